From an optimization exercise on the open Yosys and OpenROAD flow, aimed at small area; shortcuts taken in it are not production practice.
Only simulation tests tie the RTL to the original design; equivalence was not proved.
Runs are listed by start time; runs that overlapped did not see each other's results, and the first one shown may already differ from the original design.
Some runs may be left out. An edit can pass the tests and still lose a function that they never use.
Power is estimated from default activity; no workload was simulated.

--- design/flow/config.mk ---
export PLATFORM = sky130hd
export DESIGN_NAME = top
export DESIGN_NICKNAME = top
export VERILOG_FILES = /design/flow/design.v
export SDC_FILE = /design/flow/constraint.sdc
export NUM_CORES = 4
export LEC_CHECK = 0
export CAP_MARGIN = 20
export CORE_MARGIN = 2
export CORE_UTILIZATION = 40
export PLACE_DENSITY = 0.6
export SLEW_MARGIN = 20
--- design/flow/constraint.sdc ---
create_clock -name core_clock -period 8.0 [get_ports {clk}]
set_input_delay 1.6000 -clock core_clock [delete_from_list [all_inputs] [get_ports {clk}]]
set_output_delay 1.6000 -clock core_clock [all_outputs]
set_load 0.01 [all_outputs]
--- design/flow/design.v ---
module top(
      clk,
      rst,
      srx_c,
      srx_d,
      pwm_a,
      pwm_b,
      led1,
      led2,
      led3,
      led4,
      led5,
      led6,
      output_switch0,
      output_switch1,
      output_switch2,
      output_switch3,
      output0_from_A,
      output1_from_A,
      output2_from_A,
      output3_from_A,
      output0_from_B,
      output1_from_B,
      output2_from_B,
      output3_from_B,
      sw0,
      sw1,
      sw2,
      reset_CPUA_pad,
      reset_CPUB_pad,
      power_on_A_pad,
      power_on_B_pad,
      GPIO_A,
      GPIO_B
    );
input clk;
input rst;
input srx_c;
input srx_d;
input pwm_a;
input pwm_b;
output led1;
output led2;
output led3;
output led4;
output led5;
output led6;
output GPIO_A;
output GPIO_B;
output sw0;
output sw1;
output sw2;
output reset_CPUA_pad;
output reset_CPUB_pad;
output power_on_A_pad;
output power_on_B_pad;
output [7:0] output_switch0;
output [7:0] output_switch1;
output [7:0] output_switch2;
output [7:0] output_switch3;
input  [7:0] output0_from_A;
input  [7:0] output1_from_A;
input  [7:0] output2_from_A;
input  [7:0] output3_from_A;
input  [7:0] output0_from_B;
input  [7:0] output1_from_B;
input  [7:0] output2_from_B;
input  [7:0] output3_from_B;
wire switch;
wire io_a, io_b;
wire error, debug_mode;
wire reset_A, reset_B;
wire pwr_A, pwr_B;
reg [7:0] os0, os1, os2, os3;
always @(posedge clk) begin
  os0 <= switch ? output0_from_B : output0_from_A;
  os1 <= switch ? output1_from_B : output1_from_A;
  os2 <= switch ? output2_from_B : output2_from_A;
  os3 <= switch ? output3_from_B : output3_from_A;
end
assign output_switch0 = os0;
assign output_switch1 = os1;
assign output_switch2 = os2;
assign output_switch3 = os3;
assign {sw0, sw1, sw2} = {switch, switch, switch};
assign led1 = switch;
assign led2 = ~switch;
assign GPIO_A = ~switch;
assign GPIO_B = switch;
assign led3 = ~io_a;
assign led4 = ~io_b;
assign led5 = ~error;
assign led6 = ~debug_mode;
assign reset_CPUA_pad = reset_A;
assign reset_CPUB_pad = reset_B;
assign power_on_A_pad = pwr_A;
assign power_on_B_pad = pwr_B;
sc_pulse pulse_a(.clk(clk), .rst(rst), .pwm(pwm_a), .io(io_a));
sc_pulse pulse_b(.clk(clk), .rst(rst), .pwm(pwm_b), .io(io_b));
reg en;
always @(posedge clk)
  if (rst) en <= 1'b0;
  else     en <= ~en;
wire       pop;
wire       push_a, push_b;
wire       nz_a, nz_b;
wire [7:0] head_a, head_b;
sc_rx rx_a(.clk(clk), .rst(rst), .en(en), .srx(srx_c), .pop(pop),
           .push(push_a), .nz(nz_a), .head(head_a));
sc_rx rx_b(.clk(clk), .rst(rst), .en(en), .srx(srx_d), .pop(pop),
           .push(push_b), .nz(nz_b), .head(head_b));
localparam [13:0] IDLE_T = 14'd12160;    
reg [13:0] ca, cb;
reg        toa, tob, cto_d, sel;
reg [9:0]  na, nb;
wire       cto   = toa & tob;
wire       sat_a = (ca & IDLE_T) == IDLE_T;
wire       sat_b = (cb & IDLE_T) == IDLE_T;
always @(posedge clk)
  if (rst) begin
    ca <= 14'd0; cb <= 14'd0;
    na <= 10'd0; nb <= 10'd0;
    toa <= 1'b0; tob <= 1'b0;
    cto_d <= 1'b0;
    sel <= 1'b0;
  end else begin
    cto_d <= cto;
    if (push_a) begin ca <= 14'd0; na <= na + 1'b1; end
    else if (!sat_a) ca <= ca + 1'b1;
    if (push_b) begin cb <= 14'd0; nb <= nb + 1'b1; end
    else if (!sat_b) cb <= cb + 1'b1;
    toa <= sat_a;
    tob <= sat_b;
    if (cto_d) begin na <= 10'd0; nb <= 10'd0; end
    if (cto) begin
      if (na > nb) sel <= 1'b0;
      if (na < nb) sel <= 1'b1;
    end
  end
wire       data_flag = sel ? nz_b : nz_a;
wire [7:0] byte_in   = sel ? head_b : head_a;
reg       dfd;
reg [1:0] cyc;
reg       popr;
assign pop = popr;
always @(posedge clk)
  if (rst) begin
    dfd <= 1'b0; cyc <= 2'd0; popr <= 1'b0;
  end else begin
    dfd  <= data_flag;
    popr <= data_flag & cto_d & (cyc == 2'd2);
    if (data_flag & cto_d)
      cyc <= (cyc == 2'd2) ? 2'd0 : cyc + 1'b1;
  end
reg  [4:0] cnt;
reg  [4:0] step;
reg        crst;
wire       rd_en = step[0] & (step <= 5'd17);
wire       do_wr = popr & ~cnt[4];
wire       do_rd = rd_en & (cnt != 5'd0);
always @(posedge clk)
  if (rst | crst) cnt <= 5'd0;
  else if (do_wr & ~do_rd) cnt <= cnt + 1'b1;
  else if (do_rd & ~do_wr) cnt <= cnt - 1'b1;
reg  [1:0] hdr;     
reg  [7:0] sum;     
reg  [3:0] cls;     
wire       acc = do_wr & (step == 5'd0) & ~crst & ~cnt[3];
reg  [3:0] enc;
always @* begin
  case (byte_in)
    8'h0a: enc = 4'b0000;
    8'h0b: enc = 4'b0001;
    8'hab: enc = 4'b0010;
    8'hba: enc = 4'b0011;
    8'h55: enc = 4'b0100;
    8'haa: enc = 4'b0101;
    8'h44: enc = 4'b0110;
    8'hbb: enc = 4'b0111;
    8'ha0: enc = 4'b1000;
    8'hb0: enc = 4'b1010;
    8'h11: enc = 4'b1100;
    8'h22: enc = 4'b1101;
    default: enc = 4'b1111;
  endcase
end
always @(posedge clk)
  if (acc)
    case (cnt[2:0])
      3'd0: hdr[0] <= (byte_in == 8'heb);
      3'd1: hdr[1] <= (byte_in == 8'h90);
      3'd2: sum <= byte_in;
      3'd3: begin
              sum <= sum + byte_in;
              cls <= (byte_in == 8'hab) ? 4'b0000 : 4'b1111;
            end
      3'd4: begin
              sum <= sum + byte_in;
              cls <= (&cls) ? 4'b1111 : enc;
            end
      3'd5: sum <= sum + byte_in;
      3'd6: sum <= sum | (byte_in ^ 8'h09);
      3'd7: sum <= sum | (byte_in ^ 8'hd7);
    endcase
wire trig  = cto_d & ~data_flag & dfd;
wire valid = (sum == 8'd0);
wire g0    = (cls[3:2] == 2'b00);
wire g1    = (cls[3:2] == 2'b01);
wire g2    = (cls[3:2] == 2'b10);
wire condreq = g2 | (g1 & ~cls[0]);
reg  act;
reg  err_r, dbg_r;
assign error      = err_r;
assign debug_mode = dbg_r;
always @(posedge clk)
  if (rst) begin
    step <= 5'd0; crst <= 1'b0; err_r <= 1'b0; dbg_r <= 1'b0; act <= 1'b0;
  end else begin
    act <= 1'b0;
    case (step)
      5'd0: begin
              crst <= trig & (cnt != 5'd8);
              if (trig & (cnt == 5'd8)) step <= 5'd1;
            end
      5'd2: if (hdr[0]) step <= 5'd3;
            else begin step <= 5'd21; crst <= 1'b1; err_r <= 1'b1; end
      5'd4: if (hdr[1]) step <= 5'd5;
            else begin step <= 5'd21; crst <= 1'b1; err_r <= 1'b1; end
      5'd20: begin
              step <= 5'd0;
              crst <= 1'b1;
              err_r <= ~valid;
              act <= valid & (~condreq | (switch ^ cls[1]));
              if (valid & (cls == 4'b1100)) dbg_r <= 1'b1;
              if (valid & (cls == 4'b1101)) dbg_r <= 1'b0;
            end
      5'd21: step <= 5'd0;
      default: step <= step + 1'b1;
    endcase
  end
wire force_swi = act & g0;
wire cmd_swi   = cls[0];
wire reset_a_flag = act & ((g0 & cls[1]) | (g2 & ~cls[1]));
wire reset_b_flag = act & ((g0 & cls[1]) | (g2 & cls[1]));
wire fpc_A  = act & g1 & ~cls[1];
wire fpc_B  = act & g1 & cls[1];
wire cpw_A  = cls[0];
wire cpw_B  = cls[0];
localparam [13:0] RST_T = 14'd10000;
reg        rsa, rsb;
reg [13:0] ka, kb;
wire       done_a = (ka & RST_T) == RST_T;
wire       done_b = (kb & RST_T) == RST_T;
assign reset_A = rsa;
assign reset_B = rsb;
always @(posedge clk)
  if (rst) begin
    rsa <= 1'b0; rsb <= 1'b0; ka <= 14'd0; kb <= 14'd0;
  end else begin
    ka <= rsa ? ka + 1'b1 : 14'd0;
    kb <= rsb ? kb + 1'b1 : 14'd0;
    if (done_a) rsa <= 1'b0; else if (reset_a_flag) rsa <= 1'b1;
    if (done_b) rsb <= 1'b0; else if (reset_b_flag) rsb <= 1'b1;
  end
localparam [14:0] FAIL_T = 15'd20000;
reg        cur_A, cur_B, nxt_A, nxt_B, afl, bfl, fda, fdb, sw_r;
reg [14:0] fa, fb;
wire       a_fail = (fa & FAIL_T) == FAIL_T;
wire       b_fail = (fb & FAIL_T) == FAIL_T;
wire       a_ff = ((~io_a & cur_A) | afl) & ~debug_mode;
wire       b_ff = ((~io_b & cur_B) | bfl) & ~debug_mode;
assign switch = sw_r;
assign pwr_A = cur_A;
assign pwr_B = cur_B;
always @(posedge clk)
  if (rst) begin
    cur_A <= 1'b1; cur_B <= 1'b0;
    nxt_A <= 1'b1; nxt_B <= 1'b0;
    afl <= 1'b0; bfl <= 1'b0;
    fda <= 1'b0; fdb <= 1'b0;
    fa <= 15'd0; fb <= 15'd0;
    sw_r <= 1'b0;
  end else begin
    cur_A <= nxt_A;
    cur_B <= nxt_B;
    fda <= fpc_A;
    fdb <= fpc_B;
    if (a_ff & ~fpc_A & ~fda & ~debug_mode) begin if (!a_fail) fa <= fa + 1'b1; end
    else fa <= 15'd0;
    if (b_ff & ~fpc_B & ~fdb & ~debug_mode) begin if (!b_fail) fb <= fb + 1'b1; end
    else fb <= 15'd0;
    if (force_swi) sw_r <= cmd_swi;
    else if (~a_fail & b_fail) sw_r <= 1'b0;
    else if (a_fail & ~b_fail) sw_r <= 1'b1;
    if (fpc_A | fpc_B | fda | fdb) begin
      if (fpc_A | fda) begin afl <= 1'b0; nxt_A <= cpw_A; end
      if (fpc_B | fdb) begin bfl <= 1'b0; nxt_B <= cpw_B; end
    end else if (~a_fail & b_fail) begin
      nxt_B <= 1'b0; nxt_A <= 1'b1; bfl <= 1'b1;
    end else if (a_fail & ~b_fail) begin
      nxt_A <= 1'b0; nxt_B <= 1'b1; afl <= 1'b1;
    end
  end
endmodule
module sc_pulse(clk, rst, pwm, io);
input  clk;
input  rst;
input  pwm;
output io;
reg        d1, d2, st, st1, st2;
reg [10:0] tc;           
reg        rok, fok;     
reg        io_r;
wire rise = d1 & ~d2;
wire fall = ~d1 & d2;
wire rin  = (tc >= 11'd950) & (tc <= 11'd1050);
wire fin  = (tc >= 11'd450) & (tc <= 11'd550);
assign io = io_r;
always @(posedge clk)
  if (rst) begin
    d1 <= 1'b0; d2 <= 1'b0; st <= 1'b0; st1 <= 1'b0; st2 <= 1'b0;
    tc <= 11'd0; rok <= 1'b0; fok <= 1'b0; io_r <= 1'b1;
  end else begin
    d1 <= pwm;
    d2 <= d1;
    st1 <= st;
    st2 <= st1;
    if (rise) st <= ~st;
    if (st & fall) fok <= fin;
    if (st & rise) rok <= rin;
    if (~st2) begin rok <= 1'b0; fok <= 1'b0; end
    if (~st1) tc <= 11'd0;
    else if (st & ~(&tc)) tc <= tc + 1'b1;
    if (~st1) io_r <= rok & fok;
  end
endmodule
module sc_rx(clk, rst, en, srx, pop, push, nz, head);
input        clk;
input        rst;
input        en;
input        srx;
input        pop;
output       push;
output       nz;
output [7:0] head;
reg s1, s2;
always @(posedge clk)
  if (rst) begin s1 <= 1'b0; s2 <= 1'b0; end
  else begin s1 <= srx; s2 <= s1; end
localparam [2:0] IDLE = 3'd0, START = 3'd1, PREP = 3'd2, BIT = 3'd3,
                 ENDB = 3'd4, STOP = 3'd5, PUSH = 3'd6;
reg [2:0] st;
reg [3:0] rc;
reg [2:0] bc;
reg [7:0] sh;
reg       ferr;
reg       rpush;
wire      rc7 = (rc == 4'd7);
wire      rc0 = (rc == 4'd0);
wire [3:0] rcm = rc - 1'b1;
always @(posedge clk)
  if (rst) begin
    st <= IDLE; rpush <= 1'b0;
  end else if (en) begin
    case (st)
      IDLE:  begin rpush <= 1'b0; rc <= 4'd14; if (!s2) st <= START; end
      START: begin rpush <= 1'b0; if (rc7) st <= s2 ? IDLE : PREP; rc <= rcm; end
      PREP:  begin bc <= 3'd7; if (rc0) st <= BIT; rc <= rcm; end
      BIT:   begin if (rc0) st <= ENDB; if (rc7) sh <= {s2, sh[7:1]}; rc <= rcm; end
      ENDB:  begin
               if (bc == 3'd0) st <= STOP;
               else begin st <= BIT; bc <= bc - 1'b1; end
               rc <= 4'd14;
             end
      STOP:  begin if (rc7) begin ferr <= ~s2; st <= PUSH; end rc <= rcm; end
      PUSH:  if (s2) begin rpush <= 1'b1; st <= IDLE; end
             else if (~ferr) begin rpush <= 1'b1; rc <= 4'd14; st <= START; end
      default: st <= IDLE;
    endcase
  end
assign push = rpush & ~en;
reg [7:0] mem [0:15];
reg [3:0] top, bot;
reg       full;
assign nz   = full | (top != bot);
assign head = mem[bot];
always @(posedge clk)
  if (push & ~full) mem[top] <= sh;
always @(posedge clk)
  if (rst) begin
    top <= 4'd0; bot <= 4'd0; full <= 1'b0;
  end else
    case ({push, pop})
      2'b10: if (~full) begin
               top <= top + 1'b1;
               if (top + 4'd1 == bot) full <= 1'b1;
             end
      2'b01: if (nz) begin bot <= bot + 1'b1; full <= 1'b0; end
      2'b11: begin top <= top + 1'b1; bot <= bot + 1'b1; end
      default: ;
    endcase
endmodule
--- design/flow/run.sh ---
#!/bin/bash
# synth_recipe.tcl (not shown) runs the flow's synth.tcl, then flattens the netlist and writes it again
# the make line also repeats each setting of config.mk as NAME=value (left out here)
make -C /OpenROAD-flow-scripts/flow DESIGN_CONFIG=/design/flow/config.mk WORK_HOME=/design/flow/orfs CLKGATE_MAP_FILE= SYNTH_SCRIPT=/design/flow/synth_recipe.tcl finish
==> impl_metrics.ini, run 1 <==
[sta]
tightestPinTransition_ps = 1108
fmax_mhz = 210.5
finalHoldViolCount = 0
hold_ws_ps = 432.2
max_slew_margin = 0.2589
rsz0062_at_grt = no
period_share = 0.5938
clock_skew_ps = 28.07
timing.final.ws_setup_ps = 3250
final-setup-viol-count = 0
fin_tns_setup_ps = 0
fin_crit_ps = 4750
drv_slew = 0

[synthesis]
yosysUniqueCellTypes = 72
async_flop_share = 0
synth-edff-count = 302
syn_inst = 2031
yosys.area.top_type_share = 0.3812
synth_ff_type = edfxtp_1
synth_area_mm2 = 0.02379
yosysSeqAreaShare = 0.5898
syn_area_per_cell_um2 = 11.71
ys_warn_count = 3
synth.net_count = 2161
yosys.area.top_type = edfxtp_1
synth-seq-cells = 550
synth_area_leaders = edfxtp_1 38%, dfxtp_1 21%, nor2_1 3.8%, xor2_1 3.1%, ha_1 3.1%

[detailed_routing]
drc = 0
ant_nets = 0
vias_per_cell = 5.256
drt_iter0_markers = 997
firstDrtPassIters = 5
avgRoutedWirePerCell_um = 17.30
wl_mm = 51.03
num_vias = 15500

[worst_setup_path]
cp_max_fo = 20
slowest_delay_ps = 710
cp-end-kind = flip-flop
crit_type = flip-flop to flip-flop
cp_num_buf_inv = 2
crit_top_cell = o21ai_0
crit_family = compound AO/OA/AOI/OAI gates
startpoint_type = flip-flop
arrival_ps = 5090
crit_chain = buf_4, mux4_2, mux2i_1, nor2_1, nor4_4, inv_4, ha_1, a21o_1, a21oi_1, o21ai_0, a21oi_1, o21ai_0, a221o_1, o21ai_0, o211ai_1
crit_required_ps = 8340
cp_slowest_cell = dfxtp_1

[worst_hold_path]
min_path_type = flip-flop to flip-flop

[final_layout]
diodes = 0
seq_area_mm2 = 0.01404
nFillCells = 5207
multi_input_area_mm2 = 0.009014
nets = 2260
final_layout_size_suffix_gt1_frac = 0.09467
fin_util = 0.4673
area.growth.synth_to_final_pct = 15.70

[place]
detailedPlace.worstSlack_ps = 3229
dpl.hpwl_mm = 34.68
routabilityCongestion = 0.8627
port_buffers = 116

[power]
peakVddDrop_mv = 0.1509
power_mw = 5.902
p_leak_nw = 9.164
powerDensity_mw_per_mm2 = 214.4

[cts]
clk_latency_ps = 610
cts_sinks = 550
post_cts_buffers = 0
hold_buffers = 0
cts-root-buf = clkbuf_16
numCtsBuffers = 58
cts_buffer_depth = 3
htreeDepth = 2
tritoncts = yes
path_clk_slew_ps = 60
cts_resized = 0

[floorplanning]
die_w_um = 247.9
num_rows = 89
start_util = 0.4039
top_level_ports = 117
core_area_mm2 = 0.05891
dieArea_mm2 = 0.06145
die_y_um = 247.9

[global_route]
antenna_found_initial = 0
first_global_vias = 15130
grt_overflow_total = 0
grt_pass1_wl_mm = 80.77
grt_max_degree = 52
grt_use_total = 0.1642

[flow_run]
drv_cap = 0

[outcome]
status = complete, no violations
cells in the mapped netlist (9+ instances only):
cell type	number
a211oi_1	18
a21o_1	10
a21oi_1	89
a22oi_1	23
a311oi_1	11
a31oi_1	20
and3_1	33
buf_2	12
buf_4	9
clkbuf_1	59
dfxtp_1	248
edfxtp_1	302
ha_1	58
inv_1	69
mux2_2	36
mux2i_1	65
mux4_2	30
nand2_1	131
nand2b_1	23
nand3_1	86
nand4_1	40
nor2_1	238
nor2b_1	35
nor3_1	56
nor4_1	11
o21ai_0	47
or2_2	10
or3_1	14
xnor2_1	62
xor2_1	83
worst paths after layout:
kind	from	to	slack, ps	cells after the start
worst min register to register	rx_a.s1$_SDFF_PP0_	rx_a.s2$_SDFF_PP0_	430	1
worst max register to register	flip-flop	sum[7]$_DFFE_PP_	3250	15
worst min-delay path	rx_a.s1$_SDFF_PP0_	rx_a.s2$_SDFF_PP0_	430	1
worst max-delay path	flip-flop	sum[7]$_DFFE_PP_	3250	15
worst register-to-register path: stages, from the launching register on:
cell	delay, ps
dfxtp_1	710
buf_4	390
mux4_2	550
mux2i_1	140
nor2_1	90
nor4_4	590
inv_4	130
ha_1	230
a21o_1	190
a21oi_1	230
o21ai_0	110
a21oi_1	220
o21ai_0	270
a221o_1	390
o21ai_0	160
o211ai_1	120
sequential cells by signal, summed over array words and instances (netlist names), 11 cells and up, named ones only:
signal	cells
rx_a.mem	128
rx_b.mem	128
fa	15
fb	15
ca	14
cb	14
ka	14
kb	14
pulse_a.tc	11
pulse_b.tc	11
cells by family after synthesis:
family	count (synthesis)	synth area share
and+or+nand+nor	717	0.1467
DFF	550	0.5898
AOI/OAI and AO/OA	254	0.06721
buffers and inverters	168	0.03134
xor gates and xnor gates	145	0.05338
muxes	137	0.07941
adders and majority gates	60	0.03218
per-stage QoR:
step                instance area [um2]  std cells
CTS                               27530       2949
finish                            27530       2949
global route                      27530       2949
detailed placement                25580       2843
floorplan                         23790       2031
global placement                  25580       2843
report_power, final:
group	switching, mW	internal (mW)	leakage [nW]	total (mW)
sequential	0.0273	2.98	4.71	3.00
combinational	0.0932	0.0987	3.50	0.192
clock	1.10	1.61	0.953	2.71
total	1.22	4.68	9.16	5.90
final cells by class:
| class | instances | area share |
|---|---|---|
| inverters | 76 | 0.01054 |
| flip-flops and latches | 550 | 0.5099 |
| clock buffers | 75 | 0.05968 |
| multi-input cells | 1313 | 0.3274 |
| repair buffers | 131 | 0.04618 |
| well taps | 773 | 0.03513 |
| clock inverters | 31 | 0.01109 |
layout by cell type, fill, tap and decap left out, types with 14 or more instances in the layout:
cell,count
o21ai_0,47
clkbuf_16,61
xnor2_1,62
or3_1,14
buf_4,16
a211oi_1,18
nor3_1,56
mux2i_1,65
nor2b_1,35
dfxtp_1,245
a21oi_1,89
xor2_1,83
nand2_1,131
mux4_2,30
nor2_1,238
ha_1,58
a31oi_1,20
clkdlybuf4s50_1,115
inv_1,69
a22oi_1,23
mux2_2,36
nand3_1,86
nand4_1,40
nand2b_1,23
edfxtp_1,302
and3_1,33
layer usage:
layer  track usage  vias to the layer above  part of all wire
met5             0                        -                 0
met4       0.04315                        0             0.019
met3       0.02606                       78             0.045
met2        0.2704                      331              0.48
met1        0.2256                     7562              0.46
li1              -                     7528                 -
==> inputs of run 2 (changes only) <==
--- a/design/flow/design.v
+++ b/design/flow/design.v
@@ -111,14 +111,19 @@
            .push(push_b), .nz(nz_b), .head(head_b));
-localparam [13:0] IDLE_T = 14'd12160;    
-reg [13:0] ca, cb;
+localparam [14:0] IDLE_HIT = 15'b001010011111011;    
+reg [14:0] la, lb;
+reg        fla, flb;
 reg        toa, tob, cto_d, sel;
 reg [9:0]  na, nb;
-wire       cto   = toa & tob;
-wire       sat_a = (ca & IDLE_T) == IDLE_T;
-wire       sat_b = (cb & IDLE_T) == IDLE_T;
+wire       cto = toa & tob;
+always @(posedge clk) begin
+  la  <= (rst | push_a) ? 15'd0 : {la[13:0], ~(la[14] ^ la[13])};
+  lb  <= (rst | push_b) ? 15'd0 : {lb[13:0], ~(lb[14] ^ lb[13])};
+  fla <= ~rst & ~push_a & (fla | (la == IDLE_HIT));
+  flb <= ~rst & ~push_b & (flb | (lb == IDLE_HIT));
+  toa <= ~rst & fla;
+  tob <= ~rst & flb;
+end
 always @(posedge clk)
   if (rst) begin
-    ca <= 14'd0; cb <= 14'd0;
     na <= 10'd0; nb <= 10'd0;
-    toa <= 1'b0; tob <= 1'b0;
     cto_d <= 1'b0;
@@ -127,8 +132,4 @@
     cto_d <= cto;
-    if (push_a) begin ca <= 14'd0; na <= na + 1'b1; end
-    else if (!sat_a) ca <= ca + 1'b1;
-    if (push_b) begin cb <= 14'd0; nb <= nb + 1'b1; end
-    else if (!sat_b) cb <= cb + 1'b1;
-    toa <= sat_a;
-    tob <= sat_b;
+    if (push_a) na <= na + 1'b1;
+    if (push_b) nb <= nb + 1'b1;
     if (cto_d) begin na <= 10'd0; nb <= 10'd0; end
@@ -248,15 +249,21 @@
 wire cpw_B  = cls[0];
-localparam [13:0] RST_T = 14'd10000;
-reg        rsa, rsb;
+localparam [13:0] RST_HIT = 14'b01100001001011;    
+reg        rsa, rsb, dla, dlb;
 reg [13:0] ka, kb;
-wire       done_a = (ka & RST_T) == RST_T;
-wire       done_b = (kb & RST_T) == RST_T;
+wire       eq_a   = (ka == RST_HIT);
+wire       eq_b   = (kb == RST_HIT);
+wire       done_a = eq_a | dla;
+wire       done_b = eq_b | dlb;
 assign reset_A = rsa;
 assign reset_B = rsb;
+always @(posedge clk) begin
+  ka  <= (rst | ~rsa) ? 14'd0 : {ka[12:0], ~(ka[13] ^ ka[12])};
+  kb  <= (rst | ~rsb) ? 14'd0 : {kb[12:0], ~(kb[13] ^ kb[12])};
+  dla <= ~rst & eq_a;
+  dlb <= ~rst & eq_b;
+end
 always @(posedge clk)
   if (rst) begin
-    rsa <= 1'b0; rsb <= 1'b0; ka <= 14'd0; kb <= 14'd0;
+    rsa <= 1'b0; rsb <= 1'b0;
   end else begin
-    ka <= rsa ? ka + 1'b1 : 14'd0;
-    kb <= rsb ? kb + 1'b1 : 14'd0;
     if (done_a) rsa <= 1'b0; else if (reset_a_flag) rsa <= 1'b1;
@@ -264,9 +271,16 @@
   end
-localparam [14:0] FAIL_T = 15'd20000;
+localparam [14:0] FAIL_HIT = 15'b010001011110011;    
 reg        cur_A, cur_B, nxt_A, nxt_B, afl, bfl, fda, fdb, sw_r;
 reg [14:0] fa, fb;
-wire       a_fail = (fa & FAIL_T) == FAIL_T;
-wire       b_fail = (fb & FAIL_T) == FAIL_T;
+reg        a_fail, b_fail;
 wire       a_ff = ((~io_a & cur_A) | afl) & ~debug_mode;
 wire       b_ff = ((~io_b & cur_B) | bfl) & ~debug_mode;
+wire       a_cnt = a_ff & ~fpc_A & ~fda & ~debug_mode;
+wire       b_cnt = b_ff & ~fpc_B & ~fdb & ~debug_mode;
+always @(posedge clk) begin
+  fa <= (rst | ~a_cnt) ? 15'd0 : {fa[13:0], ~(fa[14] ^ fa[13])};
+  fb <= (rst | ~b_cnt) ? 15'd0 : {fb[13:0], ~(fb[14] ^ fb[13])};
+  a_fail <= ~rst & a_cnt & (a_fail | (fa == FAIL_HIT));
+  b_fail <= ~rst & b_cnt & (b_fail | (fb == FAIL_HIT));
+end
 assign switch = sw_r;
@@ -280,3 +294,2 @@
     fda <= 1'b0; fdb <= 1'b0;
-    fa <= 15'd0; fb <= 15'd0;
     sw_r <= 1'b0;
@@ -287,6 +300,2 @@
     fdb <= fpc_B;
-    if (a_ff & ~fpc_A & ~fda & ~debug_mode) begin if (!a_fail) fa <= fa + 1'b1; end
-    else fa <= 15'd0;
-    if (b_ff & ~fpc_B & ~fdb & ~debug_mode) begin if (!b_fail) fb <= fb + 1'b1; end
-    else fb <= 15'd0;
     if (force_swi) sw_r <= cmd_swi;
@@ -315,4 +324,6 @@
 wire fall = ~d1 & d2;
-wire rin  = (tc >= 11'd950) & (tc <= 11'd1050);
-wire fin  = (tc >= 11'd450) & (tc <= 11'd550);
+localparam [10:0] P_LO = 11'd950, P_HI = 11'd1050;    
+localparam [10:0] D_LO = 11'd450, D_HI = 11'd550;     
+wire rin  = (tc >= P_LO) & (tc <= P_HI);
+wire fin  = (tc >= D_LO) & (tc <= D_HI);
 assign io = io_r;
==> run 2 against run 1 <==
Net effect: synthesized cell count down 5.3%; clock skew hardly changed; wire length is 5.2% lower; non-clock buffer count up 2; cell area is 1.3% lower; largest power group unchanged.
==> impl_metrics.ini, run 2 <==
[synthesis]
synth_area_leaders = edfxtp_1 39%, dfxtp_1 22%, mux2i_1 5.5%, ha_1 2.9%, nor2_1 2.8%
yosys.area.top_type_share = 0.3901
syn_inst = 1924
synth-edff-count = 302
syn_area_per_cell_um2 = 12.08
synth_ff_type = edfxtp_1
yosysMostFrequentCell = edfxtp_1
ys_warn_count = 3
async_flop_share = 0
yosysSeqAreaShare = 0.6106
synth_area_mm2 = 0.02324
synth_common_cells = 302 x edfxtp_1, 256 x dfxtp_1, 172 x nor2_1
yosysUniqueCellTypes = 84
synth-seq-cells = 558
synth.net_count = 2050
yosys.area.top_type = edfxtp_1

[final_layout]
reg_top3 = rx_a.mem (128), rx_b.mem (128)
nets = 2153
nFillCells = 5094
final_layout_size_suffix_gt1_frac = 0.09056
fin_cells = 2841
mostFrequentLayoutCells = 302 x edfxtp_1, 252 x dfxtp_1, 172 x nor2_1
diodes = 0
final_common_cell = edfxtp_1
area.growth.synth_to_final_pct = 16.88

[floorplanning]
dieArea_mm2 = 0.06006
core_area_mm2 = 0.05759
num_rows = 88
start_util = 0.4037
top_level_ports = 117
die_w_um = 245.1
die_y_um = 245.1

[worst_setup_path]
cp_slowest_cell = dfxtp_2
cp_num_buf_inv = 1
arrival_ps = 4950
crit_type = flip-flop to flip-flop
crit_chain = nor2b_1, a22oi_1, nand3_1, o41ai_1, nor3_2, inv_1, ha_1, a21oi_1, o21ai_0, nand2b_1, a21bo_2, o221ai_1, a32oi_1, o21ai_0
crit_required_ps = 8370
reg2reg_slack_ps = 3420
startpoint_type = flip-flop
crit_family = simple AND/OR/NAND/NOR gates
crit_top_cell = o21ai_0
cp-end-kind = flip-flop
slowest_delay_ps = 1010
cp_max_fo = 34

[sta]
clock_skew_ps = 28.55
rsz0062_at_grt = no
finalHoldViolCount = 0
timing.final.ws_setup_ps = 3421
fin_crit_ps = 4579
drv_slew = 0
tightestPinTransition_ps = 1117
max_slew_margin = 0.2556
fmax_mhz = 218.4
period_share = 0.5723
hold_ws_ps = 443.7
fin_tns_setup_ps = 0
final-setup-viol-count = 0

[detailed_routing]
num_vias = 14510
wl_mm = 48.37
firstDrtPassIters = 5
ant_nets = 0
drc = 0
avgRoutedWirePerCell_um = 17.02
drt_iter0_markers = 844
vias_per_cell = 5.106

[outcome]
status = complete, no violations

[power]
seqPwrFrac = 0.488
power_mw = 6.234
p_leak_nw = 9.134
powerDensity_mw_per_mm2 = 229.5
internal_power_mw = 4.969
p_sw_frac = 0.2030
clkPwrFrac = 0.483
p_comb_frac = 0.030
peakVddDrop_mv = 0.1571
p_sw_mw = 1.266

[cts]
path_clk_slew_ps = 60
htreeDepth = 2
hold_buffers = 0
cts-root-buf = clkbuf_16
cts_buffer_depth = 3
cts_sinks = 558
numCtsBuffers = 59
cts_resized = 0
tritoncts = yes
post_cts_buffers = 0
clk_latency_ps = 640

[place]
place_inst = 2731
detailedPlace.worstSlack_ps = 3471
dpl.hpwl_mm = 32.43
routabilityCongestion = 0.8937
port_buffers = 116

[global_route]
first_global_vias = 14440
grt_use_total = 0.1593
grt_overflow_total = 0
antenna_found_initial = 0
grt_max_degree = 77
grt_pass1_wl_mm = 77.15

[worst_hold_path]
min_path_type = flip-flop to flip-flop

[flow_run]
drv_cap = 0
==> run 2: worst paths after layout <==
check,from,end,cells after the start
setup / recovery,flip-flop,sum[7]$_DFFE_PP_,14
hold / removal,rx_a.s1$_SDFF_PP0_,rx_a.s2$_SDFF_PP0_,1
setup reg to reg,flip-flop,sum[7]$_DFFE_PP_,14
hold reg to reg,rx_a.s1$_SDFF_PP0_,rx_a.s2$_SDFF_PP0_,1
==> run 2: cell families after synthesis <==
kind of cell / after synthesis / share of synthesized area
fa+ha+maj: 56 / 0.03079
simple gates: 643 / 0.1424
mux: 165 / 0.07504
compound gates: 262 / 0.07590
buf+inv: 152 / 0.03213
flops: 558 / 0.6106
xor+xnor: 88 / 0.03316
==> run 2: cell type report <==
| type | count | area (um2) | share of cell area |
|---|---|---|---|
| Clock buffer | 78 | 1702 | 0.06263 |
| Sequential cell | 558 | 14200 | 0.5226 |
| Clock inverter | 32 | 486.7 | 0.01791 |
| Tap cell | 765 | 957.2 | 0.03523 |
| Inverter | 61 | 229.0 | 0.008428 |
| Multi-Input combinational cell | 1214 | 8309 | 0.3058 |
| Timing Repair Buffer | 133 | 1286 | 0.04734 |
==> run 2: worst register-to-register path: stages (launching register included) <==
cell and delay (ps):
dfxtp_2 1010, nor2b_1 570, a22oi_1 180, nand3_1 110, o41ai_1 110, nor3_2 590, inv_1 250, ha_1 380
a21oi_1 230, o21ai_0 230, nand2b_1 160, a21bo_2 130, o221ai_1 90, a32oi_1 170, o21ai_0 120
==> run 2: stage by stage <==
stage | cell area (um2) | utilization
CTS | 27170 | 0.4718
global placement | 24980 | 0.4338
finish | 27170 | 0.4718
global route | 27170 | 0.4718
floorplan | 23240 | -
detailed placement | 24980 | 0.4338
==> run 2: power groups by stage <==
stage	Clock, mW	Sequential, mW	Combinational, mW
after floorplan	0	3.10	0.105
after global placement	0	3.10	0.183
after detailed placement	0	3.10	0.184
after CTS	3.08	3.04	0.186
after global routing	3.20	3.04	0.206
final	3.01	3.04	0.185
==> run 2: routing by layer <==
layer | wire length [um] | track usage | vias up
li1 | - | - | 7129
met1 | 22220 | 0.2154 | 7001
met2 | 22660 | 0.2582 | 297
met3 | 2132 | 0.02941 | 80
met4 | 1358 | 0.05201 | 0
met5 | 0 | 0 | -
==> inputs of run 3 (changes only) <==
--- a/design/flow/config.mk
+++ b/design/flow/config.mk
@@ -10,2 +10,3 @@
 export CORE_UTILIZATION = 40
+export CTS_BUF_LIST = sky130_fd_sc_hd__clkbuf_2 sky130_fd_sc_hd__clkbuf_4 sky130_fd_sc_hd__clkbuf_8
 export PLACE_DENSITY = 0.6
==> run 3 against run 2 <==
Net effect: register-to-register slack got worse by 50 ps; worst hold slack got worse by 4.0 ps; highest routed layer unchanged; count of clock-buffer cells in the layout increased by 55; largest power group unchanged; cell area decreased by 0.83%; critical path type unchanged.
==> impl_metrics.ini, run 3 <==
[synthesis]
synth.net_count = 2050
synth-seq-cells = 558
synth_ff_type = edfxtp_1
syn_inst = 1924
synth_area_mm2 = 0.02324
yosysSeqAreaShare = 0.6106
async_flop_share = 0
syn_area_per_cell_um2 = 12.08
yosysMostFrequentCell = edfxtp_1
synth_area_leaders = edfxtp_1 39%, dfxtp_1 22%, mux2i_1 5.5%, ha_1 2.9%, nor2_1 2.8%
synth_common_cells = 302 x edfxtp_1, 256 x dfxtp_1, 172 x nor2_1
yosysUniqueCellTypes = 84
synth-edff-count = 302
yosys.area.top_type = edfxtp_1
yosys.area.top_type_share = 0.3901
ys_warn_count = 3

[outcome]
status = complete, no violations

[power]
peakVddDrop_mv = 0.1167
powerDensity_mw_per_mm2 = 215.7
p_leak_nw = 9.089

[final_layout]
reg_top3 = rx_a.mem (128), rx_b.mem (128)
mostFrequentLayoutCells = 302 x edfxtp_1, 252 x dfxtp_1, 172 x nor2_1
fin_area_mm2 = 0.02694
seq_area_mm2 = 0.01420
multi_input_area_mm2 = 0.008309
nFillCells = 5169
final_layout_size_suffix_gt1_frac = 0.1136
final_common_cell = edfxtp_1
area.growth.synth_to_final_pct = 15.91
nets = 2188

[floorplanning]
top_level_ports = 117
start_util = 0.4037
die_w_um = 245.1
die_y_um = 245.1
core_area_mm2 = 0.05759
dieArea_mm2 = 0.06006
num_rows = 88

[cts]
hold_buffers = 0
clk_latency_ps = 670
cts_resized = 0
tritoncts = yes
numCtsBuffers = 94
htreeDepth = 3
cts-root-buf = clkbuf_8
path_clk_slew_ps = 60
cts_buffer_depth = 3
cts_sinks = 558
post_cts_buffers = 0

[worst_setup_path]
crit_required_ps = 8380
startpoint_type = flip-flop
crit_type = flip-flop to flip-flop
crit_top_cell = a21oi_1
cp_max_fo = 34
cp_num_buf_inv = 1
slowest_delay_ps = 1000
cp_slowest_cell = dfxtp_2
crit_chain = nor2b_1, a22o_1, a21oi_1, a211oi_2, inv_1, ha_1, a21oi_1, o21bai_1, a21oi_1, o21ai_0, nand2b_1, a21bo_2, o221ai_1, a32oi_1, o21ai_0
arrival_ps = 5010
crit_family = compound AO/OA/AOI/OAI gates
cp-end-kind = flip-flop

[sta]
tightestPinTransition_ps = 1097
period_share = 0.5789
fin_crit_ps = 4631
final-setup-viol-count = 0
fmax_mhz = 215.9
drv_slew = 0
max_slew_margin = 0.2686
finalHoldViolCount = 0
fin_tns_setup_ps = 0
rsz0062_at_grt = no
clock_skew_ps = 31.03

[global_route]
grt_pass1_wl_mm = 77.76
grt_use_total = 0.1614
grt_max_degree = 77
grt_overflow_total = 0
first_global_vias = 14780
antenna_found_initial = 1

[detailed_routing]
drt_iter0_markers = 708
firstDrtPassIters = 5
drc = 0
vias_per_cell = 5.078
ant_nets = 0
num_vias = 14750
wl_mm = 48.79
avgRoutedWirePerCell_um = 16.80

[worst_hold_path]
min_path_type = flip-flop to flip-flop

[flow_run]
drv_cap = 0

[place]
routabilityCongestion = 0.8937
port_buffers = 116
dpl_cell_area_mm2 = 0.02498
dpl.hpwl_mm = 32.43
==> run 3: changes by cell type in the layout (fill, tap and decap cells not counted), sizes merged <==
cell and delta:
clkbuf +55, clkinv +17, bufinv -9, clkinvlp +2, inv -2, diode +1
==> run 3: stage by stage <==
stage,cells,total power [mW],setup slack [ps],hold WS [ps],util
global route,2905,6.051,3039,464.7,0.4679
floorplan,1924,3.202,4358,413.8,-
detailed placement,2731,3.287,3471,430.8,0.4338
global placement,2731,3.284,3615,429.0,0.4338
finish,2905,5.812,3369,439.7,0.4679
CTS,2904,5.892,3423,451.1,0.4678
==> run 3: logic make-up (layout without fill, tap and decap cells) <==
group / count (synthesis) / in the layout / synth area share
buf+inv: 152 / 367 / 0.03213
xor+xnor: 88 / 88 / 0.03316
mux: 165 / 165 / 0.07504
other cells: 0 / 1 / 0
simple gates: 643 / 643 / 0.1424
fa+ha+maj: 56 / 56 / 0.03079
flops: 558 / 558 / 0.6106
compound gates: 262 / 262 / 0.07590
==> run 3: worst paths after layout <==
path,start,to,cells past startpoint,slack (ps)
worst max-delay path,flip-flop,sum[7]$_DFFE_PP_,15,3370
worst min-delay path,fb[8]$_SDFF_PN0_,fb[9]$_SDFF_PN0_,1,440
worst min register to register,fb[8]$_SDFF_PN0_,fb[9]$_SDFF_PN0_,1,440
worst max register to register,flip-flop,sum[7]$_DFFE_PP_,15,3370
==> run 3: layout make-up <==
type	instances	share of cell area
Antenna cell	1	0.00009288
Inverter	61	0.008499
Timing Repair Buffer	133	0.04774
Sequential cell	558	0.5270
Tap cell	765	0.03553
Multi-Input combinational cell	1214	0.3084
Clock inverter	40	0.009195
Clock buffer	133	0.06353
==> run 3: worst register-to-register path, cell delays in order, from the launching register on <==
cell	delay, ps
dfxtp_2	1000
nor2b_1	540
a22o_1	250
a21oi_1	70
a211oi_2	430
inv_1	220
ha_1	370
a21oi_1	220
o21bai_1	90
a21oi_1	230
o21ai_0	240
nand2b_1	160
a21bo_2	140
o221ai_1	90
a32oi_1	180
o21ai_0	120
==> run 3: where the power goes <==
part	leakage, nW	switching, mW	internal, mW	total (mW)
clock	1.04	1.14	1.45	2.59
combinational	3.28	0.0889	0.0958	0.185
sequential	4.77	0.0236	3.02	3.04
==> run 3: layer usage <==
layer,track usage,routed length (um),up-vias
li1,-,-,7206
met1,0.2135,21940,7115
met2,0.2625,23040,354
met3,0.03072,2616,78
met4,0.06115,1195,0
met5,0,0,-
==> inputs of run 4 (changes only) <==
--- a/design/flow/design.v
+++ b/design/flow/design.v
@@ -112,14 +112,22 @@
 localparam [14:0] IDLE_HIT = 15'b001010011111011;    
-reg [14:0] la, lb;
+localparam [14:0] PM15 = 15'b010101010101010;
+localparam [13:0] PM14 = 14'b10101010101010;
+reg [14:0] la, lb;       
 reg        fla, flb;
-reg        toa, tob, cto_d, sel;
+reg        cto, cto_d, sel;    
 reg [9:0]  na, nb;
-wire       cto = toa & tob;
+function [14:0] lfsr15;
+  input [14:0] x;
+  lfsr15 = {x[13:0], ~(x[14] ^ x[13])};
+endfunction
+function [13:0] lfsr14;
+  input [13:0] x;
+  lfsr14 = {x[12:0], ~(x[13] ^ x[12])};
+endfunction
 always @(posedge clk) begin
-  la  <= (rst | push_a) ? 15'd0 : {la[13:0], ~(la[14] ^ la[13])};
-  lb  <= (rst | push_b) ? 15'd0 : {lb[13:0], ~(lb[14] ^ lb[13])};
-  fla <= ~rst & ~push_a & (fla | (la == IDLE_HIT));
-  flb <= ~rst & ~push_b & (flb | (lb == IDLE_HIT));
-  toa <= ~rst & fla;
-  tob <= ~rst & flb;
+  la  <= ((rst | push_a) ? 15'd0 : lfsr15(la ^ PM15)) ^ PM15;
+  lb  <= ((rst | push_b) ? 15'd0 : lfsr15(lb ^ PM15)) ^ PM15;
+  fla <= ~rst & ~push_a & (fla | (la == (IDLE_HIT ^ PM15)));
+  flb <= ~rst & ~push_b & (flb | (lb == (IDLE_HIT ^ PM15)));
+  cto <= ~rst & fla & flb;
 end
@@ -251,5 +259,5 @@
 reg        rsa, rsb, dla, dlb;
-reg [13:0] ka, kb;
-wire       eq_a   = (ka == RST_HIT);
-wire       eq_b   = (kb == RST_HIT);
+reg [13:0] ka, kb;       
+wire       eq_a   = (ka == (RST_HIT ^ PM14));
+wire       eq_b   = (kb == (RST_HIT ^ PM14));
 wire       done_a = eq_a | dla;
@@ -259,4 +267,4 @@
 always @(posedge clk) begin
-  ka  <= (rst | ~rsa) ? 14'd0 : {ka[12:0], ~(ka[13] ^ ka[12])};
-  kb  <= (rst | ~rsb) ? 14'd0 : {kb[12:0], ~(kb[13] ^ kb[12])};
+  ka  <= ((rst | ~rsa) ? 14'd0 : lfsr14(ka ^ PM14)) ^ PM14;
+  kb  <= ((rst | ~rsb) ? 14'd0 : lfsr14(kb ^ PM14)) ^ PM14;
   dla <= ~rst & eq_a;
@@ -273,3 +281,3 @@
 reg        cur_A, cur_B, nxt_A, nxt_B, afl, bfl, fda, fdb, sw_r;
-reg [14:0] fa, fb;
+reg [14:0] fa, fb;       
 reg        a_fail, b_fail;
@@ -280,6 +288,6 @@
 always @(posedge clk) begin
-  fa <= (rst | ~a_cnt) ? 15'd0 : {fa[13:0], ~(fa[14] ^ fa[13])};
-  fb <= (rst | ~b_cnt) ? 15'd0 : {fb[13:0], ~(fb[14] ^ fb[13])};
-  a_fail <= ~rst & a_cnt & (a_fail | (fa == FAIL_HIT));
-  b_fail <= ~rst & b_cnt & (b_fail | (fb == FAIL_HIT));
+  fa <= ((rst | ~a_cnt) ? 15'd0 : lfsr15(fa ^ PM15)) ^ PM15;
+  fb <= ((rst | ~b_cnt) ? 15'd0 : lfsr15(fb ^ PM15)) ^ PM15;
+  a_fail <= ~rst & a_cnt & (a_fail | (fa == (FAIL_HIT ^ PM15)));
+  b_fail <= ~rst & b_cnt & (b_fail | (fb == (FAIL_HIT ^ PM15)));
 end
@@ -364,4 +372,3 @@
 reg [3:0] rc;
-reg [2:0] bc;
-reg [7:0] sh;
+reg [8:0] sh;       
 reg       ferr;
@@ -378,9 +385,5 @@
       START: begin rpush <= 1'b0; if (rc7) st <= s2 ? IDLE : PREP; rc <= rcm; end
-      PREP:  begin bc <= 3'd7; if (rc0) st <= BIT; rc <= rcm; end
-      BIT:   begin if (rc0) st <= ENDB; if (rc7) sh <= {s2, sh[7:1]}; rc <= rcm; end
-      ENDB:  begin
-               if (bc == 3'd0) st <= STOP;
-               else begin st <= BIT; bc <= bc - 1'b1; end
-               rc <= 4'd14;
-             end
+      PREP:  begin sh <= 9'h100; if (rc0) st <= BIT; rc <= rcm; end
+      BIT:   begin if (rc0) st <= ENDB; if (rc7) sh <= {s2, sh[8:1]}; rc <= rcm; end
+      ENDB:  begin st <= sh[0] ? STOP : BIT; rc <= 4'd14; end
       STOP:  begin if (rc7) begin ferr <= ~s2; st <= PUSH; end rc <= rcm; end
@@ -398,3 +401,3 @@
 always @(posedge clk)
-  if (push & ~full) mem[top] <= sh;
+  if (push & ~full) mem[top] <= sh[8:1];
 always @(posedge clk)
--- a/design/flow/config.mk
+++ b/design/flow/config.mk
@@ -10,3 +10,5 @@
 export CORE_UTILIZATION = 40
-export CTS_BUF_LIST = sky130_fd_sc_hd__clkbuf_2 sky130_fd_sc_hd__clkbuf_4 sky130_fd_sc_hd__clkbuf_8
+export CTS_BUF_LIST = sky130_fd_sc_hd__clkbuf_8
+export CTS_CLUSTER_DIAMETER = 50
+export CTS_CLUSTER_SIZE = 14
 export PLACE_DENSITY = 0.6
==> run 4 against run 3 <==
Net effect: still clean on timing, DRC and antenna; global-route usage is 0.13 points lower; sequential power hardly changed; synthesized cell count is 3.0% lower; power is 10% lower; via count is 2.7% lower; largest power group unchanged; critical path type unchanged; sequential share of layout area is 1.4 points higher; combinational power is 2% higher.
==> impl_metrics.ini, run 4 <==
[global_route]
grt_max_degree = 64
grt_overflow_total = 0
grt_use_total = 0.1601
antenna_found_initial = 2
first_global_vias = 14370
grt_pass1_wl_mm = 76.90

[worst_hold_path]
min_path_type = flip-flop to flip-flop
whs_path_depth = 1
hold_start = la[12]$_SDFF_PN0_
hold_end = la[13]$_DFF_P_

[cts]
cts_buffer_depth = 3
path_clk_slew_ps = 80
clk_latency_ps = 700
hold_buffers = 0
htreeDepth = 2
numCtsBuffers = 59
tritoncts = yes
cts-root-buf = clkbuf_8
cts_resized = 0
cts_sinks = 553
post_cts_buffers = 0

[worst_setup_path]
crit_required_ps = 8400
cp_max_fo = 24
crit_type = flip-flop to flip-flop
worst-r2r-cell-count = 14
startpoint_type = flip-flop
arrival_ps = 5260
reg2reg_slack_ps = 3140
cp-end-kind = flip-flop
worstReg2RegEnd = sum[6]$_DFFE_PP_

[floorplanning]
die_w_um = 243.1
die_y_um = 243.1
top_level_ports = 117
num_rows = 87
core_area_mm2 = 0.05650
dieArea_mm2 = 0.05908
start_util = 0.4046

[synthesis]
yosysUniqueCellTypes = 80
yosysMostFrequentCell = edfxtp_1
synth_ff_type = edfxtp_1
synth-edff-count = 298
synth_area_mm2 = 0.02286
syn_area_per_cell_um2 = 12.24
synth_common_cells = 298 x edfxtp_1, 255 x dfxtp_1, 224 x nor2_1
yosys.area.top_type = edfxtp_1
ys_warn_count = 3
synth.net_count = 1990
async_flop_share = 0
synth_area_leaders = edfxtp_1 39%, dfxtp_1 22%, mux4_2 4.6%, nor2_1 3.7%, ha_1 2.8%
syn_inst = 1867
synth-seq-cells = 553
yosys.area.top_type_share = 0.3914
yosysSeqAreaShare = 0.6147

[final_layout]
area.growth.synth_to_final_pct = 13.64
mostFrequentLayoutCells = 298 x edfxtp_1, 251 x dfxtp_1, 224 x nor2_1
fin_area_mm2 = 0.02598
final_layout_size_suffix_gt1_frac = 0.1103
nets = 2100
final_common_cell = edfxtp_1
reg_top3 = rx_a.mem (128), rx_b.mem (128)

[power]
p_comb_frac = 0.036
clkPwrFrac = 0.384
seqPwrFrac = 0.579
peakVddDrop_mv = 0.1381
p_sw_frac = 0.2273
power_mw = 5.203
p_leak_nw = 8.657
internal_power_mw = 4.020
p_sw_mw = 1.183
powerDensity_mw_per_mm2 = 200.3

[sta]
max_slew_margin = 0.2714
rsz0062_at_grt = no
fin_crit_ps = 4864
final-setup-viol-count = 0
fin_tns_setup_ps = 0
drv_slew = 0
fmax_mhz = 205.6
period_share = 0.6079
finalHoldViolCount = 0
tightestPinTransition_ps = 1089
clock_skew_ps = 50.32

[outcome]
status = complete, no violations

[detailed_routing]
wl_mm = 47.46
drc = 0
avgRoutedWirePerCell_um = 17.08
drt_iter0_markers = 970
ant_nets = 0
vias_per_cell = 5.167
num_vias = 14360
firstDrtPassIters = 5

[place]
dpl_cell_area_mm2 = 0.02467
routabilityCongestion = 0.8380
dpl.hpwl_mm = 32.33
port_buffers = 116

[flow_run]
drv_cap = 0
-- run 4: cell types whose count changed after synthesis, sizes merged, moves of 20 or more --
cell	before	now
a22oi	34	14
mux4	4	47
mux2i	127	53
nor2	177	226
nand2	116	156
and2	96	27
nand3	26	46
-- run 4: worst max-delay path by stage --
stage                       end  startpoint  cells after the start
2_1_floorplan  sum[6]$_DFFE_PP_   flip-flop                     16
3_3_place_gp   sum[6]$_DFFE_PP_   flip-flop                     14
3_5_place_dp   sum[6]$_DFFE_PP_   flip-flop                     14
4_1_cts        sum[6]$_DFFE_PP_   flip-flop                     14
5_1_grt        sum[6]$_DFFE_PP_   flip-flop                     14
6_report       sum[6]$_DFFE_PP_   flip-flop                     14
-- run 4: power by group through the flow --
stage / sequential, mW / combinational [mW] / clock, mW
floorplan: 3.07 / 0.113 / 0
global placement: 3.08 / 0.188 / 0
detailed placement: 3.08 / 0.190 / 0
CTS: 3.01 / 0.191 / 2.07
global route: 3.02 / 0.212 / 2.17
finish: 3.01 / 0.189 / 2.00
-- run 4: per-layer routing --
metal / part of all wire / track usage / vias to the layer above
li1: - / - / 6958
met1: 0.46 / 0.2135 / 7012
met2: 0.48 / 0.2692 / 298
met3: 0.042 / 0.02355 / 87
met4: 0.024 / 0.05052 / 0
met5: 0 / 0 / -
-- run 4: cell type report --
cell class	instances	area (um2)
sequential	553	14060
clock buffer	63	867.1
tap	756	945.9
inverter	61	229.0
fill	5074	30520
antenna	1	2.502
timing repair buffer	133	1286
clock inverter	42	434.2
multi-input combinational	1169	8157
-- run 4: critical path, cell delays in order, from the launching register on --
cell	delay [ps]
dfxtp_2	670
buf_4	500
mux4_2	560
a22oi_1	240
nand4_1	460
ha_1	410
fa_1	420
a21o_1	170
a21oi_1	220
o21bai_1	100
a21oi_1	170
xor2_1	190
o21ai_0	90
a221oi_1	250
a21boi_0	120
-- run 4: kinds of logic (layout without fill, tap and decap cells) --
group / Yosys count / count (layout) / synth area share
AOI/OAI and AO/OA: 216 / 216 / 0.06294
DFF: 553 / 553 / 0.6147
and+or+nand+nor: 678 / 678 / 0.1436
adders and majority gates: 53 / 53 / 0.02966
other: 0 / 1 / 0
buffers and inverters: 145 / 299 / 0.02890
xor gates and xnor gates: 86 / 86 / 0.03295
muxes: 136 / 136 / 0.08724
-- run 4: metrics by stage --
stage | setup slack (ps) | utilization | instances | hold slack (ps)
CTS | 3098 | 0.4598 | 2777 | 380.5
floorplan | 4303 | - | 1867 | 352.7
detailed placement | 3094 | 0.4368 | 2672 | 361.0
finish | 3136 | 0.4599 | 2778 | 374.2
global route | 2628 | 0.4599 | 2778 | 394.9
global placement | 3135 | 0.4368 | 2672 | 359.1
==> inputs of run 5 (changes only) <==
--- a/design/flow/config.mk
+++ b/design/flow/config.mk
@@ -10,5 +10,5 @@
 export CORE_UTILIZATION = 40
-export CTS_BUF_LIST = sky130_fd_sc_hd__clkbuf_8
+export CTS_BUF_LIST = sky130_fd_sc_hd__clkbuf_4
 export CTS_CLUSTER_DIAMETER = 50
-export CTS_CLUSTER_SIZE = 14
+export CTS_CLUSTER_SIZE = 8
 export PLACE_DENSITY = 0.6
==> run 5 against run 4 <==
Net effect: via count is 1.0% higher; clock power down 9.5%; critical path depth is the same; still clean on timing, DRC and antenna; sequential power hardly changed; clock skew increased by 11 ps; die area stayed put; synthesized area stayed put; sequential share of layout area grew 0.42 points; critical path type unchanged; synthesized cell count did not move; critical endpoint unchanged; core utilization is 0.36 points lower; first-iteration DRC count increased by 0.52%; register-to-register slack worse by 40 ps.
==> impl_metrics.ini, run 5 <==
[final_layout]
mostFrequentLayoutCells = 298 x edfxtp_1, 251 x dfxtp_1, 224 x nor2_1
final_layout_size_suffix_gt1_frac = 0.1278
seq_area_mm2 = 0.01406
multi_input_area_mm2 = 0.008157
area.growth.synth_to_final_pct = 12.76
reg_top3 = rx_a.mem (128), rx_b.mem (128)
fin_util = 0.4563
nFillCells = 5142
final_common_cell = edfxtp_1
fin_cells = 2812
nets = 2124

[detailed_routing]
firstDrtPassIters = 5
drt_iter0_markers = 975
drc = 0
num_vias = 14510
avgRoutedWirePerCell_um = 17.01
vias_per_cell = 5.158
ant_nets = 0
wl_mm = 47.82

[power]
p_leak_nw = 8.594
powerDensity_mw_per_mm2 = 194.5
power_mw = 5.015
peakVddDrop_mv = 0.1262

[floorplanning]
top_level_ports = 117
die_y_um = 243.1
die_w_um = 243.1
core_area_mm2 = 0.05650
num_rows = 87
start_util = 0.4046
dieArea_mm2 = 0.05908

[global_route]
first_global_vias = 14570
grt_overflow_total = 0
grt_pass1_wl_mm = 77.78
grt_max_degree = 64
antenna_found_initial = 3
grt_use_total = 0.1631

[synthesis]
synth.net_count = 1990
synth_area_mm2 = 0.02286
yosysSeqAreaShare = 0.6147
synth-edff-count = 298
yosys.area.top_type_share = 0.3914
synth_area_leaders = edfxtp_1 39%, dfxtp_1 22%, mux4_2 4.6%, nor2_1 3.7%, ha_1 2.8%
syn_area_per_cell_um2 = 12.24
synth_common_cells = 298 x edfxtp_1, 255 x dfxtp_1, 224 x nor2_1
yosysMostFrequentCell = edfxtp_1
yosysUniqueCellTypes = 80
synth_ff_type = edfxtp_1
async_flop_share = 0
syn_inst = 1867
ys_warn_count = 3
yosys.area.top_type = edfxtp_1
synth-seq-cells = 553

[cts]
path_clk_slew_ps = 100
clk_latency_ps = 870
cts_sinks = 553
htreeDepth = 3
hold_buffers = 0
post_cts_buffers = 0
cts-root-buf = clkbuf_4
numCtsBuffers = 83
cts_resized = 0
tritoncts = yes
cts_buffer_depth = 3

[worst_setup_path]
worstReg2RegEnd = sum[6]$_DFFE_PP_
arrival_ps = 5460
crit_type = flip-flop to flip-flop
crit_required_ps = 8560
cp-end-kind = flip-flop
startpoint_type = flip-flop
reg2reg_slack_ps = 3100
cp_max_fo = 24
worst-r2r-cell-count = 14

[sta]
finalHoldViolCount = 0
fin_tns_setup_ps = 0
tightestPinTransition_ps = 1079
period_share = 0.6124
clock_skew_ps = 61.41
max_slew_margin = 0.2779
final-setup-viol-count = 0
rsz0062_at_grt = no
fmax_mhz = 204.1
drv_slew = 0
fin_crit_ps = 4899

[flow_run]
drv_cap = 0

[place]
port_buffers = 116
routabilityCongestion = 0.8380
dpl.hpwl_mm = 32.33
place_inst = 2672

[worst_hold_path]
whs_path_depth = 1
hold_start = fa[12]$_SDFF_PP0_
min_path_type = flip-flop to flip-flop
hold_end = fa[13]$_DFF_P_

[outcome]
status = complete, no violations
run 5: cell types whose count changed in the layout (fill, tap and decap cells not counted), moves of 4 or more:
cell,change
clkbuf_4,+121
clkbuf_8,-63
inv_1,-10
inv_6,-7
diode_2,+5
clkinv_2,-4
clkinv_4,-4
inv_8,-4
run 5: routing by layer:
layer  up-vias  GRT usage  share of wire
li1       7029          -              -
met1      7058     0.2164           0.46
met2       316     0.2682           0.48
met3       102    0.03218          0.044
met4         0    0.05341          0.024
met5         -          0              0
run 5: cell families after synthesis:
group | Yosys count | synth area share
flip-flops | 553 | 0.6147
XOR/XNOR | 86 | 0.03295
adder cells (fa/ha/maj) | 53 | 0.02966
buffers and inverters | 145 | 0.02890
AND/OR/NAND/NOR | 678 | 0.1436
multiplexers | 136 | 0.08724
AO/OA/AOI/OAI | 216 | 0.06294
run 5: final cells by class:
class / instances / share of cell area
antenna: 6 / 0.0005824
clock buffer: 121 / 0.03524
clock inverter: 13 / 0.006941
inverter: 61 / 0.008882
multi-input combinational: 1169 / 0.3164
sequential: 553 / 0.5454
tap: 756 / 0.03669
timing repair buffer: 133 / 0.04990
run 5: worst max path at each step:
stage	start	to	cells past startpoint
floorplan	flip-flop	sum[6]$_DFFE_PP_	16
finish	flip-flop	sum[6]$_DFFE_PP_	14
global route	flip-flop	sum[6]$_DFFE_PP_	14
global placement	flip-flop	sum[6]$_DFFE_PP_	14
detailed placement	flip-flop	sum[6]$_DFFE_PP_	14
CTS	flip-flop	sum[6]$_DFFE_PP_	14
run 5: through the flow:
step	instance area (um2)	worst slack, ps	hold WS, ps
2_1_floorplan	22860	4303	352.7
3_3_place_gp	24670	3135	359.1
3_5_place_dp	24670	3094	361.0
4_1_cts	25760	3039	360.6
5_1_grt	25780	2553	364.4
6_report	25780	3101	365.2
run 5: report_power, final:
group          switching [mW]  internal, mW
clock                   0.991         0.822
combinational          0.0912        0.0979
sequential             0.0255          2.99
total                    1.11          3.91
run 5: critical path, cell delays in order, from the launching register on:
cell	delay [ps]
dfxtp_2	670
buf_4	500
mux4_2	560
a22oi_1	240
nand4_1	450
ha_1	410
fa_1	420
a21o_1	170
a21oi_1	240
o21bai_1	100
a21oi_1	170
xor2_1	190
o21ai_0	90
a221oi_1	250
a21boi_0	120
==> inputs of run 6 (changes only) <==
==> design/flow/flow/run.sh (new file) <==
#!/bin/bash
# Own layout flow: the standard flow (standard.sh) with three ORFS
# variables changed:
#   - port buffers use the smallest buffer cell (buf_1);
#   - clock tree: clkbuf_4 leaf clusters of at most 10 sinks, no dummy loads;
#   - global route recovers power (downsizes cells) on all paths with slack.
# Everything else (synthesis, floorplan, power grid, taps, routing) is the
# standard flow's. The full make output goes to flow_make.log here.
set -uo pipefail
bash standard.sh \
  "BUFFER_PORTS_ARGS=-buffer_cell sky130_fd_sc_hd__buf_1" \
  "CTS_ARGS=-sink_clustering_enable -repair_clock_nets -dont_use_dummy_load -buf_list sky130_fd_sc_hd__clkbuf_4 -sink_clustering_size 10 -sink_clustering_max_diameter 50" \
  "RECOVER_POWER=100" \
  finish > flow_make.log 2>&1
status=$?
tail -n 30 flow_make.log
exit $status
==> design/flow/standard.sh (new file) <==
#!/bin/bash
# synth_recipe.tcl (not shown) runs the flow's synth.tcl, then flattens the netlist and writes it again
# the make line also repeats each setting of config.mk as NAME=value (left out here)
make -C /OpenROAD-flow-scripts/flow DESIGN_CONFIG=/design/flow/config.mk WORK_HOME=/design/flow/orfs CLKGATE_MAP_FILE= SYNTH_SCRIPT=/design/flow/synth_recipe.tcl "${@:-finish}"
--- a/design/flow/config.mk
+++ b/design/flow/config.mk
@@ -10,5 +10,2 @@
 export CORE_UTILIZATION = 40
-export CTS_BUF_LIST = sky130_fd_sc_hd__clkbuf_4
-export CTS_CLUSTER_DIAMETER = 50
-export CTS_CLUSTER_SIZE = 8
 export PLACE_DENSITY = 0.6
removed: design/flow/run.sh
==> run 6 against run 5 <==
Net effect: the layout now fails its checks (max-capacitance violations, max-slew violations); wire length decreased by 2.3%; core utilization decreased by 2.4 points; highest routed layer is now met5; power decreased by 11%; maximum frequency decreased by 8.7%; clock skew increased by 51 ps.
==> impl_metrics.ini, run 6 <==
[outcome]
status = finished with violations
so.violations = max-capacitance violations, max-slew violations

[sta]
drv_slew = 152
fin_crit_ps = 5369
timing.final.ws_setup_ps = 2631
hold_ws_ps = 372.7
max_slew_margin = -0.5256
final-setup-viol-count = 0
clock_skew_ps = 111.9
rsz0062_at_grt = no
period_share = 0.6711
fmax_mhz = 186.2
finalHoldViolCount = 0
tightestPinTransition_ps = 2288
fin_tns_setup_ps = 0

[cts]
tritoncts = yes
cts_buffer_depth = 3
cts_resized = 0
numCtsBuffers = 71
path_clk_slew_ps = 110
htreeDepth = 3
clk_latency_ps = 810
cts_sinks = 553
hold_buffers = 0
post_cts_buffers = 0
cts-root-buf = clkbuf_4

[floorplanning]
top_level_ports = 117
start_util = 0.4046
dieArea_mm2 = 0.05908
num_rows = 87
core_area_mm2 = 0.05650
die_w_um = 243.1
die_y_um = 243.1

[detailed_routing]
wl_mm = 46.72
num_vias = 14370
wl_met3_mm = 2.240
drt_iter0_markers = 978
met2WireLength_mm = 21.99
top_layer_used = met5
avgRoutedWirePerCell_um = 17.02
drc = 0
ant_nets = 0
vias_per_cell = 5.236
drt-met1-wl_mm = 21.12
firstDrtPassIters = 5

[place]
dpl.hpwl_mm = 31.71
port_buffers = 116
detailedPlace.worstSlack_ps = 3072
routabilityCongestion = 0.8291

[synthesis]
synth-seq-cells = 553
synth-edff-count = 298
yosysMostFrequentCell = edfxtp_1
ys_warn_count = 3
syn_inst = 1867
yosysUniqueCellTypes = 80
yosys.area.top_type = edfxtp_1
async_flop_share = 0
synth_area_mm2 = 0.02286
synth_common_cells = 298 x edfxtp_1, 255 x dfxtp_1, 224 x nor2_1
synth.net_count = 1990
syn_area_per_cell_um2 = 12.24
yosys.area.top_type_share = 0.3914
synth_ff_type = edfxtp_1
yosysSeqAreaShare = 0.6147
synth_area_leaders = edfxtp_1 39%, dfxtp_1 22%, mux4_2 4.6%, nor2_1 3.7%, ha_1 2.8%

[global_route]
grt_pass1_wl_mm = 75.43
first_global_vias = 14370
grt_max_degree = 53
grt_overflow_total = 0
grt_use_total = 0.1582
antenna_found_initial = 4

[final_layout]
final_layout_size_suffix_gt1_frac = 0.09109
nets = 2112
multi_input_area_mm2 = 0.008147
nFillCells = 5263
reg_top3 = rx_a.mem (128), rx_b.mem (128)
area.growth.synth_to_final_pct = 6.912
final_common_cell = edfxtp_1
seq_area_mm2 = 0.01406
mostFrequentLayoutCells = 298 x edfxtp_1, 253 x dfxtp_1, 224 x nor2_1

[worst_hold_path]
min_path_type = flip-flop to flip-flop

[flow_run]
drv_cap = 5

[worst_setup_path]
startpoint_type = flip-flop
cp-end-kind = flip-flop
crit_required_ps = 8430
crit_type = flip-flop to flip-flop
cp_max_fo = 22
arrival_ps = 5800

[power]
p_leak_nw = 7.892
powerDensity_mw_per_mm2 = 182.0
peakVddDrop_mv = 0.08931
run 6: path summary, 6_finish.rpt:
check | cells after the start | slack, ps | to | start
setup / recovery | 14 | 2630 | sum[7]$_DFFE_PP_ | flip-flop
hold / removal | 1 | 370 | fb[11]$_DFF_P_ | fb[10]$_SDFF_PP0_
setup reg to reg | 14 | 2630 | sum[7]$_DFFE_PP_ | flip-flop
hold reg to reg | 1 | 370 | fb[11]$_DFF_P_ | fb[10]$_SDFF_PP0_
run 6: cell families (layout without fill, tap and decap cells):
group / Yosys count / after routing / synth area share
other: 0 / 2 / 0
muxes: 136 / 136 / 0.08724
adders and majority gates: 53 / 53 / 0.02966
buffers and inverters: 145 / 265 / 0.02890
DFF: 553 / 553 / 0.6147
and+or+nand+nor: 678 / 678 / 0.1436
AOI/OAI and AO/OA: 216 / 216 / 0.06294
xor gates and xnor gates: 86 / 86 / 0.03295
run 6: layer usage:
layer | up-vias | global-route usage
met2 | 322 | 0.2578
met5 | - | 0
met4 | 2 | 0.05323
met1 | 6972 | 0.2116
met3 | 103 | 0.03096
li1 | 6974 | -
run 6: worst max-delay path, stage by stage, from the launching register on:
cell      delay [ps]
dfxtp_1         1110
buf_4            530
mux4_2           570
a22oi_1          220
and4_1           410
inv_1            170
ha_1             310
a21o_1           170
a21oi_1          230
o21bai_1          90
a21oi_1          230
o21ai_0          240
and4_1           280
a311oi_1         320
o211ai_1         130
run 6: stage by stage:
stage | utilization | area [um2] | instances | power, mW
global route | 0.4326 | 24440 | 2745 | 4.652
finish | 0.4326 | 24440 | 2745 | 4.448
CTS | 0.4334 | 24490 | 2743 | 4.527
floorplan | - | 22860 | 1867 | 3.184
global placement | 0.4240 | 23950 | 2672 | 3.229
detailed placement | 0.4240 | 23950 | 2672 | 3.233
run 6: cell type report:
cell class              instances  area share
diodes                          2   0.0002048
clock buffers                  71     0.02181
inverters                      61    0.009368
multi-input cells            1169      0.3333
flip-flops and latches        553      0.5751
well taps                     756     0.03870
repair buffers                133     0.02150
run 6: report_power, final:
group	internal, mW	leakage [nW]	switching [mW]	total, mW
sequential	2.99	4.74	0.0263	3.01
clock	0.409	0.327	0.871	1.28
combinational	0.0624	2.82	0.0903	0.153
total	3.46	7.89	0.988	4.45
==> inputs of run 7 (changes only) <==
==> design/flow/flow/run.sh (replaced) <==
#!/bin/bash
# Own layout flow: the standard flow (standard.sh) with two ORFS
# variables changed:
#   - port buffers use the smallest buffer cell (buf_1);
#   - clock tree: clkbuf_4 leaf clusters of at most 10 sinks, no dummy loads.
# Everything else (synthesis, floorplan, power grid, taps, routing) is the
# standard flow's. The full make output goes to flow_make.log here.
set -uo pipefail
bash standard.sh \
  "BUFFER_PORTS_ARGS=-buffer_cell sky130_fd_sc_hd__buf_1" \
  "CTS_ARGS=-sink_clustering_enable -repair_clock_nets -dont_use_dummy_load -buf_list sky130_fd_sc_hd__clkbuf_4 -sink_clustering_size 10 -sink_clustering_max_diameter 50" \
  finish > flow_make.log 2>&1
status=$?
tail -n 30 flow_make.log
exit $status
==> run 7 against run 6 <==
Net effect: now clean on timing, DRC and antenna; sequential power hardly changed; count of clock-buffer cells in the layout is the same; maximum frequency rose by 8.1%; register-to-register slack better by 400 ps; sequential share of layout area shrank 0.12 points; critical path depth unchanged; power about the same; flip-flop and latch count is the same; die area stayed put; largest cell class unchanged.
==> impl_metrics.ini, run 7 <==
[outcome]
status = complete, no violations

[detailed_routing]
drc = 0
met2WireLength_mm = 21.95
firstDrtPassIters = 5
wl_met3_mm = 2.112
top_layer_used = met5
drt_iter0_markers = 1009
num_vias = 14310
drt-met1-wl_mm = 21.18
ant_nets = 0
wl_mm = 46.59
avgRoutedWirePerCell_um = 16.97
vias_per_cell = 5.213

[sta]
clock_skew_ps = 110.6
period_share = 0.6208
fin_tns_setup_ps = 0
tightestPinTransition_ps = 990.9
max_slew_margin = 0.3370
fin_crit_ps = 4967
drv_slew = 0
fmax_mhz = 201.3
rsz0062_at_grt = no
timing.final.ws_setup_ps = 3033
finalHoldViolCount = 0
final-setup-viol-count = 0

[final_layout]
area.growth.synth_to_final_pct = 7.153
reg_top3 = rx_a.mem (128), rx_b.mem (128)
nets = 2112
mostFrequentLayoutCells = 298 x edfxtp_1, 252 x dfxtp_1, 223 x nor2_1
final_layout_size_suffix_gt1_frac = 0.1007
final_common_cell = edfxtp_1

[synthesis]
synth_ff_type = edfxtp_1
ys_warn_count = 3
yosysSeqAreaShare = 0.6147
synth_common_cells = 298 x edfxtp_1, 255 x dfxtp_1, 224 x nor2_1
syn_area_per_cell_um2 = 12.24
synth-seq-cells = 553
synth.net_count = 1990
yosysUniqueCellTypes = 80
synth_area_leaders = edfxtp_1 39%, dfxtp_1 22%, mux4_2 4.6%, nor2_1 3.7%, ha_1 2.8%
yosys.area.top_type_share = 0.3914
synth_area_mm2 = 0.02286
syn_inst = 1867
async_flop_share = 0
synth-edff-count = 298
yosysMostFrequentCell = edfxtp_1
yosys.area.top_type = edfxtp_1

[cts]
clk_latency_ps = 810
hold_buffers = 0
numCtsBuffers = 71
cts_sinks = 553
path_clk_slew_ps = 110
post_cts_buffers = 0
cts_buffer_depth = 3
tritoncts = yes
htreeDepth = 3
cts-root-buf = clkbuf_4
cts_resized = 0

[power]
p_leak_nw = 7.975
powerDensity_mw_per_mm2 = 181.6
peakVddDrop_mv = 0.08950

[place]
dpl.hpwl_mm = 31.71
routabilityCongestion = 0.8291
port_buffers = 116
detailedPlace.worstSlack_ps = 3072

[floorplanning]
die_y_um = 243.1
core_area_mm2 = 0.05650
die_w_um = 243.1
top_level_ports = 117
start_util = 0.4046
dieArea_mm2 = 0.05908
num_rows = 87

[worst_setup_path]
crit_type = flip-flop to flip-flop
worstReg2RegEnd = sum[7]$_DFFE_PP_
cp-end-kind = flip-flop
startpoint_type = flip-flop
worst-r2r-cell-count = 14
cp_max_fo = 22
crit_required_ps = 8430
reg2reg_slack_ps = 3030
arrival_ps = 5400

[flow_run]
drv_cap = 0

[global_route]
grt_pass1_wl_mm = 75.43
grt_max_degree = 53
antenna_found_initial = 4
grt_use_total = 0.1582
first_global_vias = 14370
grt_overflow_total = 0

[worst_hold_path]
hold_end = fb[11]$_DFF_P_
min_path_type = flip-flop to flip-flop
hold_start = fb[10]$_SDFF_PP0_
whs_path_depth = 1
[run 7: worst max-delay path, cell delays in order (launching register included)]
cell	delay [ps]
dfxtp_2	750
buf_4	480
mux4_2	570
a22oi_1	230
and4_1	410
inv_1	170
ha_1	310
a21o_1	170
a21oi_1	220
o21bai_1	90
a21oi_1	220
o21ai_0	240
and4_1	280
a311oi_1	320
o211ai_1	130
[run 7: power breakdown]
group          switching [mW]  total [mW]  internal [mW]  leakage (nW)
sequential             0.0261        3.01           2.99          4.74
clock                   0.873        1.28          0.409         0.327
combinational          0.0898       0.153         0.0628          2.90
[run 7: per-layer routing]
metal	GRT usage	vias to the layer above
li1	-	6976
met1	0.2116	6943
met5	0	-
met4	0.05323	2
met2	0.2578	288
met3	0.03096	100
[run 7: worst max path at each step]
stage | from | end | slack [ps] | depth (start not counted)
floorplan | flip-flop | sum[6]$_DFFE_PP_ | 4300 | 16
global placement | flip-flop | sum[6]$_DFFE_PP_ | 3120 | 14
detailed placement | flip-flop | sum[6]$_DFFE_PP_ | 3070 | 14
CTS | flip-flop | sum[7]$_DFFE_PP_ | 3000 | 14
global route | flip-flop | sum[7]$_DFFE_PP_ | 2660 | 13
finish | flip-flop | sum[7]$_DFFE_PP_ | 3030 | 14
[run 7: logic make-up (layout without fill, tap and decap cells)]
kind of cell | after synthesis | count (layout) | share of synthesized area
compound gates | 216 | 216 | 0.06294
other cells | 0 | 2 | 0
fa+ha+maj | 53 | 53 | 0.02966
flops | 553 | 553 | 0.6147
xor+xnor | 86 | 86 | 0.03295
simple gates | 678 | 678 | 0.1436
mux | 136 | 136 | 0.08724
buf+inv | 145 | 265 | 0.02890
[run 7: layout make-up]
cell class | instances | area (um2)
inverters | 61 | 229.0
clock buffers | 71 | 533.0
flip-flops and latches | 553 | 14060
multi-input cells | 1169 | 8159
well taps | 756 | 945.9
repair buffers | 133 | 566.8
diodes | 2 | 5.005
fillers | 5251 | 32000
[run 7: per-stage QoR]
step | total power [mW] | area [um2] | utilization | hold WS (ps) | instances
floorplan | 3.184 | 22860 | - | 352.7 | 1867
global placement | 3.229 | 23950 | 0.4240 | 359.8 | 2672
detailed placement | 3.233 | 23950 | 0.4240 | 367.1 | 2672
CTS | 4.527 | 24490 | 0.4334 | 379.0 | 2743
global route | 4.652 | 24500 | 0.4336 | 401.4 | 2745
finish | 4.449 | 24500 | 0.4336 | 371.6 | 2745
==> inputs of run 8 (changes only) <==
--- a/design/flow/design.v
+++ b/design/flow/design.v
@@ -107,5 +107,5 @@
 wire [7:0] head_a, head_b;
-sc_rx rx_a(.clk(clk), .rst(rst), .en(en), .srx(srx_c), .pop(pop),
+sc_rx rx_a(.clk(clk), .rst(rst), .en(en), .srx(srx_c), .pop(pop), .rd(~sel),
            .push(push_a), .nz(nz_a), .head(head_a));
-sc_rx rx_b(.clk(clk), .rst(rst), .en(en), .srx(srx_d), .pop(pop),
+sc_rx rx_b(.clk(clk), .rst(rst), .en(en), .srx(srx_d), .pop(pop), .rd(sel),
            .push(push_b), .nz(nz_b), .head(head_b));
@@ -149,3 +149,3 @@
 wire       data_flag = sel ? nz_b : nz_a;
-wire [7:0] byte_in   = sel ? head_b : head_a;
+wire [7:0] byte_in   = head_a | head_b;    
 reg       dfd;
@@ -355,3 +355,3 @@
 endmodule
-module sc_rx(clk, rst, en, srx, pop, push, nz, head);
+module sc_rx(clk, rst, en, srx, pop, rd, push, nz, head);
 input        clk;
@@ -363,2 +363,3 @@
 output       nz;
+input        rd;      
 output [7:0] head;
@@ -399,3 +400,15 @@
 assign nz   = full | (top != bot);
-assign head = mem[bot];
+reg [7:0] grp [0:3];
+reg [7:0] head_r;
+integer   hi, hj;
+always @* begin
+  head_r = 8'h00;
+  for (hj = 0; hj < 4; hj = hj + 1) begin
+    grp[hj] = 8'h00;
+    for (hi = 0; hi < 4; hi = hi + 1)
+      grp[hj] = grp[hj] | (mem[{hj[1:0], hi[1:0]}] & {8{bot[1:0] == hi[1:0]}});
+    head_r = head_r | (grp[hj] & {8{rd & (bot[3:2] == hj[1:0])}});
+  end
+end
+assign head = head_r;
 always @(posedge clk)
==> run 8 against run 7 <==
Net effect: still clean on timing, DRC and antenna; count of clock-buffer cells in the layout shrank 2; synthesized cell count up 1.7%; critical path depth increased by 2; clock power is essentially flat; worst hold slack worse by 19 ps; synthesized area shrank 2.9%; wire length up 4.6%; cell count increased by 0.58%.
==> impl_metrics.ini, run 8 <==
[detailed_routing]
firstDrtPassIters = 7
ant_nets = 0
vias_per_cell = 5.259
drc = 0
wl_mm = 48.76
num_vias = 14520
drt_iter0_markers = 1012
avgRoutedWirePerCell_um = 17.66

[synthesis]
ys_warn_count = 4
yosys.area.top_type = edfxtp_1
yosys.area.top_type_share = 0.4030
syn_area_per_cell_um2 = 11.70
synth-seq-cells = 545
synth.net_count = 2028
yosysSeqAreaShare = 0.6257
synth_area_mm2 = 0.02220
yosysMostFrequentCell = edfxtp_1
synth_common_cells = 298 x edfxtp_1, 247 x dfxtp_1, 227 x nor2_1
synth_area_leaders = edfxtp_1 40%, dfxtp_1 22%, a22oi_1 4.7%, nor2_1 3.8%, ha_1 3.3%
async_flop_share = 0
synth-edff-count = 298
synth_ff_type = edfxtp_1
syn_inst = 1898
yosysUniqueCellTypes = 76

[cts]
path_clk_slew_ps = 100
post_cts_buffers = 0
cts_sinks = 545
cts-root-buf = clkbuf_4
numCtsBuffers = 69
clk_latency_ps = 820
htreeDepth = 3
hold_buffers = 0
cts_resized = 0
tritoncts = yes
cts_buffer_depth = 3

[sta]
fin_crit_ps = 4338
timing.final.ws_setup_ps = 3662
fin_tns_setup_ps = 0
fmax_mhz = 230.5
max_slew_margin = 0.3291
clock_skew_ps = 97.57
final-setup-viol-count = 0
finalHoldViolCount = 0
tightestPinTransition_ps = 1003
period_share = 0.5423
drv_slew = 0
rsz0062_at_grt = no

[worst_setup_path]
cp_slowest_cell = ha_1
reg2reg_slack_ps = 3660
slowest_delay_ps = 520
crit_type = flip-flop to flip-flop
crit_top_cell = a21oi_1
cp-end-kind = flip-flop
regToRegStartpoint = rx_b.bot[0]$_SDFFE_PP0P_
startpoint_type = flip-flop
arrival_ps = 4810
worstReg2RegEnd = sum[7]$_DFFE_PP_
startpoint = rx_b.bot[0]$_SDFFE_PP0P_
crit_required_ps = 8470
crit_chain = inv_1, ha_1, buf_4, a22oi_1, a21oi_1, a21oi_1, nand4_1, ha_1, a21boi_0, o21ai_0, a21oi_1, o21ai_0, nand2b_1, a221oi_1, a21oi_1, a211o_1
worst-r2r-cell-count = 16
cp_max_fo = 32

[global_route]
grt_pass1_wl_mm = 76.22
grt_max_degree = 62
first_global_vias = 14400
grt_overflow_total = 0
antenna_found_initial = 1
grt_use_total = 0.1689

[power]
p_sw_frac = 0.2229
peakVddDrop_mv = 0.07911
seqPwrFrac = 0.678
p_leak_nw = 7.865
p_sw_mw = 0.9782
p_comb_frac = 0.036
powerDensity_mw_per_mm2 = 184.7
internal_power_mw = 3.409
clkPwrFrac = 0.287

[floorplanning]
num_rows = 86
die_y_um = 239.6
dieArea_mm2 = 0.05741
top_level_ports = 117
core_area_mm2 = 0.05499
die_w_um = 239.6
start_util = 0.4038

[place]
place_inst = 2691
routabilityCongestion = 0.8815
port_buffers = 116
dpl.hpwl_mm = 32.70
detailedPlace.worstSlack_ps = 3791

[worst_hold_path]
min_path_type = flip-flop to flip-flop
hold_end = ka[7]$_DFF_P_
whs_path_depth = 1
hold_start = ka[6]$_SDFF_PP0_

[final_layout]
area.growth.synth_to_final_pct = 6.970
final_common_cell = edfxtp_1
fin_cells = 2761
final_layout_size_suffix_gt1_frac = 0.07853
reg_top3 = rx_a.mem (128), rx_b.mem (128)
nets = 2144
fin_util = 0.4320
mostFrequentLayoutCells = 298 x edfxtp_1, 247 x dfxtp_1, 227 x nor2_1

[outcome]
status = complete, no violations

[flow_run]
drv_cap = 0
## run 8: logic make-up after synthesis
kind of cell / after synthesis / share of synthesized area
xor+xnor: 87 / 0.03432
fa+ha+maj: 60 / 0.03449
compound gates: 358 / 0.1059
mux: 42 / 0.02085
buf+inv: 148 / 0.03257
simple gates: 658 / 0.1461
flops: 545 / 0.6257
## run 8: final cells by class
cell class,instances,area [um2]
timing repair buffer,131,551.8
clock buffer,69,518.0
inverter,62,232.7
antenna,1,2.502
fill,5142,31230
tap,748,935.9
multi-input combinational,1205,7617
sequential,545,13890
## run 8: stage by stage
step	total power, mW	hold WS [ps]	area, um2
after floorplan	3.141	352.7	22200
after global placement	3.191	360.3	23210
after detailed placement	3.193	362.4	23210
after CTS	4.456	350.6	23730
after global routing	4.575	349.9	23750
final	4.388	352.5	23750
## run 8: worst max-delay path by stage
| stage | endpoint | slack, ps |
|---|---|---|
| floorplan | sum[7]$_DFFE_PP_ | 4420 |
| global placement | sum[7]$_DFFE_PP_ | 3970 |
| detailed placement | sum[7]$_DFFE_PP_ | 3790 |
| CTS | sum[7]$_DFFE_PP_ | 3690 |
| global route | sum[7]$_DFFE_PP_ | 3320 |
| finish | sum[7]$_DFFE_PP_ | 3660 |
## run 8: per-layer routing
| metal | track usage | up-vias | part of all wire |
|---|---|---|---|
| met2 | 0.2692 | 387 | 0.46 |
| met5 | 0 | - | 0 |
| li1 | - | 7041 | - |
| met3 | 0.03112 | 91 | 0.055 |
| met4 | 0.07102 | 0 | 0.029 |
| met1 | 0.2262 | 7000 | 0.45 |
## run 8: critical path, delay by kind of cell, from the launching register on
kind / cells / cell delay (ps)
buffers and inverters: 2 / 350
AOI/OAI and AO/OA: 10 / 1840
adders and majority gates: 2 / 720
and+or+nand+nor: 2 / 600
DFF: 1 / 470
## run 8: power groups by stage
stage | clock network (mW) | registers, mW | logic, mW
after global routing | 1.42 | 2.98 | 0.178
after floorplan | 0 | 3.03 | 0.109
final | 1.26 | 2.97 | 0.158
after global placement | 0 | 3.04 | 0.155
after detailed placement | 0 | 3.04 | 0.156
after CTS | 1.32 | 2.97 | 0.158
==> inputs of run 9 (changes only) <==
==> design/flow/run.sh (new file) <==
#!/bin/bash
# synth_recipe.tcl (not shown) runs the flow's synth.tcl, then flattens the netlist and writes it again
# the make line also repeats each setting of config.mk as NAME=value (left out here)
make -C /OpenROAD-flow-scripts/flow DESIGN_CONFIG=/design/flow/config.mk WORK_HOME=/design/flow/orfs CLKGATE_MAP_FILE= SYNTH_SCRIPT=/design/flow/synth_recipe.tcl finish
--- a/design/flow/config.mk
+++ b/design/flow/config.mk
@@ -10,2 +10,5 @@
 export CORE_UTILIZATION = 40
+export CTS_BUF_LIST = sky130_fd_sc_hd__clkbuf_4
+export CTS_CLUSTER_DIAMETER = 50
+export CTS_CLUSTER_SIZE = 8
 export PLACE_DENSITY = 0.6
removed: design/flow/flow/run.sh
removed: design/flow/standard.sh
==> run 9 against run 8 <==
Net effect: combinational power increased by 21%; clock skew decreased by 52 ps; largest cell class unchanged; critical endpoint unchanged; setup slack improved by 37 ps.
==> impl_metrics.ini, run 9 <==
[final_layout]
fin_area_mm2 = 0.02497
reg_top3 = rx_a.mem (128), rx_b.mem (128)
final_common_cell = edfxtp_1
area.growth.synth_to_final_pct = 12.45
nets = 2159
mostFrequentLayoutCells = 298 x edfxtp_1, 247 x dfxtp_1, 227 x nor2_1
fin_cells = 2817
final_layout_size_suffix_gt1_frac = 0.1020

[sta]
period_share = 0.5376
hold_ws_ps = 368.2
rsz0062_at_grt = no
tightestPinTransition_ps = 1069
fin_crit_ps = 4301
finalHoldViolCount = 0
final-setup-viol-count = 0
fmax_mhz = 232.5
fin_tns_setup_ps = 0
clock_skew_ps = 45.86
max_slew_margin = 0.2846
drv_slew = 0

[floorplanning]
start_util = 0.4038
die_w_um = 239.6
core_area_mm2 = 0.05499
num_rows = 86
dieArea_mm2 = 0.05741
die_y_um = 239.6
top_level_ports = 117

[cts]
hold_buffers = 0
tritoncts = yes
cts_buffer_depth = 3
post_cts_buffers = 0
cts_resized = 0
cts_sinks = 545
numCtsBuffers = 83
clk_latency_ps = 840
htreeDepth = 3
cts-root-buf = clkbuf_4
path_clk_slew_ps = 110

[worst_hold_path]
hold_end = ka[3]$_DFF_P_
hold_start = ka[2]$_SDFF_PP0_
min_path_type = flip-flop to flip-flop
whs_path_depth = 1

[power]
powerDensity_mw_per_mm2 = 195.8
peakVddDrop_mv = 0.09856
p_leak_nw = 8.459

[synthesis]
yosys.area.top_type = edfxtp_1
async_flop_share = 0
syn_area_per_cell_um2 = 11.70
ys_warn_count = 4
synth_area_mm2 = 0.02220
synth_ff_type = edfxtp_1
synth_area_leaders = edfxtp_1 40%, dfxtp_1 22%, a22oi_1 4.7%, nor2_1 3.8%, ha_1 3.3%
synth-seq-cells = 545
yosysSeqAreaShare = 0.6257
synth_common_cells = 298 x edfxtp_1, 247 x dfxtp_1, 227 x nor2_1
synth-edff-count = 298
yosys.area.top_type_share = 0.4030
synth.net_count = 2028
yosysMostFrequentCell = edfxtp_1
syn_inst = 1898
yosysUniqueCellTypes = 76

[place]
routabilityCongestion = 0.8582
place_inst = 2692
dpl_cell_area_mm2 = 0.02393
dpl.hpwl_mm = 32.93
port_buffers = 116

[worst_setup_path]
reg2reg_slack_ps = 3700
worstReg2RegEnd = sum[7]$_DFFE_PP_
regToRegStartpoint = rx_a.bot[0]$_SDFFE_PP0P_
startpoint_type = flip-flop
cp-end-kind = flip-flop
worst-r2r-cell-count = 16
cp_max_fo = 32
arrival_ps = 4870
crit_type = flip-flop to flip-flop
crit_required_ps = 8570

[flow_run]
drv_cap = 0

[global_route]
antenna_found_initial = 1
grt_overflow_total = 0
grt_max_degree = 65
first_global_vias = 14620
grt_use_total = 0.1715
grt_pass1_wl_mm = 77.51

[detailed_routing]
wl_mm = 49.26
firstDrtPassIters = 5
drc = 0
ant_nets = 0
avgRoutedWirePerCell_um = 17.49
num_vias = 14700
drt_iter0_markers = 1114
vias_per_cell = 5.220

[outcome]
status = complete, no violations
[run 9: cell counts after synthesis]
No cell type changed its count.
[run 9: kinds of logic (layout without fill, tap and decap cells)]
family	after synthesis	in the layout	synth area share
buffers and inverters	148	318	0.03257
and+or+nand+nor	658	658	0.1461
DFF	545	545	0.6257
adders and majority gates	60	60	0.03449
AOI/OAI and AO/OA	358	358	0.1059
other	0	1	0
xor gates and xnor gates	87	87	0.03432
muxes	42	42	0.02085
[run 9: critical path: stages (launching register included)]
cell      delay (ps)
dfxtp_1          480
inv_1            110
ha_1             210
buf_4            240
a22oi_1          230
a21oi_1          110
a21oi_1          190
nand4_1          490
ha_1             530
a21boi_0         130
o21ai_0          210
a21oi_1          110
o21ai_0          160
nand2b_1         150
a221oi_1         310
a21oi_1          110
a211o_1          230
[run 9: stage by stage]
stage	power, mW	setup WS (ps)	util
after floorplan	3.141	4421	-
after global placement	3.225	3956	0.4352
after detailed placement	3.228	3828	0.4353
after CTS	4.962	3786	0.4536
after global routing	5.105	3329	0.4541
final	4.889	3699	0.4541
[run 9: metal layers]
layer	share of wire	global-route usage	up-vias
met5	0	0	-
met1	0.45	0.2313	7097
li1	-	-	7126
met2	0.47	0.2739	395
met3	0.053	0.02939	86
met4	0.026	0.07083	0
[run 9: how the worst max path moves through the flow]
stage / start / end
after global routing: rx_a.bot[0]$_SDFFE_PP0P_ / sum[7]$_DFFE_PP_
final: rx_a.bot[0]$_SDFFE_PP0P_ / sum[7]$_DFFE_PP_
after global placement: rx_a.bot[0]$_SDFFE_PP0P_ / sum[7]$_DFFE_PP_
after CTS: rx_a.bot[0]$_SDFFE_PP0P_ / sum[7]$_DFFE_PP_
after floorplan: rx_a.bot[0]$_SDFFE_PP0P_ / sum[7]$_DFFE_PP_
after detailed placement: rx_a.bot[0]$_SDFFE_PP0P_ / sum[7]$_DFFE_PP_
[run 9: power by group]
part	internal (mW)	leakage, nW	total, mW	switching, mW
sequential	2.95	4.68	2.97	0.0254
combinational	0.0980	3.19	0.191	0.0926
clock	0.772	0.593	1.73	0.954
[run 9: area by class of cell]
class / instances / area [um2]
diodes: 1 / 2.502
well taps: 748 / 935.9
multi-input cells: 1205 / 7617
repair buffers: 132 / 1279
fillers: 5024 / 30020
clock buffers: 112 / 840.8
clock inverters: 12 / 166.4
inverters: 62 / 232.7
flip-flops and latches: 545 / 13890
==> inputs of run 10 (changes only) <==
==> design/flow/flow/run.sh (new file) <==
#!/bin/bash
# Own layout flow: the standard flow (standard.sh) with two ORFS
# variables changed:
#   - port buffers use the smallest buffer cell (buf_1);
#   - clock tree: clkbuf_4 leaf clusters of at most 10 sinks, no dummy loads.
# Everything else (synthesis, floorplan, power grid, taps, routing) is the
# standard flow's. The full make output goes to flow_make.log here.
set -uo pipefail
bash standard.sh \
  "BUFFER_PORTS_ARGS=-buffer_cell sky130_fd_sc_hd__buf_1" \
  "CTS_ARGS=-sink_clustering_enable -repair_clock_nets -dont_use_dummy_load -buf_list sky130_fd_sc_hd__clkbuf_2 -sink_clustering_size 6 -sink_clustering_max_diameter 30" \
  finish > flow_make.log 2>&1
status=$?
tail -n 30 flow_make.log
exit $status
==> design/flow/standard.sh (new file) <==
#!/bin/bash
# synth_recipe.tcl (not shown) runs the flow's synth.tcl, then flattens the netlist and writes it again
# the make line also repeats each setting of config.mk as NAME=value (left out here)
make -C /OpenROAD-flow-scripts/flow DESIGN_CONFIG=/design/flow/config.mk WORK_HOME=/design/flow/orfs CLKGATE_MAP_FILE= SYNTH_SCRIPT=/design/flow/synth_recipe.tcl "${@:-finish}"
--- a/design/flow/config.mk
+++ b/design/flow/config.mk
@@ -10,5 +10,2 @@
 export CORE_UTILIZATION = 40
-export CTS_BUF_LIST = sky130_fd_sc_hd__clkbuf_4
-export CTS_CLUSTER_DIAMETER = 50
-export CTS_CLUSTER_SIZE = 8
 export PLACE_DENSITY = 0.6
removed: design/flow/run.sh
==> run 10 against run 9 <==
Net effect: non-clock buffer count is 1 lower; die area stayed put; via count is 0.44% higher; global-route usage is 0.20 points lower; clock power is 24% lower; clock skew is 77 ps higher; cell area is 4.6% lower; maximum frequency is 0.38% lower; largest cell class unchanged; highest routed layer unchanged.
==> impl_metrics.ini, run 10 <==
[outcome]
status = complete, no violations

[synthesis]
ys_warn_count = 4
synth.net_count = 2028
synth-seq-cells = 545
syn_area_per_cell_um2 = 11.70
synth_ff_type = edfxtp_1
yosys.area.top_type = edfxtp_1
yosys.area.top_type_share = 0.4030
async_flop_share = 0
syn_inst = 1898
synth_common_cells = 298 x edfxtp_1, 247 x dfxtp_1, 227 x nor2_1
yosysUniqueCellTypes = 76
synth-edff-count = 298
synth_area_mm2 = 0.02220
yosysMostFrequentCell = edfxtp_1
yosysSeqAreaShare = 0.6257
synth_area_leaders = edfxtp_1 40%, dfxtp_1 22%, a22oi_1 4.7%, nor2_1 3.8%, ha_1 3.3%

[place]
routabilityCongestion = 0.8815
place_inst = 2691
port_buffers = 116
dpl.hpwl_mm = 32.70
detailedPlace.worstSlack_ps = 3791

[cts]
tritoncts = yes
cts_buffer_depth = 3
clk_latency_ps = 1110
post_cts_buffers = 0
cts_resized = 0
path_clk_slew_ps = 110
htreeDepth = 3
cts-root-buf = clkbuf_2
hold_buffers = 0
cts_sinks = 545
numCtsBuffers = 119

[worst_setup_path]
cp-end-kind = flip-flop
cp_max_fo = 32
crit_type = flip-flop to flip-flop
crit_required_ps = 8740
startpoint_type = flip-flop
arrival_ps = 5050
worst-r2r-cell-count = 17

[floorplanning]
die_w_um = 239.6
core_area_mm2 = 0.05499
dieArea_mm2 = 0.05741
num_rows = 86
top_level_ports = 117
die_y_um = 239.6
start_util = 0.4038

[sta]
drv_slew = 0
finalHoldViolCount = 0
max_slew_margin = 0.3222
fin_tns_setup_ps = 0
period_share = 0.5397
clock_skew_ps = 122.7
final-setup-viol-count = 0
timing.final.ws_setup_ps = 3683
fin_crit_ps = 4317
fmax_mhz = 231.6
tightestPinTransition_ps = 1013
rsz0062_at_grt = no

[power]
p_sw_mw = 1.055
peakVddDrop_mv = 0.07784
p_leak_nw = 8.042
powerDensity_mw_per_mm2 = 186.8
internal_power_mw = 3.396
clkPwrFrac = 0.297
p_comb_frac = 0.035
p_sw_frac = 0.2369
seqPwrFrac = 0.668

[final_layout]
final_common_cell = edfxtp_1
mostFrequentLayoutCells = 298 x edfxtp_1, 247 x dfxtp_1, 227 x nor2_1
area.growth.synth_to_final_pct = 7.320
final_layout_size_suffix_gt1_frac = 0.1009
fin_util = 0.4334
nets = 2194
reg_top3 = rx_a.mem (128), rx_b.mem (128)
fin_cells = 2811

[detailed_routing]
avgRoutedWirePerCell_um = 17.45
vias_per_cell = 5.254
firstDrtPassIters = 5
drt_iter0_markers = 941
drc = 0
wl_mm = 49.05
ant_nets = 0
num_vias = 14770

[worst_hold_path]
min_path_type = flip-flop to flip-flop
whs_path_depth = 1

[global_route]
first_global_vias = 14790
grt_use_total = 0.1696
antenna_found_initial = 1
grt_max_degree = 62
grt_overflow_total = 0
grt_pass1_wl_mm = 76.58

[flow_run]
drv_cap = 0
## run 10: final timing paths
kind	from	end	slack [ps]
worst max-delay path	rx_a.bot[1]$_SDFFE_PP0P_	sum[7]$_DFFE_PP_	3680
worst min-delay path	kb[11]$_DFF_P_	kb[12]$_SDFF_PP0_	310
worst max register to register	rx_a.bot[1]$_SDFFE_PP0P_	sum[7]$_DFFE_PP_	3680
worst min register to register	kb[11]$_DFF_P_	kb[12]$_SDFF_PP0_	310
## run 10: cell type report
type,count,area (um2)
antenna,1,2.502
clock buffer,119,595.6
fill,5150,31160
inverter,62,232.7
multi-input combinational,1205,7617
sequential,545,13890
tap,748,935.9
timing repair buffer,131,551.8
## run 10: worst max-delay path, stage by stage, from the launching register on
cell	delay (ps)
dfxtp_1	480
inv_1	110
ha_1	190
buf_4	250
a22oi_1	260
nand2_1	90
a21oi_1	290
nand4_2	320
ha_1	430
a21oi_1	190
a21boi_0	100
o21ai_0	210
a21oi_1	110
o21ai_0	180
nand2b_1	140
a221oi_1	290
a21oi_1	110
a211o_1	240
## run 10: cell families after synthesis
logic type	after synthesis	share of synthesized area
AOI/OAI and AO/OA	358	0.1059
muxes	42	0.02085
xor gates and xnor gates	87	0.03432
adders and majority gates	60	0.03449
buffers and inverters	148	0.03257
and+or+nand+nor	658	0.1461
DFF	545	0.6257
## run 10: power groups by stage
stage	logic, mW	clock network (mW)	registers, mW
2_1_floorplan	0.109	0	3.03
6_report	0.157	1.32	2.97
4_1_cts	0.158	1.39	2.97
3_5_place_dp	0.156	0	3.04
3_3_place_gp	0.155	0	3.04
5_1_grt	0.178	1.49	2.98
## run 10: per-layer routing
layer | global-route usage | up-vias | wire length [um]
met2 | 0.2682 | 425 | 22600
li1 | - | 7159 | -
met4 | 0.08163 | 0 | 1507
met1 | 0.2221 | 7075 | 22100
met5 | 0 | - | 0
met3 | 0.03515 | 110 | 2842
## run 10: metrics by stage
| stage | power, mW | instance area [um2] | hold slack, ps |
|---|---|---|---|
| detailed placement | 3.193 | 23210 | 362.4 |
| finish | 4.451 | 23830 | 308.6 |
| CTS | 4.522 | 23810 | 273.7 |
| floorplan | 3.141 | 22200 | 352.7 |
| global placement | 3.191 | 23210 | 360.3 |
| global route | 4.650 | 23830 | 315.2 |
==> inputs of run 11 (changes only) <==
--- a/design/flow/flow/run.sh
+++ b/design/flow/flow/run.sh
@@ -10,3 +10,3 @@
   "BUFFER_PORTS_ARGS=-buffer_cell sky130_fd_sc_hd__buf_1" \
-  "CTS_ARGS=-sink_clustering_enable -repair_clock_nets -dont_use_dummy_load -buf_list sky130_fd_sc_hd__clkbuf_2 -sink_clustering_size 6 -sink_clustering_max_diameter 30" \
+  "CTS_ARGS=-sink_clustering_enable -repair_clock_nets -dont_use_dummy_load -buf_list sky130_fd_sc_hd__clkbuf_8 -sink_clustering_size 16 -sink_clustering_max_diameter 40" \
   finish > flow_make.log 2>&1
==> run 11 against run 10 <==
Net effect: combinational power barely moved; maximum frequency is 0.11% lower; via count down 1.7%; sequential power about the same; critical path type unchanged; still clean; highest routed layer unchanged; cell count fell by 1.5%; core utilization increased by 0.84 points; count of clock-buffer cells in the layout is 42 lower; clock skew is 42 ps lower; cell area rose by 1.9%; first-iteration DRC count grew 4.7%; clock power grew 34%.
==> impl_metrics.ini, run 11 <==
[cts]
clk_latency_ps = 660
cts-root-buf = clkbuf_8
path_clk_slew_ps = 90
cts_resized = 0
post_cts_buffers = 0
hold_buffers = 0
cts_buffer_depth = 3
numCtsBuffers = 77
tritoncts = yes
cts_sinks = 545
htreeDepth = 3

[synthesis]
syn_inst = 1898
yosysUniqueCellTypes = 76
syn_area_per_cell_um2 = 11.70
yosysSeqAreaShare = 0.6257
synth_area_mm2 = 0.02220
synth_common_cells = 298 x edfxtp_1, 247 x dfxtp_1, 227 x nor2_1
async_flop_share = 0
yosys.area.top_type_share = 0.4030
synth_area_leaders = edfxtp_1 40%, dfxtp_1 22%, a22oi_1 4.7%, nor2_1 3.8%, ha_1 3.3%
ys_warn_count = 4
synth-edff-count = 298
synth.net_count = 2028
synth_ff_type = edfxtp_1
synth-seq-cells = 545
yosysMostFrequentCell = edfxtp_1
yosys.area.top_type = edfxtp_1

[sta]
clock_skew_ps = 80.85
timing.final.ws_setup_ps = 3678
period_share = 0.5403
fin_tns_setup_ps = 0
max_slew_margin = 0.3191
final-setup-viol-count = 0
fmax_mhz = 231.4
finalHoldViolCount = 0
drv_slew = 0
tightestPinTransition_ps = 1018
hold_ws_ps = 340.5
fin_crit_ps = 4322
rsz0062_at_grt = no

[place]
routabilityCongestion = 0.8815
port_buffers = 116
dpl.hpwl_mm = 32.70
dpl_cell_area_mm2 = 0.02321
detailedPlace.worstSlack_ps = 3791

[worst_setup_path]
crit_family = compound AO/OA/AOI/OAI gates
startpoint_type = flip-flop
cp_num_buf_inv = 2
cp-end-kind = flip-flop
startpoint = rx_a.bot[1]$_SDFFE_PP0P_
worstReg2RegEnd = sum[7]$_DFFE_PP_
cp-endpoint = sum[7]$_DFFE_PP_
arrival_ps = 4650
crit_type = flip-flop to flip-flop
crit_top_cell = a21oi_1
worst-r2r-cell-count = 17
cp_slowest_cell = dfxtp_1
crit_required_ps = 8330
regToRegStartpoint = rx_a.bot[1]$_SDFFE_PP0P_
reg2reg_slack_ps = 3680
cp_max_fo = 32
slowest_delay_ps = 470
crit_cells = 17
crit_chain = inv_1, ha_1, buf_4, a22oi_1, nand2_1, a21oi_1, nand4_2, ha_1, a21oi_1, a21boi_0, o21ai_0, a21oi_1, o21ai_0, nand2b_1, a221oi_1, a21oi_1, a211o_1

[detailed_routing]
drc = 0
avgRoutedWirePerCell_um = 17.60
firstDrtPassIters = 5
vias_per_cell = 5.244
ant_nets = 0
drt_iter0_markers = 985
num_vias = 14520
wl_mm = 48.72

[final_layout]
final_common_cell = edfxtp_1
area.growth.synth_to_final_pct = 9.411
reg_top3 = rx_a.mem (128), rx_b.mem (128)
nets = 2152
mostFrequentLayoutCells = 298 x edfxtp_1, 247 x dfxtp_1, 227 x nor2_1
final_layout_size_suffix_gt1_frac = 0.08218
fin_area_mm2 = 0.02429

[global_route]
grt_use_total = 0.1683
grt_pass1_wl_mm = 75.87
first_global_vias = 14410
antenna_found_initial = 1
grt_overflow_total = 0
grt_max_degree = 62

[floorplanning]
die_w_um = 239.6
num_rows = 86
top_level_ports = 117
dieArea_mm2 = 0.05741
core_area_mm2 = 0.05499
start_util = 0.4038
die_y_um = 239.6

[power]
p_leak_nw = 8.101
peakVddDrop_mv = 0.1066
powerDensity_mw_per_mm2 = 201.7

[outcome]
status = complete, no violations

[worst_hold_path]
min_path_type = flip-flop to flip-flop

[flow_run]
drv_cap = 0
-- run 11: layout make-up --
type	instances	area (um2)
diodes	1	2.502
clock buffers	77	1060
fillers	5068	30690
inverters	62	232.7
multi-input cells	1205	7617
flip-flops and latches	545	13890
well taps	748	935.9
repair buffers	131	551.8
-- run 11: where the power goes --
part | switching (mW) | internal [mW] | total [mW]
clock network | 0.917 | 0.848 | 1.77
logic | 0.0940 | 0.0636 | 0.158
registers | 0.0251 | 2.95 | 2.98
-- run 11: cells by family (layout without fill, tap and decap cells) --
| family | after synthesis | count (layout) | synth area share |
|---|---|---|---|
| mux | 42 | 42 | 0.02085 |
| other cells | 0 | 1 | 0 |
| buf+inv | 148 | 270 | 0.03257 |
| compound gates | 358 | 358 | 0.1059 |
| fa+ha+maj | 60 | 60 | 0.03449 |
| flops | 545 | 545 | 0.6257 |
| xor+xnor | 87 | 87 | 0.03432 |
| simple gates | 658 | 658 | 0.1461 |
-- run 11: how the worst min path moves through the flow --
stage / from / end / slack [ps] / cells past startpoint
after floorplan: la[8]$_SDFF_PN0_ / la[9]$_DFF_P_ / 350 / 1
after global placement: ka[4]$_SDFF_PP0_ / ka[5]$_DFF_P_ / 360 / 1
after detailed placement: lb[8]$_SDFF_PN0_ / lb[9]$_DFF_P_ / 360 / 1
after CTS: fb[12]$_SDFF_PP0_ / fb[13]$_DFF_P_ / 340 / 1
after global routing: fb[12]$_SDFF_PP0_ / fb[13]$_DFF_P_ / 340 / 1
final: fb[12]$_SDFF_PP0_ / fb[13]$_DFF_P_ / 340 / 1
-- run 11: metrics by stage --
step,std cells,util,power (mW)
after floorplan,1898,-,3.141
after global placement,2691,0.4221,3.191
after detailed placement,2691,0.4221,3.193
after CTS,2768,0.4414,4.970
after global routing,2769,0.4418,5.087
final,2769,0.4418,4.900
-- run 11: worst register-to-register path, cell delays in order (launching register included) --
cell      delay [ps]
dfxtp_1          470
inv_1            100
ha_1             200
buf_4            260
a22oi_1          260
nand2_1           90
a21oi_1          280
nand4_2          320
ha_1             440
a21oi_1          190
a21boi_0         100
o21ai_0          210
a21oi_1          110
o21ai_0          180
nand2b_1         150
a221oi_1         290
a21oi_1          110
a211o_1          240
-- run 11: metal layers --
layer | track usage | part of all wire
met3 | 0.03273 | 0.057
met1 | 0.2243 | 0.45
met5 | 0 | 0
met4 | 0.07197 | 0.029
met2 | 0.2677 | 0.46
==> inputs of run 12 (changes only) <==
--- a/design/flow/design.v
+++ b/design/flow/design.v
@@ -69,4 +69,4 @@
 wire switch;
-wire io_a, io_b;
-wire error, debug_mode;
+wire bad_a, bad_b;      
+wire debug_mode;
 wire reset_A, reset_B;
@@ -89,5 +89,5 @@
 assign GPIO_B = switch;
-assign led3 = ~io_a;
-assign led4 = ~io_b;
-assign led5 = ~error;
+assign led3 = bad_a;
+assign led4 = bad_b;
+assign led5 = ok_r;
 assign led6 = ~debug_mode;
@@ -97,4 +97,4 @@
 assign power_on_B_pad = pwr_B;
-sc_pulse pulse_a(.clk(clk), .rst(rst), .pwm(pwm_a), .io(io_a));
-sc_pulse pulse_b(.clk(clk), .rst(rst), .pwm(pwm_b), .io(io_b));
+sc_pulse pulse_a(.clk(clk), .rst(rst), .pwm(pwm_a), .io_n(bad_a));
+sc_pulse pulse_b(.clk(clk), .rst(rst), .pwm(pwm_b), .io_n(bad_b));
 reg en;
@@ -166,9 +166,8 @@
 reg        crst;
-wire       rd_en = step[0] & (step <= 5'd17);
+wire       trig  = cto_d & ~data_flag & dfd;
+wire       start = (step == 5'd0) & trig & (cnt == 5'd8);
 wire       do_wr = popr & ~cnt[4];
-wire       do_rd = rd_en & (cnt != 5'd0);
 always @(posedge clk)
-  if (rst | crst) cnt <= 5'd0;
-  else if (do_wr & ~do_rd) cnt <= cnt + 1'b1;
-  else if (do_rd & ~do_wr) cnt <= cnt - 1'b1;
+  if (rst | crst | start) cnt <= 5'd0;
+  else if (do_wr) cnt <= cnt + 1'b1;
 reg  [1:0] hdr;     
@@ -213,3 +212,2 @@
     endcase
-wire trig  = cto_d & ~data_flag & dfd;
 wire valid = (sum == 8'd0);
@@ -220,4 +218,3 @@
 reg  act;
-reg  err_r, dbg_r;
-assign error      = err_r;
+reg  ok_r, dbg_r;       
 assign debug_mode = dbg_r;
@@ -225,3 +222,3 @@
   if (rst) begin
-    step <= 5'd0; crst <= 1'b0; err_r <= 1'b0; dbg_r <= 1'b0; act <= 1'b0;
+    step <= 5'd0; crst <= 1'b0; ok_r <= 1'b1; dbg_r <= 1'b0; act <= 1'b0;
   end else begin
@@ -234,5 +231,5 @@
       5'd2: if (hdr[0]) step <= 5'd3;
-            else begin step <= 5'd21; crst <= 1'b1; err_r <= 1'b1; end
+            else begin step <= 5'd21; crst <= 1'b1; ok_r <= 1'b0; end
       5'd4: if (hdr[1]) step <= 5'd5;
-            else begin step <= 5'd21; crst <= 1'b1; err_r <= 1'b1; end
+            else begin step <= 5'd21; crst <= 1'b1; ok_r <= 1'b0; end
       5'd20: begin
@@ -240,3 +237,3 @@
               crst <= 1'b1;
-              err_r <= ~valid;
+              ok_r <= valid;
               act <= valid & (~condreq | (switch ^ cls[1]));
@@ -253,4 +250,7 @@
 wire reset_b_flag = act & ((g0 & cls[1]) | (g2 & cls[1]));
+reg  act_d;              
 wire fpc_A  = act & g1 & ~cls[1];
 wire fpc_B  = act & g1 & cls[1];
+wire fda    = act_d & g1 & ~cls[1];
+wire fdb    = act_d & g1 & cls[1];
 wire cpw_A  = cls[0];
@@ -280,7 +280,7 @@
 localparam [14:0] FAIL_HIT = 15'b010001011110011;    
-reg        cur_A, cur_B, nxt_A, nxt_B, afl, bfl, fda, fdb, sw_r;
+reg        cur_A, cur_B, nxt_A, nxt_B, afl, bfl, sw_r;
 reg [14:0] fa, fb;       
 reg        a_fail, b_fail;
-wire       a_ff = ((~io_a & cur_A) | afl) & ~debug_mode;
-wire       b_ff = ((~io_b & cur_B) | bfl) & ~debug_mode;
+wire       a_ff = ((bad_a & cur_A) | afl) & ~debug_mode;
+wire       b_ff = ((bad_b & cur_B) | bfl) & ~debug_mode;
 wire       a_cnt = a_ff & ~fpc_A & ~fda & ~debug_mode;
@@ -301,3 +301,3 @@
     afl <= 1'b0; bfl <= 1'b0;
-    fda <= 1'b0; fdb <= 1'b0;
+    act_d <= 1'b0;
     sw_r <= 1'b0;
@@ -306,4 +306,3 @@
     cur_B <= nxt_B;
-    fda <= fpc_A;
-    fdb <= fpc_B;
+    act_d <= act;
     if (force_swi) sw_r <= cmd_swi;
@@ -321,3 +320,3 @@
 endmodule
-module sc_pulse(clk, rst, pwm, io);
+module sc_pulse(clk, rst, pwm, io_n);
 input  clk;
@@ -325,3 +324,3 @@
 input  pwm;
-output io;
+output io_n;      
 reg        d1, d2, st, st1, st2;
@@ -329,3 +328,3 @@
 reg        rok, fok;     
-reg        io_r;
+reg        bad;          
 wire rise = d1 & ~d2;
@@ -336,3 +335,3 @@
 wire fin  = (tc >= D_LO) & (tc <= D_HI);
-assign io = io_r;
+assign io_n = bad;
 always @(posedge clk)
@@ -340,3 +339,3 @@
     d1 <= 1'b0; d2 <= 1'b0; st <= 1'b0; st1 <= 1'b0; st2 <= 1'b0;
-    tc <= 11'd0; rok <= 1'b0; fok <= 1'b0; io_r <= 1'b1;
+    tc <= 11'd0; rok <= 1'b0; fok <= 1'b0; bad <= 1'b0;
   end else begin
@@ -351,4 +350,4 @@
     if (~st1) tc <= 11'd0;
-    else if (st & ~(&tc)) tc <= tc + 1'b1;
-    if (~st1) io_r <= rok & fok;
+    else if (~(&tc)) tc <= tc + 1'b1;
+    if (~st1) bad <= ~(rok & fok);
   end
--- a/design/flow/flow/run.sh
+++ b/design/flow/flow/run.sh
@@ -10,3 +10,3 @@
   "BUFFER_PORTS_ARGS=-buffer_cell sky130_fd_sc_hd__buf_1" \
-  "CTS_ARGS=-sink_clustering_enable -repair_clock_nets -dont_use_dummy_load -buf_list sky130_fd_sc_hd__clkbuf_8 -sink_clustering_size 16 -sink_clustering_max_diameter 40" \
+  "CTS_ARGS=-sink_clustering_enable -repair_clock_nets -dont_use_dummy_load -buf_list sky130_fd_sc_hd__clkbuf_4 -sink_clustering_size 10 -sink_clustering_max_diameter 50" \
   finish > flow_make.log 2>&1
==> run 12 against run 11 <==
Net effect: critical path type unchanged; core utilization down 0.63 points; register-to-register slack better by 40 ps; power decreased by 13%; largest power group unchanged; largest cell class unchanged; wire length about the same; via count down 1.2%; non-clock buffer count increased by 5; first-iteration DRC count up 4.3%; maximum frequency increased by 0.91%; sequential power barely moved.
==> impl_metrics.ini, run 12 <==
[outcome]
status = complete, no violations

[worst_setup_path]
crit_required_ps = 8520
startpoint_type = flip-flop
cp_max_fo = 32
cp-end-kind = flip-flop
reg2reg_slack_ps = 3720
crit_type = flip-flop to flip-flop
arrival_ps = 4810

[floorplanning]
die_y_um = 238.4
start_util = 0.4066
core_area_mm2 = 0.05403
num_rows = 85
top_level_ports = 117
die_w_um = 238.4
dieArea_mm2 = 0.05682

[synthesis]
yosys.area.top_type = edfxtp_1
syn_inst = 1853
synthAdderAreaFrac = 0.03508
synth_area_leaders = edfxtp_1 41%, dfxtp_1 22%, a22oi_1 4.4%, nor2_1 3.5%, ha_1 3.4%
synth-seq-cells = 544
ys_warn_count = 4
synth.net_count = 1984
async_flop_share = 0
synth_ff_type = edfxtp_1
syn_area_per_cell_um2 = 11.86
synth_top_family_by_area = simple AND/OR/NAND/NOR gates
synth_common_cells = 298 x edfxtp_1, 246 x dfxtp_1, 207 x nor2_1
yosysMostFrequentCell = edfxtp_1
yosysSeqAreaShare = 0.6315
synth_area_mm2 = 0.02197
synth-xor-area-share = 0.03149
synth-simple-area-share = 0.1442
yosysUniqueCellTypes = 74
synth_compound_area_frac = 0.1068
synth-edff-count = 298
yosys.area.top_type_share = 0.4073
muxShareOfSynthArea = 0.02147

[final_layout]
mostFrequentLayoutCells = 298 x edfxtp_1, 246 x dfxtp_1, 207 x nor2_1
reg_top3 = rx_a.mem (128), rx_b.mem (128)
area.growth.synth_to_final_pct = 7.096
final_layout_size_suffix_gt1_frac = 0.07891
multi_input_area_mm2 = 0.007465
nFillCells = 5044
nets = 2110
fin_util = 0.4355
seq_area_mm2 = 0.01387
final_common_cell = edfxtp_1

[sta]
clock_skew_ps = 72.46
drv_slew = 0
fmax_mhz = 233.5
final-setup-viol-count = 0
period_share = 0.5354
fin_crit_ps = 4283
finalHoldViolCount = 0
tightestPinTransition_ps = 1115
rsz0062_at_grt = no
fin_tns_setup_ps = 0
max_slew_margin = 0.2542

[global_route]
first_global_vias = 14040
grt_use_total = 0.1704
grt_overflow_total = 0
grt_pass1_wl_mm = 76.34
antenna_found_initial = 3
grt_max_degree = 65

[place]
port_buffers = 116
dpl.hpwl_mm = 32.56
routabilityCongestion = 0.8393

[cts]
hold_buffers = 0
cts-root-buf = clkbuf_4
post_cts_buffers = 0
numCtsBuffers = 66
clk_latency_ps = 820
cts_resized = 0
cts_buffer_depth = 3
path_clk_slew_ps = 120
tritoncts = yes
cts_sinks = 544
htreeDepth = 3

[detailed_routing]
wl_mm = 48.71
num_vias = 14350
avgRoutedWirePerCell_um = 18.19
drc = 0
ant_nets = 0
drt_iter0_markers = 1027
vias_per_cell = 5.359
firstDrtPassIters = 6

[flow_run]
drv_cap = 0

[worst_hold_path]
min_path_type = flip-flop to flip-flop

[power]
powerDensity_mw_per_mm2 = 181.7
peakVddDrop_mv = 0.1022
p_leak_nw = 7.787
[run 12: area by class of cell]
class,instances,area share
Clock buffer,66,0.02106
Inverter,60,0.009572
Multi-Input combinational cell,1171,0.3173
Antenna cell,4,0.0004254
Sequential cell,544,0.5896
Timing Repair Buffer,136,0.02505
Tap cell,696,0.03701
[run 12: final timing paths]
| path | depth (start not counted) | startpoint | end |
|---|---|---|---|
| max | 16 | rx_a.bot[1]$_SDFFE_PP0P_ | sum[7]$_DFFE_PP_ |
| min | 1 | lb[6]$_SDFF_PN0_ | lb[7]$_DFF_P_ |
| min reg2reg | 1 | lb[6]$_SDFF_PN0_ | lb[7]$_DFF_P_ |
| max reg2reg | 16 | rx_a.bot[1]$_SDFFE_PP0P_ | sum[7]$_DFFE_PP_ |
[run 12: critical path: stages (launching register included)]
cell      delay, ps
dfxtp_1         510
inv_1           110
ha_1            200
buf_4           260
a22oi_1         220
nand2_1          70
a21oi_1         250
nand4_2         380
ha_1            450
a21boi_0        150
o21ai_0         170
nand2b_1        120
a21o_1          190
a21oi_1         290
mux2i_1         220
a21oi_1          90
o32a_1          280
[run 12: per-stage QoR]
| step | setup slack (ps) | hold WS [ps] | instances | area, um2 | power, mW |
|---|---|---|---|---|---|
| 6_report | 3717 | 352.3 | 2677 | 23530 | 4.276 |
| 3_5_place_dp | 3838 | 363.6 | 2607 | 23020 | 3.111 |
| 2_1_floorplan | 3987 | 352.7 | 1853 | 21970 | 3.074 |
| 4_1_cts | 3728 | 365.0 | 2673 | 23520 | 4.336 |
| 3_3_place_gp | 4015 | 359.4 | 2607 | 23020 | 3.108 |
| 5_1_grt | 3362 | 377.8 | 2677 | 23530 | 4.440 |
[run 12: cells by family (layout without fill, tap and decap cells)]
| family | after synthesis | count (layout) |
|---|---|---|
| xor+xnor | 79 | 79 |
| buf+inv | 138 | 262 |
| other cells | 0 | 4 |
| compound gates | 357 | 357 |
| flops | 544 | 544 |
| mux | 43 | 43 |
| fa+ha+maj | 61 | 61 |
| simple gates | 631 | 631 |
[run 12: where the power goes]
part	leakage, nW	switching, mW	internal [mW]	total, mW
registers	4.67	0.0172	2.94	2.95
clock network	0.304	0.849	0.381	1.23
logic	2.82	0.0536	0.0380	0.0916
[run 12: routing by layer]
metal / up-vias / share of wire / GRT usage
li1: 6947 / - / -
met1: 6948 / 0.45 / 0.2328
met2: 362 / 0.47 / 0.2777
met3: 89 / 0.049 / 0.03043
met4: 0 / 0.026 / 0.05000
met5: - / 0 / 0
==> inputs of run 13 (changes only) <==
--- a/design/flow/config.mk
+++ b/design/flow/config.mk
@@ -9,4 +9,4 @@
 export CORE_MARGIN = 2
-export CORE_UTILIZATION = 40
-export PLACE_DENSITY = 0.6
+export CORE_UTILIZATION = 65
+export PLACE_DENSITY = 0.75
 export SLEW_MARGIN = 20
==> run 13 against run 12 <==
Net effect: still clean on timing, DRC and antenna; sequential power hardly changed; clock power is 5% lower; synthesized cell count stayed put; combinational power is 0.4% lower; register-to-register slack better by 110 ps; non-clock buffer count is 1 lower; critical path type unchanged; critical endpoint unchanged; largest cell class unchanged; largest power group unchanged.
==> impl_metrics.ini, run 13 <==
[outcome]
status = complete, no violations

[sta]
timing.final.ws_setup_ps = 3830
clock_skew_ps = 59.79
hold_ws_ps = 375.2
drv_slew = 0
finalHoldViolCount = 0
fmax_mhz = 239.8
period_share = 0.5213
fin_tns_setup_ps = 0
rsz0062_at_grt = no
fin_crit_ps = 4170
max_slew_margin = 0.3026
final-setup-viol-count = 0
tightestPinTransition_ps = 1037

[worst_setup_path]
cp-end-kind = flip-flop
arrival_ps = 4760
cp_max_fo = 32
reg2reg_slack_ps = 3830
crit_type = flip-flop to flip-flop
startpoint_type = flip-flop
crit_required_ps = 8590

[synthesis]
synth_common_cells = 298 x edfxtp_1, 246 x dfxtp_1, 207 x nor2_1
yosysUniqueCellTypes = 74
syn_inst = 1853
synth.net_count = 1984
ys_warn_count = 4
yosys.area.top_type_share = 0.4073
async_flop_share = 0
yosys.area.top_type = edfxtp_1
synth-edff-count = 298
synth_area_leaders = edfxtp_1 41%, dfxtp_1 22%, a22oi_1 4.4%, nor2_1 3.5%, ha_1 3.4%
synth_ff_type = edfxtp_1
synth_area_mm2 = 0.02197
synth-seq-cells = 544
yosysSeqAreaShare = 0.6315
yosysMostFrequentCell = edfxtp_1
syn_area_per_cell_um2 = 11.86

[place]
place_inst = 2358
dpl_cell_area_mm2 = 0.02269
detailedPlace.worstSlack_ps = 3894
routabilityCongestion = 0.8641
dpl.hpwl_mm = 30.52
port_buffers = 116

[cts]
cts_resized = 0
cts_sinks = 544
path_clk_slew_ps = 110
clk_latency_ps = 850
cts-root-buf = clkbuf_4
tritoncts = yes
cts_buffer_depth = 3
numCtsBuffers = 61
hold_buffers = 0
htreeDepth = 2
post_cts_buffers = 0

[global_route]
first_global_vias = 13820
grt_max_degree = 59
grt_overflow_total = 0
grt_pass1_wl_mm = 72.43
grt_use_total = 0.2577
antenna_found_initial = 1

[final_layout]
final_layout_size_suffix_gt1_frac = 0.07560
fin_cells = 2420
final_common_cell = edfxtp_1
fin_area_mm2 = 0.02317
nFillCells = 2437
mostFrequentLayoutCells = 298 x edfxtp_1, 245 x dfxtp_1, 207 x nor2_1
reg_top3 = rx_a.mem (128), rx_b.mem (128)
fin_util = 0.6926
area.growth.synth_to_final_pct = 5.450
nets = 2104

[detailed_routing]
firstDrtPassIters = 5
avgRoutedWirePerCell_um = 18.80
ant_nets = 0
drt_iter0_markers = 1212
vias_per_cell = 5.943
num_vias = 14380
wl_mm = 45.50
drc = 0

[floorplanning]
die_w_um = 187.8
top_level_ports = 117
start_util = 0.6568
num_rows = 67
core_area_mm2 = 0.03345
dieArea_mm2 = 0.03529
die_y_um = 187.8

[worst_hold_path]
min_path_type = flip-flop to flip-flop

[power]
peakVddDrop_mv = 0.1742
p_leak_nw = 7.749
powerDensity_mw_per_mm2 = 182.1
power_mw = 4.220

[flow_run]
drv_cap = 0
run 13: cell count changes in the layout (fill, tap and decap cells not counted):
cell,previous run,this run
buf_2,0,1
a2111oi_4,0,1
clkbuf_4,67,61
nor3_2,2,0
nor3_1,37,39
dfxtp_1,246,245
buf_4,20,19
diode_2,4,1
a2111oi_2,1,0
dfxtp_2,0,1
run 13: cell type report:
type                    instances  area [um2]  share of cell area
flip-flops and latches        544       13870              0.5989
multi-input cells            1171        7467              0.3223
repair buffers                135       579.3             0.02501
well taps                     448       560.5             0.02420
clock buffers                  61       457.9             0.01977
inverters                      60       225.2            0.009721
diodes                          1       2.502           0.0001080
run 13: final timing paths:
kind | from | end | cells after the start
setup / recovery | rx_a.bot[1]$_SDFFE_PP0P_ | sum[7]$_DFFE_PP_ | 17
hold / removal | fb[10]$_SDFF_PP0_ | fb[11]$_DFF_P_ | 1
hold reg to reg | fb[10]$_SDFF_PP0_ | fb[11]$_DFF_P_ | 1
setup reg to reg | rx_a.bot[1]$_SDFFE_PP0P_ | sum[7]$_DFFE_PP_ | 17
run 13: logic make-up after synthesis:
kind of cell / count (synthesis) / synth area share
flops: 544 / 0.6315
compound gates: 357 / 0.1068
simple gates: 631 / 0.1442
buf+inv: 138 / 0.02950
xor+xnor: 79 / 0.03149
mux: 43 / 0.02147
fa+ha+maj: 61 / 0.03508
run 13: worst max-delay path: stages, from the launching register on:
cell and delay [ps]:
dfxtp_1 500, inv_1 120, ha_1 200, buf_4 260
a22oi_1 250, nand2_1 90, a21oi_2 220, nand4_4 240
ha_1 390, a21oi_1 180, a21boi_0 130, o21ai_0 170
nand2b_1 120, a21o_1 190, a21oi_1 270, mux2i_1 230
a21oi_1 100, o32a_1 280
run 13: power breakdown:
group / internal, mW / switching [mW]
sequential: 2.94 / 0.0175
combinational: 0.0379 / 0.0533
clock: 0.348 / 0.827
total: 3.32 / 0.897
run 13: routing by layer:
| layer | track usage | vias to the layer above | wire length, um |
|---|---|---|---|
| li1 | - | 6912 | - |
| met1 | 0.3599 | 6856 | 19660 |
| met2 | 0.4066 | 525 | 21330 |
| met3 | 0.04305 | 88 | 3177 |
| met4 | 0.1036 | 0 | 1340 |
| met5 | 0 | - | 0 |
==> inputs of run 14 (changes only) <==
--- a/design/flow/design.v
+++ b/design/flow/design.v
@@ -114,5 +114,6 @@
 localparam [13:0] PM14 = 14'b10101010101010;
-reg [14:0] la, lb;       
-reg        fla, flb;
+reg [14:0] la;           
+reg        fl;
 reg        cto, cto_d, sel;    
+wire       push_any = push_a | push_b;
 reg [9:0]  na, nb;
@@ -127,7 +128,5 @@
 always @(posedge clk) begin
-  la  <= ((rst | push_a) ? 15'd0 : lfsr15(la ^ PM15)) ^ PM15;
-  lb  <= ((rst | push_b) ? 15'd0 : lfsr15(lb ^ PM15)) ^ PM15;
-  fla <= ~rst & ~push_a & (fla | (la == (IDLE_HIT ^ PM15)));
-  flb <= ~rst & ~push_b & (flb | (lb == (IDLE_HIT ^ PM15)));
-  cto <= ~rst & fla & flb;
+  la  <= ((rst | push_any) ? 15'd0 : lfsr15(la ^ PM15)) ^ PM15;
+  fl  <= ~rst & ~push_any & (fl | (la == (IDLE_HIT ^ PM15)));
+  cto <= ~rst & fl;
 end
@@ -258,8 +257,6 @@
 localparam [13:0] RST_HIT = 14'b01100001001011;    
-reg        rsa, rsb, dla, dlb;
-reg [13:0] ka, kb;       
-wire       eq_a   = (ka == (RST_HIT ^ PM14));
-wire       eq_b   = (kb == (RST_HIT ^ PM14));
-wire       done_a = eq_a | dla;
-wire       done_b = eq_b | dlb;
+reg        rsa, rsb, dlk;
+reg [13:0] kc;           
+wire       eq_k   = (kc == (RST_HIT ^ PM14));
+wire       done_k = eq_k | dlk;
 assign reset_A = rsa;
@@ -267,6 +264,4 @@
 always @(posedge clk) begin
-  ka  <= ((rst | ~rsa) ? 14'd0 : lfsr14(ka ^ PM14)) ^ PM14;
-  kb  <= ((rst | ~rsb) ? 14'd0 : lfsr14(kb ^ PM14)) ^ PM14;
-  dla <= ~rst & eq_a;
-  dlb <= ~rst & eq_b;
+  kc  <= ((rst | ~(rsa | rsb)) ? 14'd0 : lfsr14(kc ^ PM14)) ^ PM14;
+  dlk <= ~rst & eq_k;
 end
@@ -276,4 +271,4 @@
   end else begin
-    if (done_a) rsa <= 1'b0; else if (reset_a_flag) rsa <= 1'b1;
-    if (done_b) rsb <= 1'b0; else if (reset_b_flag) rsb <= 1'b1;
+    if (done_k) rsa <= 1'b0; else if (reset_a_flag) rsa <= 1'b1;
+    if (done_k) rsb <= 1'b0; else if (reset_b_flag) rsb <= 1'b1;
   end
==> run 14 against run 13 <==
Net effect: worst hold slack improved by 8.4 ps; via count fell by 3.9%; sequential share of layout area rose by 0.30 points; critical path depth fell by 2; cell count down 6.1%; synthesized area fell by 4.8%; critical endpoint unchanged; maximum frequency rose by 1.9%; clock skew is 12 ps higher; critical path type unchanged; register-to-register slack improved by 80 ps; synthesized cell count is 5.0% lower; power fell by 3.4%; still clean on timing, DRC and antenna; die area fell by 4.7%.
==> impl_metrics.ini, run 14 <==
[outcome]
status = complete, no violations

[flow_run]
drv_cap = 0

[worst_setup_path]
cp_max_fo = 32
startpoint_type = flip-flop
crit_type = flip-flop to flip-flop
arrival_ps = 4580
cp-end-kind = flip-flop
crit_required_ps = 8490

[place]
dpl_cell_area_mm2 = 0.02156
place_inst = 2213
routabilityCongestion = 0.8944
port_buffers = 116
detailedPlace.worstSlack_ps = 3948
dpl.hpwl_mm = 29.58

[floorplanning]
die_y_um = 183.4
die_w_um = 183.4
num_rows = 65
core_area_mm2 = 0.03164
top_level_ports = 117
start_util = 0.6613
dieArea_mm2 = 0.03364

[final_layout]
final_common_cell = edfxtp_1
multi_input_area_mm2 = 0.007074
reg_top3 = rx_a.mem (128), rx_b.mem (128)
fin_cells = 2272
nFillCells = 2312
nets = 1999
fin_area_mm2 = 0.02202
fin_util = 0.6960
seq_area_mm2 = 0.01325
mostFrequentLayoutCells = 298 x edfxtp_1, 215 x dfxtp_1, 189 x nor2_1
area.growth.synth_to_final_pct = 5.257
final_layout_size_suffix_gt1_frac = 0.07063

[cts]
post_cts_buffers = 0
hold_buffers = 0
numCtsBuffers = 58
cts_sinks = 513
cts_resized = 0
tritoncts = yes
cts-root-buf = clkbuf_4
path_clk_slew_ps = 110
htreeDepth = 2
clk_latency_ps = 790
cts_buffer_depth = 3

[synthesis]
syn_area_per_cell_um2 = 11.89
async_flop_share = 0
yosysSeqAreaShare = 0.6335
synth-edff-count = 298
synth_common_cells = 298 x edfxtp_1, 215 x dfxtp_1, 189 x nor2_1
ys_warn_count = 4
yosysUniqueCellTypes = 68
synth_area_mm2 = 0.02092
syn_inst = 1760
synth_area_leaders = edfxtp_1 43%, dfxtp_1 21%, a22oi_1 4.8%, ha_1 3.4%, nor2_1 3.4%
yosys.area.top_type = edfxtp_1
synth_ff_type = edfxtp_1
synth-seq-cells = 513
synth.net_count = 1888
yosys.area.top_type_share = 0.4278
yosysMostFrequentCell = edfxtp_1

[global_route]
top_usage_layer = met2
grt_use_met1 = 0.3351
first_global_vias = 13450
grt_overflow_total = 0
grt_pass1_wl_mm = 68.51
antenna_found_initial = 1
grt_max_degree = 50
grtUsageMet2 = 0.4423
met3_usage = 0.04607
grt_use_total = 0.2585

[detailed_routing]
drt_iter0_markers = 1133
ant_nets = 0
avgRoutedWirePerCell_um = 19.21
vias_per_cell = 6.085
drc = 0
num_vias = 13820
firstDrtPassIters = 7
wl_mm = 43.64

[power]
peakVddDrop_mv = 0.1257
power_mw = 4.078
p_leak_nw = 7.359
powerDensity_mw_per_mm2 = 185.2

[sta]
max_slew_margin = 0.3197
hold_ws_ps = 383.6
fmax_mhz = 244.2
rsz0062_at_grt = no
timing.final.ws_setup_ps = 3906
fin_crit_ps = 4094
clock_skew_ps = 71.88
finalHoldViolCount = 0
period_share = 0.5118
tightestPinTransition_ps = 1018
fin_tns_setup_ps = 0
drv_slew = 0
final-setup-viol-count = 0

[worst_hold_path]
min_path_type = flip-flop to flip-flop
[run 14: cell types whose count changed after synthesis, sizes merged, moves of 4 or more]
cell    previous run  this run
a21o               9         3
inv               60        56
dfxtp            246       215
a211oi             6        11
clkbuf            39        44
buf               39        35
and2              30        24
xnor2             40        36
nand2            158       149
nor2             207       189
[run 14: path summary, 6_finish.rpt]
kind	startpoint	depth (start not counted)	to	slack [ps]
hold reg to reg	fa[0]$_SDFF_PP0_	1	fa[1]$_DFF_P_	380
hold / removal	fa[0]$_SDFF_PP0_	1	fa[1]$_DFF_P_	380
setup / recovery	rx_a.bot[0]$_SDFFE_PP0P_	15	sum[7]$_DFFE_PP_	3910
setup reg to reg	rx_a.bot[0]$_SDFFE_PP0P_	15	sum[7]$_DFFE_PP_	3910
[run 14: kinds of logic (layout without fill, tap and decap cells)]
family	Yosys count	count (layout)	synth area share
AO/OA/AOI/OAI	349	349	0.1078
XOR/XNOR	77	77	0.03224
adder cells (fa/ha/maj)	58	58	0.03505
buffers and inverters	135	244	0.03038
flip-flops	513	513	0.6335
multiplexers	40	40	0.02111
other	0	1	0
AND/OR/NAND/NOR	588	588	0.1399
[run 14: area by class of cell]
type	instances	share of cell area
diodes	1	0.0001136
clock buffers	58	0.01977
repair buffers	130	0.02460
flip-flops and latches	513	0.6019
inverters	56	0.009546
multi-input cells	1112	0.3213
well taps	402	0.02284
[run 14: power by group]
| group | switching (mW) | internal [mW] | leakage [nW] | total, mW |
|---|---|---|---|---|
| Sequential | 0.0233 | 2.79 | 4.41 | 2.81 |
| Clock | 0.782 | 0.331 | 0.267 | 1.11 |
| Combinational | 0.0907 | 0.0627 | 2.68 | 0.153 |
[run 14: per-layer routing]
metal  share of wire  vias to the layer above
met5               0                        -
met4           0.028                        0
met3           0.063                       89
met2            0.49                      454
met1            0.42                     6664
li1                -                     6617
[run 14: critical path: stages, from the launching register on]
cell and delay, ps:
dfxtp_1 480, inv_1 130, ha_1 220, buf_4 260, a22oi_1 250, a21oi_1 100
a21oi_1 190, nand4_1 420, ha_1 480, a21boi_0 150, o21ai_0 210, a21boi_0 140
o21ai_0 180, nand2b_1 130, o311ai_0 330, a211oi_1 120
==> inputs of run 15 (changes only) <==
--- a/design/flow/config.mk
+++ b/design/flow/config.mk
@@ -9,4 +9,4 @@
 export CORE_MARGIN = 2
-export CORE_UTILIZATION = 65
-export PLACE_DENSITY = 0.75
+export CORE_UTILIZATION = 80
+export PLACE_DENSITY = 0.88
 export SLEW_MARGIN = 20
==> run 15 against run 14 <==
Net effect: still clean on timing, DRC and antenna; count of clock-buffer cells in the layout decreased by 1; register-to-register slack got worse by 60 ps; sequential power about the same; critical path type unchanged; critical endpoint unchanged; largest cell class unchanged; largest power group unchanged.
==> impl_metrics.ini, run 15 <==
[sta]
tightestPinTransition_ps = 1032
rsz0062_at_grt = no
fin_crit_ps = 4153
fmax_mhz = 240.8
timing.final.ws_setup_ps = 3847
finalHoldViolCount = 0
drv_slew = 0
period_share = 0.5191
fin_tns_setup_ps = 0
final-setup-viol-count = 0
clock_skew_ps = 43.08
max_slew_margin = 0.3054

[power]
p_leak_nw = 7.356
powerDensity_mw_per_mm2 = 184.0
peakVddDrop_mv = 0.1618

[floorplanning]
num_rows = 59
die_w_um = 165.7
die_y_um = 165.7
core_area_mm2 = 0.02584
dieArea_mm2 = 0.02746
start_util = 0.8097
top_level_ports = 117

[worst_setup_path]
worst-r2r-cell-count = 16
crit_type = flip-flop to flip-flop
arrival_ps = 4600
cp_max_fo = 32
crit_top_cell = a21oi_1
cp_slowest_cell = dfxtp_1
crit_family = compound AO/OA/AOI/OAI gates
startpoint_type = flip-flop
cp_num_buf_inv = 2
crit_chain = inv_1, ha_1, buf_4, a22oi_1, a21oi_1, a21oi_1, nand4_4, ha_1, a21oi_1, a21boi_0, o21ai_0, a21boi_0, o21ai_0, nand2b_1, o311ai_0, a211oi_1
crit_cells = 16
crit_required_ps = 8450
slowest_delay_ps = 490
cp-end-kind = flip-flop

[detailed_routing]
avgRoutedWirePerCell_um = 20.41
drt_iter0_markers = 1788
vias_per_cell = 6.516
wl_mm = 45.04
num_vias = 14380
firstDrtPassIters = 6
ant_nets = 0
drc = 0

[cts]
hold_buffers = 0
clk_latency_ps = 710
cts_buffer_depth = 3
cts-root-buf = clkbuf_4
tritoncts = yes
numCtsBuffers = 57
cts_sinks = 513
cts_resized = 0
post_cts_buffers = 0
htreeDepth = 2
path_clk_slew_ps = 110

[synthesis]
synth_area_mm2 = 0.02092
synth-seq-cells = 513
syn_area_per_cell_um2 = 11.89
synth-edff-count = 298
yosysMostFrequentCell = edfxtp_1
yosys.area.top_type = edfxtp_1
syn_inst = 1760
yosysUniqueCellTypes = 68
yosys.area.top_type_share = 0.4278
synth.net_count = 1888
synth_area_leaders = edfxtp_1 43%, dfxtp_1 21%, a22oi_1 4.8%, ha_1 3.4%, nor2_1 3.4%
synth_common_cells = 298 x edfxtp_1, 215 x dfxtp_1, 189 x nor2_1
synth_ff_type = edfxtp_1
ys_warn_count = 4
yosysSeqAreaShare = 0.6335
async_flop_share = 0

[final_layout]
final_layout_size_suffix_gt1_frac = 0.06948
mostFrequentLayoutCells = 298 x edfxtp_1, 215 x dfxtp_1, 189 x nor2_1
multi_input_area_mm2 = 0.007066
seq_area_mm2 = 0.01325
reg_top3 = rx_a.mem (128), rx_b.mem (128)
nets = 2001
nFillCells = 1404
area.growth.synth_to_final_pct = 4.862
final_common_cell = edfxtp_1

[global_route]
antenna_found_initial = 1
grt_overflow_total = 0
first_global_vias = 13970
grt_max_degree = 48
grt_use_total = 0.3216
grt_pass1_wl_mm = 71.35

[place]
detailedPlace.worstSlack_ps = 3966
port_buffers = 116
dpl.hpwl_mm = 30.59
routabilityCongestion = 0.9242

[outcome]
status = complete, no violations

[worst_hold_path]
whs_path_depth = 1
min_path_type = flip-flop to flip-flop

[flow_run]
drv_cap = 0
[run 15: path summary, 6_finish.rpt]
kind,from,to,slack (ps)
worst max-delay path,rx_b.bot[0]$_SDFFE_PP0P_,sum[7]$_DFFE_PP_,3850
worst min-delay path,la[1]$_DFF_P_,la[2]$_SDFF_PP0_,350
worst max register to register,rx_b.bot[0]$_SDFFE_PP0P_,sum[7]$_DFFE_PP_,3850
worst min register to register,la[1]$_DFF_P_,la[2]$_SDFF_PP0_,350
[run 15: cell families after synthesis]
logic type      Yosys count  share of synthesized area
flops                   513                     0.6335
xor+xnor                 77                    0.03224
fa+ha+maj                58                    0.03505
simple gates            588                     0.1399
compound gates          349                     0.1078
mux                      40                    0.02111
buf+inv                 135                    0.03038
[run 15: power breakdown]
part	internal (mW)	leakage, nW	switching (mW)
Sequential	2.79	4.41	0.0236
Combinational	0.0629	2.68	0.0918
Clock	0.326	0.262	0.745
Total	3.18	7.36	0.860
[run 15: worst reg2reg max path, cell delays in order, from the launching register on]
cell,delay [ps]
dfxtp_1,490
inv_1,120
ha_1,230
buf_4,260
a22oi_1,250
a21oi_1,110
a21oi_1,260
nand4_4,240
ha_1,380
a21oi_1,200
a21boi_0,140
o21ai_0,240
a21boi_0,170
o21ai_0,170
nand2b_1,130
o311ai_0,360
a211oi_1,130
[run 15: per-stage QoR]
stage	utilization	instances	hold slack, ps	power (mW)	area (um2)
after floorplan	-	1760	352.7	2.973	20920
after global placement	0.8309	2147	361.0	3.014	21470
after detailed placement	0.8315	2149	365.7	3.023	21480
after CTS	0.8481	2206	355.2	4.053	21910
after global routing	0.8491	2207	365.8	4.175	21940
final	0.8491	2207	350.6	4.037	21940
[run 15: layout make-up]
type / instances / area share
inverters: 56 / 0.009582
repair buffers: 133 / 0.02549
diodes: 1 / 0.0001141
multi-input cells: 1112 / 0.3221
flip-flops and latches: 513 / 0.6041
clock buffers: 57 / 0.01951
well taps: 335 / 0.01911
[run 15: layer usage]
layer / track usage / part of all wire / up-vias
met5: 0 / 0 / -
met4: 0.1263 / 0.035 / 0
met3: 0.04755 / 0.094 / 106
met1: 0.4400 / 0.39 / 6871
li1: - / - / 6612
met2: 0.5288 / 0.48 / 792
==> inputs of run 16 (changes only) <==
--- a/design/flow/flow/run.sh
+++ b/design/flow/flow/run.sh
@@ -10,3 +10,3 @@
   "BUFFER_PORTS_ARGS=-buffer_cell sky130_fd_sc_hd__buf_1" \
-  "CTS_ARGS=-sink_clustering_enable -repair_clock_nets -dont_use_dummy_load -buf_list sky130_fd_sc_hd__clkbuf_4 -sink_clustering_size 10 -sink_clustering_max_diameter 50" \
+  "CTS_ARGS=-sink_clustering_enable -repair_clock_nets -dont_use_dummy_load -buf_list sky130_fd_sc_hd__clkbuf_4 -sink_clustering_size 8 -sink_clustering_max_diameter 40" \
   finish > flow_make.log 2>&1
--- a/design/flow/config.mk
+++ b/design/flow/config.mk
@@ -9,4 +9,4 @@
 export CORE_MARGIN = 2
-export CORE_UTILIZATION = 80
-export PLACE_DENSITY = 0.88
+export CORE_UTILIZATION = 65
+export PLACE_DENSITY = 0.75
 export SLEW_MARGIN = 20
==> run 16 against run 15 <==
Net effect: setup slack improved by 56 ps; synthesized area unchanged; power increased by 4.6%; sequential share of layout area decreased by 0.63 points; first-iteration DRC count decreased by 40%; count of clock-buffer cells in the layout increased by 21; synthesized cell count unchanged; largest power group unchanged; highest routed layer unchanged.
==> impl_metrics.ini, run 16 <==
[sta]
finalHoldViolCount = 0
drv_slew = 0
fin_tns_setup_ps = 0
fmax_mhz = 244.1
rsz0062_at_grt = no
final-setup-viol-count = 0
fin_crit_ps = 4097
period_share = 0.5121
tightestPinTransition_ps = 1023
clock_skew_ps = 50.59
max_slew_margin = 0.3166

[final_layout]
area.growth.synth_to_final_pct = 5.975
final_layout_size_suffix_gt1_frac = 0.08047
mostFrequentLayoutCells = 298 x edfxtp_1, 215 x dfxtp_1, 189 x nor2_1
nets = 2019
reg_top3 = rx_a.mem (128), rx_b.mem (128)
final_common_cell = edfxtp_1

[worst_hold_path]
min_path_type = flip-flop to flip-flop

[worst_setup_path]
arrival_ps = 4520
crit_chain = inv_1, ha_1, buf_4, a22oi_1, a21oi_1, a21oi_1, nand4_4, ha_1, a21oi_1, a21boi_0, o21ai_0, a21boi_0, o21ai_0, nand2b_1, o311ai_0, a211oi_1
crit_type = flip-flop to flip-flop
cp-end-kind = flip-flop
cp_num_buf_inv = 2
cp_max_fo = 32
cp_slowest_cell = dfxtp_1
crit_family = compound AO/OA/AOI/OAI gates
crit_required_ps = 8420
startpoint_type = flip-flop
crit_top_cell = a21oi_1
slowest_delay_ps = 510

[floorplanning]
core_area_mm2 = 0.03164
start_util = 0.6613
die_y_um = 183.4
dieArea_mm2 = 0.03364
die_w_um = 183.4
num_rows = 65
top_level_ports = 117

[power]
p_comb_frac = 0.037
internal_power_mw = 3.299
p_sw_frac = 0.2188
p_leak_nw = 7.451
seqPwrFrac = 0.666
power_mw = 4.223
clkPwrFrac = 0.298
peakVddDrop_mv = 0.1545
powerDensity_mw_per_mm2 = 190.5
p_sw_mw = 0.9241

[cts]
tritoncts = yes
cts_resized = 0
clk_latency_ps = 710
hold_buffers = 0
cts_buffer_depth = 3
numCtsBuffers = 78
path_clk_slew_ps = 90
cts_sinks = 513
htreeDepth = 3
cts-root-buf = clkbuf_4
post_cts_buffers = 0

[synthesis]
synth-simple-area-share = 0.1399
synth_area_mm2 = 0.02092
yosysMostFrequentCell = edfxtp_1
muxShareOfSynthArea = 0.02111
ys_warn_count = 4
yosysUniqueCellTypes = 68
yosys.area.top_type = edfxtp_1
synth_compound_area_frac = 0.1078
yosys.area.top_type_share = 0.4278
synth_top_family_by_area = simple AND/OR/NAND/NOR gates
synth-xor-area-share = 0.03224
synth_ff_type = edfxtp_1
syn_area_per_cell_um2 = 11.89
synth_area_leaders = edfxtp_1 43%, dfxtp_1 21%, a22oi_1 4.8%, ha_1 3.4%, nor2_1 3.4%
synthAdderAreaFrac = 0.03505
synth_common_cells = 298 x edfxtp_1, 215 x dfxtp_1, 189 x nor2_1
async_flop_share = 0
synth-edff-count = 298
synth-seq-cells = 513
syn_inst = 1760
yosysSeqAreaShare = 0.6335
synth.net_count = 1888

[detailed_routing]
avgRoutedWirePerCell_um = 19.13
drt_iter0_markers = 1071
num_vias = 13930
firstDrtPassIters = 5
wl_mm = 43.84
drc = 0
vias_per_cell = 6.079
ant_nets = 0

[global_route]
first_global_vias = 13550
top_usage_layer = met2
grtUsageMet2 = 0.4486
grt_use_total = 0.2601
grt_pass1_wl_mm = 68.92
grt_overflow_total = 0
grt_max_degree = 50
met3_usage = 0.04150
antenna_found_initial = 1
grt_use_met1 = 0.3401

[place]
port_buffers = 116
routabilityCongestion = 0.8944
dpl.hpwl_mm = 29.58

[flow_run]
drv_cap = 0

[outcome]
status = complete, no violations
run 16: worst paths after layout:
check	endpoint	start	depth (start not counted)	slack [ps]
setup / recovery	sum[7]$_DFFE_PP_	rx_a.bot[1]$_SDFFE_PP0P_	16	3900
hold / removal	la[13]$_DFF_P_	la[12]$_SDFF_PP0_	1	370
setup reg to reg	sum[7]$_DFFE_PP_	rx_a.bot[1]$_SDFFE_PP0P_	16	3900
hold reg to reg	la[13]$_DFF_P_	la[12]$_SDFF_PP0_	1	370
run 16: cell type report:
| class | count | area (um2) |
|---|---|---|
| Fill cell | 2279 | 9467 |
| Tap cell | 402 | 503.0 |
| Antenna cell | 1 | 2.502 |
| Inverter | 56 | 210.2 |
| Clock buffer | 78 | 585.6 |
| Sequential cell | 513 | 13250 |
| Multi-Input combinational cell | 1112 | 7074 |
| Timing Repair Buffer | 130 | 541.8 |
run 16: metrics by stage:
| stage | instance area, um2 | utilization | instances | setup WS, ps | hold slack, ps |
|---|---|---|---|---|---|
| after floorplan | 20920 | - | 1760 | 4009 | 352.7 |
| after global placement | 21560 | 0.6814 | 2213 | 4204 | 359.3 |
| after detailed placement | 21560 | 0.6814 | 2213 | 3948 | 364.7 |
| after CTS | 22140 | 0.6999 | 2291 | 3930 | 372.4 |
| after global routing | 22170 | 0.7008 | 2292 | 3509 | 386.1 |
| final | 22170 | 0.7008 | 2292 | 3903 | 368.8 |
run 16: layer usage:
metal | wire, um | vias up | part of all wire
met2 | 21760 | 471 | 0.50
met3 | 2616 | 81 | 0.060
met4 | 954 | 0 | 0.022
li1 | - | 6661 | -
met5 | 0 | - | 0
met1 | 18510 | 6721 | 0.42
run 16: power groups by stage:
stage | Clock, mW | Combinational (mW) | Sequential (mW)
floorplan | 0 | 0.105 | 2.87
global placement | 0 | 0.148 | 2.87
detailed placement | 0 | 0.152 | 2.87
CTS | 1.29 | 0.155 | 2.81
global route | 1.39 | 0.176 | 2.82
finish | 1.26 | 0.155 | 2.81
run 16: worst reg2reg max path, delay by kind of cell (launching register included):
family	cells	cell delay [ps]
AO/OA/AOI/OAI	10	1940
adder cells (fa/ha/maj)	2	580
buffers and inverters	2	360
flip-flops	1	510
AND/OR/NAND/NOR	2	400
run 16: logic make-up after synthesis:
family | after synthesis
AND/OR/NAND/NOR | 588
flip-flops | 513
AO/OA/AOI/OAI | 349
buffers and inverters | 135
XOR/XNOR | 77
adder cells (fa/ha/maj) | 58
multiplexers | 40
==> inputs of run 17 (changes only) <==
--- a/design/flow/design.v
+++ b/design/flow/design.v
@@ -151,3 +151,3 @@
 reg [1:0] cyc;
-reg       popr;
+wire      popr = (cyc == 2'd3);
 assign pop = popr;
@@ -155,8 +155,9 @@
   if (rst) begin
-    dfd <= 1'b0; cyc <= 2'd0; popr <= 1'b0;
+    dfd <= 1'b0; cyc <= 2'd0;
   end else begin
-    dfd  <= data_flag;
-    popr <= data_flag & cto_d & (cyc == 2'd2);
+    dfd <= data_flag;
     if (data_flag & cto_d)
-      cyc <= (cyc == 2'd2) ? 2'd0 : cyc + 1'b1;
+      cyc <= (cyc == 2'd3) ? 2'd1 : cyc + 1'b1;
+    else if (cyc == 2'd3)
+      cyc <= 2'd0;
   end
@@ -164,5 +165,6 @@
 reg  [4:0] step;
-reg        crst;
+wire       idle  = (step == 5'd0) | (step == 5'd22);
+wire       crst  = (step == 5'd21) | (step == 5'd22);    
 wire       trig  = cto_d & ~data_flag & dfd;
-wire       start = (step == 5'd0) & trig & (cnt == 5'd8);
+wire       start = idle & trig & (cnt == 5'd8);
 wire       do_wr = popr & ~cnt[4];
@@ -174,3 +176,3 @@
 reg  [3:0] cls;     
-wire       acc = do_wr & (step == 5'd0) & ~crst & ~cnt[3];
+wire       acc = do_wr & (step == 5'd0) & ~cnt[3];
 reg  [3:0] enc;
@@ -221,3 +223,3 @@
   if (rst) begin
-    step <= 5'd0; crst <= 1'b0; ok_r <= 1'b1; dbg_r <= 1'b0; act <= 1'b0;
+    step <= 5'd0; ok_r <= 1'b1; dbg_r <= 1'b0; act <= 1'b0;
   end else begin
@@ -225,13 +227,10 @@
     case (step)
-      5'd0: begin
-              crst <= trig & (cnt != 5'd8);
-              if (trig & (cnt == 5'd8)) step <= 5'd1;
-            end
+      5'd0, 5'd22:
+            step <= ~trig ? 5'd0 : (cnt == 5'd8) ? 5'd1 : 5'd22;
       5'd2: if (hdr[0]) step <= 5'd3;
-            else begin step <= 5'd21; crst <= 1'b1; ok_r <= 1'b0; end
+            else begin step <= 5'd21; ok_r <= 1'b0; end
       5'd4: if (hdr[1]) step <= 5'd5;
-            else begin step <= 5'd21; crst <= 1'b1; ok_r <= 1'b0; end
+            else begin step <= 5'd21; ok_r <= 1'b0; end
       5'd20: begin
-              step <= 5'd0;
-              crst <= 1'b1;
+              step <= 5'd22;
               ok_r <= valid;
@@ -241,3 +240,3 @@
             end
-      5'd21: step <= 5'd0;
+      5'd21: step <= 5'd22;
       default: step <= step + 1'b1;
@@ -257,6 +256,5 @@
 localparam [13:0] RST_HIT = 14'b01100001001011;    
-reg        rsa, rsb, dlk;
+reg        rsa, rsb;
 reg [13:0] kc;           
-wire       eq_k   = (kc == (RST_HIT ^ PM14));
-wire       done_k = eq_k | dlk;
+wire       done_k = (kc == (RST_HIT ^ PM14));
 assign reset_A = rsa;
@@ -265,3 +263,2 @@
   kc  <= ((rst | ~(rsa | rsb)) ? 14'd0 : lfsr14(kc ^ PM14)) ^ PM14;
-  dlk <= ~rst & eq_k;
 end
--- a/design/flow/flow/run.sh
+++ b/design/flow/flow/run.sh
@@ -10,3 +10,3 @@
   "BUFFER_PORTS_ARGS=-buffer_cell sky130_fd_sc_hd__buf_1" \
-  "CTS_ARGS=-sink_clustering_enable -repair_clock_nets -dont_use_dummy_load -buf_list sky130_fd_sc_hd__clkbuf_4 -sink_clustering_size 8 -sink_clustering_max_diameter 40" \
+  "CTS_ARGS=-sink_clustering_enable -repair_clock_nets -dont_use_dummy_load -buf_list sky130_fd_sc_hd__clkbuf_4 -sink_clustering_size 10 -sink_clustering_max_diameter 50" \
   finish > flow_make.log 2>&1
==> run 17 against run 16 <==
Net effect: setup slack lost 410 ps; power shrank 4.4%; still clean on timing, DRC and antenna; non-clock buffer count shrank 1; cell area shrank 0.50%; sequential share of layout area is essentially flat; synthesized area grew 0.23%.
==> impl_metrics.ini, run 17 <==
[cts]
htreeDepth = 2
clk_latency_ps = 760
cts-root-buf = clkbuf_4
path_clk_slew_ps = 100
cts_sinks = 510
tritoncts = yes
cts_resized = 0
post_cts_buffers = 0
numCtsBuffers = 59
cts_buffer_depth = 3
hold_buffers = 0

[synthesis]
syn_area_per_cell_um2 = 11.96
synth_area_leaders = edfxtp_1 43%, dfxtp_1 20%, a22oi_1 4.7%, ha_1 3.6%, nor2_1 3.4%
yosysMostFrequentCell = edfxtp_1
synth-seq-cells = 510
synth.net_count = 1885
async_flop_share = 0
syn_inst = 1753
synth_ff_type = edfxtp_1
yosys.area.top_type = edfxtp_1
synth_area_mm2 = 0.02097
yosysSeqAreaShare = 0.6292
synth_common_cells = 298 x edfxtp_1, 212 x dfxtp_1, 191 x nor2_1
yosysUniqueCellTypes = 78
yosys.area.top_type_share = 0.4268
ys_warn_count = 4
synth-edff-count = 298

[worst_setup_path]
cp-endpoint = sum[7]$_DFFE_PP_
crit_chain = inv_1, ha_1, buf_4, a22oi_1, a21oi_1, a21oi_1, nand4_1, ha_1, a21o_1, a21oi_1, o21ai_0, a21o_1, a21oi_1, o21ai_0, a22o_1, a311oi_1
reg2reg_slack_ps = 3500
crit_family = compound AO/OA/AOI/OAI gates
crit_top_cell = a21oi_1
worstReg2RegEnd = sum[7]$_DFFE_PP_
crit_type = flip-flop to flip-flop
startpoint_type = flip-flop
startpoint = rx_b.bot[0]$_SDFFE_PP0P_
cp-end-kind = flip-flop
cp_num_buf_inv = 2
cp_slowest_cell = dfxtp_1
worst-r2r-cell-count = 16
regToRegStartpoint = rx_b.bot[0]$_SDFFE_PP0P_
arrival_ps = 5020
crit_required_ps = 8510
cp_max_fo = 32
slowest_delay_ps = 490
crit_cells = 16

[final_layout]
final_layout_size_suffix_gt1_frac = 0.07388
nets = 2002
final_common_cell = edfxtp_1
reg_top3 = rx_a.mem (128), rx_b.mem (128)
mostFrequentLayoutCells = 298 x edfxtp_1, 212 x dfxtp_1, 191 x nor2_1
nFillCells = 2331
area.growth.synth_to_final_pct = 5.203
fin_util = 0.6973

[worst_hold_path]
whs_path_depth = 1
min_path_type = flip-flop to flip-flop

[place]
detailedPlace.worstSlack_ps = 3667
dpl.hpwl_mm = 29.38
routabilityCongestion = 0.8571
port_buffers = 116

[sta]
fmax_mhz = 222.0
fin_tns_setup_ps = 0
max_slew_margin = 0.3824
finalHoldViolCount = 0
rsz0062_at_grt = no
final-setup-viol-count = 0
fin_crit_ps = 4505
tightestPinTransition_ps = 926.4
timing.final.ws_setup_ps = 3495
drv_slew = 0
clock_skew_ps = 96.75
hold_ws_ps = 385.8
period_share = 0.5631

[detailed_routing]
drt-met1-wl_mm = 18.71
met2WireLength_mm = 19.65
vias_per_cell = 6.081
ant_nets = 0
top_layer_used = met4
wl_met3_mm = 3.405
num_vias = 13810
drc = 0
wl_mm = 42.67
drt_iter0_markers = 1180
firstDrtPassIters = 5
avgRoutedWirePerCell_um = 18.79

[floorplanning]
core_area_mm2 = 0.03164
start_util = 0.6628
num_rows = 65
die_y_um = 183.6
die_w_um = 183.6
top_level_ports = 117
dieArea_mm2 = 0.03371

[power]
p_leak_nw = 7.389
peakVddDrop_mv = 0.1119
power_mw = 4.036
powerDensity_mw_per_mm2 = 183.0

[global_route]
grt_max_degree = 68
antenna_found_initial = 1
grt_use_total = 0.2564
first_global_vias = 13420
grt_overflow_total = 0
grt_pass1_wl_mm = 68.52

[outcome]
status = complete, no violations

[flow_run]
drv_cap = 0
## run 17: per-layer routing
metal | track usage | up-vias
met5 | 0 | -
met4 | 0.07360 | 0
met3 | 0.04814 | 69
met2 | 0.4066 | 470
met1 | 0.3649 | 6666
li1 | - | 6605
## run 17: worst min path at each step
stage                                start            end  slack (ps)
after floorplan           la[8]$_SDFF_PP0_  la[9]$_DFF_P_         350
after global placement    fa[6]$_SDFF_PP0_  fa[7]$_DFF_P_         360
after detailed placement  fa[6]$_SDFF_PP0_  fa[7]$_DFF_P_         360
after CTS                 fa[6]$_SDFF_PP0_  fa[7]$_DFF_P_         390
after global routing      fb[8]$_SDFF_PP0_  fb[9]$_DFF_P_         400
final                     kc[2]$_SDFF_PP0_  kc[3]$_DFF_P_         390
## run 17: cell families after synthesis
family	after synthesis	share of synthesized area
compound gates	358	0.1131
xor+xnor	80	0.03341
fa+ha+maj	62	0.03735
buf+inv	134	0.03157
flops	510	0.6292
mux	41	0.02160
simple gates	568	0.1338
## run 17: through the flow
step / instances / instance area [um2]
2_1_floorplan: 1753 / 20970
3_3_place_gp: 2211 / 21570
3_5_place_dp: 2211 / 21580
4_1_cts: 2270 / 22020
5_1_grt: 2271 / 22060
6_report: 2271 / 22060
## run 17: layout make-up
class                           instances  area (um2)  share of cell area
Antenna cell                            1       2.502           0.0001134
Clock buffer                           59       442.9             0.02008
Inverter                               61       229.0             0.01038
Multi-Input combinational cell       1109        7156              0.3244
Sequential cell                       510       13190              0.5980
Tap cell                              402       503.0             0.02280
Timing Repair Buffer                  129       534.3             0.02422
## run 17: power by group
part           total, mW  switching (mW)  internal (mW)
clock               1.09           0.749          0.337
sequential          2.80          0.0245           2.77
combinational      0.153          0.0921         0.0609
==> inputs of run 18 (changes only) <==
--- a/design/flow/config.mk
+++ b/design/flow/config.mk
@@ -7,3 +7,3 @@
 export LEC_CHECK = 0
-export CAP_MARGIN = 20
+export CAP_MARGIN = 5
 export CORE_MARGIN = 2
@@ -11,2 +11,2 @@
 export PLACE_DENSITY = 0.75
-export SLEW_MARGIN = 20
+export SLEW_MARGIN = 5
==> run 18 against run 17 <==
Net effect: still clean; count of clock-buffer cells in the layout is the same; global-route usage about the same; cell area fell by 0.15%; register-to-register slack improved by 50 ps; worst hold slack got worse by 6.0 ps; sequential power about the same; critical path type unchanged; largest power group unchanged.
==> impl_metrics.ini, run 18 <==
[outcome]
status = complete, no violations

[worst_setup_path]
arrival_ps = 4990
crit_type = flip-flop to flip-flop
cp-end-kind = flip-flop
startpoint_type = flip-flop
crit_required_ps = 8540
cp_max_fo = 32

[synthesis]
yosysMostFrequentCell = edfxtp_1
synthAdderAreaFrac = 0.03735
synth-xor-area-share = 0.03341
synth_area_leaders = edfxtp_1 43%, dfxtp_1 20%, a22oi_1 4.7%, ha_1 3.6%, nor2_1 3.4%
async_flop_share = 0
synth-simple-area-share = 0.1338
synth.net_count = 1885
yosysSeqAreaShare = 0.6292
synth_area_mm2 = 0.02097
ys_warn_count = 4
yosys.area.top_type_share = 0.4268
syn_area_per_cell_um2 = 11.96
synth_top_family_by_area = simple AND/OR/NAND/NOR gates
synth_ff_type = edfxtp_1
yosys.area.top_type = edfxtp_1
synth_common_cells = 298 x edfxtp_1, 212 x dfxtp_1, 191 x nor2_1
muxShareOfSynthArea = 0.02160
syn_inst = 1753
synth_compound_area_frac = 0.1131
synth-edff-count = 298
yosysUniqueCellTypes = 78
synth-seq-cells = 510

[sta]
max_slew_margin = 0.1143
fin_tns_setup_ps = 0
final-setup-viol-count = 0
timing.final.ws_setup_ps = 3547
tightestPinTransition_ps = 1318
finalHoldViolCount = 0
drv_slew = 0
clock_skew_ps = 83.97
fin_crit_ps = 4453
hold_ws_ps = 379.8
rsz0062_at_grt = no
period_share = 0.5566
fmax_mhz = 224.6

[floorplanning]
die_y_um = 183.6
dieArea_mm2 = 0.03371
top_level_ports = 117
num_rows = 65
core_area_mm2 = 0.03164
start_util = 0.6628
die_w_um = 183.6

[flow_run]
drv_cap = 0

[power]
peakVddDrop_mv = 0.1443
p_sw_frac = 0.2152
seqPwrFrac = 0.692
p_leak_nw = 7.363
clkPwrFrac = 0.270
p_comb_frac = 0.038
p_sw_mw = 0.8696
internal_power_mw = 3.171
powerDensity_mw_per_mm2 = 183.5

[cts]
post_cts_buffers = 0
hold_buffers = 0
cts_resized = 0
htreeDepth = 2
numCtsBuffers = 59
cts_buffer_depth = 3
tritoncts = yes
cts_sinks = 510
clk_latency_ps = 770
path_clk_slew_ps = 100
cts-root-buf = clkbuf_4

[final_layout]
reg_top3 = rx_a.mem (128), rx_b.mem (128)
final_common_cell = edfxtp_1
fin_area_mm2 = 0.02203
final_layout_size_suffix_gt1_frac = 0.07013
mostFrequentLayoutCells = 298 x edfxtp_1, 212 x dfxtp_1, 191 x nor2_1
fin_util = 0.6962
area.growth.synth_to_final_pct = 5.042
nets = 2002

[global_route]
grt_pass1_wl_mm = 68.45
grt_use_total = 0.2563
first_global_vias = 13510
grt_max_degree = 68
antenna_found_initial = 1
grt_overflow_total = 0

[place]
dpl.hpwl_mm = 29.40
port_buffers = 116
dpl_cell_area_mm2 = 0.02157
detailedPlace.worstSlack_ps = 3648
routabilityCongestion = 0.8571

[detailed_routing]
drc = 0
vias_per_cell = 6.054
num_vias = 13760
top_layer_used = met4
ant_nets = 0
drt_iter0_markers = 1214
avgRoutedWirePerCell_um = 18.72
wl_mm = 42.53
firstDrtPassIters = 5
wl_met3_mm = 3.418
met2WireLength_mm = 19.59
drt-met1-wl_mm = 18.57

[worst_hold_path]
min_path_type = flip-flop to flip-flop
run 18: cell counts after synthesis:
Identical to the previous run, type by type.
run 18: routing by layer:
| metal | vias to the layer above | GRT usage |
|---|---|---|
| li1 | 6588 | - |
| met1 | 6615 | 0.3629 |
| met2 | 467 | 0.4035 |
| met3 | 85 | 0.05428 |
| met4 | 0 | 0.07424 |
| met5 | - | 0 |
run 18: final cells by class:
class                      count  area [um2]
multi-input combinational   1109        7119
timing repair buffer         129       534.3
inverter                      61       229.0
clock buffer                  59       442.9
antenna                        2       5.005
fill                        2334        9610
sequential                   510       13190
tap                          402       503.0
run 18: final timing paths:
check,start,end,slack [ps],cells past startpoint
max reg2reg,rx_b.bot[0]$_SDFFE_PP0P_,sum[7]$_DFFE_PP_,3550,16
min,la[10]$_SDFF_PP0_,la[11]$_DFF_P_,380,1
min reg2reg,la[10]$_SDFF_PP0_,la[11]$_DFF_P_,380,1
max,rx_b.bot[0]$_SDFFE_PP0P_,sum[7]$_DFFE_PP_,3550,16
run 18: kinds of logic after synthesis:
family,count (synthesis)
flip-flops,510
multiplexers,41
AND/OR/NAND/NOR,568
XOR/XNOR,80
buffers and inverters,134
adder cells (fa/ha/maj),62
AO/OA/AOI/OAI,358
run 18: power groups by stage:
stage                     registers (mW)  logic (mW)  clock network (mW)
after floorplan                     2.85       0.107                   0
final                               2.80       0.152                1.09
after CTS                           2.80       0.153                1.12
after global placement              2.86       0.147                   0
after detailed placement            2.86       0.152                   0
after global routing                2.80       0.172                1.23
run 18: per-stage QoR:
stage | total power, mW | std cells
floorplan | 2.960 | 1753
global placement | 3.004 | 2211
detailed placement | 3.009 | 2211
CTS | 4.072 | 2270
global route | 4.202 | 2272
finish | 4.041 | 2272
run 18: worst max-delay path, stage by stage, from the launching register on:
cell and delay [ps]:
dfxtp_1 480, inv_1 100, ha_1 210, buf_4 250, a22oi_1 240, a21oi_1 130
a21oi_1 220, nand4_1 470, ha_1 410, a21o_1 180, a21oi_1 200, o21ai_0 200
a21o_1 220, a21oi_1 310, o21ai_0 140, a22o_1 200, a311oi_1 260
==> inputs of run 19 (changes only) <==
--- a/design/flow/design.v
+++ b/design/flow/design.v
@@ -319,3 +319,3 @@
 reg [10:0] tc;           
-reg        rok, fok;     
+reg        ok;
 reg        bad;          
@@ -331,3 +331,3 @@
     d1 <= 1'b0; d2 <= 1'b0; st <= 1'b0; st1 <= 1'b0; st2 <= 1'b0;
-    tc <= 11'd0; rok <= 1'b0; fok <= 1'b0; bad <= 1'b0;
+    tc <= 11'd0; ok <= 1'b0; bad <= 1'b0;
   end else begin
@@ -338,8 +338,8 @@
     if (rise) st <= ~st;
-    if (st & fall) fok <= fin;
-    if (st & rise) rok <= rin;
-    if (~st2) begin rok <= 1'b0; fok <= 1'b0; end
+    if (st & fall) ok <= fin;
+    if (st & rise) ok <= ok & rin;
+    if (~st2) ok <= 1'b0;
     if (~st1) tc <= 11'd0;
     else if (~(&tc)) tc <= tc + 1'b1;
-    if (~st1) bad <= ~(rok & fok);
+    if (~st1) bad <= ~ok;
   end
--- a/design/flow/config.mk
+++ b/design/flow/config.mk
@@ -7,3 +7,3 @@
 export LEC_CHECK = 0
-export CAP_MARGIN = 5
+export CAP_MARGIN = 20
 export CORE_MARGIN = 2
@@ -11,2 +11,2 @@
 export PLACE_DENSITY = 0.75
-export SLEW_MARGIN = 5
+export SLEW_MARGIN = 20
==> run 19 against run 18 <==
Net effect: still clean; sequential share of layout area up 0.076 points; cell area is 0.42% lower; critical endpoint is now sum[6]$_DFFE_PP_; die area shrank 0.29%; highest routed layer unchanged; maximum frequency up 1.2%.
==> impl_metrics.ini, run 19 <==
[outcome]
status = complete, no violations

[power]
power_mw = 4.046
peakVddDrop_mv = 0.1468
powerDensity_mw_per_mm2 = 184.5
p_leak_nw = 7.373

[detailed_routing]
vias_per_cell = 6.118
drt_iter0_markers = 1172
num_vias = 13800
firstDrtPassIters = 6
avgRoutedWirePerCell_um = 19.52
ant_nets = 0
drc = 0
wl_mm = 44.02

[synthesis]
syn_inst = 1745
yosysSeqAreaShare = 0.6291
ys_warn_count = 4
yosys.area.top_type = edfxtp_1
synth-edff-count = 298
syn_area_per_cell_um2 = 11.98
synth_area_mm2 = 0.02091
synth_ff_type = edfxtp_1
synth-seq-cells = 508
yosysMostFrequentCell = edfxtp_1
yosys.area.top_type_share = 0.4280
synth_common_cells = 298 x edfxtp_1, 210 x dfxtp_1, 187 x nor2_1
synth.net_count = 1874
async_flop_share = 0
yosysUniqueCellTypes = 73
synth_area_leaders = edfxtp_1 43%, dfxtp_1 20%, a22oi_1 4.8%, ha_1 3.5%, nor2_1 3.4%

[global_route]
grt_pass1_wl_mm = 68.86
grt_use_total = 0.2598
first_global_vias = 13230
antenna_found_initial = 1
grt_overflow_total = 0
grt_max_degree = 77

[final_layout]
final_layout_size_suffix_gt1_frac = 0.07343
seq_area_mm2 = 0.01315
reg_top3 = rx_a.mem (128), rx_b.mem (128)
fin_cells = 2255
nets = 1983
multi_input_area_mm2 = 0.007102
final_common_cell = edfxtp_1
nFillCells = 2332
mostFrequentLayoutCells = 298 x edfxtp_1, 209 x dfxtp_1, 187 x nor2_1
area.growth.synth_to_final_pct = 4.907
fin_area_mm2 = 0.02193

[cts]
path_clk_slew_ps = 100
hold_buffers = 0
cts_sinks = 508
htreeDepth = 2
post_cts_buffers = 0
tritoncts = yes
cts_buffer_depth = 3
cts-root-buf = clkbuf_4
cts_resized = 0
clk_latency_ps = 750
numCtsBuffers = 57

[place]
place_inst = 2197
routabilityCongestion = 0.8634
dpl_cell_area_mm2 = 0.02148
port_buffers = 116
dpl.hpwl_mm = 29.82

[sta]
clock_skew_ps = 30.11
fin_tns_setup_ps = 0
drv_slew = 0
rsz0062_at_grt = no
final-setup-viol-count = 0
fin_crit_ps = 4401
period_share = 0.5502
fmax_mhz = 227.2
tightestPinTransition_ps = 960.8
max_slew_margin = 0.3536
hold_ws_ps = 376.6
finalHoldViolCount = 0

[floorplanning]
num_rows = 65
start_util = 0.6609
top_level_ports = 117
core_area_mm2 = 0.03164
dieArea_mm2 = 0.03362
die_w_um = 183.3
die_y_um = 183.3

[worst_setup_path]
crit_required_ps = 8500
arrival_ps = 4900
crit_type = flip-flop to flip-flop
cp-end-kind = flip-flop
startpoint_type = flip-flop
cp_max_fo = 20

[flow_run]
drv_cap = 0

[worst_hold_path]
min_path_type = flip-flop to flip-flop
[run 19: cell count changes after synthesis, sizes merged, moves of 5 or more]
cell / before / now
o21ai: 33 / 27
and2: 27 / 20
nand2: 147 / 139
and3: 6 / 15
nand4: 25 / 30
and4: 1 / 6
[run 19: kinds of logic (layout without fill, tap and decap cells)]
kind of cell             after synthesis  count (layout)  share of synthesized area
buffers and inverters                136             243                    0.03381
AO/OA/AOI/OAI                        341             341                     0.1066
multiplexers                          42              42                    0.02208
adder cells (fa/ha/maj)               59              59                    0.03567
other                                  0               1                          0
XOR/XNOR                              82              82                    0.03435
flip-flops                           508             508                     0.6291
AND/OR/NAND/NOR                      577             577                     0.1384
[run 19: where the power goes]
part / total (mW) / switching [mW] / leakage, nW / internal, mW
Clock: 1.08 / 0.757 / 0.262 / 0.326
Sequential: 2.79 / 0.0293 / 4.38 / 2.76
Combinational: 0.170 / 0.101 / 2.73 / 0.0695
Total: 4.05 / 0.887 / 7.37 / 3.16
[run 19: worst max-delay path: stages (launching register included)]
cell and delay [ps]:
dfxtp_1 510, ha_1 670, buf_4 380, a22oi_1 110
a21oi_1 220, a21oi_1 80, nand4_1 450, ha_1 270
inv_1 60, fa_1 400, inv_1 70, a21oi_1 60
o21bai_1 220, a21o_1 150, a21oi_1 70, xnor2_1 120
a221o_1 280
[run 19: area by class of cell]
| class | count | area share |
|---|---|---|
| repair buffers | 128 | 0.02402 |
| multi-input cells | 1101 | 0.3238 |
| diodes | 1 | 0.0001141 |
| inverters | 58 | 0.009926 |
| well taps | 402 | 0.02293 |
| flip-flops and latches | 508 | 0.5997 |
| clock buffers | 57 | 0.01951 |
[run 19: layer usage]
layer,vias to the layer above,global-route usage,wire length (um)
met5,-,0,0
li1,6574,-,-
met3,83,0.04130,2709
met2,439,0.4397,21650
met4,0,0.07808,1279
met1,6699,0.3488,18380
[run 19: final timing paths]
check,start,to,slack [ps],cells after the start
max,rx_b.bot[1]$_SDFFE_PP0P_,sum[6]$_DFFE_PP_,3600,16
min,la[10]$_SDFF_PP0_,la[11]$_DFF_P_,380,1
max reg2reg,rx_b.bot[1]$_SDFFE_PP0P_,sum[6]$_DFFE_PP_,3600,16
min reg2reg,la[10]$_SDFF_PP0_,la[11]$_DFF_P_,380,1
[run 19: stage by stage]
stage / setup WS [ps] / utilization
detailed placement: 3713 / 0.6790
global placement: 3921 / 0.6787
global route: 3387 / 0.6933
floorplan: 3987 / -
finish: 3599 / 0.6933
CTS: 3695 / 0.6925
==> inputs of run 20 (changes only) <==
--- a/design/flow/design.v
+++ b/design/flow/design.v
@@ -361,3 +361,3 @@
 localparam [2:0] IDLE = 3'd0, START = 3'd1, PREP = 3'd2, BIT = 3'd3,
-                 ENDB = 3'd4, STOP = 3'd5, PUSH = 3'd6;
+                 ENDB = 3'd4, STOP = 3'd5, PUSH = 3'd6, PUSHF = 3'd7;
 reg [2:0] st;
@@ -365,3 +365,2 @@
 reg [8:0] sh;       
-reg       ferr;
 reg       rpush;
@@ -380,6 +379,9 @@
       ENDB:  begin st <= sh[0] ? STOP : BIT; rc <= 4'd14; end
-      STOP:  begin if (rc7) begin ferr <= ~s2; st <= PUSH; end rc <= rcm; end
-      PUSH:  if (s2) begin rpush <= 1'b1; st <= IDLE; end
-             else if (~ferr) begin rpush <= 1'b1; rc <= 4'd14; st <= START; end
-      default: st <= IDLE;
+      STOP:  begin if (rc7) st <= s2 ? PUSH : PUSHF; rc <= rcm; end
+      PUSH:  begin
+               rpush <= 1'b1;
+               if (s2) st <= IDLE;
+               else begin rc <= 4'd14; st <= START; end
+             end
+      PUSHF: if (s2) begin rpush <= 1'b1; st <= IDLE; end
     endcase
==> run 20 against run 19 <==
Net effect: highest routed layer unchanged; largest power group unchanged; register-to-register slack better by 220 ps; critical path type unchanged; first-iteration DRC count is 2.5% lower; critical endpoint is now sum[7]$_DFFE_PP_; synthesized area is 0.29% higher.
==> impl_metrics.ini, run 20 <==
[cts]
post_cts_buffers = 0
hold_buffers = 0
cts_buffer_depth = 3
clk_latency_ps = 760
cts_resized = 0
htreeDepth = 2
tritoncts = yes
numCtsBuffers = 57
cts_sinks = 506
cts-root-buf = clkbuf_4
path_clk_slew_ps = 110

[synthesis]
yosysMostFrequentCell = edfxtp_1
synth-simple-area-share = 0.1358
synth-seq-cells = 506
synth_ff_type = edfxtp_1
yosys.area.top_type_share = 0.4239
syn_area_per_cell_um2 = 12.06
async_flop_share = 0
yosysSeqAreaShare = 0.6244
synth_top_family_by_area = simple AND/OR/NAND/NOR gates
synth.net_count = 1871
ys_warn_count = 4
synth-xor-area-share = 0.03383
yosysUniqueCellTypes = 77
syn_inst = 1739
synth_area_mm2 = 0.02097
synth_common_cells = 296 x edfxtp_1, 210 x dfxtp_1, 174 x nor2_1
synthAdderAreaFrac = 0.03736
yosys.area.top_type = edfxtp_1
synth_compound_area_frac = 0.1134
synth-edff-count = 296
synth_area_leaders = edfxtp_1 42%, dfxtp_1 20%, a22oi_1 4.5%, ha_1 3.6%, nor2_1 3.1%
muxShareOfSynthArea = 0.02262

[worst_setup_path]
worstReg2RegEnd = sum[7]$_DFFE_PP_
crit_type = flip-flop to flip-flop
startpoint_type = flip-flop
arrival_ps = 4670
crit_required_ps = 8490
cp_max_fo = 32
reg2reg_slack_ps = 3820
worst-r2r-cell-count = 17
regToRegStartpoint = rx_b.bot[1]$_SDFFE_PP0P_
cp-end-kind = flip-flop

[sta]
max_slew_margin = 0.3099
fmax_mhz = 239.1
fin_crit_ps = 4182
final-setup-viol-count = 0
rsz0062_at_grt = no
clock_skew_ps = 48.64
fin_tns_setup_ps = 0
finalHoldViolCount = 0
tightestPinTransition_ps = 1035
drv_slew = 0
hold_ws_ps = 375.4
period_share = 0.5228

[final_layout]
mostFrequentLayoutCells = 296 x edfxtp_1, 210 x dfxtp_1, 174 x nor2_1
final_common_cell = edfxtp_1
reg_top3 = rx_a.mem (128), rx_b.mem (128)
final_layout_size_suffix_gt1_frac = 0.08013
area.growth.synth_to_final_pct = 4.911
nets = 1981

[global_route]
first_global_vias = 13040
grt_pass1_wl_mm = 67.85
antenna_found_initial = 1
grt_overflow_total = 0
grt_max_degree = 54
grt_use_total = 0.2538

[detailed_routing]
num_vias = 13580
ant_nets = 0
vias_per_cell = 6.036
avgRoutedWirePerCell_um = 19.02
drt_iter0_markers = 1143
wl_mm = 42.79
firstDrtPassIters = 6
drc = 0

[floorplanning]
core_area_mm2 = 0.03164
top_level_ports = 117
start_util = 0.6628
die_w_um = 183.6
die_y_um = 183.6
dieArea_mm2 = 0.03371
num_rows = 65

[place]
routabilityCongestion = 0.8501
port_buffers = 116
dpl.hpwl_mm = 29.04

[outcome]
status = complete, no violations

[flow_run]
drv_cap = 0

[worst_hold_path]
hold_end = la[5]$_DFF_P_
whs_path_depth = 1
min_path_type = flip-flop to flip-flop
hold_start = la[4]$_SDFF_PP0_

[power]
peakVddDrop_mv = 0.1250
powerDensity_mw_per_mm2 = 183.0
p_leak_nw = 7.422
-- run 20: worst max path at each step --
| stage | start | to | depth (start not counted) |
|---|---|---|---|
| finish | rx_b.bot[1]$_SDFFE_PP0P_ | sum[7]$_DFFE_PP_ | 17 |
| global route | rx_b.bot[1]$_SDFFE_PP0P_ | sum[7]$_DFFE_PP_ | 17 |
| CTS | rx_a.bot[0]$_SDFFE_PP0P_ | sum[7]$_DFFE_PP_ | 17 |
| detailed placement | rx_b.bot[1]$_SDFFE_PP0P_ | sum[7]$_DFFE_PP_ | 17 |
| global placement | rx_a.bot[1]$_SDFFE_PP0P_ | sum[7]$_DFFE_PP_ | 17 |
| floorplan | rx_a.bot[0]$_SDFFE_PP0P_ | sum[7]$_DFFE_PP_ | 18 |
-- run 20: kinds of logic after synthesis --
kind of cell    after synthesis
mux                          43
fa+ha+maj                    62
flops                       506
xor+xnor                     81
compound gates              356
buf+inv                     136
simple gates                555
-- run 20: layout make-up --
class,instances,area [um2]
fill,2272,9639
clock buffer,57,427.9
sequential,506,13090
timing repair buffer,132,556.8
multi-input combinational,1097,7208
tap,402,503.0
inverter,55,206.4
antenna,1,2.502
-- run 20: critical path, stage by stage (launching register included) --
cell and delay [ps]:
dfxtp_1 480, inv_1 100, ha_1 190, buf_4 260, a22oi_1 240, a21oi_1 100, a21oi_1 170, and4_1 420
clkinv_1 270, ha_1 400, a21oi_1 150, o21ai_0 140, a21o_1 200, a21oi_1 300, nand3_1 110, o21ai_0 100
a311oi_1 120, o32a_1 190
-- run 20: stage by stage --
step                worst slack (ps)    util  total power [mW]  cell area, um2  std cells
floorplan                       4433       -             2.952           20970       1739
global placement                4018  0.6812             2.997           21550       2192
detailed placement              3847  0.6814             3.003           21560       2192
CTS                             3836  0.6949             4.054           21980       2249
global route                    3449  0.6953             4.179           22000       2250
finish                          3818  0.6953             4.025           22000       2250
-- run 20: power by group --
| part | internal [mW] | switching [mW] | leakage (nW) | total, mW |
|---|---|---|---|---|
| clock | 0.326 | 0.755 | 0.262 | 1.08 |
| combinational | 0.0674 | 0.0927 | 2.79 | 0.160 |
| sequential | 2.75 | 0.0307 | 4.37 | 2.78 |
-- run 20: layer usage --
metal / GRT usage / routed length (um) / vias to the layer above / part of all wire
met3: 0.04319 / 2802 / 97 / 0.065
met4: 0.08736 / 1403 / 0 / 0.033
met5: 0 / 0 / - / 0
met1: 0.3613 / 19030 / 6503 / 0.44
li1: - / - / 6537 / -
met2: 0.3985 / 19560 / 443 / 0.46
==> inputs of run 21 (changes only) <==
--- a/design/flow/config.mk
+++ b/design/flow/config.mk
@@ -7,3 +7,3 @@
 export LEC_CHECK = 0
-export CAP_MARGIN = 20
+export CAP_MARGIN = 5
 export CORE_MARGIN = 2
@@ -11,2 +11,2 @@
 export PLACE_DENSITY = 0.75
-export SLEW_MARGIN = 20
+export SLEW_MARGIN = 5
==> run 21 against run 20 <==
Net effect: still clean on timing, DRC and antenna; flip-flop and latch count unchanged; wire length increased by 0.71%; via count decreased by 0.23%; cell area about the same; worst hold slack got worse by 10 ps; combinational power about the same; non-clock buffer count unchanged; critical path depth unchanged; critical path type unchanged.
==> impl_metrics.ini, run 21 <==
[synthesis]
synth_area_leaders = edfxtp_1 42%, dfxtp_1 20%, a22oi_1 4.5%, ha_1 3.6%, nor2_1 3.1%
ys_warn_count = 4
synth-seq-cells = 506
synth_common_cells = 296 x edfxtp_1, 210 x dfxtp_1, 174 x nor2_1
yosys.area.top_type_share = 0.4239
async_flop_share = 0
yosysUniqueCellTypes = 77
synth_area_mm2 = 0.02097
syn_area_per_cell_um2 = 12.06
yosysSeqAreaShare = 0.6244
yosys.area.top_type = edfxtp_1
synth-edff-count = 296
synth.net_count = 1871
syn_inst = 1739
synth_ff_type = edfxtp_1
yosysMostFrequentCell = edfxtp_1

[worst_setup_path]
crit_top_cell = a21oi_1
crit_type = flip-flop to flip-flop
cp-end-kind = flip-flop
reg2reg_slack_ps = 3820
slowest_delay_ps = 500
cp_slowest_cell = dfxtp_1
cp_num_buf_inv = 3
crit_family = compound AO/OA/AOI/OAI gates
crit_chain = inv_1, ha_1, buf_4, a22oi_1, a21oi_1, a21oi_1, and4_1, clkinv_1, ha_1, a21oi_1, o21ai_0, a21o_1, a21oi_1, nand3_1, o21ai_0, a311oi_1, o32a_1
arrival_ps = 4710
startpoint_type = flip-flop
crit_required_ps = 8530
cp_max_fo = 32

[detailed_routing]
num_vias = 13550
ant_nets = 0
avgRoutedWirePerCell_um = 19.15
vias_per_cell = 6.019
drt_iter0_markers = 1147
drc = 0
wl_mm = 43.10
firstDrtPassIters = 5

[global_route]
antenna_found_initial = 1
first_global_vias = 13000
grt_use_total = 0.2565
grt_max_degree = 54
grt_overflow_total = 0
grt_pass1_wl_mm = 68.06

[power]
p_sw_mw = 0.8853
peakVddDrop_mv = 0.1332
p_sw_frac = 0.2192
internal_power_mw = 3.153
p_comb_frac = 0.040
p_leak_nw = 7.415
power_mw = 4.038
clkPwrFrac = 0.270
powerDensity_mw_per_mm2 = 183.6
seqPwrFrac = 0.690

[final_layout]
final_layout_size_suffix_gt1_frac = 0.07900
nets = 1982
fin_cells = 2251
reg_top3 = rx_a.mem (128), rx_b.mem (128)
mostFrequentLayoutCells = 296 x edfxtp_1, 210 x dfxtp_1, 174 x nor2_1
final_common_cell = edfxtp_1
area.growth.synth_to_final_pct = 4.869
fin_util = 0.6950

[floorplanning]
die_w_um = 183.6
core_area_mm2 = 0.03164
start_util = 0.6628
die_y_um = 183.6
num_rows = 65
dieArea_mm2 = 0.03371
top_level_ports = 117

[sta]
timing.final.ws_setup_ps = 3817
finalHoldViolCount = 0
max_slew_margin = 0.1664
clock_skew_ps = 68.40
final-setup-viol-count = 0
fmax_mhz = 239.0
fin_tns_setup_ps = 0
tightestPinTransition_ps = 1241
fin_crit_ps = 4183
rsz0062_at_grt = no
period_share = 0.5229
drv_slew = 0

[cts]
numCtsBuffers = 58
clk_latency_ps = 800
cts-root-buf = clkbuf_4
tritoncts = yes
htreeDepth = 2
cts_sinks = 506
post_cts_buffers = 0
cts_buffer_depth = 3
cts_resized = 0
hold_buffers = 0
path_clk_slew_ps = 110

[place]
place_inst = 2192
detailedPlace.worstSlack_ps = 3842
port_buffers = 116
dpl.hpwl_mm = 29.10
routabilityCongestion = 0.8501

[worst_hold_path]
min_path_type = flip-flop to flip-flop

[outcome]
status = complete, no violations

[flow_run]
drv_cap = 0
run 21: cell counts after synthesis:
Identical to the previous run, type by type.
run 21: kinds of logic (layout without fill, tap and decap cells):
kind of cell | after synthesis | count (layout) | synth area share
AND/OR/NAND/NOR | 555 | 555 | 0.1358
AO/OA/AOI/OAI | 356 | 356 | 0.1134
buffers and inverters | 136 | 245 | 0.03258
flip-flops | 506 | 506 | 0.6244
adder cells (fa/ha/maj) | 62 | 62 | 0.03736
multiplexers | 43 | 43 | 0.02262
XOR/XNOR | 81 | 81 | 0.03383
other | 0 | 1 | 0
run 21: layout make-up:
type | instances | area, um2
clock buffer | 58 | 435.4
tap | 402 | 503.0
sequential | 506 | 13090
multi-input combinational | 1097 | 7192
timing repair buffer | 132 | 556.8
antenna | 1 | 2.502
fill | 2269 | 9648
inverter | 55 | 206.4
run 21: metrics by stage:
stage	hold slack (ps)	cell area, um2
after global placement	361.7	21550
after detailed placement	363.9	21550
after CTS	364.4	21990
after floorplan	352.7	20970
final	365.0	21990
after global routing	360.6	21990
run 21: worst paths after layout:
kind	from	to	cells after the start
setup reg to reg	rx_b.bot[1]$_SDFFE_PP0P_	sum[7]$_DFFE_PP_	17
setup / recovery	rx_b.bot[1]$_SDFFE_PP0P_	sum[7]$_DFFE_PP_	17
hold / removal	fa[10]$_SDFF_PP0_	fa[11]$_DFF_P_	1
hold reg to reg	fa[10]$_SDFF_PP0_	fa[11]$_DFF_P_	1
run 21: per-layer routing:
layer  track usage  routed length (um)  vias to the layer above
met3       0.04992                2860                       84
met5             0                   0                        -
met2        0.3997               19860                      448
met1        0.3614               19080                     6483
met4       0.09376                1297                        0
li1              -                   -                     6534
run 21: power by group through the flow:
| stage | registers [mW] | logic, mW | clock network, mW |
|---|---|---|---|
| finish | 2.78 | 0.161 | 1.09 |
| global route | 2.79 | 0.184 | 1.22 |
| CTS | 2.78 | 0.160 | 1.12 |
| detailed placement | 2.84 | 0.159 | 0 |
| global placement | 2.84 | 0.155 | 0 |
| floorplan | 2.83 | 0.120 | 0 |
==> inputs of run 22 (changes only) <==
--- a/design/flow/design.v
+++ b/design/flow/design.v
@@ -361,3 +361,3 @@
 localparam [2:0] IDLE = 3'd0, START = 3'd1, PREP = 3'd2, BIT = 3'd3,
-                 ENDB = 3'd4, STOP = 3'd5, PUSH = 3'd6, PUSHF = 3'd7;
+                 ENDB = 3'd4, STOP = 3'd5, PUSH = 3'd6;
 reg [2:0] st;
@@ -365,2 +365,3 @@
 reg [8:0] sh;       
+reg       ferr;
 reg       rpush;
@@ -379,9 +380,6 @@
       ENDB:  begin st <= sh[0] ? STOP : BIT; rc <= 4'd14; end
-      STOP:  begin if (rc7) st <= s2 ? PUSH : PUSHF; rc <= rcm; end
-      PUSH:  begin
-               rpush <= 1'b1;
-               if (s2) st <= IDLE;
-               else begin rc <= 4'd14; st <= START; end
-             end
-      PUSHF: if (s2) begin rpush <= 1'b1; st <= IDLE; end
+      STOP:  begin if (rc7) begin ferr <= ~s2; st <= PUSH; end rc <= rcm; end
+      PUSH:  if (s2) begin rpush <= 1'b1; st <= IDLE; end
+             else if (~ferr) begin rpush <= 1'b1; rc <= 4'd14; st <= START; end
+      default: st <= IDLE;
     endcase
--- a/design/flow/flow/run.sh
+++ b/design/flow/flow/run.sh
@@ -10,3 +10,3 @@
   "BUFFER_PORTS_ARGS=-buffer_cell sky130_fd_sc_hd__buf_1" \
-  "CTS_ARGS=-sink_clustering_enable -repair_clock_nets -dont_use_dummy_load -buf_list sky130_fd_sc_hd__clkbuf_4 -sink_clustering_size 10 -sink_clustering_max_diameter 50" \
+  "CTS_ARGS=-sink_clustering_enable -repair_clock_nets -dont_use_dummy_load -buf_list sky130_fd_sc_hd__clkbuf_4 -sink_clustering_size 9 -sink_clustering_max_diameter 50" \
   finish > flow_make.log 2>&1
--- a/design/flow/config.mk
+++ b/design/flow/config.mk
@@ -7,3 +7,3 @@
 export LEC_CHECK = 0
-export CAP_MARGIN = 5
+export CAP_MARGIN = 20
 export CORE_MARGIN = 2
@@ -11,2 +11,2 @@
 export PLACE_DENSITY = 0.75
-export SLEW_MARGIN = 5
+export SLEW_MARGIN = 20
==> run 22 against run 21 <==
Net effect: critical endpoint is now sum[6]$_DFFE_PP_; register-to-register slack worse by 210 ps; still clean; maximum frequency is 4.8% lower; critical path depth down 1; largest cell class unchanged; die area decreased by 0.28%; first-iteration DRC count decreased by 4.6%.
==> impl_metrics.ini, run 22 <==
[worst_setup_path]
crit_required_ps = 8430
slowest_delay_ps = 660
arrival_ps = 4820
crit_top_cell = a21oi_1
cp-endpoint = sum[6]$_DFFE_PP_
startpoint = rx_b.bot[1]$_SDFFE_PP0P_
crit_family = adder cells
worstReg2RegEnd = sum[6]$_DFFE_PP_
regToRegStartpoint = rx_b.bot[1]$_SDFFE_PP0P_
crit_chain = ha_1, buf_4, a22oi_1, a21oi_1, a21oi_1, nand4_1, ha_1, inv_1, fa_1, inv_1, a21oi_1, o21bai_1, a21o_1, a21oi_1, xnor2_1, a221o_1
cp_max_fo = 20
reg2reg_slack_ps = 3600
cp_num_buf_inv = 3
startpoint_type = flip-flop
worst-r2r-cell-count = 16
cp-end-kind = flip-flop
crit_type = flip-flop to flip-flop
cp_slowest_cell = ha_1
crit_cells = 16

[detailed_routing]
ant_nets = 0
wl_mm = 44.55
avgRoutedWirePerCell_um = 19.68
drt_iter0_markers = 1094
num_vias = 13890
vias_per_cell = 6.133
firstDrtPassIters = 5
drc = 0

[final_layout]
fin_util = 0.6954
final_layout_size_suffix_gt1_frac = 0.07792
area.growth.synth_to_final_pct = 5.230
nets = 1992
nFillCells = 2336
fin_cells = 2264
final_common_cell = edfxtp_1
mostFrequentLayoutCells = 298 x edfxtp_1, 209 x dfxtp_1, 187 x nor2_1
reg_top3 = rx_a.mem (128), rx_b.mem (128)

[sta]
period_share = 0.5495
tightestPinTransition_ps = 961.8
timing.final.ws_setup_ps = 3604
final-setup-viol-count = 0
max_slew_margin = 0.3553
fin_crit_ps = 4396
fin_tns_setup_ps = 0
finalHoldViolCount = 0
rsz0062_at_grt = no
clock_skew_ps = 78.88
drv_slew = 0
fmax_mhz = 227.5

[flow_run]
drv_cap = 0

[floorplanning]
dieArea_mm2 = 0.03362
start_util = 0.6609
top_level_ports = 117
num_rows = 65
die_y_um = 183.3
die_w_um = 183.3
core_area_mm2 = 0.03164

[worst_hold_path]
min_path_type = flip-flop to flip-flop

[place]
routabilityCongestion = 0.8634
dpl.hpwl_mm = 29.82
place_inst = 2197
detailedPlace.worstSlack_ps = 3713
port_buffers = 116

[synthesis]
synth_compound_area_frac = 0.1066
synth_common_cells = 298 x edfxtp_1, 210 x dfxtp_1, 187 x nor2_1
synth_ff_type = edfxtp_1
synth-edff-count = 298
synth_area_mm2 = 0.02091
yosys.area.top_type_share = 0.4280
yosysSeqAreaShare = 0.6291
synthAdderAreaFrac = 0.03567
ys_warn_count = 4
syn_area_per_cell_um2 = 11.98
yosys.area.top_type = edfxtp_1
async_flop_share = 0
synth_area_leaders = edfxtp_1 43%, dfxtp_1 20%, a22oi_1 4.8%, ha_1 3.5%, nor2_1 3.4%
synth_top_family_by_area = simple AND/OR/NAND/NOR gates
synth-simple-area-share = 0.1384
syn_inst = 1745
yosysUniqueCellTypes = 73
muxShareOfSynthArea = 0.02208
synth-xor-area-share = 0.03435
yosysMostFrequentCell = edfxtp_1
synth-seq-cells = 508
synth.net_count = 1874

[cts]
path_clk_slew_ps = 110
clk_latency_ps = 720
cts-root-buf = clkbuf_4
cts_sinks = 508
cts_resized = 0
post_cts_buffers = 0
htreeDepth = 3
tritoncts = yes
numCtsBuffers = 66
hold_buffers = 0
cts_buffer_depth = 3

[outcome]
status = complete, no violations

[global_route]
grt_use_total = 0.2621
grt_pass1_wl_mm = 69.28
first_global_vias = 13380
antenna_found_initial = 1
grt_overflow_total = 0
grt_max_degree = 77

[power]
powerDensity_mw_per_mm2 = 187.7
p_leak_nw = 7.415
seqPwrFrac = 0.676
clkPwrFrac = 0.282
p_sw_mw = 0.9143
p_sw_frac = 0.2214
internal_power_mw = 3.215
p_comb_frac = 0.041
peakVddDrop_mv = 0.1299
-- run 22: changes by cell type after synthesis, sizes merged, moves of 6 or more --
cell	previous run	this run
clkbuf	43	36
o21a	10	0
nand4	24	30
nor2b	34	28
nand3	30	39
o21ai	33	27
nor2	174	189
-- run 22: final cells by class --
cell class	instances	area, um2	area share
Antenna cell	1	2.502	0.0001137
Clock buffer	66	495.5	0.02252
Inverter	58	217.7	0.009895
Multi-Input combinational cell	1101	7102	0.3228
Sequential cell	508	13150	0.5979
Tap cell	402	503.0	0.02286
Timing Repair Buffer	128	526.8	0.02394
-- run 22: worst min path at each step --
stage                                 start        endpoint  slack (ps)  cells past startpoint
final                     la[10]$_SDFF_PP0_  la[11]$_DFF_P_         370                      1
after global routing      fa[10]$_SDFF_PP0_  fa[11]$_DFF_P_         400                      1
after CTS                 la[10]$_SDFF_PP0_  la[11]$_DFF_P_         380                      1
after detailed placement  fb[12]$_SDFF_PP0_  fb[13]$_DFF_P_         370                      1
after global placement     fa[2]$_SDFF_PP0_   fa[3]$_DFF_P_         360                      1
after floorplan            la[8]$_SDFF_PP0_   la[9]$_DFF_P_         350                      1
-- run 22: routing by layer --
layer | GRT usage | part of all wire | routed length (um) | vias to the layer above
met5 | 0 | 0 | 0 | -
met3 | 0.04925 | 0.063 | 2808 | 85
li1 | - | - | - | 6573
met2 | 0.4411 | 0.49 | 21940 | 456
met1 | 0.3475 | 0.42 | 18550 | 6771
met4 | 0.08224 | 0.028 | 1241 | 0
-- run 22: kinds of logic (layout without fill, tap and decap cells) --
group                      count (synthesis)  after routing
other                                      0              1
buffers and inverters                    136            252
AOI/OAI and AO/OA                        341            341
muxes                                     42             42
DFF                                      508            508
adders and majority gates                 59             59
and+or+nand+nor                          577            577
xor gates and xnor gates                  82             82
-- run 22: power by group through the flow --
stage | sequential [mW] | clock, mW | combinational, mW
finish | 2.79 | 1.17 | 0.171
floorplan | 2.84 | 0 | 0.121
global placement | 2.85 | 0 | 0.162
CTS | 2.79 | 1.19 | 0.169
global route | 2.80 | 1.28 | 0.194
detailed placement | 2.85 | 0 | 0.168
-- run 22: metrics by stage --
step / hold slack, ps / total power [mW] / area, um2
floorplan: 352.7 / 2.965 / 20910
global placement: 360.5 / 3.013 / 21470
detailed placement: 366.5 / 3.021 / 21480
CTS: 375.3 / 4.153 / 21980
global route: 395.1 / 4.272 / 22000
finish: 374.9 / 4.129 / 22000
==> inputs of run 23 (changes only) <==
--- a/design/flow/flow/run.sh
+++ b/design/flow/flow/run.sh
@@ -10,3 +10,3 @@
   "BUFFER_PORTS_ARGS=-buffer_cell sky130_fd_sc_hd__buf_1" \
-  "CTS_ARGS=-sink_clustering_enable -repair_clock_nets -dont_use_dummy_load -buf_list sky130_fd_sc_hd__clkbuf_4 -sink_clustering_size 9 -sink_clustering_max_diameter 50" \
+  "CTS_ARGS=-sink_clustering_enable -repair_clock_nets -dont_use_dummy_load -buf_list sky130_fd_sc_hd__clkbuf_4 -sink_clustering_size 10 -sink_clustering_max_diameter 40" \
   finish > flow_make.log 2>&1
==> run 23 against run 22 <==
Net effect: worst hold slack lost 16 ps; sequential share of layout area grew 0.12 points; maximum frequency grew 0.37%; clock skew shrank 24 ps; flip-flop and latch count is the same; critical endpoint unchanged.
==> impl_metrics.ini, run 23 <==
[outcome]
status = complete, no violations

[sta]
fin_tns_setup_ps = 0
drv_slew = 0
fin_crit_ps = 4380
hold_ws_ps = 359.0
tightestPinTransition_ps = 950.2
max_slew_margin = 0.3607
fmax_mhz = 228.3
finalHoldViolCount = 0
clock_skew_ps = 55.02
period_share = 0.5474
rsz0062_at_grt = no
final-setup-viol-count = 0

[power]
power_mw = 4.063
p_leak_nw = 7.387
peakVddDrop_mv = 0.1532
powerDensity_mw_per_mm2 = 185.0

[floorplanning]
top_level_ports = 117
dieArea_mm2 = 0.03362
core_area_mm2 = 0.03164
num_rows = 65
die_y_um = 183.3
die_w_um = 183.3
start_util = 0.6609

[detailed_routing]
drt_iter0_markers = 1098
num_vias = 13740
top_layer_used = met4
wl_met3_mm = 2.835
ant_nets = 0
avgRoutedWirePerCell_um = 19.53
met2WireLength_mm = 21.54
vias_per_cell = 6.083
drt-met1-wl_mm = 18.50
drc = 0
wl_mm = 44.10
firstDrtPassIters = 6

[synthesis]
muxShareOfSynthArea = 0.02208
yosysMostFrequentCell = edfxtp_1
yosysUniqueCellTypes = 73
synth-xor-area-share = 0.03435
async_flop_share = 0
synthAdderAreaFrac = 0.03567
synth-edff-count = 298
ys_warn_count = 4
synth-seq-cells = 508
syn_area_per_cell_um2 = 11.98
synth_area_leaders = edfxtp_1 43%, dfxtp_1 20%, a22oi_1 4.8%, ha_1 3.5%, nor2_1 3.4%
synth.net_count = 1874
synth_compound_area_frac = 0.1066
yosysSeqAreaShare = 0.6291
synth_common_cells = 298 x edfxtp_1, 210 x dfxtp_1, 187 x nor2_1
synth_area_mm2 = 0.02091
syn_inst = 1745
synth_top_family_by_area = simple AND/OR/NAND/NOR gates
synth-simple-area-share = 0.1384
yosys.area.top_type_share = 0.4280
synth_ff_type = edfxtp_1
yosys.area.top_type = edfxtp_1

[global_route]
antenna_found_initial = 1
grt_pass1_wl_mm = 68.89
first_global_vias = 13250
grt_max_degree = 77
grt_use_total = 0.2600
grt_overflow_total = 0

[worst_setup_path]
cp-end-kind = flip-flop
startpoint = rx_b.bot[1]$_SDFFE_PP0P_
arrival_ps = 4900
crit_required_ps = 8520
reg2reg_slack_ps = 3620
startpoint_type = flip-flop
cp_max_fo = 20
crit_type = flip-flop to flip-flop
regToRegStartpoint = rx_b.bot[1]$_SDFFE_PP0P_

[cts]
cts_resized = 0
htreeDepth = 2
cts-root-buf = clkbuf_4
path_clk_slew_ps = 110
cts_buffer_depth = 3
tritoncts = yes
numCtsBuffers = 60
hold_buffers = 0
post_cts_buffers = 0
clk_latency_ps = 770
cts_sinks = 508

[final_layout]
fin_cells = 2258
mostFrequentLayoutCells = 298 x edfxtp_1, 209 x dfxtp_1, 187 x nor2_1
seq_area_mm2 = 0.01315
reg_top3 = rx_a.mem (128), rx_b.mem (128)
nFillCells = 2319
nets = 1986
final_common_cell = edfxtp_1
final_layout_size_suffix_gt1_frac = 0.07493
area.growth.synth_to_final_pct = 5.015
multi_input_area_mm2 = 0.007102

[place]
place_inst = 2197
routabilityCongestion = 0.8634
dpl.hpwl_mm = 29.82
port_buffers = 116

[flow_run]
drv_cap = 0

[worst_hold_path]
hold_start = kc[6]$_SDFF_PP0_
min_path_type = flip-flop to flip-flop
## run 23: stage by stage
stage	setup WS, ps	cell area (um2)	utilization
floorplan	3987	20910	-
global placement	3921	21470	0.6787
detailed placement	3713	21480	0.6790
CTS	3724	21930	0.6932
global route	3391	21960	0.6940
finish	3620	21960	0.6940
## run 23: layout make-up
cell class | count | area share
well taps | 402 | 0.02291
multi-input cells | 1101 | 0.3235
repair buffers | 128 | 0.02399
inverters | 58 | 0.009916
clock buffers | 60 | 0.02052
diodes | 1 | 0.0001140
flip-flops and latches | 508 | 0.5991
## run 23: power breakdown
part | internal [mW] | total [mW] | switching, mW
Combinational | 0.0695 | 0.170 | 0.101
Clock | 0.342 | 1.10 | 0.757
Sequential | 2.76 | 2.79 | 0.0292
Total | 3.18 | 4.06 | 0.887
## run 23: worst paths after layout
| path | to | depth (start not counted) |
|---|---|---|
| worst max-delay path | sum[6]$_DFFE_PP_ | 16 |
| worst min-delay path | kc[7]$_DFF_P_ | 1 |
| worst max register to register | sum[6]$_DFFE_PP_ | 16 |
| worst min register to register | kc[7]$_DFF_P_ | 1 |
## run 23: critical path: stages (launching register included)
cell and delay, ps:
dfxtp_1 510, ha_1 680, buf_4 380, a22oi_1 110
a21oi_1 210, a21oi_1 70, nand4_1 440, ha_1 280
inv_1 60, fa_1 400, inv_1 80, a21oi_1 60
o21bai_1 220, a21o_1 150, a21oi_1 70, xnor2_1 130
a221o_1 280
## run 23: cell families after synthesis
logic type               count (synthesis)
multiplexers                            42
XOR/XNOR                                82
buffers and inverters                  136
AND/OR/NAND/NOR                        577
flip-flops                             508
AO/OA/AOI/OAI                          341
adder cells (fa/ha/maj)                 59
## run 23: routing by layer
metal | global-route usage | vias to the layer above
li1 | - | 6573
met1 | 0.3465 | 6657
met2 | 0.4371 | 434
met3 | 0.04766 | 72
met4 | 0.08032 | 0
met5 | 0 | -
==> inputs of run 24 (changes only) <==
--- a/design/flow/flow/run.sh
+++ b/design/flow/flow/run.sh
@@ -4,3 +4,4 @@
 #   - port buffers use the smallest buffer cell (buf_1);
-#   - clock tree: clkbuf_4 leaf clusters of at most 10 sinks, no dummy loads.
+#   - clock tree: clkbuf_4 leaf clusters of at most 10 sinks within 40 um,
+#     no dummy loads.
 # Everything else (synthesis, floorplan, power grid, taps, routing) is the
==> run 24 against run 23 <==
Net effect: still clean on timing, DRC and antenna; cell area is the same; combinational power is essentially flat; register-to-register slack is essentially flat; critical path type unchanged; largest power group unchanged.
==> impl_metrics.ini, run 24 <==
[final_layout]
multi_input_area_mm2 = 0.007102
reg_top3 = rx_a.mem (128), rx_b.mem (128)
seq_area_mm2 = 0.01315
mostFrequentLayoutCells = 298 x edfxtp_1, 209 x dfxtp_1, 187 x nor2_1
nets = 1986
fin_cells = 2258
fin_area_mm2 = 0.02196
nFillCells = 2319
final_common_cell = edfxtp_1
final_layout_size_suffix_gt1_frac = 0.07493
area.growth.synth_to_final_pct = 5.015

[floorplanning]
die_y_um = 183.3
top_level_ports = 117
die_w_um = 183.3
dieArea_mm2 = 0.03362
start_util = 0.6609
core_area_mm2 = 0.03164
num_rows = 65

[detailed_routing]
top_layer_used = met4
ant_nets = 0
wl_met3_mm = 2.835
firstDrtPassIters = 6
avgRoutedWirePerCell_um = 19.53
num_vias = 13740
met2WireLength_mm = 21.54
vias_per_cell = 6.083
drc = 0
drt-met1-wl_mm = 18.50
drt_iter0_markers = 1098
wl_mm = 44.10

[synthesis]
async_flop_share = 0
synth_area_leaders = edfxtp_1 43%, dfxtp_1 20%, a22oi_1 4.8%, ha_1 3.5%, nor2_1 3.4%
yosys.area.top_type_share = 0.4280
ys_warn_count = 4
yosysMostFrequentCell = edfxtp_1
synth_common_cells = 298 x edfxtp_1, 210 x dfxtp_1, 187 x nor2_1
yosysUniqueCellTypes = 73
synth-edff-count = 298
synth.net_count = 1874
synth-seq-cells = 508
yosysSeqAreaShare = 0.6291
syn_area_per_cell_um2 = 11.98
syn_inst = 1745
synth_area_mm2 = 0.02091
synth_ff_type = edfxtp_1
yosys.area.top_type = edfxtp_1

[worst_setup_path]
arrival_ps = 4900
worst-r2r-cell-count = 16
cp_max_fo = 20
reg2reg_slack_ps = 3620
crit_required_ps = 8520
crit_type = flip-flop to flip-flop
cp-end-kind = flip-flop
startpoint_type = flip-flop

[global_route]
grt_overflow_total = 0
first_global_vias = 13250
grt_max_degree = 77
antenna_found_initial = 1
grt_pass1_wl_mm = 68.89
grt_use_total = 0.2600

[sta]
final-setup-viol-count = 0
clock_skew_ps = 55.02
period_share = 0.5474
max_slew_margin = 0.3607
fin_tns_setup_ps = 0
tightestPinTransition_ps = 950.2
fmax_mhz = 228.3
fin_crit_ps = 4380
drv_slew = 0
finalHoldViolCount = 0
rsz0062_at_grt = no

[place]
dpl_cell_area_mm2 = 0.02148
port_buffers = 116
dpl.hpwl_mm = 29.82
place_inst = 2197
routabilityCongestion = 0.8634

[cts]
clk_latency_ps = 770
numCtsBuffers = 60
cts_sinks = 508
tritoncts = yes
path_clk_slew_ps = 110
cts-root-buf = clkbuf_4
cts_buffer_depth = 3
htreeDepth = 2
cts_resized = 0
post_cts_buffers = 0
hold_buffers = 0

[power]
p_sw_frac = 0.2183
p_leak_nw = 7.387
power_mw = 4.063
peakVddDrop_mv = 0.1532
internal_power_mw = 3.176
p_comb_frac = 0.042
powerDensity_mw_per_mm2 = 185.0
clkPwrFrac = 0.271
seqPwrFrac = 0.688
p_sw_mw = 0.8868

[worst_hold_path]
min_path_type = flip-flop to flip-flop
whs_path_depth = 1

[outcome]
status = complete, no violations

[flow_run]
drv_cap = 0
## run 24: stage by stage
stage | hold slack (ps) | util | setup slack (ps)
after floorplan | 352.7 | - | 3987
after global placement | 360.5 | 0.6787 | 3921
after detailed placement | 366.5 | 0.6790 | 3713
after CTS | 362.6 | 0.6932 | 3724
after global routing | 377.9 | 0.6940 | 3391
final | 359.0 | 0.6940 | 3620
## run 24: final cells by class
cell class | count | area share
inverter | 58 | 0.009916
timing repair buffer | 128 | 0.02399
tap | 402 | 0.02291
clock buffer | 60 | 0.02052
antenna | 1 | 0.0001140
multi-input combinational | 1101 | 0.3235
sequential | 508 | 0.5991
## run 24: final timing paths
| path | startpoint | endpoint |
|---|---|---|
| hold / removal | kc[6]$_SDFF_PP0_ | kc[7]$_DFF_P_ |
| setup reg to reg | rx_b.bot[1]$_SDFFE_PP0P_ | sum[6]$_DFFE_PP_ |
| hold reg to reg | kc[6]$_SDFF_PP0_ | kc[7]$_DFF_P_ |
| setup / recovery | rx_b.bot[1]$_SDFFE_PP0P_ | sum[6]$_DFFE_PP_ |
## run 24: cells by family (layout without fill, tap and decap cells)
family | Yosys count | count (layout) | synth area share
AND/OR/NAND/NOR | 577 | 577 | 0.1384
flip-flops | 508 | 508 | 0.6291
AO/OA/AOI/OAI | 341 | 341 | 0.1066
buffers and inverters | 136 | 246 | 0.03381
XOR/XNOR | 82 | 82 | 0.03435
adder cells (fa/ha/maj) | 59 | 59 | 0.03567
multiplexers | 42 | 42 | 0.02208
other | 0 | 1 | 0
## run 24: power groups by stage
| stage | sequential, mW | clock (mW) | combinational, mW |
|---|---|---|---|
| after floorplan | 2.84 | 0 | 0.121 |
| after global placement | 2.85 | 0 | 0.162 |
| after detailed placement | 2.85 | 0 | 0.168 |
| after CTS | 2.79 | 1.13 | 0.169 |
| after global routing | 2.80 | 1.22 | 0.194 |
| final | 2.79 | 1.10 | 0.170 |
## run 24: worst max-delay path, stage by stage, from the launching register on
cell and delay [ps]:
dfxtp_1 510, ha_1 680, buf_4 380, a22oi_1 110
a21oi_1 210, a21oi_1 70, nand4_1 440, ha_1 280
inv_1 60, fa_1 400, inv_1 80, a21oi_1 60
o21bai_1 220, a21o_1 150, a21oi_1 70, xnor2_1 130
a221o_1 280
## run 24: routing by layer
metal	track usage	vias to the layer above
met4	0.08032	0
met5	0	-
li1	-	6573
met1	0.3465	6657
met2	0.4371	434
met3	0.04766	72
==> inputs of run 25 (changes only) <==
--- a/design/flow/design.v
+++ b/design/flow/design.v
@@ -165,4 +165,4 @@
 reg  [4:0] step;
-wire       idle  = (step == 5'd0) | (step == 5'd22);
-wire       crst  = (step == 5'd21) | (step == 5'd22);    
+wire       idle  = (step == 5'd0) | (step >= 5'd22);
+wire       crst  = (step >= 5'd21) & (step <= 5'd23);    
 wire       trig  = cto_d & ~data_flag & dfd;
@@ -173,6 +173,7 @@
   else if (do_wr) cnt <= cnt + 1'b1;
-reg  [1:0] hdr;     
 reg  [7:0] sum;     
 reg  [3:0] cls;     
-wire       acc = do_wr & (step == 5'd0) & ~cnt[3];
+localparam [3:0] BAD0 = 4'b1001, BAD1 = 4'b1011;
+wire       badh = cls[3] & ~cls[2] & cls[0];    
+wire       acc = do_wr & ((step == 5'd0) | (step == 5'd24)) & ~cnt[3];
 reg  [3:0] enc;
@@ -198,4 +199,4 @@
     case (cnt[2:0])
-      3'd0: hdr[0] <= (byte_in == 8'heb);
-      3'd1: hdr[1] <= (byte_in == 8'h90);
+      3'd0: cls <= (byte_in == 8'heb) ? 4'b0000 : BAD0;
+      3'd1: if (~badh) cls <= (byte_in == 8'h90) ? 4'b0000 : BAD1;
       3'd2: sum <= byte_in;
@@ -203,3 +204,3 @@
               sum <= sum + byte_in;
-              cls <= (byte_in == 8'hab) ? 4'b0000 : 4'b1111;
+              if (~badh) cls <= (byte_in == 8'hab) ? 4'b0000 : 4'b1111;
             end
@@ -207,3 +208,3 @@
               sum <= sum + byte_in;
-              cls <= (&cls) ? 4'b1111 : enc;
+              if (~badh & ~(&cls)) cls <= enc;
             end
@@ -218,3 +219,3 @@
 wire condreq = g2 | (g1 & ~cls[0]);
-reg  act;
+wire act = (step == 5'd23);
 reg  ok_r, dbg_r;       
@@ -223,16 +224,16 @@
   if (rst) begin
-    step <= 5'd0; ok_r <= 1'b1; dbg_r <= 1'b0; act <= 1'b0;
+    step <= 5'd0; ok_r <= 1'b1; dbg_r <= 1'b0;
   end else begin
-    act <= 1'b0;
     case (step)
-      5'd0, 5'd22:
+      5'd0, 5'd22, 5'd24:
             step <= ~trig ? 5'd0 : (cnt == 5'd8) ? 5'd1 : 5'd22;
-      5'd2: if (hdr[0]) step <= 5'd3;
+      5'd23:
+            step <= ~trig ? 5'd24 : (cnt == 5'd8) ? 5'd1 : 5'd22;
+      5'd2: if (cls != BAD0) step <= 5'd3;
             else begin step <= 5'd21; ok_r <= 1'b0; end
-      5'd4: if (hdr[1]) step <= 5'd5;
+      5'd4: if (cls != BAD1) step <= 5'd5;
             else begin step <= 5'd21; ok_r <= 1'b0; end
       5'd20: begin
-              step <= 5'd22;
+              step <= (valid & (~condreq | (switch ^ cls[1]))) ? 5'd23 : 5'd22;
               ok_r <= valid;
-              act <= valid & (~condreq | (switch ^ cls[1]));
               if (valid & (cls == 4'b1100)) dbg_r <= 1'b1;
@@ -248,3 +249,3 @@
 wire reset_b_flag = act & ((g0 & cls[1]) | (g2 & cls[1]));
-reg  act_d;              
+wire act_d = (step == 5'd24);    
 wire fpc_A  = act & g1 & ~cls[1];
@@ -293,3 +294,2 @@
     afl <= 1'b0; bfl <= 1'b0;
-    act_d <= 1'b0;
     sw_r <= 1'b0;
@@ -298,3 +298,2 @@
     cur_B <= nxt_B;
-    act_d <= act;
     if (force_swi) sw_r <= cmd_swi;
==> run 25 against run 24 <==
Net effect: still clean; count of clock-buffer cells in the layout rose by 1; sequential power about the same; synthesized cell count grew 1.1%; flip-flop and latch count fell by 4; worst hold slack better by 13 ps; combinational power about the same; sequential share of layout area shrank 1.1 points; power is 0.71% lower; critical path depth up 1; clock power hardly changed; register-to-register slack better by 180 ps; critical path type unchanged; largest cell class unchanged.
==> impl_metrics.ini, run 25 <==
[detailed_routing]
vias_per_cell = 6.012
num_vias = 13730
drc = 0
wl_mm = 42.90
ant_nets = 0
firstDrtPassIters = 5
drt_iter0_markers = 1102
avgRoutedWirePerCell_um = 18.79

[cts]
htreeDepth = 2
cts_sinks = 504
clk_latency_ps = 750
numCtsBuffers = 61
post_cts_buffers = 0
hold_buffers = 0
path_clk_slew_ps = 110
cts_buffer_depth = 3
cts-root-buf = clkbuf_4
tritoncts = yes
cts_resized = 0

[synthesis]
synthAdderAreaFrac = 0.03596
muxShareOfSynthArea = 0.02160
synth_area_mm2 = 0.02109
synth_compound_area_frac = 0.1192
synth.net_count = 1894
yosysSeqAreaShare = 0.6190
synth-xor-area-share = 0.03364
syn_inst = 1764
ys_warn_count = 4
synth-edff-count = 296
syn_area_per_cell_um2 = 11.95
yosys.area.top_type = edfxtp_1
yosys.area.top_type_share = 0.4215
yosysUniqueCellTypes = 80
synth_top_family_by_area = simple AND/OR/NAND/NOR gates
yosysMostFrequentCell = edfxtp_1
async_flop_share = 0
synth_ff_type = edfxtp_1
synth_common_cells = 296 x edfxtp_1, 208 x dfxtp_1, 186 x nor2_1
synth-seq-cells = 504
synth-simple-area-share = 0.1382
synth_area_leaders = edfxtp_1 42%, dfxtp_1 20%, a22oi_1 4.5%, ha_1 3.5%, nor2_1 3.3%

[final_layout]
multi_input_area_mm2 = 0.007367
final_common_cell = edfxtp_1
seq_area_mm2 = 0.01305
mostFrequentLayoutCells = 296 x edfxtp_1, 208 x dfxtp_1, 186 x nor2_1
nFillCells = 2354
reg_top3 = rx_a.mem (128), rx_b.mem (128)
fin_cells = 2283
nets = 2012
final_layout_size_suffix_gt1_frac = 0.09202
area.growth.synth_to_final_pct = 5.304
fin_area_mm2 = 0.02221

[sta]
period_share = 0.5253
rsz0062_at_grt = no
final-setup-viol-count = 0
drv_slew = 0
max_slew_margin = 0.2708
clock_skew_ps = 57.32
tightestPinTransition_ps = 1085
fmax_mhz = 237.9
finalHoldViolCount = 0
fin_tns_setup_ps = 0
fin_crit_ps = 4203

[worst_setup_path]
arrival_ps = 4630
crit_top_cell = a21oi_1
slowest_delay_ps = 490
crit_family = compound AO/OA/AOI/OAI gates
startpoint_type = flip-flop
cp-end-kind = flip-flop
crit_required_ps = 8430
cp_slowest_cell = dfxtp_1
reg2reg_slack_ps = 3800
worst-r2r-cell-count = 17
worstReg2RegEnd = sum[7]$_DFFE_PP_
cp_num_buf_inv = 2
crit_chain = inv_1, ha_1, buf_4, a22oi_1, a21oi_1, a21oi_1, nand4_2, ha_1, a21o_1, a21oi_1, o21bai_1, a21oi_1, o21bai_1, a21oi_1, o21ai_0, a221oi_1, o21ai_0
crit_type = flip-flop to flip-flop
cp_max_fo = 32
regToRegStartpoint = rx_b.bot[1]$_SDFFE_PP0P_

[outcome]
status = complete, no violations

[floorplanning]
start_util = 0.6649
die_w_um = 184.1
num_rows = 65
core_area_mm2 = 0.03172
dieArea_mm2 = 0.03390
top_level_ports = 117
die_y_um = 184.1

[global_route]
first_global_vias = 13310
top_usage_layer = met2
met3_usage = 0.03715
grt_use_met1 = 0.3426
grt_overflow_total = 0
antenna_found_initial = 1
grt_pass1_wl_mm = 68.51
grtUsageMet2 = 0.4335
grt_max_degree = 40
grt_use_total = 0.2547

[power]
power_mw = 4.034
p_leak_nw = 7.427
powerDensity_mw_per_mm2 = 181.7
peakVddDrop_mv = 0.1554

[flow_run]
drv_cap = 0

[worst_hold_path]
hold_start = la[0]$_SDFF_PP0_
min_path_type = flip-flop to flip-flop
whs_path_depth = 1
hold_end = la[1]$_DFF_P_

[place]
dpl.hpwl_mm = 29.46
dpl_cell_area_mm2 = 0.02174
place_inst = 2221
port_buffers = 116
routabilityCongestion = 0.8976
run 25: how the worst max path moves through the flow:
stage,endpoint,cells after the start,slack (ps),from
after global routing,sum[7]$_DFFE_PP_,17,3360,rx_b.bot[1]$_SDFFE_PP0P_
after global placement,sum[7]$_DFFE_PP_,17,4100,rx_b.bot[1]$_SDFFE_PP0P_
after detailed placement,sum[7]$_DFFE_PP_,17,3890,rx_b.bot[1]$_SDFFE_PP0P_
final,sum[7]$_DFFE_PP_,17,3800,rx_b.bot[1]$_SDFFE_PP0P_
after CTS,sum[7]$_DFFE_PP_,17,3850,rx_b.bot[1]$_SDFFE_PP0P_
after floorplan,sum[7]$_DFFE_PP_,17,4510,rx_b.bot[0]$_SDFFE_PP0P_
run 25: per-stage QoR:
stage / hold slack (ps) / setup WS, ps / utilization
after detailed placement: 367.6 / 3887 / 0.6854
final: 372.4 / 3797 / 0.7001
after global placement: 362.7 / 4099 / 0.6851
after floorplan: 352.7 / 4511 / -
after CTS: 379.0 / 3849 / 0.6999
after global routing: 386.9 / 3357 / 0.7001
run 25: final cells by class:
type,instances,area share
timing repair buffer,134,0.02575
tap,402,0.02265
antenna,1,0.0001127
inverter,67,0.01133
multi-input combinational,1114,0.3318
sequential,504,0.5878
clock buffer,61,0.02062
run 25: where the power goes:
| part | total (mW) | switching (mW) | leakage (nW) | internal [mW] |
|---|---|---|---|---|
| combinational | 0.173 | 0.102 | 2.81 | 0.0714 |
| clock | 1.09 | 0.741 | 0.281 | 0.348 |
| sequential | 2.77 | 0.0301 | 4.34 | 2.74 |
| total | 4.03 | 0.873 | 7.43 | 3.16 |
run 25: logic make-up (layout without fill, tap and decap cells):
logic type | after synthesis | count (layout)
fa+ha+maj | 60 | 60
compound gates | 367 | 367
flops | 504 | 504
xor+xnor | 81 | 81
mux | 41 | 41
other cells | 0 | 1
simple gates | 565 | 565
buf+inv | 146 | 262
run 25: worst reg2reg max path, stage by stage, from the launching register on:
cell	delay [ps]
dfxtp_1	490
inv_1	100
ha_1	190
buf_4	250
a22oi_1	240
a21oi_1	100
a21oi_1	210
nand4_2	330
ha_1	340
a21o_1	180
a21oi_1	220
o21bai_1	110
a21oi_1	230
o21bai_1	100
a21oi_1	270
o21ai_0	120
a221oi_1	310
o21ai_0	120
run 25: layer usage:
metal | part of all wire | vias up
met2 | 0.50 | 379
met3 | 0.052 | 76
li1 | - | 6650
met1 | 0.43 | 6621
met5 | 0 | -
met4 | 0.025 | 0
==> inputs of run 26 (changes only) <==
--- a/design/flow/design.v
+++ b/design/flow/design.v
@@ -92,3 +92,3 @@
 assign led5 = ok_r;
-assign led6 = ~debug_mode;
+assign led6 = ndbg_r;
 assign reset_CPUA_pad = reset_A;
@@ -165,4 +165,4 @@
 reg  [4:0] step;
-wire       idle  = (step == 5'd0) | (step >= 5'd22);
-wire       crst  = (step >= 5'd21) & (step <= 5'd23);    
+wire       idle  = (step == 5'd0) | (step == 5'd22);
+wire       crst  = (step == 5'd21) | (step == 5'd22);    
 wire       trig  = cto_d & ~data_flag & dfd;
@@ -173,7 +173,6 @@
   else if (do_wr) cnt <= cnt + 1'b1;
+reg  [1:0] hdr;     
 reg  [7:0] sum;     
 reg  [3:0] cls;     
-localparam [3:0] BAD0 = 4'b1001, BAD1 = 4'b1011;
-wire       badh = cls[3] & ~cls[2] & cls[0];    
-wire       acc = do_wr & ((step == 5'd0) | (step == 5'd24)) & ~cnt[3];
+wire       acc = do_wr & (step == 5'd0) & ~cnt[3];
 reg  [3:0] enc;
@@ -199,4 +198,4 @@
     case (cnt[2:0])
-      3'd0: cls <= (byte_in == 8'heb) ? 4'b0000 : BAD0;
-      3'd1: if (~badh) cls <= (byte_in == 8'h90) ? 4'b0000 : BAD1;
+      3'd0: hdr[0] <= (byte_in == 8'heb);
+      3'd1: hdr[1] <= (byte_in == 8'h90);
       3'd2: sum <= byte_in;
@@ -204,3 +203,3 @@
               sum <= sum + byte_in;
-              if (~badh) cls <= (byte_in == 8'hab) ? 4'b0000 : 4'b1111;
+              cls <= (byte_in == 8'hab) ? 4'b0000 : 4'b1111;
             end
@@ -208,3 +207,3 @@
               sum <= sum + byte_in;
-              if (~badh & ~(&cls)) cls <= enc;
+              cls <= (&cls) ? 4'b1111 : enc;
             end
@@ -219,23 +218,23 @@
 wire condreq = g2 | (g1 & ~cls[0]);
-wire act = (step == 5'd23);
-reg  ok_r, dbg_r;       
-assign debug_mode = dbg_r;
+reg  act;
+reg  ok_r, ndbg_r;      
+assign debug_mode = ~ndbg_r;
 always @(posedge clk)
   if (rst) begin
-    step <= 5'd0; ok_r <= 1'b1; dbg_r <= 1'b0;
+    step <= 5'd0; ok_r <= 1'b1; ndbg_r <= 1'b1; act <= 1'b0;
   end else begin
+    act <= 1'b0;
     case (step)
-      5'd0, 5'd22, 5'd24:
+      5'd0, 5'd22:
             step <= ~trig ? 5'd0 : (cnt == 5'd8) ? 5'd1 : 5'd22;
-      5'd23:
-            step <= ~trig ? 5'd24 : (cnt == 5'd8) ? 5'd1 : 5'd22;
-      5'd2: if (cls != BAD0) step <= 5'd3;
+      5'd2: if (hdr[0]) step <= 5'd3;
             else begin step <= 5'd21; ok_r <= 1'b0; end
-      5'd4: if (cls != BAD1) step <= 5'd5;
+      5'd4: if (hdr[1]) step <= 5'd5;
             else begin step <= 5'd21; ok_r <= 1'b0; end
       5'd20: begin
-              step <= (valid & (~condreq | (switch ^ cls[1]))) ? 5'd23 : 5'd22;
+              step <= 5'd22;
               ok_r <= valid;
-              if (valid & (cls == 4'b1100)) dbg_r <= 1'b1;
-              if (valid & (cls == 4'b1101)) dbg_r <= 1'b0;
+              act <= valid & (~condreq | (switch ^ cls[1]));
+              if (valid & (cls == 4'b1100)) ndbg_r <= 1'b0;
+              if (valid & (cls == 4'b1101)) ndbg_r <= 1'b1;
             end
@@ -249,3 +248,3 @@
 wire reset_b_flag = act & ((g0 & cls[1]) | (g2 & cls[1]));
-wire act_d = (step == 5'd24);    
+reg  act_d;              
 wire fpc_A  = act & g1 & ~cls[1];
@@ -294,2 +293,3 @@
     afl <= 1'b0; bfl <= 1'b0;
+    act_d <= 1'b0;
     sw_r <= 1'b0;
@@ -298,2 +298,3 @@
     cur_B <= nxt_B;
+    act_d <= act;
     if (force_swi) sw_r <= cmd_swi;
==> run 26 against run 25 <==
Net effect: count of clock-buffer cells in the layout is 7 higher; register-to-register slack worse by 340 ps; synthesized area is 1.7% lower; flip-flop and latch count is 4 higher; die area is 1.7% lower; setup slack worse by 340 ps; largest power group unchanged.
==> impl_metrics.ini, run 26 <==
[outcome]
status = complete, no violations

[floorplanning]
die_y_um = 182.6
num_rows = 65
die_w_um = 182.6
core_area_mm2 = 0.03147
dieArea_mm2 = 0.03334
start_util = 0.6586
top_level_ports = 117

[flow_run]
drv_cap = 0

[synthesis]
synth_ff_type = edfxtp_1
yosys.area.top_type = edfxtp_1
ys_warn_count = 4
yosysSeqAreaShare = 0.6345
yosysMostFrequentCell = edfxtp_1
yosysUniqueCellTypes = 72
synth-edff-count = 298
async_flop_share = 0
yosys.area.top_type_share = 0.4317
synth_area_leaders = edfxtp_1 43%, dfxtp_1 20%, a22oi_1 4.8%, ha_1 3.6%, nor2_1 3.5%
synth_area_mm2 = 0.02073
syn_area_per_cell_um2 = 11.88
synth.net_count = 1876
synth-seq-cells = 508
synth_common_cells = 298 x edfxtp_1, 210 x dfxtp_1, 191 x nor2_1
syn_inst = 1745

[worst_setup_path]
cp-end-kind = flip-flop
arrival_ps = 4960
crit_required_ps = 8420
crit_type = flip-flop to flip-flop
startpoint_type = flip-flop
cp_max_fo = 20

[global_route]
grt_pass1_wl_mm = 69.66
grt_overflow_total = 0
grt_max_degree = 63
grt_use_total = 0.2643
antenna_found_initial = 1
first_global_vias = 13550

[power]
p_leak_nw = 7.400
p_sw_frac = 0.2164
clkPwrFrac = 0.283
internal_power_mw = 3.223
p_sw_mw = 0.8904
seqPwrFrac = 0.678
peakVddDrop_mv = 0.1284
powerDensity_mw_per_mm2 = 187.5
p_comb_frac = 0.039

[final_layout]
final_common_cell = edfxtp_1
final_layout_size_suffix_gt1_frac = 0.07380
nets = 2003
mostFrequentLayoutCells = 298 x edfxtp_1, 210 x dfxtp_1, 191 x nor2_1
reg_top3 = rx_a.mem (128), rx_b.mem (128)
fin_cells = 2274
area.growth.synth_to_final_pct = 5.861

[sta]
finalHoldViolCount = 0
fmax_mhz = 220.3
period_share = 0.5673
rsz0062_at_grt = no
fin_tns_setup_ps = 0
hold_ws_ps = 336.4
drv_slew = 0
max_slew_margin = 0.3541
tightestPinTransition_ps = 968.8
clock_skew_ps = 86.54
final-setup-viol-count = 0
fin_crit_ps = 4539

[cts]
post_cts_buffers = 0
cts_buffer_depth = 3
cts-root-buf = clkbuf_4
numCtsBuffers = 68
htreeDepth = 3
path_clk_slew_ps = 100
hold_buffers = 0
cts_resized = 0
clk_latency_ps = 720
tritoncts = yes
cts_sinks = 508

[place]
port_buffers = 116
place_inst = 2204
dpl.hpwl_mm = 29.48
routabilityCongestion = 0.8686

[detailed_routing]
drc = 0
vias_per_cell = 6.125
firstDrtPassIters = 6
avgRoutedWirePerCell_um = 19.26
num_vias = 13930
ant_nets = 0
wl_mm = 43.79
drt_iter0_markers = 1452

[worst_hold_path]
min_path_type = flip-flop to flip-flop
==> run 26: cell types whose count changed in the layout (fill, tap and decap cells not counted), moves of 7 or more <==
cell and change:
a21oi_2 -18, clkbuf_4 +7, inv_1 -12, a21oi_1 +11, nand3_1 +12, and3_1 -11
o221ai_1 -7, o21ai_0 +8, and2_1 +7
==> run 26: final timing paths <==
path	slack (ps)	endpoint	depth (start not counted)	startpoint
max	3460	sum[7]$_DFFE_PP_	16	rx_b.bot[1]$_SDFFE_PP0P_
min	340	la[1]$_DFF_P_	1	la[0]$_SDFF_PP0_
max reg2reg	3460	sum[7]$_DFFE_PP_	16	rx_b.bot[1]$_SDFFE_PP0P_
min reg2reg	340	la[1]$_DFF_P_	1	la[0]$_SDFF_PP0_
==> run 26: kinds of logic (layout without fill, tap and decap cells) <==
group / after synthesis / after routing / synth area share
AND/OR/NAND/NOR: 581 / 581 / 0.1362
flip-flops: 508 / 508 / 0.6345
AO/OA/AOI/OAI: 345 / 345 / 0.1084
buffers and inverters: 129 / 254 / 0.02813
XOR/XNOR: 80 / 80 / 0.03380
adder cells (fa/ha/maj): 61 / 61 / 0.03718
multiplexers: 41 / 41 / 0.02179
other: 0 / 2 / 0
==> run 26: layout make-up <==
cell class	count	area, um2
fillers	2344	9529
inverters	54	202.7
multi-input cells	1108	7014
repair buffers	132	556.8
flip-flops and latches	508	13150
well taps	402	503.0
clock buffers	68	510.5
diodes	2	5.005
==> run 26: power groups by stage <==
stage | Combinational, mW | Clock, mW | Sequential (mW)
final | 0.161 | 1.16 | 2.79
after global routing | 0.186 | 1.30 | 2.79
after CTS | 0.162 | 1.19 | 2.79
after detailed placement | 0.161 | 0 | 2.85
after global placement | 0.157 | 0 | 2.85
after floorplan | 0.115 | 0 | 2.84
==> run 26: per-stage QoR <==
stage	util	instance area (um2)	worst slack, ps	total power, mW
2_1_floorplan	-	20730	4315	2.957
3_3_place_gp	0.6802	21410	3658	3.002
3_5_place_dp	0.6805	21420	3562	3.008
4_1_cts	0.6968	21930	3512	4.143
5_1_grt	0.6972	21940	3058	4.274
6_report	0.6972	21940	3461	4.114
==> run 26: metal layers <==
metal,up-vias,GRT usage,wire (um)
met5,-,0,0
met1,6668,0.3573,18520
met4,0,0.08710,943
met2,597,0.4263,20380
met3,84,0.06087,3951
li1,6579,-,-
==> run 26: critical path, stage by stage, from the launching register on <==
cell	delay, ps
dfxtp_1	400
ha_1	400
buf_4	300
a22oi_1	180
a21oi_1	100
a21oi_1	180
nand4_1	540
ha_1	470
a21o_1	160
a21o_1	200
a21oi_1	160
nor2_1	70
o41ai_1	480
nand3_1	130
o21ai_0	100
a21oi_1	100
o32a_1	300
==> inputs of run 27 (changes only) <==
==> design/flow/flow/run.sh (replaced) <==
#!/bin/bash
# Own layout flow: the standard flow (standard.sh), with
#   - port buffers of the smallest buffer cell (buf_1);
#   - a clock tree of clkbuf_4 leaf clusters of at most 10 sinks within
#     40 um, without dummy loads;
#   - the standard synthesis's combinational logic mapped again for area
#     (flow/remap.tcl): its flip-flops are kept as they are, same cells and
#     names; only the gates between them are re-mapped by ABC.
# Everything else (floorplan, power grid, taps, placement, routing) is the
# standard flow's. Each tool's full output goes to a log file here:
# flow_synth.log (standard synthesis), flow_remap.log (re-mapping),
# flow_make.log (the rest of the standard flow).
set -uo pipefail
KNOBS=("BUFFER_PORTS_ARGS=-buffer_cell sky130_fd_sc_hd__buf_1"
       "CTS_ARGS=-sink_clustering_enable -repair_clock_nets -dont_use_dummy_load -buf_list sky130_fd_sc_hd__clkbuf_4 -sink_clustering_size 10 -sink_clustering_max_diameter 40")
RES=orfs/results/${FLOW_PLATFORM}/top/base
LOGS=orfs/logs/${FLOW_PLATFORM}/top/base

bash standard.sh "${KNOBS[@]}" synth > flow_synth.log 2>&1 || { tail -n 30 flow_synth.log; exit 1; }

# re-map the combinational logic of the standard netlist
cp "$RES/1_2_yosys.v" "$RES/1_2_yosys_standard.v"
export REMAP_IN="$RES/1_2_yosys_standard.v"
export REMAP_OUT="$RES/1_2_yosys_remap.v"
export REMAP_LIB="$FLOW_HOME/platforms/${FLOW_PLATFORM}/lib/sky130_fd_sc_hd__tt_025C_1v80.lib"
export REMAP_DONT_USE="$(grep -m1 -- '-dont_use' "$LOGS/1_2_yosys.log" | grep -oE -- '-dont_use [^ ]+' | tr '\n' ' ')"
export REMAP_SEQ="$(grep -oE 'sky130_fd_sc_hd__(e?dfx[a-z]*|df[rs][a-z]*|dfbbp|sdf[a-z]*|dl[a-z]*)_[0-9]+' "$REMAP_IN" | sort -u | tr '\n' ' ')"
"$FLOW_HOME/../tools/install/yosys/bin/yosys" -c flow/remap.tcl > flow_remap.log 2>&1 || { tail -n 30 flow_remap.log; exit 1; }
# same flip-flops, by cell type and name, or keep the standard netlist
ff() { grep -oE 'sky130_fd_sc_hd__(e?dfx[a-z]*|df[rs][a-z]*|dfbbp|sdf[a-z]*|dl[a-z]*)_[0-9]+ +[^ ]+' "$1" | sort; }
if [[ -s "$REMAP_OUT" ]] && cmp -s <(ff "$REMAP_IN") <(ff "$REMAP_OUT"); then
  cp "$REMAP_OUT" "$RES/1_2_yosys.v"
  echo "re-mapped netlist used" >> flow_remap.log
else
  echo "re-mapped netlist NOT used" >> flow_remap.log
fi

bash standard.sh "${KNOBS[@]}" finish > flow_make.log 2>&1
status=$?
tail -n 30 flow_make.log
exit $status
==> design/flow/flow/remap.tcl (new file) <==
# Re-map the combinational gates of a mapped netlist for area. The flip-flop
# cells are made black boxes, so they, their names and their connections
# stay exactly as they are; every other cell is replaced by its function,
# and ABC maps that logic again with an area-oriented script.
yosys read_liberty -ignore_miss_func $::env(REMAP_LIB)
yosys read_verilog $::env(REMAP_IN)
yosys hierarchy -top top
yosys blackbox {*}$::env(REMAP_SEQ)
yosys flatten
yosys hierarchy -top top
yosys opt -purge
yosys abc -liberty $::env(REMAP_LIB) {*}$::env(REMAP_DONT_USE) -script "+strash;&get -n;&st;&dch;&nf -a;&put;topo;dnsize -c"
yosys setundef -zero
yosys splitnets
yosys opt_clean -purge
yosys hilomap -singleton -hicell sky130_fd_sc_hd__conb_1 HI -locell sky130_fd_sc_hd__conb_1 LO
yosys insbuf -buf sky130_fd_sc_hd__buf_4 A X
yosys opt_clean -purge
yosys rename -hide w:_*_.*
yosys tee -o remap_stat.txt stat -liberty $::env(REMAP_LIB)
yosys write_verilog -noattr -nohex -nodec $::env(REMAP_OUT)
==> run 27 against run 26 <==
Net effect: count of clock-buffer cells in the layout down 2; core utilization up 1.3 points; sequential share of layout area up 2.7 points; setup slack better by 360 ps; sequential power about the same; critical endpoint unchanged; power down 0.66%; still clean; via count down 1.3%; register-to-register slack better by 360 ps.
==> impl_metrics.ini, run 27 <==
[place]
dpl_cell_area_mm2 = 0.02048
detailedPlace.worstSlack_ps = 3966
dpl.hpwl_mm = 29.42
port_buffers = 116
routabilityCongestion = 0.9382
place_inst = 2104

[global_route]
top_usage_layer = met2
first_global_vias = 12820
grt_use_total = 0.2808
grtUsageMet2 = 0.4324
grt_use_met1 = 0.3877
grt_overflow_total = 0
met3_usage = 0.06229
antenna_found_initial = 1
grt_pass1_wl_mm = 68.01
grt_max_degree = 58

[synthesis]
synth.net_count = 1660
syn_area_per_cell_um2 = 12.25
syn_inst = 1590
ys_warn_count = 4
synth_area_mm2 = 0.01948

[final_layout]
fin_area_mm2 = 0.02100
mostFrequentLayoutCells = 298 x edfxtp_1, 209 x dfxtp_1, 168 x nor2_1
reg_top3 = rx_a.mem (128), rx_b.mem (128)
multi_input_area_mm2 = 0.006230
nFillCells = 2122
seq_area_mm2 = 0.01315
area.growth.synth_to_final_pct = 7.824
final_layout_size_suffix_gt1_frac = 0.05169
nets = 1852
fin_cells = 2171
final_common_cell = edfxtp_1

[floorplanning]
die_w_um = 177.1
dieArea_mm2 = 0.03137
top_level_ports = 117
die_y_um = 177.1
core_area_mm2 = 0.02956
start_util = 0.6589
num_rows = 63

[sta]
fin_tns_setup_ps = 0
timing.final.ws_setup_ps = 3826
drv_slew = 0
clock_skew_ps = 77.20
finalHoldViolCount = 0
rsz0062_at_grt = no
fmax_mhz = 239.6
fin_crit_ps = 4174
tightestPinTransition_ps = 1087
final-setup-viol-count = 0
max_slew_margin = 0.2699
period_share = 0.5218

[worst_hold_path]
min_path_type = flip-flop to flip-flop

[worst_setup_path]
cp_max_fo = 26
crit_type = flip-flop to flip-flop
startpoint_type = flip-flop
cp-end-kind = flip-flop
crit_required_ps = 8410
arrival_ps = 4580

[cts]
clk_latency_ps = 710
cts-root-buf = clkbuf_4
cts_sinks = 508
cts_buffer_depth = 3
htreeDepth = 3
numCtsBuffers = 66
tritoncts = yes
cts_resized = 0
path_clk_slew_ps = 100
post_cts_buffers = 0
hold_buffers = 0

[detailed_routing]
num_vias = 13750
wl_mm = 43.50
drt_iter0_markers = 1466
avgRoutedWirePerCell_um = 20.04
firstDrtPassIters = 8
vias_per_cell = 6.332
ant_nets = 0
drc = 0

[power]
powerDensity_mw_per_mm2 = 194.6
power_mw = 4.087
p_leak_nw = 6.967
peakVddDrop_mv = 0.1577

[outcome]
status = complete, no violations

[flow_run]
drv_cap = 0
[run 27: through the flow]
step	hold slack [ps]	utilization
2_1_floorplan	353.1	-
3_5_place_dp	366.1	0.6928
6_report	382.6	0.7105
4_1_cts	380.2	0.7095
5_1_grt	395.1	0.7105
3_3_place_gp	363.4	0.6928
[run 27: final timing paths]
kind,to,depth (start not counted),from,slack (ps)
worst min-delay path,fb[9]$_DFF_P_,1,fb[8]$_SDFF_PP0_,380
worst max-delay path,sum[7]$_DFFE_PP_,13,rx_a.bot[0]$_SDFFE_PP0P_,3830
worst min register to register,fb[9]$_DFF_P_,1,fb[8]$_SDFF_PP0_,380
worst max register to register,sum[7]$_DFFE_PP_,13,rx_a.bot[0]$_SDFFE_PP0P_,3830
[run 27: worst max-delay path, stage by stage, from the launching register on]
cell and delay, ps:
dfxtp_1 410, and2_0 350, buf_4 310, a22oi_1 210, a21oi_1 110, or4_1 570
o21a_1 230, maj3_1 430, a221oi_1 400, o31a_1 240, a31o_1 200, o21ai_0 120
xor2_1 160, a2bb2oi_1 140
[run 27: per-layer routing]
metal	up-vias	routed length (um)
met5	-	0
met1	6506	17810
met4	0	1847
met3	129	4033
li1	6434	-
met2	678	19810
[run 27: cell type report]
cell class                 instances  area share
antenna                            1   0.0001192
clock buffer                      66     0.02359
inverter                          26    0.004647
multi-input combinational       1051      0.2966
sequential                       508      0.6263
tap                              390     0.02324
timing repair buffer             129     0.02544
[run 27: report_power, final]
| group | internal [mW] | switching (mW) | total [mW] |
|---|---|---|---|
| sequential | 2.76 | 0.0298 | 2.79 |
| combinational | 0.0558 | 0.0844 | 0.140 |
| clock | 0.382 | 0.772 | 1.15 |
==> inputs of run 28 (changes only) <==
--- a/design/flow/flow/remap.tcl
+++ b/design/flow/flow/remap.tcl
@@ -11,3 +11,3 @@
 yosys opt -purge
-yosys abc -liberty $::env(REMAP_LIB) {*}$::env(REMAP_DONT_USE) -script "+strash;&get -n;&st;&dch;&nf -a;&put;topo;dnsize -c"
+yosys abc -liberty $::env(REMAP_LIB) {*}$::env(REMAP_DONT_USE) -script "+strash;&get -n;&st;&dch;&nf -a -F 20 -A 20;&put;topo;dnsize -c"
 yosys setundef -zero
==> run 28 against run 27 <==
Net effect: sequential power is essentially flat; clock power shrank 3%; power shrank 0.84%; synthesized cell count shrank 0.75%; sequential share of layout area grew 0.14 points; wire length shrank 2.7%; critical endpoint is now cls[0]$_DFFE_PP_; largest cell class unchanged; global-route usage shrank 0.85 points; flip-flop and latch count is the same; non-clock buffer count grew 2; first-iteration DRC count grew 0.95%; critical path depth is the same; core utilization shrank 0.16 points.
==> impl_metrics.ini, run 28 <==
[final_layout]
nFillCells = 2093
fin_util = 0.7089
area.growth.synth_to_final_pct = 7.746
reg_top3 = rx_a.mem (128), rx_b.mem (128)
nets = 1837
mostFrequentLayoutCells = 298 x edfxtp_1, 209 x dfxtp_1, 157 x nor2_1
fin_area_mm2 = 0.02095
final_layout_size_suffix_gt1_frac = 0.05099
final_common_cell = edfxtp_1

[global_route]
grt_max_degree = 50
antenna_found_initial = 1
grt_pass1_wl_mm = 67.04
grt_use_total = 0.2723
grt_overflow_total = 0
first_global_vias = 12660

[flow_run]
drv_cap = 0

[detailed_routing]
firstDrtPassIters = 8
wl_mm = 42.31
drc = 0
avgRoutedWirePerCell_um = 19.62
ant_nets = 0
num_vias = 13640
vias_per_cell = 6.327
drt_iter0_markers = 1480

[synthesis]
ys_warn_count = 4
synth.net_count = 1648
syn_inst = 1578
synth_area_mm2 = 0.01945
syn_area_per_cell_um2 = 12.32

[worst_setup_path]
crit_top_cell = nor3_1
cp_slowest_cell = nor3_1
startpoint = rx_b.bot[0]$_SDFFE_PP0P_
regToRegStartpoint = rx_b.bot[0]$_SDFFE_PP0P_
crit_required_ps = 8500
crit_chain = nor2b_2, buf_4, a22oi_1, a21oi_1, or4_1, nor3_1, nor2_1, nor3_1, a21oi_1, nor4b_1, nor3_1, nand3_1, o31ai_1
startpoint_type = flip-flop
slowest_delay_ps = 890
cp_max_fo = 32
crit_family = simple AND/OR/NAND/NOR gates
crit_type = flip-flop to flip-flop
arrival_ps = 4640
cp-end-kind = flip-flop
cp_num_buf_inv = 1

[floorplanning]
die_w_um = 177.0
start_util = 0.6579
core_area_mm2 = 0.02956
dieArea_mm2 = 0.03132
die_y_um = 177.0
top_level_ports = 117
num_rows = 63

[cts]
htreeDepth = 2
cts_resized = 0
numCtsBuffers = 61
cts-root-buf = clkbuf_4
tritoncts = yes
cts_buffer_depth = 3
path_clk_slew_ps = 100
post_cts_buffers = 0
hold_buffers = 0
cts_sinks = 508
clk_latency_ps = 760

[place]
dpl.hpwl_mm = 28.28
routabilityCongestion = 0.9514
dpl_cell_area_mm2 = 0.02048
detailedPlace.worstSlack_ps = 3981
port_buffers = 116

[worst_hold_path]
min_path_type = flip-flop to flip-flop
hold_start = la[6]$_SDFF_PP0_

[sta]
fmax_mhz = 241.5
max_slew_margin = 0.2961
fin_crit_ps = 4141
clock_skew_ps = 53.44
period_share = 0.5177
tightestPinTransition_ps = 1048
fin_tns_setup_ps = 0
rsz0062_at_grt = no
finalHoldViolCount = 0
timing.final.ws_setup_ps = 3859
drv_slew = 0
final-setup-viol-count = 0

[power]
internal_power_mw = 3.171
clkPwrFrac = 0.275
p_comb_frac = 0.035
peakVddDrop_mv = 0.1597
p_leak_nw = 6.952
powerDensity_mw_per_mm2 = 193.4
seqPwrFrac = 0.690
p_sw_frac = 0.2174
p_sw_mw = 0.8810

[outcome]
status = complete, no violations
[run 28: layout make-up]
cell class              instances  area, um2  share of cell area
diodes                          1      2.502           0.0001194
repair buffers                131      549.3             0.02621
inverters                      27      101.3            0.004837
flip-flops and latches        508      13150              0.6278
clock buffers                  61      457.9             0.02185
well taps                     390      488.0             0.02329
multi-input cells            1038       6201              0.2959
[run 28: layer usage]
metal | GRT usage | wire length (um) | vias to the layer above
met3 | 0.04575 | 3161 | 88
met5 | 0 | 0 | -
met2 | 0.4212 | 19290 | 612
met4 | 0.1006 | 1425 | 0
met1 | 0.3919 | 18430 | 6533
li1 | - | - | 6408
[run 28: power groups by stage]
stage,registers [mW],logic (mW),clock network (mW)
2_1_floorplan,2.85,0.0879,0
3_3_place_gp,2.85,0.138,0
3_5_place_dp,2.86,0.141,0
4_1_cts,2.80,0.141,1.14
5_1_grt,2.80,0.160,1.24
6_report,2.80,0.141,1.11
[run 28: path summary, 6_finish.rpt]
path / endpoint / slack [ps] / depth (start not counted)
setup / recovery: cls[0]$_DFFE_PP_ / 3860 / 13
hold / removal: la[7]$_DFF_P_ / 380 / 1
hold reg to reg: la[7]$_DFF_P_ / 380 / 1
setup reg to reg: cls[0]$_DFFE_PP_ / 3860 / 13
[run 28: per-stage QoR]
step	std cells	hold WS [ps]	power [mW]
floorplan	1578	353.1	2.941
global placement	2094	360.9	2.993
detailed placement	2094	368.1	2.997
CTS	2155	375.7	4.076
global route	2156	397.2	4.199
finish	2156	381.2	4.052
==> inputs of run 29 (changes only) <==
--- a/design/flow/flow/run.sh
+++ b/design/flow/flow/run.sh
@@ -4,3 +4,3 @@
 #   - a clock tree of clkbuf_4 leaf clusters of at most 10 sinks within
-#     40 um, without dummy loads;
+#     50 um, without dummy loads;
 #   - the standard synthesis's combinational logic mapped again for area
@@ -14,3 +14,3 @@
 KNOBS=("BUFFER_PORTS_ARGS=-buffer_cell sky130_fd_sc_hd__buf_1"
-       "CTS_ARGS=-sink_clustering_enable -repair_clock_nets -dont_use_dummy_load -buf_list sky130_fd_sc_hd__clkbuf_4 -sink_clustering_size 10 -sink_clustering_max_diameter 40")
+       "CTS_ARGS=-sink_clustering_enable -repair_clock_nets -dont_use_dummy_load -buf_list sky130_fd_sc_hd__clkbuf_4 -sink_clustering_size 10 -sink_clustering_max_diameter 50")
 RES=orfs/results/${FLOW_PLATFORM}/top/base
--- a/design/flow/flow/remap.tcl
+++ b/design/flow/flow/remap.tcl
@@ -11,3 +11,3 @@
 yosys opt -purge
-yosys abc -liberty $::env(REMAP_LIB) {*}$::env(REMAP_DONT_USE) -script "+strash;&get -n;&st;&dch;&nf -a -F 20 -A 20;&put;topo;dnsize -c"
+yosys abc -liberty $::env(REMAP_LIB) {*}$::env(REMAP_DONT_USE) -script "+strash;&get -n;&st;&dch;&nf -a;&put;topo;dnsize -c"
 yosys setundef -zero
==> run 29 against run 28 <==
Net effect: register-to-register slack lost 50 ps; global-route usage grew 0.58 points; flip-flop and latch count is the same; combinational power is essentially flat; worst hold slack gained 7.0 ps; non-clock buffer count shrank 2; die area grew 0.15%; via count grew 0.39%; synthesized cell count grew 0.76%; cell area is essentially flat; sequential share of layout area is essentially flat; first-iteration DRC count shrank 7.6%; highest routed layer unchanged.
==> impl_metrics.ini, run 29 <==
[sta]
final-setup-viol-count = 0
fmax_mhz = 238.6
clock_skew_ps = 61.48
fin_crit_ps = 4192
rsz0062_at_grt = no
tightestPinTransition_ps = 1070
drv_slew = 0
finalHoldViolCount = 0
max_slew_margin = 0.2811
period_share = 0.5240
fin_tns_setup_ps = 0

[synthesis]
ys_warn_count = 4
synth.net_count = 1660
syn_area_per_cell_um2 = 12.25
synth_area_mm2 = 0.01948
syn_inst = 1590

[floorplanning]
dieArea_mm2 = 0.03137
core_area_mm2 = 0.02956
die_w_um = 177.1
top_level_ports = 117
start_util = 0.6589
num_rows = 63
die_y_um = 177.1

[detailed_routing]
num_vias = 13690
wl_mm = 43.54
vias_per_cell = 6.331
firstDrtPassIters = 6
ant_nets = 0
avgRoutedWirePerCell_um = 20.13
drt_iter0_markers = 1368
drc = 0

[final_layout]
mostFrequentLayoutCells = 298 x edfxtp_1, 209 x dfxtp_1, 168 x nor2_1
final_common_cell = edfxtp_1
reg_top3 = rx_a.mem (128), rx_b.mem (128)
fin_util = 0.7084
final_layout_size_suffix_gt1_frac = 0.04740
nets = 1844
area.growth.synth_to_final_pct = 7.516

[worst_setup_path]
crit_type = flip-flop to flip-flop
crit_chain = and2_0, buf_4, a22oi_1, a21oi_1, or4_1, o21a_1, maj3_1, a221oi_1, o31a_1, a31o_1, o21ai_0, xor2_1, a2bb2oi_1
crit_required_ps = 8440
worst-r2r-cell-count = 13
cp_slowest_cell = or4_1
cp-end-kind = flip-flop
slowest_delay_ps = 570
arrival_ps = 4630
cp_max_fo = 26
crit_family = compound AO/OA/AOI/OAI gates
crit_cells = 13
cp_num_buf_inv = 1
startpoint_type = flip-flop

[global_route]
grt_pass1_wl_mm = 67.65
grt_max_degree = 58
first_global_vias = 12700
antenna_found_initial = 1
grt_use_total = 0.2781
grt_overflow_total = 0

[power]
clkPwrFrac = 0.272
peakVddDrop_mv = 0.1493
seqPwrFrac = 0.693
p_sw_frac = 0.2179
p_comb_frac = 0.035
internal_power_mw = 3.151
p_leak_nw = 6.930
powerDensity_mw_per_mm2 = 192.4
p_sw_mw = 0.8776

[cts]
post_cts_buffers = 0
tritoncts = yes
htreeDepth = 2
cts-root-buf = clkbuf_4
numCtsBuffers = 58
cts_buffer_depth = 3
clk_latency_ps = 750
cts_resized = 0
path_clk_slew_ps = 110
hold_buffers = 0
cts_sinks = 508

[flow_run]
drv_cap = 0

[outcome]
status = complete, no violations

[place]
dpl.hpwl_mm = 29.42
port_buffers = 116
routabilityCongestion = 0.9382

[worst_hold_path]
min_path_type = flip-flop to flip-flop
whs_path_depth = 1
## run 29: cell count changes in the layout (fill, tap and decap cells not counted), sizes merged, moves of 4 or more
cell | before | now
and2 | 10 | 14
o21ai | 50 | 63
a221oi | 16 | 12
a21oi | 139 | 135
nor2 | 159 | 170
or4 | 6 | 10
a22oi | 104 | 109
nor3 | 70 | 60
## run 29: metal layers
layer | global-route usage | vias up | share of wire
li1 | - | 6398 | -
met1 | 0.3862 | 6508 | 0.41
met2 | 0.4313 | 671 | 0.46
met3 | 0.05863 | 117 | 0.088
met4 | 0.1123 | 0 | 0.039
met5 | 0 | - | 0
## run 29: cell type report
class                           count  area [um2]
Tap cell                          390       488.0
Antenna cell                        1       2.502
Clock buffer                       58       435.4
Timing Repair Buffer              129       534.3
Sequential cell                   508       13150
Multi-Input combinational cell   1051        6230
Inverter                           26       97.59
Fill cell                        2121        8618
## run 29: power by group through the flow
stage          registers (mW)  logic, mW  clock network [mW]
2_1_floorplan            2.85     0.0864                   0
3_3_place_gp             2.85      0.135                   0
3_5_place_dp             2.85      0.138                   0
4_1_cts                  2.79      0.140                1.11
5_1_grt                  2.80      0.157                1.21
6_report                 2.79      0.140                1.10
## run 29: per-stage QoR
step	setup slack [ps]	power [mW]	hold slack [ps]	cells	instance area [um2]
global route	3589	4.163	401.4	2163	20940
CTS	3864	4.043	390.4	2162	20910
detailed placement	3966	2.990	366.1	2104	20480
global placement	4066	2.987	363.4	2104	20480
finish	3808	4.028	388.2	2163	20940
floorplan	3987	2.935	353.1	1590	19480
## run 29: worst paths after layout
kind | start | endpoint | slack (ps)
setup / recovery | rx_a.bot[0]$_SDFFE_PP0P_ | sum[7]$_DFFE_PP_ | 3810
hold / removal | kc[10]$_SDFF_PP0_ | kc[11]$_DFF_P_ | 390
setup reg to reg | rx_a.bot[0]$_SDFFE_PP0P_ | sum[7]$_DFFE_PP_ | 3810
hold reg to reg | kc[10]$_SDFF_PP0_ | kc[11]$_DFF_P_ | 390
==> inputs of run 30 (changes only) <==
--- a/design/flow/flow/remap.tcl
+++ b/design/flow/flow/remap.tcl
@@ -11,3 +11,3 @@
 yosys opt -purge
-yosys abc -liberty $::env(REMAP_LIB) {*}$::env(REMAP_DONT_USE) -script "+strash;&get -n;&st;&dch;&nf -a;&put;topo;dnsize -c"
+yosys abc -liberty $::env(REMAP_LIB) {*}$::env(REMAP_DONT_USE) -script "+strash;&get -n;&st;&dch;&nf -a -F 20 -A 20;&put;topo;dnsize -c"
 yosys setundef -zero
==> run 30 against run 29 <==
Net effect: first-iteration DRC count is 9.4% higher; maximum frequency is 0.40% higher; power is 0.16% higher; critical endpoint is now cls[0]$_DFFE_PP_; wire length is 2.9% lower; synthesized area is 0.15% lower; critical path depth stayed put; global-route usage is 0.66 points lower; clock skew is 29 ps higher; core utilization hardly changed; synthesized cell count is 0.75% lower.
==> impl_metrics.ini, run 30 <==
[sta]
max_slew_margin = 0.3229
period_share = 0.5219
hold_ws_ps = 357.9
drv_slew = 0
clock_skew_ps = 90.05
timing.final.ws_setup_ps = 3825
fin_crit_ps = 4175
final-setup-viol-count = 0
fin_tns_setup_ps = 0
rsz0062_at_grt = no
fmax_mhz = 239.5
tightestPinTransition_ps = 1008
finalHoldViolCount = 0

[place]
dpl.hpwl_mm = 28.28
routabilityCongestion = 0.9514
detailedPlace.worstSlack_ps = 3981
port_buffers = 116

[final_layout]
final_layout_size_suffix_gt1_frac = 0.04938
final_common_cell = edfxtp_1
mostFrequentLayoutCells = 298 x edfxtp_1, 209 x dfxtp_1, 157 x nor2_1
nets = 1834
fin_util = 0.7081
reg_top3 = rx_a.mem (128), rx_b.mem (128)
nFillCells = 2087
area.growth.synth_to_final_pct = 7.630

[worst_setup_path]
crit_required_ps = 8450
cp_slowest_cell = nor3_1
cp-end-kind = flip-flop
cp-endpoint = cls[0]$_DFFE_PP_
arrival_ps = 4630
worst-r2r-cell-count = 13
crit_type = flip-flop to flip-flop
crit_chain = and2_0, buf_4, a22oi_1, a21oi_1, or4_1, nor3_1, nor2_1, nor3_1, a21oi_1, nor4b_1, nor3_1, nand3_1, o31ai_1
worstReg2RegEnd = cls[0]$_DFFE_PP_
cp_max_fo = 33
crit_top_cell = nor3_1
reg2reg_slack_ps = 3830
slowest_delay_ps = 860
regToRegStartpoint = rx_a.bot[0]$_SDFFE_PP0P_
startpoint = rx_a.bot[0]$_SDFFE_PP0P_
startpoint_type = flip-flop

[floorplanning]
dieArea_mm2 = 0.03132
die_y_um = 177.0
start_util = 0.6579
top_level_ports = 117
core_area_mm2 = 0.02956
die_w_um = 177.0
num_rows = 63

[global_route]
grt_overflow_total = 0
first_global_vias = 12640
grt_use_total = 0.2716
grt_max_degree = 50
antenna_found_initial = 1
grt_pass1_wl_mm = 66.80

[cts]
cts-root-buf = clkbuf_4
numCtsBuffers = 58
cts_resized = 0
cts_sinks = 508
tritoncts = yes
hold_buffers = 0
htreeDepth = 2
cts_buffer_depth = 3
path_clk_slew_ps = 100
clk_latency_ps = 770
post_cts_buffers = 0

[outcome]
status = complete, no violations

[detailed_routing]
avgRoutedWirePerCell_um = 19.64
vias_per_cell = 6.279
wl_mm = 42.28
drc = 0
num_vias = 13520
drt_iter0_markers = 1496
ant_nets = 0
firstDrtPassIters = 7

[synthesis]
syn_inst = 1578
syn_area_per_cell_um2 = 12.32
synth.net_count = 1648
synth_area_mm2 = 0.01945
ys_warn_count = 4

[power]
powerDensity_mw_per_mm2 = 192.8
p_leak_nw = 6.939
peakVddDrop_mv = 0.1622
power_mw = 4.035

[worst_hold_path]
hold_start = fa[8]$_SDFF_PP0_
min_path_type = flip-flop to flip-flop

[flow_run]
drv_cap = 0
-- run 30: worst max-delay path: cells and delay by family (launching register included) --
kind | cells | cell delay [ps]
AOI/OAI and AO/OA | 4 | 490
DFF | 1 | 400
and+or+nand+nor | 8 | 2700
buffers and inverters | 1 | 250
-- run 30: stage by stage --
stage,cell area [um2],std cells
after global placement,20460,2094
after global routing,20930,2153
after detailed placement,20480,2094
final,20930,2153
after floorplan,19450,1578
after CTS,20920,2152
-- run 30: cell type report --
class | instances | area (um2) | share of cell area
Antenna cell | 1 | 2.502 | 0.0001196
Clock buffer | 58 | 435.4 | 0.02080
Multi-Input combinational cell | 1038 | 6201 | 0.2963
Tap cell | 390 | 488.0 | 0.02331
Inverter | 27 | 101.3 | 0.004842
Timing Repair Buffer | 131 | 549.3 | 0.02624
Sequential cell | 508 | 13150 | 0.6284
-- run 30: routing by layer --
| metal | track usage | vias to the layer above | share of wire |
|---|---|---|---|
| met4 | 0.1019 | 0 | 0.031 |
| met5 | 0 | - | 0 |
| met1 | 0.3891 | 6471 | 0.43 |
| met2 | 0.4220 | 567 | 0.46 |
| met3 | 0.04424 | 82 | 0.077 |
| li1 | - | 6398 | - |
-- run 30: worst min path at each step --
stage                          to  slack (ps)  cells after the start
floorplan           kc[1]$_DFF_P_         350                      1
global route        la[9]$_DFF_P_         390                      1
CTS                 la[9]$_DFF_P_         380                      1
detailed placement  la[9]$_DFF_P_         370                      1
global placement    kc[7]$_DFF_P_         360                      1
finish              fa[9]$_DFF_P_         360                      1
-- run 30: power breakdown --
part           total, mW  internal [mW]  leakage [nW]  switching [mW]
Clock               1.10          0.332         0.267           0.766
Combinational      0.141         0.0596          2.25          0.0810
Sequential          2.80           2.76          4.42          0.0334

## what the ideal ports hide
No port has a modelled driver above. Below, the same layouts with a new extraction and two added sets of constraints.
Step 1, drivers: a clkbuf_16 drives clk and a buf_2 each remaining input, both assumed.
Step 2 also shifts input and output timing later by t, the mid clock arrival at the registers, as if the neighbouring blocks saw the same clock.
Slacks: no drivers / after step 1 / after step 2; pairs: no drivers / after step 1.
run	shift t [ns]	slack for setup (ns)	slew at the worst register clock pin (ns)	worst data-port slew with drivers (ns)	cell pins on the clock port's net
run 1	0.657	3.250 / 3.250 / 3.250	0.06 / 0.06	0.06	1
run 2	0.680	3.421 / 3.421 / 3.421	0.06 / 0.06	0.07	1
run 3	0.703	3.369 / 3.369 / 3.369	0.07 / 0.07	0.07	1
run 4	0.726	3.136 / 3.136 / 3.136	0.10 / 0.10	0.08	1
run 5	0.896	3.101 / 3.101 / 3.101	0.11 / 0.11	0.07	1
run 6	0.806	2.631 / 2.631 / 1.981	0.11 / 0.11	0.05	1
run 7	0.809	3.033 / 3.033 / 3.033	0.12 / 0.12	0.05	1
run 8	0.823	3.662 / 3.662 / 3.662	0.11 / 0.11	0.04	1
run 9	0.869	3.699 / 3.699 / 3.699	0.11 / 0.11	0.06	1
run 10	1.095	3.683 / 3.683 / 3.683	0.12 / 0.12	0.04	1
run 11	0.676	3.678 / 3.678 / 3.678	0.09 / 0.09	0.04	1
run 12	0.830	3.717 / 3.717 / 3.717	0.12 / 0.12	0.04	1
run 13	0.871	3.830 / 3.830 / 3.830	0.12 / 0.12	0.05	1
run 14	0.805	3.906 / 3.906 / 3.906	0.11 / 0.11	0.05	1
run 15	0.744	3.847 / 3.847 / 3.847	0.11 / 0.11	0.05	1
run 16	0.740	3.903 / 3.903 / 3.903	0.09 / 0.09	0.05	1
run 17	0.754	3.495 / 3.495 / 3.495	0.11 / 0.11	0.05	1
run 18	0.774	3.547 / 3.547 / 3.547	0.11 / 0.11	0.05	1
run 19	0.784	3.599 / 3.599 / 3.599	0.12 / 0.12	0.05	1
run 20	0.776	3.818 / 3.818 / 3.818	0.12 / 0.12	0.05	1
run 21	0.814	3.817 / 3.817 / 3.817	0.11 / 0.11	0.05	1
run 22	0.732	3.604 / 3.604 / 3.604	0.11 / 0.11	0.05	1
run 23	0.786	3.620 / 3.620 / 3.620	0.11 / 0.11	0.05	1
run 24	0.786	3.620 / 3.620 / 3.620	0.11 / 0.11	0.05	1
run 25	0.768	3.797 / 3.797 / 3.797	0.11 / 0.11	0.04	1
run 26	0.728	3.461 / 3.461 / 3.461	0.12 / 0.12	0.05	1
run 27	0.720	3.826 / 3.826 / 3.826	0.11 / 0.11	0.05	1
run 28	0.778	3.859 / 3.859 / 3.859	0.11 / 0.11	0.04	1
run 29	0.760	3.808 / 3.808 / 3.808	0.12 / 0.12	0.05	1
run 30	0.771	3.825 / 3.825 / 3.825	0.11 / 0.11	0.04	1
The setup slack of run 6, which loses most, moves by 0.000 ns with the drivers and by -0.650 ns with both steps.
